Source: an optimization exercise on an open RTL-to-GDS flow (aim: small area and a short achievable clock period). Production flows keep margins and buffers that such runs may drop.
At most, simulation tests tie the RTL to the original design; equivalence was not proved.
Order is by start time. A run may have started before the one above it ended, and the first run may already hold edits.
The series may have gaps, and a smaller design here may also do less where the tests do not look.
Function not checked in runs 4 to 6: the RTL went through the layout flow alone.
No activity file was given, so power comes from the tool's default toggle rates.

File: flow/run.sh
#!/bin/bash
# synth_recipe.tcl (not shown) runs the flow's synth.tcl, then flattens the netlist and writes it again
# the make line also repeats each setting of config.mk as NAME=value (left out here)
make -C /OpenROAD-flow-scripts/flow DESIGN_CONFIG=/design/flow/config.mk WORK_HOME=/design/flow/orfs CLKGATE_MAP_FILE= SYNTH_SCRIPT=/design/flow/synth_recipe.tcl finish
File: flow/config.mk
export PLATFORM = sky130hd
export DESIGN_NAME = cpu_top
export DESIGN_NICKNAME = cpu_top
export VERILOG_FILES = /design/flow/design.v
export SDC_FILE = /design/flow/constraint.sdc
export NUM_CORES = 4
export LEC_CHECK = 0
export CAP_MARGIN = 20
export CORE_MARGIN = 2
export CORE_UTILIZATION = 30
export SLEW_MARGIN = 20
File: flow/constraint.sdc
create_clock -name core_clock -period 14.0 [get_ports {clk}]
set_input_delay 2.8000 -clock core_clock [delete_from_list [all_inputs] [get_ports {clk}]]
set_output_delay 2.8000 -clock core_clock [all_outputs]
set_load 0.01 [all_outputs]
File: flow/design.v
`timescale 1ns/10ps
module extend_unit #(parameter WIDTH_I) (in, sign, out);
    input  logic [WIDTH_I-1 :0] in;
    input  logic                sign;
    output logic [31:0]         out;
    assign out[WIDTH_I-1:0] = in;
    assign out[31:WIDTH_I] = sign ? in[WIDTH_I-1] ? '1 : '0 : '0;
endmodule
`timescale 1ns/10ps
module fw_unit (SourceReg, DestReg1, DestReg2, WrEn1, WrEn2, Fw_SourceReg);
	input  logic [3:0] SourceReg, DestReg1, DestReg2;
	input  logic       WrEn1, WrEn2;
	output logic [1:0] Fw_SourceReg;                         
	assign Fw_SourceReg[0] = (SourceReg == DestReg1) && WrEn1;
	assign Fw_SourceReg[1] = (SourceReg == DestReg2) && WrEn2;
endmodule
`timescale 1ns/10ps
module alu (A, B, ctrl, result, negative, zero, overflow, cout);
    input  logic [31:0] A, B;
    input  logic [ 2:0] ctrl;
    output logic [31:0] result;
    output logic        negative, zero, overflow, cout;
    logic [32:0] result_w_cout;
    always_comb begin
        case (ctrl)
            3'd0:    result_w_cout = {1'b0, A};
            3'd1:    result_w_cout = {1'b0, B};
            3'd2:    result_w_cout = A + B;
            3'd3:    result_w_cout = A - B;
            3'd4:    result_w_cout = ~A;
            3'd5:    result_w_cout = A & B;
            3'd6:    result_w_cout = A | B;
            3'd7:    result_w_cout = A ^ B;
            default: result_w_cout = '0;
        endcase
    end
    logic overflow_add, overflow_sub;
    assign overflow_add = (A[31] == B[31]) && (A[31] != result[31]); 
    assign overflow_sub = (A[31] != B[31]) && (A[31] != result[31]);
    assign result = result_w_cout[31:0];
    assign negative = result[31];
    assign zero     = (result == 0);
    always_comb begin
        case (ctrl)
            3'd2: overflow = overflow_add;
            3'd3: overflow = overflow_sub;
            default: overflow = 1'b0;
        endcase
    end
    assign cout = result_w_cout[32];
endmodule
`timescale 1ns/10ps
module shifter (in, op, shAmt, out);
    input  logic [31:0] in, shAmt;
    input  logic [ 1:0] op;      
    output logic [31:0] out;
    logic [127:0] temp;
    always_comb begin
        temp = '0;
        case(op)
            2'b00: out = in << shAmt;             
            2'b01: out = in >> shAmt;             
            2'b10: out = $signed(in) >>> shAmt;   
            2'b11: begin
                temp = {in, in} >> shAmt;
                out = temp[31:0];                 
            end
        endcase
    end
endmodule
`timescale 1ns/10ps
module regfile (rdAddr1, rdAddr2, rdData1, rdData2, rdPC, wrAddr, wrData, wrPC, wrEn, clk, rst);
    input  logic [ 3:0] rdAddr1, rdAddr2, wrAddr;
    input  logic        clk, rst, wrEn;
    input  logic [31:0] wrData, wrPC;
    output logic [31:0] rdData1, rdData2, rdPC;
    logic [15:0][31:0] mem;
    assign rdData1 = mem[rdAddr1];
    assign rdData2 = mem[rdAddr2];
    always_ff @(posedge clk)
        rdPC <= mem[15];
    always_ff @(negedge clk) begin
        if (rst) mem <= '0;
        else begin
            if (wrEn && wrAddr < 15) mem[wrAddr] <= wrData;
            mem[15] <= wrPC;
        end
    end
endmodule
`timescale 1ns/10ps
module instr_dec (instr, ctrl, cmp, addsub, movbx, zero, negative, overflow, carry, ctrl_flags);
    input  logic [15:0] instr;
    output logic [18:0] ctrl;                              
    input  logic        zero, negative, overflow, carry;   
    output logic        cmp, addsub, movbx;                
    output logic [ 3:0] ctrl_flags;                        
    parameter ALUOp = 16'b00xxxxxxxxxxxxxx,  
              DPOp  = 16'b010000xxxxxxxxxx,  
              SDIOp = 16'b010001xxxxxxxxxx,  
              LDROp = 16'b01101xxxxxxxxxxx,  
              STROp = 16'b01100xxxxxxxxxxx,  
              SPOp  = 16'b101100xxxxxxxxxx,  
              CBOp  = 16'b1101xxxxxxxxxxxx,  
              BOp   = 16'b11100xxxxxxxxxxx,  
              NOp   = 16'b1011111100000000;  
    assign cmp    = (instr[15:10] == 6'b010000) && (instr[9:6] == 4'b1010);                           
    assign addsub = (instr[15:14] == 2'b00) && (instr[13:9] == 5'b01100 || instr[13:9] == 5'b01101);  
    assign movbx  = (instr[15:10] == 6'b010001) && (instr[9:8] == 2'b10 || instr[9:7] == 3'b110);      
    always_comb begin
        casex (instr)
            ALUOp: begin
                casex (instr[13:9])
                    5'b011xx: ctrl_flags = 4'b1111;  
                    5'b100xx: ctrl_flags = 4'b1100;  
                    default:  ctrl_flags = 4'b0000;
                endcase
            end
            DPOp: begin
                case (instr[9:6])
                    4'b0000: ctrl_flags = 4'b1100;  
                    4'b0001: ctrl_flags = 4'b1100;  
                    4'b0010: ctrl_flags = 4'b1110;  
                    4'b0011: ctrl_flags = 4'b1110;  
                    4'b0100: ctrl_flags = 4'b1110;  
                    4'b0111: ctrl_flags = 4'b1110;  
                    4'b1010: ctrl_flags = 4'b1111;  
                    4'b1100: ctrl_flags = 4'b1100;  
                    4'b1111: ctrl_flags = 4'b1100;  
                    default: ctrl_flags = 4'b0000;  
                endcase
            end
            default: ctrl_flags = 4'b0000;  
        endcase 
    end
    always_comb begin
        casex (instr)
            ALUOp: begin
                casex (instr[13:9])
                    5'b01100: ctrl = 19'b111_00_0_010_0_00_0000000;  
                    5'b01101: ctrl = 19'b111_00_0_011_0_00_0000000;  
                    5'b01110: ctrl = 19'b101_00_1_010_0_00_0000000;  
                    5'b01111: ctrl = 19'b101_00_1_011_0_00_0000000;  
                    5'b100xx: ctrl = 19'b001_11_1_001_0_00_0000000;  
                    default:  ctrl = 19'b000_00_0_000_0_00_0000000;  
                endcase
            end
            DPOp: begin
                case (instr[9:6])
                    4'b0000: ctrl = 19'b001_00_0_101_0_00_0000000;  
                    4'b0001: ctrl = 19'b001_00_0_111_0_00_0000000;  
                    4'b0010: ctrl = 19'b001_00_0_000_1_00_0000000;  
                    4'b0011: ctrl = 19'b001_00_0_000_1_01_0000000;  
                    4'b0100: ctrl = 19'b001_00_0_000_1_10_0000000;  
                    4'b0111: ctrl = 19'b001_00_0_000_1_11_0000000;  
                    4'b1010: ctrl = 19'b110_00_0_011_0_00_0000000;  
                    4'b1100: ctrl = 19'b001_00_0_110_0_00_0000000;  
                    4'b1111: ctrl = 19'b001_00_0_100_0_00_0000000;  
                    default: ctrl = 19'b000_00_0_000_0_00_0000000;  
                endcase
            end
            SDIOp: begin
                casex (instr[9:6])
                    4'b10xx: ctrl = 19'b001_00_0_000_0_00_0000000;  
                    4'b110x: ctrl = 19'b000_00_0_000_0_00_0001000;  
                    4'b0100: ctrl = 19'b001_00_0_000_0_00_0000110;  
                    default: ctrl = 19'b000_00_0_000_0_00_0000000;  
                endcase
            end
            LDROp: ctrl = 19'b101_01_1_010_0_00_0100000;  
            STROp: ctrl = 19'b100_01_1_010_0_00_1000000;  
            SPOp: begin
                case (instr[9:7])
                    3'b000:  ctrl = 19'b101_10_1_010_0_00_0000001;  
                    3'b001:  ctrl = 19'b101_10_1_011_0_00_0000001;  
                    default: ctrl = 19'b000_00_0_000_0_00_0000000;  
                endcase
            end
            CBOp: begin
                ctrl[18:3] = 16'b000_00_0_000_0_00_0000;
                ctrl[ 1:0] = 2'b00;
                case (instr[11:8])  
                    4'b0000: ctrl[2] = zero;                               
                    4'b0001: ctrl[2] = ~zero;                              
                    4'b0010: ctrl[2] = carry;                              
                    4'b0011: ctrl[2] = ~carry;                             
                    4'b0100: ctrl[2] = negative;                           
                    4'b0101: ctrl[2] = ~negative;                          
                    4'b0110: ctrl[2] = overflow;                           
                    4'b0111: ctrl[2] = ~overflow;                          
                    4'b1000: ctrl[2] = (carry && ~zero);                   
                    4'b1001: ctrl[2] = (~carry || zero);                   
                    4'b1010: ctrl[2] = (negative == overflow);             
                    4'b1011: ctrl[2] = (negative != overflow);             
                    4'b1100: ctrl[2] = ~zero && (negative == overflow);    
                    4'b1101: ctrl[2] = zero || (negative != overflow);     
                    default: ctrl[2] = 1'b0;
                endcase
            end
            BOp:     ctrl = 19'b000_00_0_000_0_00_0010100;  
            NOp:     ctrl = 19'b000_00_0_000_0_00_0000000;  
            default: ctrl = 19'b000_00_0_000_0_00_0000000;  
        endcase
    end
 endmodule
`timescale 1ns/10ps
module cpu_top (
    input  logic clk,
    input  logic rst,
    input  logic activate,  
    input  logic isolate,
    output logic [31:0] imem_addr,
    input  logic [15:0] imem_data,
    output logic [31:0] dmem_addr,
    output logic        dmem_wren,
    output logic        dmem_rden,
    output logic [31:0] dmem_wrdata,
    input  logic [31:0] dmem_rddata
);
    logic [18:0] packed_ctrl;
    logic Reg1Loc, Reg2Loc, UncondBr, BX, BrTaken, SP;      
    logic [ 1:0] ImmSel;                                    
    logic [ 1:0][ 2:0] ALUOp;                               
    logic [ 1:0][ 1:0] ShiftOp;                             
    logic [ 1:0]       Shift;                               
    logic [ 1:0]       ALUSrc;                              
    logic [ 2:0]       MemWrite, MemToReg, BL;              
    logic [ 3:0]       RegWrite;                            
    always_ff @(posedge clk) begin
        ALUOp[1] <= rst ? '0 : ALUOp[0];
        ShiftOp[1] <= rst ? '0 : ShiftOp[0];
        Shift[1] <= rst ? '0 : Shift[0];
        ALUSrc[1] <= rst ? '0 : ALUSrc[0];
        MemWrite[2] <= rst ? '0 : MemWrite[1];
        MemWrite[1] <= rst ? '0 : MemWrite[0];
        MemToReg[2] <= rst ? '0 : MemToReg[1];
        MemToReg[1] <= rst ? '0 : MemToReg[0];
        BL[2] <= rst ? '0 : BL[1];
        BL[1] <= rst ? '0 : BL[0];
        RegWrite[3] <= rst ? '0 : RegWrite[2];
        RegWrite[2] <= rst ? '0 : RegWrite[1];
        RegWrite[1] <= rst ? '0 : RegWrite[0];
    end
    assign Reg1Loc     = packed_ctrl[18];
    assign Reg2Loc     = packed_ctrl[17];
    assign RegWrite[0] = packed_ctrl[16];
    assign ImmSel      = packed_ctrl[15:14];
    assign ALUSrc[0]   = packed_ctrl[13];
    assign ALUOp[0]    = packed_ctrl[12:10];
    assign Shift[0]    = packed_ctrl[9];
    assign ShiftOp[0]  = packed_ctrl[8:7];
    assign MemWrite[0] = packed_ctrl[6];
    assign MemToReg[0] = packed_ctrl[5];
    assign UncondBr    = packed_ctrl[4];
    assign BX          = packed_ctrl[3];
    assign BrTaken     = packed_ctrl[2];
    assign BL[0]       = packed_ctrl[1];
    assign SP          = packed_ctrl[0];
    logic [15:0] instr;                                 
    logic [ 3:0] Rd, Rn, Rm;
    logic        dec_cmp, dec_addsub, dec_movbx;        
    assign Rd = (instr[15:11] == 5'b00100) ? {1'b0, instr[10:8]} : {1'b0, instr[2:0]};       
    assign Rn = dec_cmp ? {1'b0, instr[2:0]} : {1'b0, instr[5:3]};
    assign Rm = (~dec_movbx) ? dec_addsub ? {1'b0, instr[8:6]} : {1'b0, instr[5:3]} : instr[6:3];
    logic [ 2:0] Imm3;
    logic [ 4:0] Imm5;
    logic [ 5:0] Imm6;
    logic [ 6:0] Imm7;
    logic [ 7:0] Imm8;
    logic [10:0] Imm11;
    assign Imm3 = instr[8:6];
    assign Imm5 = instr[10:6];
    assign Imm6 = instr[5:0];
    assign Imm7 = instr[6:0];
    assign Imm8 = instr[7:0];
    assign Imm11 = instr[10:0];
    logic [31:0] Imm3_extended, Imm5_extended, Imm6_extended,
                 Imm7_extended, Imm8_extendedz, Imm8_extendeds, Imm11_extended;  
    extend_unit #(3)  extend_imm3 (.in(Imm3), .sign(1'b0), .out(Imm3_extended));
    extend_unit #(5)  extend_imm5 (.in(Imm5), .sign(1'b0), .out(Imm5_extended));
    extend_unit #(6)  extend_imm6 (.in(Imm6), .sign(1'b1), .out(Imm6_extended));
    extend_unit #(7)  extend_imm7 (.in(Imm7), .sign(1'b0), .out(Imm7_extended));
    extend_unit #(8)  extend_imm8z (.in(Imm8), .sign(1'b0), .out(Imm8_extendedz));
    extend_unit #(8)  extend_imm8s (.in(Imm8), .sign(1'b1), .out(Imm8_extendeds));
    extend_unit #(11) extend_imm11 (.in(Imm11), .sign(1'b1), .out(Imm11_extended));
    logic [31:0] Imm_br, PC_nextval, reg_D1, PC_val, PC_prevval;
    always_ff @(posedge clk) 
        PC_prevval <= PC_val;                                    
    logic [2:0][31:0] PCplusone;                                 
    always_ff @(posedge clk) begin
        PCplusone[1] <= rst ? '0 : PCplusone[0];
        PCplusone[2] <= rst ? '0 : PCplusone[1];
    end
    assign PCplusone[0] = PC_val + 1;
    assign Imm_br = (~BL[0]) ? UncondBr ? Imm11_extended : Imm8_extendeds : Imm6_extended;
    logic [31:0] reg_D1_RD;                                     
    assign PC_nextval = (~BX) ? BrTaken ? (PC_prevval + Imm_br) : (PC_val + 1) : reg_D1_RD;
    assign imem_addr  = PC_val;
    logic [15:0] instr_IF;
    assign instr_IF = imem_data;
    logic alu_negative, alu_zero, alu_overflow, alu_cout;
    logic negative_reg, zero_reg, overflow_reg, cout_reg;
    logic [1:0][3:0] ctrl_flags;
    always_ff @(posedge clk)
        ctrl_flags[1] <= rst ? '0 : ctrl_flags[0];
    always_ff @(posedge clk) begin
        negative_reg <= (~rst) ? ctrl_flags[1][3] ? alu_negative : negative_reg : '0 ;
        zero_reg     <= (~rst) ? ctrl_flags[1][2] ? alu_zero : zero_reg : '0 ;
        cout_reg     <= (~rst) ? ctrl_flags[1][1] ? alu_cout : cout_reg : '0 ;
        overflow_reg <= (~rst) ? ctrl_flags[1][0] ? alu_overflow : overflow_reg : '0 ;
    end
    logic [15:0] instr_RD;
    always_ff @(posedge clk)
        instr_RD <= rst ? '0 : instr_IF;
    assign instr = instr_RD;
    instr_dec instr_dec1 (
        .instr,
        .ctrl       (packed_ctrl),
        .cmp        (dec_cmp),
        .addsub     (dec_addsub),
        .movbx      (dec_movbx),
        .zero       (ctrl_flags[1][2] ? alu_zero : zero_reg),
        .negative   (ctrl_flags[1][3] ? alu_negative : negative_reg),
        .overflow   (ctrl_flags[1][0] ? alu_overflow : overflow_reg),
        .carry      (ctrl_flags[1][1] ? alu_cout : cout_reg),            
        .ctrl_flags (ctrl_flags[0])
    );
    logic [ 3:0] rdAddr1, rdAddr2;
    logic [ 3:0][ 3:0] wrAddr;
    logic [31:0] reg_D2, reg_wrData; 
    assign rdAddr1 = Reg1Loc ? SP ? 4'd13 : Rn : Rm;
    assign rdAddr2 = Reg2Loc ? Rm : Rd;
    assign wrAddr[0]  = (~BL[0]) ? SP ? 4'd13 : Rd : 4'd14;
    always_ff @(posedge clk) begin
        wrAddr[1] <= rst ? '0 : wrAddr[0];
        wrAddr[2] <= rst ? '0 : wrAddr[1];
        wrAddr[3] <= rst ? '0 : wrAddr[2];
    end
    regfile regfile1(
        .rdAddr1,
        .rdAddr2,
        .rdData1(reg_D1),
        .rdData2(reg_D2),
        .rdPC   (PC_val),          
        .wrAddr (wrAddr[3]),
        .wrData (reg_wrData),
        .wrPC   (PC_nextval),      
        .wrEn   (RegWrite[3]),
        .clk,
        .rst
    );
    logic [31:0] Imm_RD, Imm_EX;
    always_comb begin
        case (ImmSel)
            2'b00: Imm_RD = Imm3_extended;
            2'b01: Imm_RD = Imm5_extended;
            2'b10: Imm_RD = Imm7_extended;
            2'b11: Imm_RD = Imm8_extendedz;
        endcase
    end
    logic [31:0] reg_D1_EX, reg_D2_RD, reg_D2_EX, reg_D2_MEM;
    logic [1:0] fwSel1, fwSel2;
    fw_unit fw_unit1 (
        .SourceReg(rdAddr1),
        .DestReg1(wrAddr[1]),
        .DestReg2(wrAddr[2]),
        .WrEn1(RegWrite[1]),
        .WrEn2(RegWrite[2]), 
        .Fw_SourceReg(fwSel1)
    );
    fw_unit fw_unit2 (
        .SourceReg(rdAddr2),
        .DestReg1(wrAddr[1]),
        .DestReg2(wrAddr[2]),
        .WrEn1(RegWrite[1]),
        .WrEn2(RegWrite[2]), 
        .Fw_SourceReg(fwSel2)
    );
    logic [31:0] ex_out_EX, mem_out_MEM;
    always_comb begin
        case (fwSel1)
            2'b00: reg_D1_RD = reg_D1;
            2'b01: reg_D1_RD = ex_out_EX;
            2'b10: reg_D1_RD = mem_out_MEM;
            2'b11: reg_D1_RD = ex_out_EX;
        endcase
        case (fwSel2)
            2'b00: reg_D2_RD = reg_D2;
            2'b01: reg_D2_RD = ex_out_EX;
            2'b10: reg_D2_RD = mem_out_MEM;
            2'b11: reg_D2_RD = ex_out_EX;
        endcase
    end
    always_ff @(posedge clk) begin
        reg_D1_EX <= rst ? '0 : reg_D1_RD;
        reg_D2_EX <= rst ? '0 : reg_D2_RD;
        Imm_EX    <= rst ? '0 : Imm_RD;
    end
    logic [31:0] op1, op2;
    assign op1 = reg_D1_EX;
    assign op2 = ALUSrc[1] ? Imm_EX : reg_D2_EX;
    logic [31:0] alu_out;
    alu alu1(
        .A       (op1),
        .B       (op2),
        .ctrl    (ALUOp[1]),
        .result  (alu_out),
        .negative(alu_negative),                  
        .zero    (alu_zero),
        .overflow(alu_overflow),
        .cout    (alu_cout)
    );
    logic [31:0] shifter_out;
    shifter shifter1(
        .in   (reg_D2_EX),
        .op   (ShiftOp[1]),
        .shAmt(reg_D1_EX),
        .out  (shifter_out)
    );
    logic [31:0] ex_out_MEM;
    assign ex_out_EX = Shift[1] ? shifter_out : alu_out;   
    always_ff @(posedge clk) begin
        ex_out_MEM <= rst ? '0 : ex_out_EX;
        reg_D2_MEM <= rst ? '0 : reg_D2_EX;
    end
    assign dmem_wrdata = ((wrAddr[3] == wrAddr[2]) && (RegWrite[3] == 1'b1)) ? reg_wrData : reg_D2_MEM;
    logic [31:0] mem_Data, mem_out_WB;
    assign dmem_addr  = ex_out_MEM;
    assign dmem_wren = MemWrite[2];
    assign dmem_rden = MemToReg[2];
    assign mem_Data = dmem_rddata; 
    assign mem_out_MEM = (~BL[2]) ? MemToReg[2] ? mem_Data : ex_out_MEM : PCplusone[2];
    always_ff @(posedge clk)
        mem_out_WB <= rst ? '0 : mem_out_MEM;
    assign reg_wrData = mem_out_WB;
endmodule
==> summary.txt, run 1 <==
DP HPWL around 160000 um; Pins Over Slew Limit 0; Vias roughly 54000; Synth Net Count between 6000 and 7000; FF/Latch Area around 17000 um^2; max incr delay on CP 0.57 ns; top-count cell post-synth nand2_1; hold_sp PCplusone[60]; mean post-synth cell area around 7.5 um^2; total gr overflow 0; #FFs+latches synth just under 900; post-synthesis cell count between 6000 and 7000; clk slew on worst S/H paths 0.06 ns; top flop regs regfile1.mem x512, PCplusone x64; area share of the largest cell type after synthesis 0.3403; Root Buffer clkbuf_16; CP Launch Point ALUSrc[1]; largest net degree at the start of global routing 158; share of layout cells above drive strength 1 0.07818; initial antenna violation count 8; sequential-to-total area share from yosys stat 0.3403; Pleak approximately 23 nW; post-route ant nets 0; Top FF cell, synth dfxtp_1; Slew @ Worst Pin around 1.2 ns; synthesized cell area between 50000 and 60000 um^2; DRC Markers 0; drt total wl around 230000 um; number of synthesized flops with an enable pin 0; critical path type reg2reg; RSZ-0062 raised after global routing no; Routability Congestion 0.9909; synth warn 14; DR iter-0 viols 6801; max-cap violations 0; top cells by area, synth dfxtp_1 34%, nand2_1 9.1%, a21oi_1 5.2%, nor2_1 4.9%, a211oi_1 4.1%; Biggest register regfile1.mem; Area growth, synth to finish 17.76%; sum of negative setup slack 0 ns; worst-path maximum fanout 19; Tot GR Track Use 0.2558; H-tree depth 3; 1st-pass router iterations 7; Die ar. around 170000 um^2; CTS tree done; clk sinks 870; Nets ~7300; top cell type by total area after synthesis dfxtp_1; Top Ports 150; Async SR Flop Fraction 0; final clock skew approximately 0.036 ns; vias in the first global route between 50000 and 60000; clock latency on the worst-skew pair about 0.72 ns; Peak supply drop about 0.11 mV; CP Data Arrival Time around 7.4 ns; max reg flops between 500 and 600; post-synth cell types 104; Startpoint Class register; Worst EP required ~7.6 ns; Non-Filler Instances between 9000 and 10000; Hold/Removal Path Class reg2reg; number of fill cells ~18000; R2R depth 27; post-DR wirelength/cell 24.65 um; number of port buffers roughly 150; Core Region 169500 um^2; Final Hold Fails 0; Hold Path End PCplusone[92]; PwrDens 123.4 nW/um^2; Die W 417.0 um; Post-synth top cells 1241 x nand2_1, 870 x dfxtp_1, 671 x nor2_1, 528 x a21oi_1, 461 x clkbuf_1; starting density of the core 0.3020; Setup violations, final 0; CP Capture Type register; worst reg2reg path startpoint ALUSrc[1]; R2R Setup Slk approximately 0.25 ns; die height around 420 um; via/cell ratio between 5 and 6; Num CTS Buffers 98; post-placement cell count 8734; Worst path slowest cell or4b_1; hold depth 1; wire length of the first global-routing pass approximately 340000 um; area occupied by multi-input gates roughly 31000 um^2; FP Rows 151; relative slew slack 0.1681; Longest Clk Path Bufs 3; status complete, no violations; Reg-to-Reg End regfile1.mem[507]
-- worst max path at each step --
stage	to	slack [ns]	depth (start not counted)
final	regfile1.mem[507]	0.25	27
after detailed placement	regfile1.mem[509]	0.11	26
after global placement	regfile1.mem[509]	0.06	26
after CTS	regfile1.mem[501]	0.08	26
after floorplan	regfile1.mem[487]	0.67	29
after global routing	regfile1.mem[510]	0.01	27
-- where the power goes --
part | internal, mW | leakage, nW | total, mW | switching (mW)
sequential | 2.54 | 7.04 | 2.65 | 0.113
combinational | 0.440 | 11.6 | 1.37 | 0.931
clock | 1.88 | 4.50 | 3.42 | 1.54
total | 4.86 | 23.2 | 7.44 | 2.58
-- routing by layer --
layer	vias to the layer above	wire (um)	track usage
li1	24670	-	-
met1	25890	89820	0.3185
met2	3063	102600	0.3968
met3	662	21420	0.04571
met4	6	18730	0.1863
met5	-	69	0
-- layout make-up --
cell class,count,share of cell area
clock inverters,580,0.04624
flip-flops and latches,870,0.2894
repair buffers,333,0.05085
clock buffers,117,0.04420
well taps,2218,0.04605
multi-input cells,5195,0.5156
inverters,119,0.007412
diodes,5,0.0002076
-- critical path: cells and delay by family, from the launching register on --
kind | cells | cell delay (ns)
and+or+nand+nor | 10 | 2.58
AOI/OAI and AO/OA | 8 | 1.76
buffers and inverters | 5 | 0.89
muxes | 2 | 0.47
DFF | 1 | 0.40
adders and majority gates | 1 | 0.37
xor gates and xnor gates | 1 | 0.15
-- cells by family after synthesis --
logic type               after synthesis  share of synthesized area
AO/OA/AOI/OAI                       1843                     0.2382
AND/OR/NAND/NOR                     2813                     0.2461
XOR/XNOR                             133                    0.02276
buffers and inverters                742                    0.05731
flip-flops                           870                     0.3403
adder cells (fa/ha/maj)              139                    0.03428
multiplexers                         267                    0.06103
-- placed cells by master (no fill, tap or decap), types with 31 or more instances in the layout --
| master | synthesis | layout |
|---|---|---|
| nand2_1 | 1241 | 1227 |
| dfxtp_1 | 870 | 857 |
| nor2_1 | 671 | 667 |
| inv_1 | 114 | 633 |
| a21oi_1 | 528 | 525 |
| a211oi_1 | 280 | 280 |
| a22oi_1 | 239 | 239 |
| o21ai_0 | 234 | 231 |
| and2_1 | 217 | 212 |
| nand3_1 | 177 | 176 |
| buf_4 | 3 | 170 |
| mux2i_1 | 159 | 157 |
| clkdlybuf4s50_1 | 0 | 146 |
| ha_1 | 137 | 136 |
| nor2b_1 | 131 | 130 |
| a31oi_1 | 128 | 127 |
| nor3_1 | 113 | 104 |
| clkbuf_16 | 0 | 100 |
| a311oi_1 | 95 | 95 |
| and3_1 | 95 | 92 |
| xnor2_1 | 78 | 78 |
| mux2_2 | 79 | 78 |
| xor2_1 | 55 | 55 |
| nand2b_1 | 48 | 48 |
| o211ai_1 | 36 | 36 |
| nand4_1 | 34 | 34 |
| o22ai_1 | 31 | 31 |
-- metrics by stage --
stage	total power, mW	util	hold WS, ns	setup WS [ns]	instance area, um^2
2_1_floorplan	3.659	-	0.3932	0.6654	51180
5_1_grt	7.754	0.3555	0.4153	0.01033	60250
6_report	7.436	0.3556	0.4136	0.2472	60260
4_1_cts	7.414	0.3552	0.4119	0.08022	60200
3_3_place_gp	4.220	0.3230	0.4142	0.06280	54740
3_5_place_dp	4.221	0.3231	0.4131	0.1150	54750
-- timing repair --
| item | 4_1_cts | 5_1_grt |
|---|---|---|
| gates resized for setup | 0 | 12 |
| endpoints found under the setup margin | 0 | 32 |
| buffers inserted | 0 | 2 |
| hold buffers | 0 | 0 |
==> run 2, diff against run 1 <==
==> flow/design.v (replaced) <==
`timescale 1ns/10ps
module cpu_top (
    input  logic clk,
    input  logic rst,
    input  logic activate,  
    input  logic isolate,   
    output logic [31:0] imem_addr,
    input  logic [15:0] imem_data,
    output logic [31:0] dmem_addr,
    output logic        dmem_wren,
    output logic        dmem_rden,
    output logic [31:0] dmem_wrdata,
    input  logic [31:0] dmem_rddata
);
    logic [31:0] pc, pc_prev;
    logic [15:0] instr;
    logic [31:0] r [0:7];
    logic [31:0] r13, r14;
    logic        n_reg, z_reg, c_reg, v_reg;
    logic [31:0] a_ex, b_ex;
    logic [ 7:0] imm_ex;
    logic        alusrc_ex, add_ex, sub_ex, sh_ex;
    logic [ 3:0] lut_ex;         
    logic [ 1:0] shop_ex;        
    logic [ 3:0] fm_ex;          
    logic        rw_ex, mw_ex, mr_ex, bl_ex;
    logic [ 3:0] wa_ex;
    logic [31:0] exo_mem, wd_mem;
    logic        rw_mem, mw_mem, mr_mem, bl_mem;
    logic [ 3:0] wa_mem;
    logic [31:0] wb_val;
    logic        rw_wb;
    logic [ 3:0] wa_wb;
    logic d_addsub_reg, d_addsub_imm, d_movimm, d_dp, d_sdi, d_mov, d_bx, d_bl;
    logic d_ldr, d_str, d_sp, d_cb, d_b, d_cmp;
    logic [3:0] dpop;
    assign dpop         = instr[9:6];
    assign d_addsub_reg = instr[15:10] == 6'b000110;
    assign d_addsub_imm = instr[15:10] == 6'b000111;
    assign d_movimm     = instr[15:11] == 5'b00100;
    assign d_dp         = instr[15:10] == 6'b010000;
    assign d_sdi        = instr[15:10] == 6'b010001;
    assign d_mov        = d_sdi && instr[9:8] == 2'b10;
    assign d_bx         = d_sdi && instr[9:7] == 3'b110;
    assign d_bl         = d_sdi && instr[9:6] == 4'b0100;
    assign d_ldr        = instr[15:11] == 5'b01101;
    assign d_str        = instr[15:11] == 5'b01100;
    assign d_sp         = instr[15:8] == 8'b10110000;
    assign d_cb         = instr[15:12] == 4'b1101;
    assign d_b          = instr[15:11] == 5'b11100;
    assign d_cmp        = d_dp && dpop == 4'b1010;
    logic dp_and, dp_eor, dp_shift, dp_orr, dp_mvn;
    assign dp_and   = d_dp && dpop == 4'b0000;
    assign dp_eor   = d_dp && dpop == 4'b0001;
    assign dp_shift = d_dp && (dpop == 4'b0010 || dpop == 4'b0011 || dpop == 4'b0100 || dpop == 4'b0111);
    assign dp_orr   = d_dp && dpop == 4'b1100;
    assign dp_mvn   = d_dp && dpop == 4'b1111;
    logic [2:0] rd;
    logic [3:0] ra1, wa;
    logic [2:0] ra2;
    assign rd  = d_movimm ? instr[10:8] : instr[2:0];
    assign ra1 = d_sp ? 4'd13 : (d_mov || d_bx) ? instr[6:3] : d_cmp ? {1'b0, instr[2:0]} : {1'b0, instr[5:3]};
    assign ra2 = d_addsub_reg ? instr[8:6] : d_cmp ? instr[5:3] : instr[2:0];
    assign wa  = d_bl ? 4'd14 : d_sp ? 4'd13 : {1'b0, rd};
    logic dec_rw, dec_add, dec_sub, dec_alusrc;
    logic [3:0] dec_lut, dec_fm;
    logic [7:0] dec_imm;
    assign dec_rw = d_addsub_reg || d_addsub_imm || d_movimm || dp_and || dp_eor || dp_shift
                 || dp_orr || dp_mvn || d_mov || d_ldr || d_sp || d_bl;
    assign dec_add = ((d_addsub_reg || d_addsub_imm) && !instr[9]) || d_ldr || d_str || (d_sp && !instr[7]);
    assign dec_sub = ((d_addsub_reg || d_addsub_imm) &&  instr[9]) || d_cmp || (d_sp && instr[7]);
    assign dec_alusrc = d_addsub_imm || d_movimm || d_ldr || d_str || d_sp;
    always_comb begin
        if (d_movimm)    dec_lut = 4'b1010;  
        else if (dp_and) dec_lut = 4'b1000;
        else if (dp_eor) dec_lut = 4'b0110;
        else if (dp_orr) dec_lut = 4'b1110;
        else if (dp_mvn) dec_lut = 4'b0011;
        else             dec_lut = 4'b1100;  
    end
    always_comb begin
        if (d_addsub_reg || d_addsub_imm || d_cmp) dec_fm = 4'b1111;
        else if (dp_shift)                         dec_fm = 4'b1110;
        else if (d_movimm || dp_and || dp_eor || dp_orr || dp_mvn) dec_fm = 4'b1100;
        else                                       dec_fm = 4'b0000;
    end
    always_comb begin
        if (d_addsub_imm)        dec_imm = {5'b0, instr[8:6]};
        else if (d_ldr || d_str) dec_imm = {3'b0, instr[10:6]};
        else if (d_sp)           dec_imm = {1'b0, instr[6:0]};
        else                     dec_imm = instr[7:0];
    end
    logic [31:0] op2, b2;
    logic [32:0] sum;
    assign op2 = alusrc_ex ? {24'b0, imm_ex} : b_ex;
    assign b2  = sub_ex ? ~op2 : op2;
    assign sum = {1'b0, a_ex} + {1'b0, b2} + {32'b0, sub_ex};
    logic [31:0] lg;
    always_comb
        for (int i = 0; i < 32; i++)
            lg[i] = lut_ex[{a_ex[i], op2[i]}];
    logic [31:0] hx;
    logic        zsum;
    always_comb begin
        hx[0] = (a_ex[0] ^ b2[0]) ~^ sub_ex;
        for (int i = 1; i < 32; i++)
            hx[i] = (a_ex[i] ^ b2[i]) ~^ (a_ex[i-1] | b2[i-1]);
    end
    assign zsum = &hx;
    logic addsub_ex;
    assign addsub_ex = add_ex || sub_ex;
    logic alu_n, alu_z, alu_c, alu_v;
    assign alu_n = addsub_ex ? sum[31] : lg[31];
    assign alu_z = addsub_ex ? zsum : ~|lg;
    assign alu_c = addsub_ex && (sum[32] ^ sub_ex);
    assign alu_v = addsub_ex && (a_ex[31] == b2[31]) && (a_ex[31] != sum[31]);
    logic [4:0]  k, rot;
    logic        big, lsl, asr, ror, allfill, fill;
    logic [31:0] rv, wrapm, shr;
    assign k    = a_ex[4:0];
    assign big  = |a_ex[31:6];
    assign lsl  = shop_ex == 2'b00;
    assign asr  = shop_ex == 2'b10;
    assign ror  = shop_ex == 2'b11;
    assign rot  = lsl ? (5'd0 - k) : k;
    assign fill = asr && b_ex[31];
    assign allfill = big || (a_ex[5] && !ror);
    always_comb begin
        rv = b_ex;
        if (rot[0]) rv = {rv[ 0:0], rv[31: 1]};
        if (rot[1]) rv = {rv[ 1:0], rv[31: 2]};
        if (rot[2]) rv = {rv[ 3:0], rv[31: 4]};
        if (rot[3]) rv = {rv[ 7:0], rv[31: 8]};
        if (rot[4]) rv = {rv[15:0], rv[31:16]};
    end
    always_comb
        for (int i = 0; i < 32; i++)
            wrapm[i] = lsl ? (i < k) : ((i + k) >= 32 && !(ror && !a_ex[5]));
    always_comb
        for (int i = 0; i < 32; i++)
            shr[i] = (allfill || wrapm[i]) ? fill : rv[i];
    logic [31:0] ex_out;
    assign ex_out = addsub_ex ? sum[31:0] : sh_ex ? shr : lg;
    logic [31:0] mem_out;
    assign mem_out = mr_mem ? dmem_rddata : bl_mem ? wd_mem : exo_mem;
    assign dmem_addr   = exo_mem;
    assign dmem_wren   = mw_mem;
    assign dmem_rden   = mr_mem;
    assign dmem_wrdata = wd_mem;
    logic [31:0] rf1, rf2;
    always_comb begin
        case (ra1)
            4'd0, 4'd1, 4'd2, 4'd3, 4'd4, 4'd5, 4'd6, 4'd7: rf1 = r[ra1[2:0]];
            4'd13:   rf1 = r13;
            4'd14:   rf1 = r14;
            4'd15:   rf1 = pc;
            default: rf1 = 32'b0;
        endcase
    end
    assign rf2 = d_bl ? pc_inc : r[ra2];
    logic fe1, fm1, fw1, fe2, fm2, fw2;
    assign fe1 = rw_ex  && wa_ex  == ra1;
    assign fm1 = rw_mem && wa_mem == ra1;
    assign fw1 = rw_wb  && wa_wb  == ra1;
    assign fe2 = !d_bl && rw_ex  && wa_ex  == {1'b0, ra2};
    assign fm2 = !d_bl && rw_mem && wa_mem == {1'b0, ra2};
    assign fw2 = !d_bl && rw_wb  && wa_wb  == {1'b0, ra2};
    logic [31:0] pc_inc;
    assign pc_inc = pc + 32'd1;
    logic [31:0] d1_bx, d1, d2;
    assign d1_bx = fe1 ? ex_out : fm1 ? mem_out : rf1;
    assign d1    = fe1 ? ex_out : fm1 ? mem_out : fw1 ? wb_val : (ra1 == 4'd15) ? pc_inc : rf1;
    assign d2    = fe2 ? ex_out : fm2 ? mem_out : fw2 ? wb_val : rf2;
    logic fn, fz, fc, fv, cond;
    assign fn = fm_ex[3] ? alu_n : n_reg;
    assign fz = fm_ex[2] ? alu_z : z_reg;
    assign fc = fm_ex[1] ? alu_c : c_reg;
    assign fv = fm_ex[0] ? alu_v : v_reg;
    always_comb begin
        case (instr[11:8])
            4'b0000: cond = fz;
            4'b0001: cond = !fz;
            4'b0010: cond = fc;
            4'b0011: cond = !fc;
            4'b0100: cond = fn;
            4'b0101: cond = !fn;
            4'b0110: cond = fv;
            4'b0111: cond = !fv;
            4'b1000: cond = fc && !fz;
            4'b1001: cond = !fc || fz;
            4'b1010: cond = fn == fv;
            4'b1011: cond = fn != fv;
            4'b1100: cond = !fz && (fn == fv);
            4'b1101: cond = fz || (fn != fv);
            default: cond = 1'b0;
        endcase
    end
    logic [31:0] imm_br, br_tgt, pc_next;
    logic        taken;
    assign imm_br = d_bl ? {{26{instr[5]}}, instr[5:0]}
                  : d_b  ? {{21{instr[10]}}, instr[10:0]}
                  :        {{24{instr[7]}}, instr[7:0]};
    assign br_tgt = pc_prev + imm_br;
    assign taken  = d_b || d_bl || (d_cb && cond);
    assign pc_next = d_bx ? d1_bx : taken ? br_tgt : pc_inc;
    assign imem_addr = pc;
    always_ff @(posedge clk) begin
        pc      <= rst ? 32'b0 : pc_next;
        pc_prev <= pc;
        instr   <= rst ? 16'b0 : imem_data;
        a_ex      <= d1;
        b_ex      <= d2;
        imm_ex    <= dec_imm;
        alusrc_ex <= dec_alusrc;
        add_ex    <= dec_add;
        sub_ex    <= dec_sub;
        sh_ex     <= dp_shift;
        shop_ex   <= {dpop[2], dpop[0]};
        lut_ex    <= dec_lut;
        wa_ex     <= wa;
        fm_ex     <= rst ? 4'b0 : dec_fm;
        rw_ex     <= !rst && dec_rw;
        mw_ex     <= !rst && d_str;
        mr_ex     <= !rst && d_ldr;
        bl_ex     <= d_bl;
        exo_mem <= ex_out;
        wd_mem  <= (!bl_ex && rw_mem && wa_mem == wa_ex) ? mem_out : b_ex;
        rw_mem  <= rw_ex;
        mw_mem  <= mw_ex;
        mr_mem  <= mr_ex;
        bl_mem  <= bl_ex;
        wa_mem  <= wa_ex;
        wb_val <= mem_out;
        rw_wb  <= rw_mem;
        wa_wb  <= wa_mem;
        if (rst) begin
            n_reg <= 1'b0; z_reg <= 1'b0; c_reg <= 1'b0; v_reg <= 1'b0;
        end else begin
            if (fm_ex[3]) n_reg <= alu_n;
            if (fm_ex[2]) z_reg <= alu_z;
            if (fm_ex[1]) c_reg <= alu_c;
            if (fm_ex[0]) v_reg <= alu_v;
        end
        if (rst) begin
            for (int i = 0; i < 8; i++) r[i] <= 32'b0;
            r13 <= 32'b0;
            r14 <= 32'b0;
        end else if (rw_wb) begin
            if (wa_wb == 4'd13)     r13 <= wb_val;
            else if (wa_wb[3]) r14 <= wb_val;
            else          r[wa_wb[2:0]] <= wb_val;
        end
    end
endmodule
==> flow/flow/run.sh (new file) <==
#!/bin/bash
# Standard ORFS layout (standard.sh, unchanged synthesis), with the
# timing repair steps asked to leave setup slack margin so that they
# optimise for a shorter period than the 14 ns constraint.
set -euo pipefail
bash standard.sh SETUP_SLACK_MARGIN=10 finish > standard_flow.log 2>&1
==> flow/standard.sh (new file) <==
#!/bin/bash
# synth_recipe.tcl (not shown) runs the flow's synth.tcl, then flattens the netlist and writes it again
# the make line also repeats each setting of config.mk as NAME=value (left out here)
make -C /OpenROAD-flow-scripts/flow DESIGN_CONFIG=/design/flow/config.mk WORK_HOME=/design/flow/orfs CLKGATE_MAP_FILE= SYNTH_SCRIPT=/design/flow/synth_recipe.tcl "${@:-finish}"
removed: flow/run.sh
==> summary.txt, run 2 <==
critical path type reg2reg; Longest Clk Path Bufs 3 (unchanged); top-count cell post-synth nand2_1; synthesized cell area 38140 um^2 (-25%); post-DR wirelength/cell 26.87 um (+9.0%); power share of the clock group 0.316 (-0.143); RSZ-0062 raised after global routing yes; Root Buffer clkbuf_16; Die W 360.6 um (-14%); wire length of the first global-routing pass 239200 um (-29%); max frequency ~210 MHz; drt total wl 167300 um (-28%); FF/Latch Area 14900 um^2 (-15%); Biggest register r; clk slew on worst S/H paths 0.06 ns (about the same); relative slew slack 0.2043 (+0.03616); area occupied by multi-input gates 24250 um^2 (-22%); Tot GR Track Use 0.2467 (-0.009172); most frequent cells in the layout 682 x nand2_1, 296 x a21oi_1, 271 x and2_1; Top FF cell, synth dfxtp_1; Int Pwr 3.948 mW (-19%); PwrDens 127.8 nW/um^2 (+3.6%); Top Ports 150 (unchanged); status complete, no violations; top cell type by total area after synthesis edfxtp_1; post-route ant nets 0 (unchanged); CP Data Arrival Time 5.18 ns (-2.20 ns); Min Hold Slack 0.3246 ns (-0.08902 ns); DR iter-0 viols 4299 (-37%); Peak supply drop 0.08629 mV (-22%); FP Rows 130 (-14%); Slew @ Worst Pin 1.181 ns (-0.06537 ns); Startpoint Class register; initial antenna violation count 7 (-1); Worst path slowest cell dfxtp_4; period utilisation layout 0.3334; Vias 36020 (-34%); Post-synth top cells 690 x nand2_1, 350 x dfxtp_1, 320 x a21oi_1, 296 x clkbuf_1, 275 x and2_1; H-tree depth 3 (unchanged); number of fill cells 12430 (-30%); total gr overflow 0 (unchanged); Setup violations, final 0 (unchanged); DP HPWL 104600 um (-35%); Area growth, synth to finish 26.78%; synth warn 1 (-13); P_sw 2.232 mW (-13%); Core Region 125900 um^2 (-26%); #FFs+latches synth 606 (-30%); number of synthesized flops with an enable pin 256 (+256); 1st-pass router iterations 12 (+5); Die ar. 130000 um^2 (-25%); Hold/Removal Path Class reg2reg; clk sinks 606 (-30%); Non-Filler Instances 6226 (-34%); vias in the first global route 34120 (-32%); Routability Congestion 0.9985 (+0.77%); via/cell ratio 5.786 (+0.58%); Seq pwr share 0.358 (+0.002); area share of the largest cell type after synthesis 0.2015 (-0.1388); Core Util, Final 0.3841 (+0.02850); Worst EP required 14.51 ns (+6.88 ns); combinational share of power 0.326 (+0.142); number of port buffers 147 (unchanged); Pins Over Slew Limit 0 (unchanged); largest net degree at the start of global routing 79 (-50%); post-synth cell types 98 (-5.8%); fin crit period between 4 and 5 ns; CP cell instances buf_12 -> buf_16 -> mux2i_4 -> xnor2_2 -> ha_2 -> a211oi_4 -> buf_4 -> o211ai_1 -> o21ai_2 -> o32ai_2 -> buf_4 -> or3_4 -> a41oi_4 -> nor3_2 -> or3_4 -> a31oi_4 -> buf_6 -> buf_16 -> or3_1 -> o31ai_1 -> a2111oi_2; top cells by area, synth edfxtp_1 20%, dfxtp_1 18%, mux4_2 6.9%, nand2_1 6.8%, and2_1 4.5%; max reg flops 256 (-50%); final clock skew 0.03272 ns (-0.003378 ns); Async SR Flop Fraction 0 (unchanged); DRC Markers 0 (unchanged); clock latency on the worst-skew pair 0.67 ns (-0.05 ns); Sw Ratio 0.3612 (+0.01429); sequential-to-total area share from yosys stat 0.3852 (+0.04490); share of layout cells above drive strength 1 0.2475 (+0.1693); post-placement cell count 5849 (-33%); commonest non-fill, non-tap cell in the layout nand2_1; starting density of the core 0.3030 (+0.001001); Final Hold Fails 0 (unchanged); CP Capture Type register; worst-path maximum fanout 8 (-11); sum of negative setup slack 0 ns (unchanged); Pleak 18.42 nW (-21%); Nets 4668 (-36%); Num CTS Buffers 72 (-27%); max incr delay on CP 0.38 ns (-0.19 ns); post-synthesis cell count 4324 (-36%); mean post-synth cell area 8.821 um^2 (+17%); Synth Net Count 4473 (-36%); die height 360.6 um (-14%); CTS tree done; max-cap violations 0 (unchanged)
run 2: cell types whose count changed in the layout (fill, tap and decap cells not counted), sizes merged, moves of 90 or more:
cell           change
a311oi            -90
clkdlybuf4s50     -98
a211oi           -150
buf              +226
dfxtp            -520
nor2             -479
nand2            -550
inv              -531
mux4              +90
a21oi            -208
a31oi            -108
a22oi            -235
edfxtp           +256
run 2: cells by family (layout without fill, tap and decap cells):
logic type                 count (synthesis)  after routing  share of synthesized area
adders and majority gates                 97             97                    0.03221
muxes                                    283            284                     0.1137
xor gates and xnor gates                 178            178                    0.04087
other                                      0              2                          0
AOI/OAI and AO/OA                        979            981                     0.1642
buffers and inverters                    484            720                    0.04924
DFF                                      606            606                     0.3852
and+or+nand+nor                         1697           1708                     0.2145
run 2: worst max-delay path, delay by kind of cell, from the launching register on:
kind	cells	cell delay (ns)
AOI/OAI and AO/OA	8	1.68
buffers and inverters	6	0.94
and+or+nand+nor	4	0.88
DFF	1	0.38
muxes	1	0.28
adders and majority gates	1	0.22
xor gates and xnor gates	1	0.12
run 2: what timing repair did:
item                                    CTS  global route
buffers inserted                        148            72
cloned                                   23             3
pin swaps                                94            50
endpoints found under the setup margin  387           209
hold buffers                              0             0
gates resized for setup                 872           139
run 2: power groups by stage:
stage / sequential (mW) / combinational (mW) / clock [mW]
floorplan: 2.10 / 1.08 / 0
global placement: 2.23 / 1.60 / 0
detailed placement: 2.23 / 1.60 / 0
CTS: 2.19 / 1.86 / 1.97
global route: 2.22 / 2.11 / 2.04
finish: 2.21 / 2.01 / 1.96
run 2: cell type report:
type	instances	share of cell area
multi-input combinational	3248	0.5014
inverter	121	0.01058
sequential	606	0.3081
tap	1650	0.04269
clock inverter	38	0.009056
timing repair inverter	2	0.0005692
timing repair buffer	468	0.08691
antenna	2	0.0001035
clock buffer	91	0.04062
run 2: worst paths after layout:
path | startpoint | cells after the start | end | slack (ns)
setup / recovery | alusrc_ex | 21 | pc[0] | 9.33
hold / removal | mr_ex | 0 | mr_mem | 0.32
setup reg to reg | alusrc_ex | 21 | pc[0] | 9.33
hold reg to reg | mr_ex | 0 | mr_mem | 0.32
run 2: per-stage QoR:
stage          power (mW)  worst slack [ns]  cell area [um^2]
2_1_floorplan       3.183             9.712             38640
3_3_place_gp        3.829             7.754             41500
3_5_place_dp        3.831             7.800             41500
4_1_cts             6.016             9.372             47050
5_1_grt             6.367             9.191             48350
6_report            6.180             9.333             48360
run 2: per-layer routing:
| layer | wire, um | share of wire | GRT usage |
|---|---|---|---|
| met3 | 17470 | 0.10 | 0.05413 |
| met2 | 75130 | 0.45 | 0.3905 |
| met1 | 64820 | 0.39 | 0.3166 |
| met4 | 9879 | 0.059 | 0.1235 |
| met5 | 26 | 0.00016 | 0 |
==> run 3, diff against run 2 <==
==> flow/run.sh (new file) <==
#!/bin/bash
# synth_recipe.tcl (not shown) runs the flow's synth.tcl, then flattens the netlist and writes it again
# the make line also repeats each setting of config.mk as NAME=value (left out here)
make -C /OpenROAD-flow-scripts/flow DESIGN_CONFIG=/design/flow/config.mk WORK_HOME=/design/flow/orfs CLKGATE_MAP_FILE= SYNTH_SCRIPT=/design/flow/synth_recipe.tcl finish
removed: flow/flow/run.sh
removed: flow/standard.sh
==> summary.txt, run 3 <==
via/cell ratio 5.679 (-1.9%); simple-gate share of the synthesized area 0.2145 (unchanged); wire length of the first global-routing pass 217900 um (-8.9%); status complete, no violations; clk slew on worst S/H paths 0.06 ns (about the same); critical path type reg2reg; post-synthesis cell count 4324 (unchanged); total gr overflow 0 (unchanged); period utilisation layout 0.4377 (+0.1043); max frequency 163.2 MHz (-24%); PwrDens 132.7 nW/um^2 (+3.8%); max reg flops 256 (unchanged); starting density of the core 0.3030 (unchanged); Async SR Flop Fraction 0 (unchanged); Num CTS Buffers 71 (-1.4%); Reg-to-Reg End pc[31]; Slew @ Worst Pin 1.267 ns (+0.08608 ns); Top FF cell, synth dfxtp_1; hold_sp mr_ex; commonest non-fill, non-tap cell in the layout nand2_1; CP most frequent cell a21oi_1; Hold Path End mr_mem; synth warn 1 (unchanged); most frequent cells in the layout 689 x nand2_1, 347 x dfxtp_1, 316 x a21oi_1; relative slew slack 0.1552 (-0.04907); R2R depth 20 (-4.8%); initial antenna violation count 5 (-2); Levels on crit path 20 (-4.8%); DP HPWL 104900 um (+0.33%); top-count cell post-synth nand2_1; Routability Congestion 0.9948 (-0.37%); Worst path slowest cell o31ai_1; combinational share of power 0.280 (-0.046); CP Capture Type register; post-DR wirelength/cell 25.10 um (-6.6%); Core Util, Final 0.3476 (-0.03650); drt total wl 150200 um (-10%); Nets 4429 (-5.1%); R2R Setup Slk 7.87 ns (-1.46 ns); top cell type by total area after synthesis edfxtp_1; #FFs+latches synth 606 (unchanged); Final Hold Fails 0 (unchanged); Synth Area in XOR/XNOR 0.04087 (unchanged); Startpoint Class register; mux cell area share after synthesis 0.1137 (unchanged); worst reg2reg path startpoint instr[14]; largest family of logic cells by synthesized area simple AND/OR/NAND/NOR gates; fin crit period 6.127 ns (+1.460 ns); CTS tree done; Core Region 125900 um^2 (unchanged); Die W 360.6 um (unchanged); hold depth 0 (unchanged); CP Data Arrival Time 6.66 ns (+1.48 ns); Pins Over Slew Limit 0 (unchanged); clk sinks 606 (unchanged); Seq pwr share 0.379 (+0.021); Top Ports 150 (unchanged); CP cell instances nor4b_2 -> and2_1 -> nand3_2 -> buf_4 -> clkinv_1 -> buf_4 -> a21o_1 -> ha_1 -> a21o_1 -> a21oi_1 -> o22ai_1 -> o31ai_1 -> a21oi_1 -> and3_1 -> o221ai_1 -> a21oi_1 -> a21o_1 -> a21oi_1 -> xnor2_1 -> o221a_2; final clock skew 0.03026 ns (-0.002453 ns); max incr delay on CP 0.75 ns (+0.37 ns); number of port buffers 147 (unchanged); post-placement cell count 5857 (+0.14%); H-tree depth 3 (unchanged); P_sw 2.005 mW (-10%); CTS Hold Bufs 0 (unchanged); Tot GR Track Use 0.2227 (-0.02394); worst-path maximum fanout 46 (+38); Sw Ratio 0.3453 (-0.01589); post-synthesis compound-gate area fraction 0.1642 (unchanged); Int Pwr 3.801 mW (-3.7%); area share of the largest cell type after synthesis 0.2015 (unchanged); Root Buffer clkbuf_16; Non-Filler Instances 5984 (-3.9%); Post-synth top cells 690 x nand2_1, 350 x dfxtp_1, 320 x a21oi_1, 296 x clkbuf_1, 275 x and2_1; Biggest register r; Longest Clk Path Bufs 3 (unchanged); vias in the first global route 31990 (-6.2%); Setup violations, final 0 (unchanged); post-synth cell types 98 (unchanged); post-route ant nets 0 (unchanged); cts repair resizes 0 (-100%); die height 360.6 um (unchanged); max-cap violations 0 (unchanged); Die ar. 130000 um^2 (unchanged); DRC Markers 0 (unchanged); Synth Net Count 4473 (unchanged); number of synthesized flops with an enable pin 256 (unchanged); sequential-to-total area share from yosys stat 0.3852 (unchanged); Hold/Removal Path Class reg2reg; Pleak 16.46 nW (-11%); largest net degree at the start of global routing 74 (-6.3%); RSZ-0062 raised after global routing no; 1st-pass router iterations 6 (-6); FP Rows 130 (unchanged); power share of the clock group 0.341 (+0.025); DR iter-0 viols 3977 (-7.5%); sum of negative setup slack 0 ns (unchanged); synthesized-area fraction occupied by adder cells 0.03221 (unchanged); Peak supply drop 0.08838 mV (+2.4%); cell family with most CP delay compound AO/OA/AOI/OAI gates; clock latency on the worst-skew pair 0.63 ns (-0.04 ns); synthesized cell area 38140 um^2 (unchanged); top cells by area, synth edfxtp_1 20%, dfxtp_1 18%, mux4_2 6.9%, nand2_1 6.8%, and2_1 4.5%; Post-CTS Setup Inserts 0 (-100%); Area growth, synth to finish 14.73%; Buf/Inv on CP 3 (-3); Worst EP required 14.53 ns (+0.02 ns); mean post-synth cell area 8.821 um^2 (unchanged); Vias 33980 (-5.7%); CP Launch Point instr[14]; share of layout cells above drive strength 1 0.1032 (-0.1443)
-- run 3: cell count changes in the layout (fill, tap and decap cells not counted), sizes merged, moves of 2 or more --
cell / before / now
clkbuf: 94 / 84
or2: 14 / 12
nor2: 192 / 189
nand3: 264 / 261
clkinv: 26 / 21
and3: 34 / 32
bufbuf: 4 / 0
buf: 413 / 100
clkdlybuf4s50: 48 / 146
bufinv: 7 / 11
-- run 3: how the worst max path moves through the flow --
stage	endpoint	slack, ns
2_1_floorplan	r[4][0]	7.94
3_3_place_gp	pc[31]	7.96
3_5_place_dp	pc[31]	7.95
4_1_cts	pc[31]	7.96
5_1_grt	pc[31]	7.68
6_report	pc[31]	7.87
-- run 3: layout make-up --
type,instances,area (um^2)
diodes,2,5.005
multi-input cells,3234,21850
flip-flops and latches,606,14700
clock inverters,41,533.0
well taps,1650,2064
fillers,12930,82140
repair buffers,246,2220
inverters,121,454.2
clock buffers,84,1939
-- run 3: per-layer routing --
metal / wire (um) / GRT usage / share of wire / vias to the layer above
li1: - / - / - / 15450
met1: 62620 / 0.2989 / 0.42 / 16510
met2: 67990 / 0.3533 / 0.45 / 1734
met3: 12800 / 0.03486 / 0.085 / 295
met4: 6806 / 0.09837 / 0.045 / 2
met5: 13 / 0 / 0.000087 / -
-- run 3: power groups by stage --
stage / Clock [mW] / Sequential (mW) / Combinational [mW]
3_5_place_dp: 0 / 2.23 / 1.59
3_3_place_gp: 0 / 2.22 / 1.59
6_report: 1.98 / 2.20 / 1.63
4_1_cts: 2.01 / 2.19 / 1.60
5_1_grt: 2.08 / 2.21 / 1.72
2_1_floorplan: 0 / 2.10 / 1.05
-- run 3: stage by stage --
stage | power, mW | hold WS [ns] | cell area [um^2] | setup WS, ns
2_1_floorplan | 3.151 | 0.3096 | 38140 | 7.935
3_3_place_gp | 3.811 | 0.3113 | 41270 | 7.956
3_5_place_dp | 3.814 | 0.3145 | 41280 | 7.948
4_1_cts | 5.795 | 0.3269 | 43760 | 7.964
5_1_grt | 6.011 | 0.3314 | 43760 | 7.682
6_report | 5.806 | 0.3250 | 43760 | 7.873
-- run 3: cell families after synthesis --
logic type / after synthesis
simple gates: 1697
compound gates: 979
flops: 606
buf+inv: 484
mux: 283
xor+xnor: 178
fa+ha+maj: 97
==> run 4, diff against run 3 <==
--- a/flow/design.v
+++ b/flow/design.v
@@ -1,3 +1,29 @@
+`timescale 1ns/10ps
+module branch_cond (
+    input  logic [3:0] cc,
+    input  logic       n, z, c, v,
+    output logic       taken
+);
+    always_comb begin
+        case (cc)
+            4'b0000: taken = z;
+            4'b0001: taken = !z;
+            4'b0010: taken = c;
+            4'b0011: taken = !c;
+            4'b0100: taken = n;
+            4'b0101: taken = !n;
+            4'b0110: taken = v;
+            4'b0111: taken = !v;
+            4'b1000: taken = c && !z;
+            4'b1001: taken = !c || z;
+            4'b1010: taken = n == v;
+            4'b1011: taken = n != v;
+            4'b1100: taken = !z && (n == v);
+            4'b1101: taken = z || (n != v);
+            default: taken = 1'b0;
+        endcase
+    end
+endmodule
 `timescale 1ns/10ps
 module cpu_top (
     input  logic clk,
@@ -17,6 +43,7 @@
     logic [31:0] r [0:7];
     logic [31:0] r13, r14;
     logic        n_reg, z_reg, c_reg, v_reg;
+    logic        rst_q;      
     logic [31:0] a_ex, b_ex;
     logic [ 7:0] imm_ex;
     logic        alusrc_ex, add_ex, sub_ex, sh_ex;
@@ -90,11 +117,15 @@
         else if (d_sp)           dec_imm = {1'b0, instr[6:0]};
         else                     dec_imm = instr[7:0];
     end
-    logic [31:0] op2, b2;
-    logic [32:0] sum;
+    logic [31:0] op2, b2, sum;
+    logic [31:0] low;            
+    logic        c31, c32;
     assign op2 = alusrc_ex ? {24'b0, imm_ex} : b_ex;
     assign b2  = sub_ex ? ~op2 : op2;
-    assign sum = {1'b0, a_ex} + {1'b0, b2} + {32'b0, sub_ex};
+    assign low = {1'b0, a_ex[30:0]} + {1'b0, b2[30:0]} + {31'b0, sub_ex};
+    assign c31 = low[31];
+    assign sum = {a_ex[31] ^ b2[31] ^ c31, low[30:0]};
+    assign c32 = (a_ex[31] & b2[31]) | ((a_ex[31] | b2[31]) & c31);
     logic [31:0] lg;
     always_comb
         for (int i = 0; i < 32; i++)
@@ -112,8 +143,17 @@
     logic alu_n, alu_z, alu_c, alu_v;
     assign alu_n = addsub_ex ? sum[31] : lg[31];
     assign alu_z = addsub_ex ? zsum : ~|lg;
-    assign alu_c = addsub_ex && (sum[32] ^ sub_ex);
+    assign alu_c = addsub_ex && (c32 ^ sub_ex);
     assign alu_v = addsub_ex && (a_ex[31] == b2[31]) && (a_ex[31] != sum[31]);
+    logic [1:0] fn_x, fc_x, fv_x;
+    logic       fz;
+    always_comb
+        for (int x = 0; x < 2; x++) begin
+            fn_x[x] = fm_ex[3] ? (addsub_ex ? (a_ex[31] ^ b2[31] ^ x[0]) : lg[31]) : n_reg;
+            fc_x[x] = fm_ex[1] ? (addsub_ex && (((a_ex[31] & b2[31]) | ((a_ex[31] | b2[31]) & x[0])) ^ sub_ex)) : c_reg;
+            fv_x[x] = fm_ex[0] ? (addsub_ex && (a_ex[31] == b2[31]) && (a_ex[31] != (a_ex[31] ^ b2[31] ^ x[0]))) : v_reg;
+        end
+    assign fz = fm_ex[2] ? alu_z : z_reg;
     logic [4:0]  k, rot;
     logic        big, lsl, asr, ror, allfill, fill;
     logic [31:0] rv, wrapm, shr;
@@ -122,11 +162,11 @@
     assign lsl  = shop_ex == 2'b00;
     assign asr  = shop_ex == 2'b10;
     assign ror  = shop_ex == 2'b11;
-    assign rot  = lsl ? (5'd0 - k) : k;
+    assign rot  = k ^ {5{lsl}};
     assign fill = asr && b_ex[31];
     assign allfill = big || (a_ex[5] && !ror);
     always_comb begin
-        rv = b_ex;
+        rv = lsl ? {b_ex[0], b_ex[31:1]} : b_ex;
         if (rot[0]) rv = {rv[ 0:0], rv[31: 1]};
         if (rot[1]) rv = {rv[ 1:0], rv[31: 2]};
         if (rot[2]) rv = {rv[ 3:0], rv[31: 4]};
@@ -141,8 +181,9 @@
             shr[i] = (allfill || wrapm[i]) ? fill : rv[i];
     logic [31:0] ex_out;
     assign ex_out = addsub_ex ? sum[31:0] : sh_ex ? shr : lg;
-    logic [31:0] mem_out;
-    assign mem_out = mr_mem ? dmem_rddata : bl_mem ? wd_mem : exo_mem;
+    logic [31:0] mem_out, mem_nold;
+    assign mem_nold = bl_mem ? wd_mem : exo_mem;
+    assign mem_out  = mr_mem ? dmem_rddata : mem_nold;
     assign dmem_addr   = exo_mem;
     assign dmem_wren   = mw_mem;
     assign dmem_rden   = mr_mem;
@@ -167,34 +208,18 @@
     assign fw2 = !d_bl && rw_wb  && wa_wb  == {1'b0, ra2};
     logic [31:0] pc_inc;
     assign pc_inc = pc + 32'd1;
+    logic        ld1, ld2;
     logic [31:0] d1_bx, d1, d2;
-    assign d1_bx = fe1 ? ex_out : fm1 ? mem_out : rf1;
-    assign d1    = fe1 ? ex_out : fm1 ? mem_out : fw1 ? wb_val : (ra1 == 4'd15) ? pc_inc : rf1;
-    assign d2    = fe2 ? ex_out : fm2 ? mem_out : fw2 ? wb_val : rf2;
-    logic fn, fz, fc, fv, cond;
-    assign fn = fm_ex[3] ? alu_n : n_reg;
-    assign fz = fm_ex[2] ? alu_z : z_reg;
-    assign fc = fm_ex[1] ? alu_c : c_reg;
-    assign fv = fm_ex[0] ? alu_v : v_reg;
-    always_comb begin
-        case (instr[11:8])
-            4'b0000: cond = fz;
-            4'b0001: cond = !fz;
-            4'b0010: cond = fc;
-            4'b0011: cond = !fc;
-            4'b0100: cond = fn;
-            4'b0101: cond = !fn;
-            4'b0110: cond = fv;
-            4'b0111: cond = !fv;
-            4'b1000: cond = fc && !fz;
-            4'b1001: cond = !fc || fz;
-            4'b1010: cond = fn == fv;
-            4'b1011: cond = fn != fv;
-            4'b1100: cond = !fz && (fn == fv);
-            4'b1101: cond = fz || (fn != fv);
-            default: cond = 1'b0;
-        endcase
-    end
+    assign ld1   = !fe1 && fm1 && mr_mem;
+    assign ld2   = !fe2 && fm2 && mr_mem;
+    assign d1_bx = fe1 ? ex_out : fm1 ? mem_nold : rf1;
+    assign d1    = ld1 ? dmem_rddata : fe1 ? ex_out : fm1 ? mem_nold : fw1 ? wb_val : (ra1 == 4'd15) ? pc_inc : rf1;
+    assign d2    = ld2 ? dmem_rddata : fe2 ? ex_out : fm2 ? mem_nold : fw2 ? wb_val : rf2;
+    logic [1:0] cond_x;
+    logic       cond;
+    branch_cond bc0 (.cc(instr[11:8]), .n(fn_x[0]), .z(fz), .c(fc_x[0]), .v(fv_x[0]), .taken(cond_x[0]));
+    branch_cond bc1 (.cc(instr[11:8]), .n(fn_x[1]), .z(fz), .c(fc_x[1]), .v(fv_x[1]), .taken(cond_x[1]));
+    assign cond = c31 ? cond_x[1] : cond_x[0];
     logic [31:0] imm_br, br_tgt, pc_next;
     logic        taken;
     assign imm_br = d_bl ? {{26{instr[5]}}, instr[5:0]}
@@ -202,12 +227,13 @@
                   :        {{24{instr[7]}}, instr[7:0]};
     assign br_tgt = pc_prev + imm_br;
     assign taken  = d_b || d_bl || (d_cb && cond);
-    assign pc_next = d_bx ? d1_bx : taken ? br_tgt : pc_inc;
+    assign pc_next = (d_bx && ld1) ? dmem_rddata : taken ? br_tgt : d_bx ? d1_bx : pc_inc;
     assign imem_addr = pc;
     always_ff @(posedge clk) begin
         pc      <= rst ? 32'b0 : pc_next;
         pc_prev <= pc;
         instr   <= rst ? 16'b0 : imem_data;
+        rst_q   <= rst;
         a_ex      <= d1;
         b_ex      <= d2;
         imm_ex    <= dec_imm;
@@ -233,7 +259,7 @@
         wb_val <= mem_out;
         rw_wb  <= rw_mem;
         wa_wb  <= wa_mem;
-        if (rst) begin
+        if (rst_q) begin
             n_reg <= 1'b0; z_reg <= 1'b0; c_reg <= 1'b0; v_reg <= 1'b0;
         end else begin
             if (fm_ex[3]) n_reg <= alu_n;
@@ -241,7 +267,7 @@
             if (fm_ex[1]) c_reg <= alu_c;
             if (fm_ex[0]) v_reg <= alu_v;
         end
-        if (rst) begin
+        if (rst_q) begin
             for (int i = 0; i < 8; i++) r[i] <= 32'b0;
             r13 <= 32'b0;
             r14 <= 32'b0;
==> flow/flow/run.sh (new file) <==
#!/bin/bash
# Standard ORFS layout (standard.sh, unchanged synthesis), with the
# timing repair steps asked to leave setup slack margin so that they
# optimise for a shorter period than the 14 ns constraint.
set -euo pipefail
bash standard.sh SETUP_SLACK_MARGIN=10.4 finish > standard_flow.log 2>&1
==> flow/standard.sh (new file) <==
#!/bin/bash
# synth_recipe.tcl (not shown) runs the flow's synth.tcl, then flattens the netlist and writes it again
# the make line also repeats each setting of config.mk as NAME=value (left out here)
make -C /OpenROAD-flow-scripts/flow DESIGN_CONFIG=/design/flow/config.mk WORK_HOME=/design/flow/orfs CLKGATE_MAP_FILE= SYNTH_SCRIPT=/design/flow/synth_recipe.tcl "${@:-finish}"
--- a/flow/config.mk
+++ b/flow/config.mk
@@ -7,5 +7,7 @@
 export LEC_CHECK = 0
 export CAP_MARGIN = 20
 export CORE_MARGIN = 2
-export CORE_UTILIZATION = 30
+export CORE_UTILIZATION = 50
+export CTS_CLUSTER_DIAMETER = 60
+export CTS_CLUSTER_SIZE = 30
 export SLEW_MARGIN = 20
removed: flow/run.sh
==> summary.txt, run 4 <==
post-synth cell types 100 (+2.0%); area share of the largest cell type after synthesis 0.1955 (-0.006016); die height 284.4 um (-21%); clk sinks 607 (+0.17%); RSZ-0062 raised after global routing yes; PwrDens 117.1 nW/um^2 (-12%); Async SR Flop Fraction 0 (unchanged); drt total wl 192100 um (+28%); synth warn 2 (+1); number of synthesized flops with an enable pin 256 (unchanged); Worst path slowest cell or4_4; CP most frequent cell buf_4; top cells by area, synth edfxtp_1 20%, dfxtp_1 18%, mux4_2 7.3%, nand2_1 5.1%, and2_1 4.3%; post-DR wirelength/cell 34.06 um (+36%); synthesized cell area 39320 um^2 (+3.1%); starting density of the core 0.5067 (+0.2037); Hold/Removal Path Class reg2reg; Worst EP required 14.53 ns (about the same); status complete, no violations; Placement Setup Slack 8.110 ns (+0.1613 ns); CP cell instances buf_12 -> buf_16 -> mux2i_4 -> xnor2_2 -> inv_2 -> ha_4 -> buf_4 -> buf_4 -> buf_4 -> o211a_1 -> o211ai_1 -> a21oi_2 -> or2_4 -> a41oi_4 -> buf_4 -> or4_4 -> and3_4 -> a22oi_2 -> a21oi_1; largest family of logic cells by synthesized area simple AND/OR/NAND/NOR gates; clock latency on the worst-skew pair 0.68 ns (+0.05 ns); Synth Net Count 4431 (-0.94%); clk slew on worst S/H paths 0.08 ns (+0.02 ns); CP Capture Type register; Pins Over Slew Limit 0 (unchanged); Biggest register r; Root Buffer clkbuf_16; #FFs+latches synth 607 (+0.17%); Top FF cell, synth dfxtp_1; period utilisation layout 0.3316 (-0.1060); vias in the first global route 35220 (+10%); CP Data Arrival Time 5.17 ns (-1.49 ns); Tot GR Track Use 0.4468 (+0.2241); total power 5.952 mW (+2.5%); Pleak 19.29 nW (+17%); wire length of the first global-routing pass 260900 um (+20%); simple-gate share of the synthesized area 0.1905 (-0.02397); post-route ant nets 0 (unchanged); mean post-synth cell area 9.182 um^2 (+4.1%); Min Hold Slack 0.3290 ns (+0.003968 ns); CTS tree done; DP HPWL 120500 um (+15%); top cell type by total area after synthesis edfxtp_1; commonest non-fill, non-tap cell in the layout nand2_1; total gr overflow 0 (unchanged); Routability Congestion 1.036 (+4.1%); sum of negative setup slack 0 ns (unchanged); max incr delay on CP 0.63 ns (-0.12 ns); number of port buffers 147 (unchanged); sequential-to-total area share from yosys stat 0.3742 (-0.01099); Setup violations, final 0 (unchanged); Post-synth top cells 535 x nand2_1, 351 x dfxtp_1, 308 x a21oi_1, 293 x clkbuf_1, 269 x and2_1; Peak supply drop 0.1194 mV (+35%); FP Rows 102 (-22%); initial antenna violation count 12 (+7); Startpoint Class register; Slew @ Worst Pin 1.100 ns (-0.1677 ns); DR iter-0 viols 6149 (+55%); final clock skew 0.04263 ns (+0.01236 ns); DRC Markers 0 (unchanged); post-synthesis cell count 4282 (-0.97%); Die W 284.4 um (-21%); CTS Hold Bufs 0 (unchanged); via/cell ratio 6.836 (+20%); relative slew slack 0.2592 (+0.1040); Final Hold Fails 0 (unchanged); share of layout cells above drive strength 1 0.3105 (+0.2073); Vias 38560 (+13%); max frequency 215.4 MHz (+32%); Area growth, synth to finish 29.23%; Top Ports 150 (unchanged); H-tree depth 2 (-1); post-synthesis compound-gate area fraction 0.1768 (+0.01257); 1st-pass router iterations 7 (+1); number of fill cells 6456 (-50%); Setup WS post-layout 9.357 ns (+1.484 ns); FF/Latch Area 15050 um^2 (+2.4%); Longest Clk Path Bufs 3 (unchanged); top-count cell post-synth nand2_1; mux cell area share after synthesis 0.1416 (+0.02795); critical path type reg2reg; Die ar. 80890 um^2 (-38%); Synth Area in XOR/XNOR 0.03876 (-0.002111); worst-path maximum fanout 7 (-85%); largest net degree at the start of global routing 55 (-26%); Core Region 77590 um^2 (-38%); fin crit period 4.643 ns (-1.484 ns); most frequent cells in the layout 526 x nand2_1, 283 x buf_4, 275 x a21oi_1; synthesized-area fraction occupied by adder cells 0.03144 (-0.0007706); max reg flops 256 (unchanged); Num CTS Buffers 52 (-27%); Nets 4701 (+6.1%); max-cap violations 0 (unchanged); area occupied by multi-input gates 25970 um^2 (+19%)
## run 4: worst paths after layout
check | cells past startpoint | slack [ns] | end | from
worst min-delay path | 0 | 0.33 | mr_mem | mr_ex
worst min register to register | 0 | 0.33 | mr_mem | mr_ex
worst max register to register | 19 | 9.36 | pc[15] | alusrc_ex
worst max-delay path | 19 | 9.36 | pc[15] | alusrc_ex
## run 4: cell type report
class,count,area share
antenna,4,0.0001970
multi-input combinational,3224,0.5112
clock inverter,38,0.008964
sequential,607,0.2962
tap,1040,0.02561
clock buffer,60,0.02721
timing repair buffer,560,0.1223
inverter,107,0.008274
## run 4: routing by layer
metal | vias to the layer above | global-route usage | part of all wire
met4 | 12 | 0.2997 | 0.094
met2 | 2755 | 0.6670 | 0.42
met5 | - | 0 | 0.00043
met3 | 793 | 0.1269 | 0.12
met1 | 18710 | 0.5630 | 0.36
li1 | 16280 | - | -
## run 4: logic make-up (layout without fill, tap and decap cells)
logic type / after synthesis / after routing
and+or+nand+nor: 1492 / 1506
buffers and inverters: 465 / 765
adders and majority gates: 97 / 97
xor gates and xnor gates: 174 / 174
other: 0 / 4
muxes: 384 / 384
DFF: 607 / 607
AOI/OAI and AO/OA: 1063 / 1063
## run 4: stage by stage
stage	area, um^2	utilization	instances
floorplan	39550	-	4282
global placement	41860	0.5395	5222
detailed placement	41860	0.5395	5222
CTS	48640	0.6269	5502
global route	50800	0.6547	5636
finish	50810	0.6548	5640
## run 4: what timing repair did
| item | 4_1_cts | 5_1_grt |
|---|---|---|
| gates resized for setup | 1182 | 248 |
| setup endpoints to repair | 232 | 218 |
| cloned | 28 | 18 |
| setup buffers | 154 | 116 |
| pin swaps | 114 | 94 |
## run 4: worst max-delay path, delay by kind of cell, from the launching register on
kind / cells / cell delay, ns
AO/OA/AOI/OAI: 6 / 1.35
XOR/XNOR: 1 / 0.16
adder cells (fa/ha/maj): 1 / 0.31
buffers and inverters: 7 / 0.86
flip-flops: 1 / 0.38
multiplexers: 1 / 0.31
AND/OR/NAND/NOR: 3 / 1.13
## run 4: power breakdown
part | total (mW) | internal (mW) | switching (mW)
registers | 2.27 | 1.98 | 0.289
clock network | 1.60 | 0.790 | 0.806
logic | 2.08 | 0.933 | 1.15
==> run 5, diff against run 4 <==
--- a/flow/config.mk
+++ b/flow/config.mk
@@ -8,6 +8,4 @@
 export CAP_MARGIN = 20
 export CORE_MARGIN = 2
 export CORE_UTILIZATION = 50
-export CTS_CLUSTER_DIAMETER = 60
-export CTS_CLUSTER_SIZE = 30
 export SLEW_MARGIN = 20
==> summary.txt, run 5 <==
status complete, no violations; R2R depth 20 (+1); relative slew slack 0.2367 (-0.02254); clk sinks 607 (unchanged); Startpoint Class register; #FFs+latches synth 607 (unchanged); post-synth cell types 100 (unchanged); most frequent cells in the layout 525 x nand2_1, 293 x buf_4, 268 x a21oi_1; Pins Over Slew Limit 0 (unchanged); cell family with most CP delay simple AND/OR/NAND/NOR gates; post-synthesis compound-gate area fraction 0.1768 (unchanged); Synth Net Count 4431 (unchanged); Area growth, synth to finish 35.04%; Reg-to-Reg End pc[8]; critical path type reg2reg; Die ar. 80890 um^2 (unchanged); hold_sp mr_ex; CP most frequent cell buf_12; 1st-pass router iterations 9 (+2); die height 284.4 um (unchanged); Biggest register r; synthesized cell area 39320 um^2 (unchanged); CP Data Arrival Time 5.15 ns (-0.02 ns); Synth Area in XOR/XNOR 0.03876 (unchanged); worst reg2reg path startpoint alusrc_ex; simple-gate share of the synthesized area 0.1905 (unchanged); CTS tree done; Routability Congestion 1.036 (unchanged); fin crit period 4.682 ns (+0.03890 ns); wire length of the first global-routing pass 265900 um (+1.9%); via/cell ratio 6.920 (+1.2%); PwrDens 122.8 nW/um^2 (+4.8%); largest family of logic cells by synthesized area simple AND/OR/NAND/NOR gates; Buf/Inv on CP 7 (unchanged); DR iter-0 viols 6046 (-1.7%); post-DR wirelength/cell 34.83 um (+2.2%); R2R Setup Slk 9.32 ns (-0.04 ns); mean post-synth cell area 9.182 um^2 (unchanged); FP Rows 102 (unchanged); post-route ant nets 0 (unchanged); Pleak 20.25 nW (+5.0%); drt total wl 199900 um (+4.1%); DRC Markers 0 (unchanged); Worst path slowest cell or4b_4; Post-synth top cells 535 x nand2_1, 351 x dfxtp_1, 308 x a21oi_1, 293 x clkbuf_1, 269 x and2_1; CP Capture Type register; Setup violations, final 0 (unchanged); Tot GR Track Use 0.4572 (+0.01039); Longest Clk Path Bufs 3 (unchanged); hold depth 0 (unchanged); CTS Hold Bufs 0 (unchanged); Top Ports 150 (unchanged); Hold Path End mr_mem; number of fill cells 6096 (-5.6%); Hold/Removal Path Class reg2reg; Vias 39730 (+3.0%); synth warn 2 (unchanged); area share of the largest cell type after synthesis 0.1955 (unchanged); Top FF cell, synth dfxtp_1; Slew @ Worst Pin 1.141 ns (+0.04156 ns); H-tree depth 3 (+1); DP HPWL 120500 um (unchanged); CP Launch Point alusrc_ex; clock latency on the worst-skew pair 0.66 ns (-0.02 ns); Peak supply drop 0.1059 mV (-11%); max incr delay on CP 0.62 ns (about the same); Core Region 77590 um^2 (unchanged); RSZ-0062 raised after global routing yes; post-synthesis cell count 4282 (unchanged); commonest non-fill, non-tap cell in the layout nand2_1; top cells by area, synth edfxtp_1 20%, dfxtp_1 18%, mux4_2 7.3%, nand2_1 5.1%, and2_1 4.3%; Final Hold Fails 0 (unchanged); synthesized-area fraction occupied by adder cells 0.03144 (unchanged); share of layout cells above drive strength 1 0.3319 (+0.02142); final clock skew 0.03585 ns (-0.006776 ns); total power 6.521 mW (+9.6%); sequential-to-total area share from yosys stat 0.3742 (unchanged); mux cell area share after synthesis 0.1416 (unchanged); max reg flops 256 (unchanged); top-count cell post-synth nand2_1; period utilisation layout 0.3344 (+0.002779); top cell type by total area after synthesis edfxtp_1; Die W 284.4 um (unchanged); initial antenna violation count 16 (+4); largest net degree at the start of global routing 55 (unchanged); sum of negative setup slack 0 ns (unchanged); vias in the first global route 35790 (+1.6%); number of port buffers 147 (unchanged); max frequency 213.6 MHz (-0.83%); clk slew on worst S/H paths 0.06 ns (-0.02 ns); max-cap violations 0 (unchanged); worst-path maximum fanout 6 (-1); Root Buffer clkbuf_16; Async SR Flop Fraction 0 (unchanged); Nets 4783 (+1.7%); starting density of the core 0.5067 (unchanged); number of synthesized flops with an enable pin 256 (unchanged); Num CTS Buffers 70 (+35%); total gr overflow 0 (unchanged); CP cell instances buf_12 -> buf_12 -> mux2i_4 -> xnor2_2 -> inv_2 -> ha_4 -> xnor2_4 -> nor4_1 -> and3_4 -> a31oi_4 -> nand2b_4 -> o2111ai_4 -> a2111o_1 -> or4b_4 -> buf_12 -> a31oi_4 -> buf_12 -> buf_8 -> buf_12 -> a221oi_2; Worst EP required 14.46 ns (-0.07 ns)
-- run 5: layer usage --
metal  share of wire  wire length, um  global-route usage
met2            0.42            83120              0.6702
met4            0.10            20620              0.3389
met1            0.34            68870              0.5698
met3            0.14            27270              0.1361
met5         0.00029               58                   0
-- run 5: logic make-up after synthesis --
| family | after synthesis |
|---|---|
| xor+xnor | 174 |
| compound gates | 1063 |
| simple gates | 1492 |
| mux | 384 |
| flops | 607 |
| fa+ha+maj | 97 |
| buf+inv | 465 |
-- run 5: worst max path at each step --
| stage | to | slack [ns] | cells past startpoint |
|---|---|---|---|
| 5_1_grt | pc[8] | 9.26 | 19 |
| 2_1_floorplan | pc[29] | 9.84 | 21 |
| 3_5_place_dp | pc[14] | 8.11 | 16 |
| 4_1_cts | pc[8] | 9.57 | 19 |
| 6_report | pc[8] | 9.32 | 20 |
| 3_3_place_gp | pc[14] | 8.11 | 16 |
-- run 5: repair_timing --
action                      CTS  global route
setup endpoints to repair   235           220
resized for setup          1226           332
pin swaps                   146           139
setup buffers               177           147
cloned                       35            20
-- run 5: area by class of cell --
| type | count | area (um^2) | share of cell area |
|---|---|---|---|
| inverter | 107 | 416.7 | 0.007848 |
| tap | 1040 | 1301 | 0.02451 |
| sequential | 607 | 15040 | 0.2832 |
| timing repair buffer | 625 | 7187 | 0.1354 |
| antenna | 10 | 25.02 | 0.0004713 |
| clock inverter | 41 | 603.1 | 0.01136 |
| multi-input combinational | 3223 | 26640 | 0.5018 |
| clock buffer | 88 | 1879 | 0.03540 |
-- run 5: stage by stage --
stage               area, um^2  std cells  utilization  hold WS [ns]  setup slack [ns]
finish                   53090       5741       0.6842        0.3262             9.318
global placement         41860       5222       0.5395        0.3132             8.107
detailed placement       41860       5222       0.5395        0.3167             8.110
CTS                      49920       5563       0.6433        0.3267             9.572
floorplan                39550       4282            -        0.3096             9.839
global route             53070       5734       0.6840        0.3292             9.260
-- run 5: report_power, final --
part / internal [mW] / switching, mW / leakage [nW]
Combinational: 1.01 / 1.20 / 13.4
Clock: 1.20 / 0.823 / 1.21
Sequential: 1.98 / 0.298 / 5.59
Total: 4.19 / 2.33 / 20.2
==> run 6, diff against run 5 <==
--- a/flow/design.v
+++ b/flow/design.v
@@ -45,8 +45,8 @@
     logic        n_reg, z_reg, c_reg, v_reg;
     logic        rst_q;      
     logic [31:0] a_ex, b_ex;
-    logic [ 7:0] imm_ex;
-    logic        alusrc_ex, add_ex, sub_ex, sh_ex;
+    logic [ 4:0] imm_ex;         
+    logic        str_ex, add_ex, sub_ex, sh_ex;
     logic [ 3:0] lut_ex;         
     logic [ 1:0] shop_ex;        
     logic [ 3:0] fm_ex;          
@@ -96,7 +96,7 @@
                  || dp_orr || dp_mvn || d_mov || d_ldr || d_sp || d_bl;
     assign dec_add = ((d_addsub_reg || d_addsub_imm) && !instr[9]) || d_ldr || d_str || (d_sp && !instr[7]);
     assign dec_sub = ((d_addsub_reg || d_addsub_imm) &&  instr[9]) || d_cmp || (d_sp && instr[7]);
-    assign dec_alusrc = d_addsub_imm || d_movimm || d_ldr || d_str || d_sp;
+    assign dec_alusrc = d_addsub_imm || d_movimm || d_ldr || d_sp;
     always_comb begin
         if (d_movimm)    dec_lut = 4'b1010;  
         else if (dp_and) dec_lut = 4'b1000;
@@ -117,19 +117,37 @@
         else if (d_sp)           dec_imm = {1'b0, instr[6:0]};
         else                     dec_imm = instr[7:0];
     end
-    logic [31:0] op2, b2, sum;
+    logic [31:0] b2, sum;
     logic [31:0] low;            
     logic        c31, c32;
-    assign op2 = alusrc_ex ? {24'b0, imm_ex} : b_ex;
-    assign b2  = sub_ex ? ~op2 : op2;
-    assign low = {1'b0, a_ex[30:0]} + {1'b0, b2[30:0]} + {31'b0, sub_ex};
+    assign b2  = b_ex;
+    logic [31:0] pg, pp, hp;
+    always_comb begin
+        pg[0] = sub_ex;
+        pp[0] = 1'b0;
+        for (int k = 1; k < 32; k++) begin
+            pg[k] = a_ex[k-1] & b2[k-1];
+            pp[k] = a_ex[k-1] ^ b2[k-1];
+        end
+        hp = pp;
+        for (int l = 0; l < 5; l++)
+            for (int k = 0; k < 32; k++)
+                if ((k >> l) & 1) begin
+                    pg[k] = pg[k] | (hp[k] & pg[((k >> l) << l) - 1]);
+                    hp[k] = hp[k] & hp[((k >> l) << l) - 1];
+                end
+    end
+    always_comb
+        for (int k = 0; k < 31; k++)
+            low[k] = a_ex[k] ^ b2[k] ^ pg[k];
+    assign low[31] = pg[31];
     assign c31 = low[31];
     assign sum = {a_ex[31] ^ b2[31] ^ c31, low[30:0]};
     assign c32 = (a_ex[31] & b2[31]) | ((a_ex[31] | b2[31]) & c31);
     logic [31:0] lg;
     always_comb
         for (int i = 0; i < 32; i++)
-            lg[i] = lut_ex[{a_ex[i], op2[i]}];
+            lg[i] = lut_ex[{a_ex[i], b_ex[i]}];
     logic [31:0] hx;
     logic        zsum;
     always_comb begin
@@ -145,15 +163,15 @@
     assign alu_z = addsub_ex ? zsum : ~|lg;
     assign alu_c = addsub_ex && (c32 ^ sub_ex);
     assign alu_v = addsub_ex && (a_ex[31] == b2[31]) && (a_ex[31] != sum[31]);
-    logic [1:0] fn_x, fc_x, fv_x;
-    logic       fz;
+    logic [1:0] fn_x, fc_x, fv_x, fz_y;
     always_comb
         for (int x = 0; x < 2; x++) begin
             fn_x[x] = fm_ex[3] ? (addsub_ex ? (a_ex[31] ^ b2[31] ^ x[0]) : lg[31]) : n_reg;
             fc_x[x] = fm_ex[1] ? (addsub_ex && (((a_ex[31] & b2[31]) | ((a_ex[31] | b2[31]) & x[0])) ^ sub_ex)) : c_reg;
             fv_x[x] = fm_ex[0] ? (addsub_ex && (a_ex[31] == b2[31]) && (a_ex[31] != (a_ex[31] ^ b2[31] ^ x[0]))) : v_reg;
         end
-    assign fz = fm_ex[2] ? alu_z : z_reg;
+    assign fz_y[0] = fm_ex[2] ? 1'b0 : z_reg;
+    assign fz_y[1] = fm_ex[2] ? 1'b1 : z_reg;
     logic [4:0]  k, rot;
     logic        big, lsl, asr, ror, allfill, fill;
     logic [31:0] rv, wrapm, shr;
@@ -179,7 +197,8 @@
     always_comb
         for (int i = 0; i < 32; i++)
             shr[i] = (allfill || wrapm[i]) ? fill : rv[i];
-    logic [31:0] ex_out;
+    logic [31:0] ex_out, str_addr;
+    assign str_addr = a_ex + {27'b0, imm_ex};
     assign ex_out = addsub_ex ? sum[31:0] : sh_ex ? shr : lg;
     logic [31:0] mem_out, mem_nold;
     assign mem_nold = bl_mem ? wd_mem : exo_mem;
@@ -198,14 +217,16 @@
             default: rf1 = 32'b0;
         endcase
     end
-    assign rf2 = d_bl ? pc_inc : r[ra2];
+    logic [31:0] imm32;
+    assign imm32 = {24'b0, dec_imm};
+    assign rf2 = dec_alusrc ? imm32 : d_bl ? pc_inc : r[ra2];
     logic fe1, fm1, fw1, fe2, fm2, fw2;
     assign fe1 = rw_ex  && wa_ex  == ra1;
     assign fm1 = rw_mem && wa_mem == ra1;
     assign fw1 = rw_wb  && wa_wb  == ra1;
-    assign fe2 = !d_bl && rw_ex  && wa_ex  == {1'b0, ra2};
-    assign fm2 = !d_bl && rw_mem && wa_mem == {1'b0, ra2};
-    assign fw2 = !d_bl && rw_wb  && wa_wb  == {1'b0, ra2};
+    assign fe2 = !d_bl && !dec_alusrc && rw_ex  && wa_ex  == {1'b0, ra2};
+    assign fm2 = !d_bl && !dec_alusrc && rw_mem && wa_mem == {1'b0, ra2};
+    assign fw2 = !d_bl && !dec_alusrc && rw_wb  && wa_wb  == {1'b0, ra2};
     logic [31:0] pc_inc;
     assign pc_inc = pc + 32'd1;
     logic        ld1, ld2;
@@ -215,11 +236,13 @@
     assign d1_bx = fe1 ? ex_out : fm1 ? mem_nold : rf1;
     assign d1    = ld1 ? dmem_rddata : fe1 ? ex_out : fm1 ? mem_nold : fw1 ? wb_val : (ra1 == 4'd15) ? pc_inc : rf1;
     assign d2    = ld2 ? dmem_rddata : fe2 ? ex_out : fm2 ? mem_nold : fw2 ? wb_val : rf2;
-    logic [1:0] cond_x;
+    logic [3:0] cond_xy;
     logic       cond;
-    branch_cond bc0 (.cc(instr[11:8]), .n(fn_x[0]), .z(fz), .c(fc_x[0]), .v(fv_x[0]), .taken(cond_x[0]));
-    branch_cond bc1 (.cc(instr[11:8]), .n(fn_x[1]), .z(fz), .c(fc_x[1]), .v(fv_x[1]), .taken(cond_x[1]));
-    assign cond = c31 ? cond_x[1] : cond_x[0];
+    branch_cond bc0 (.cc(instr[11:8]), .n(fn_x[0]), .z(fz_y[0]), .c(fc_x[0]), .v(fv_x[0]), .taken(cond_xy[0]));
+    branch_cond bc1 (.cc(instr[11:8]), .n(fn_x[1]), .z(fz_y[0]), .c(fc_x[1]), .v(fv_x[1]), .taken(cond_xy[1]));
+    branch_cond bc2 (.cc(instr[11:8]), .n(fn_x[0]), .z(fz_y[1]), .c(fc_x[0]), .v(fv_x[0]), .taken(cond_xy[2]));
+    branch_cond bc3 (.cc(instr[11:8]), .n(fn_x[1]), .z(fz_y[1]), .c(fc_x[1]), .v(fv_x[1]), .taken(cond_xy[3]));
+    assign cond = cond_xy[{alu_z, c31}];
     logic [31:0] imm_br, br_tgt, pc_next;
     logic        taken;
     assign imm_br = d_bl ? {{26{instr[5]}}, instr[5:0]}
@@ -235,9 +258,9 @@
         instr   <= rst ? 16'b0 : imem_data;
         rst_q   <= rst;
         a_ex      <= d1;
-        b_ex      <= d2;
-        imm_ex    <= dec_imm;
-        alusrc_ex <= dec_alusrc;
+        b_ex      <= d2 ^ {32{dec_sub}};
+        imm_ex    <= instr[10:6];
+        str_ex    <= d_str;
         add_ex    <= dec_add;
         sub_ex    <= dec_sub;
         sh_ex     <= dp_shift;
@@ -249,7 +272,7 @@
         mw_ex     <= !rst && d_str;
         mr_ex     <= !rst && d_ldr;
         bl_ex     <= d_bl;
-        exo_mem <= ex_out;
+        exo_mem <= str_ex ? str_addr : ex_out;
         wd_mem  <= (!bl_ex && rw_mem && wa_mem == wa_ex) ? mem_out : b_ex;
         rw_mem  <= rw_ex;
         mw_mem  <= mw_ex;
--- a/flow/config.mk
+++ b/flow/config.mk
@@ -9,3 +9,4 @@
 export CORE_MARGIN = 2
 export CORE_UTILIZATION = 50
 export SLEW_MARGIN = 20
+export TNS_END_PERCENT = 5
==> summary.txt, run 6 <==
sum of negative setup slack 0 ns (unchanged); max reg flops 256 (unchanged); area share of the largest cell type after synthesis 0.1870 (-0.008539); Final Hold Fails 0 (unchanged); top routing layer in use met5; PwrDens 121.1 nW/um^2 (-1.4%); sequential-to-total area share from yosys stat 0.3555 (-0.01878); Setup WS post-layout 9.916 ns (+0.5976 ns); number of synthesized flops with an enable pin 256 (unchanged); status complete, no violations; synth warn 3 (+1); Tot GR Track Use 0.4641 (+0.006877); clock latency on the worst-skew pair 0.66 ns (about the same); vias in the first global route 39030 (+9.1%); combinational share of power 0.347 (+0.008); Async SR Flop Fraction 0 (unchanged); Placed Area 43370 um^2 (+3.6%); Nets 5104 (+6.7%); clk slew on worst S/H paths 0.06 ns (about the same); Seq pwr share 0.354 (+0.004); RSZ-0062 raised after global routing yes; initial antenna violation count 9 (-7); total gr overflow 0 (unchanged); Post-synth top cells 632 x nand2_1, 346 x dfxtp_1, 297 x a21oi_1, 273 x clkbuf_1, 256 x edfxtp_1; Biggest register r; CTS Hold Bufs 0 (unchanged); mean post-synth cell area 8.862 um^2 (-3.5%); Root Buffer clkbuf_16; Vias 42660 (+7.4%); period utilisation layout 0.2917 (-0.04269); commonest non-fill, non-tap cell in the layout nand2_1; Int Pwr 4.013 mW (-4.3%); Core Region 81720 um^2 (+5.3%); post-synthesis cell count 4639 (+8.3%); synthesized cell area 41110 um^2 (+4.6%); Pleak 20.01 nW (-1.2%); most frequent cells in the layout 619 x nand2_1, 314 x buf_4, 270 x a21oi_1; Longest Clk Path Bufs 3 (unchanged); via/cell ratio 7.024 (+1.5%); top cell type by total area after synthesis edfxtp_1; number of port buffers 147 (unchanged); Worst EP required 14.52 ns (+0.06 ns); Die ar. 84530 um^2 (+4.5%); Placement Setup Slack 8.305 ns (+0.1953 ns); Core Util, Final 0.6487 (-0.03549); number of fill cells 6596 (+8.2%); max-cap violations 0 (unchanged); share of layout cells above drive strength 1 0.2787 (-0.05317); final clock skew 0.03476 ns (-0.001092 ns); worst-path maximum fanout 6 (unchanged); Worst path slowest cell mux4_2; max incr delay on CP 0.66 ns (+0.04 ns); Area growth, synth to finish 28.95%; FP Rows 105 (+2.9%); top cells by area, synth edfxtp_1 19%, dfxtp_1 17%, nand2_1 5.8%, mux4_2 4.8%, mux2i_1 4.2%; CTS tree done; critical path type reg2reg; CP cell instances buf_12 -> or2_4 -> buf_16 -> buf_6 -> a221o_1 -> mux4_2 -> mux2i_4 -> nand2_2 -> a311oi_4 -> o32a_1 -> nor3_2 -> a211o_1 -> a221o_1; clk sinks 602 (-0.82%); DR WL met3 28090 um (+3.0%); Hold/Removal Path Class reg2reg; die height 290.7 um (+2.2%); post-synth cell types 103 (+3.0%); drt total wl 208100 um (+4.1%); CP most frequent cell a221o_1; max frequency 244.8 MHz (+15%); CP Data Arrival Time 4.60 ns (-0.55 ns); wire length of the first global-routing pass 286100 um (+7.6%); H-tree depth 3 (unchanged); Synth Net Count 4799 (+8.3%); Pins Over Slew Limit 0 (unchanged); Peak supply drop 0.1208 mV (+14%); met2 routed WL 87150 um (+4.9%); 1st-pass router iterations 9 (unchanged); DP HPWL 124200 um (+3.1%); top-count cell post-synth nand2_1; Finished Cell Area 53010 um^2 (-0.15%); Top Ports 150 (unchanged); DR iter-0 viols 7047 (+17%); power share of the clock group 0.299 (-0.012); Routability Congestion 1.038 (+0.24%); R2R depth 13 (-35%); Top FF cell, synth dfxtp_1; Slew @ Worst Pin 1.077 ns (-0.06413 ns); DRC Markers 0 (unchanged); Startpoint Class register; Die W 290.7 um (+2.2%); P_sw 2.407 mW (+3.5%); hold depth 0 (unchanged); post-route ant nets 0 (unchanged); largest net degree at the start of global routing 110 (+100%); relative slew slack 0.2820 (+0.04533); Setup violations, final 0 (unchanged); fin crit period 4.084 ns (-0.5976 ns); Num CTS Buffers 71 (+1.4%); starting density of the core 0.5031 (-0.003584); CP Capture Type register; post-DR wirelength/cell 34.26 um (-1.6%); met1 WL 73050 um (+6.1%); Sw Ratio 0.3749 (+0.01820); #FFs+latches synth 602 (-0.82%); R2R Setup Slk 9.92 ns (+0.60 ns)
## run 6: what timing repair did
item | in CTS | in global routing
pin swaps | 94 | 84
setup buffers | 201 | 109
resized for setup | 1082 | 179
endpoints found under the setup margin | 231 | 220
cloned | 49 | 13
## run 6: layout make-up
class | instances | area (um^2) | share of cell area
multi-input combinational | 3534 | 27080 | 0.5109
clock buffer | 95 | 1969 | 0.03715
tap | 1070 | 1339 | 0.02525
sequential | 602 | 15050 | 0.2840
clock inverter | 35 | 379.1 | 0.007151
timing repair buffer | 614 | 6668 | 0.1258
antenna | 2 | 5.005 | 0.00009441
timing repair inverter | 1 | 8.758 | 0.0001652
inverter | 120 | 506.7 | 0.009559
## run 6: worst max-delay path: cells and delay by family (launching register included)
kind	cells	cell delay [ns]
buffers and inverters	3	0.44
DFF	1	0.39
muxes	2	0.90
AOI/OAI and AO/OA	5	1.72
and+or+nand+nor	3	0.47
## run 6: power by group through the flow
stage	registers [mW]	clock network (mW)	logic (mW)
final	2.28	1.92	2.23
after global routing	2.28	1.99	2.29
after global placement	2.28	0	1.68
after detailed placement	2.28	0	1.68
after floorplan	2.12	0	1.11
after CTS	2.25	1.91	2.04
## run 6: path summary, 6_finish.rpt
kind              endpoint  startpoint
setup / recovery    pc[17]   imm_ex[2]
hold / removal      mr_mem       mr_ex
setup reg to reg    pc[17]   imm_ex[2]
hold reg to reg     mr_mem       mr_ex
## run 6: logic make-up (layout without fill, tap and decap cells)
logic type,count (synthesis),in the layout,synth area share
multiplexers,331,334,0.1093
buffers and inverters,513,865,0.05165
AND/OR/NAND/NOR,1714,1718,0.2090
XOR/XNOR,193,193,0.04148
AO/OA/AOI/OAI,1178,1181,0.1988
other,0,2,0
adder cells (fa/ha/maj),108,108,0.03433
flip-flops,602,602,0.3555
## run 6: routing by layer
metal,global-route usage,up-vias
li1,-,17830
met1,0.5846,20350
met2,0.6839,3483
met3,0.1330,986
met4,0.3277,10
met5,0,-
## run 6: stage by stage
stage | cells | total power [mW] | hold WS, ns
5_1_grt | 6071 | 6.556 | 0.3262
6_report | 6073 | 6.420 | 0.3225
2_1_floorplan | 4639 | 3.235 | 0.3096
3_3_place_gp | 5569 | 3.962 | 0.3135
4_1_cts | 5949 | 6.194 | 0.3202
3_5_place_dp | 5569 | 3.962 | 0.3132
==> run 7, diff against run 6 <==
--- a/flow/design.v
+++ b/flow/design.v
@@ -1,4 +1,31 @@
 `timescale 1ns/10ps
+module prefix_add #(parameter int W = 32) (
+    input  logic [W-1:0] a, b,
+    input  logic         cin,
+    output logic [W-1:0] sum,
+    output logic         cout
+);
+    logic [W:0] g, p;
+    always_comb begin
+        g[0] = cin;
+        p[0] = 1'b0;
+        for (int k = 1; k <= W; k++) begin
+            g[k] = a[k-1] & b[k-1];
+            p[k] = a[k-1] ^ b[k-1];
+        end
+        for (int l = 0; (1 << l) <= W; l++)
+            for (int k = 0; k <= W; k++)
+                if ((k >> l) & 1) begin
+                    g[k] = g[k] | (p[k] & g[((k >> l) << l) - 1]);
+                    p[k] = p[k] & p[((k >> l) << l) - 1];
+                end
+    end
+    always_comb
+        for (int i = 0; i < W; i++)
+            sum[i] = a[i] ^ b[i] ^ g[i];
+    assign cout = g[W];
+endmodule
+`timescale 1ns/10ps
 module branch_cond (
     input  logic [3:0] cc,
     input  logic       n, z, c, v,
@@ -53,7 +80,7 @@
     logic        rw_ex, mw_ex, mr_ex, bl_ex;
     logic [ 3:0] wa_ex;
     logic [31:0] exo_mem, wd_mem;
-    logic        rw_mem, mw_mem, mr_mem, bl_mem;
+    logic        rw_mem, mw_mem, mr_mem;
     logic [ 3:0] wa_mem;
     logic [31:0] wb_val;
     logic        rw_wb;
@@ -198,10 +225,10 @@
         for (int i = 0; i < 32; i++)
             shr[i] = (allfill || wrapm[i]) ? fill : rv[i];
     logic [31:0] ex_out, str_addr;
-    assign str_addr = a_ex + {27'b0, imm_ex};
+    prefix_add #(32) add_str (.a(a_ex), .b({27'b0, imm_ex}), .cin(1'b0), .sum(str_addr), .cout());
     assign ex_out = addsub_ex ? sum[31:0] : sh_ex ? shr : lg;
     logic [31:0] mem_out, mem_nold;
-    assign mem_nold = bl_mem ? wd_mem : exo_mem;
+    assign mem_nold = exo_mem;
     assign mem_out  = mr_mem ? dmem_rddata : mem_nold;
     assign dmem_addr   = exo_mem;
     assign dmem_wren   = mw_mem;
@@ -213,7 +240,7 @@
             4'd0, 4'd1, 4'd2, 4'd3, 4'd4, 4'd5, 4'd6, 4'd7: rf1 = r[ra1[2:0]];
             4'd13:   rf1 = r13;
             4'd14:   rf1 = r14;
-            4'd15:   rf1 = pc;
+            4'd15:   rf1 = d_bx ? pc : pc_inc;   
             default: rf1 = 32'b0;
         endcase
     end
@@ -228,13 +255,12 @@
     assign fm2 = !d_bl && !dec_alusrc && rw_mem && wa_mem == {1'b0, ra2};
     assign fw2 = !d_bl && !dec_alusrc && rw_wb  && wa_wb  == {1'b0, ra2};
     logic [31:0] pc_inc;
-    assign pc_inc = pc + 32'd1;
+    prefix_add #(32) add_inc (.a(pc), .b(32'b0), .cin(1'b1), .sum(pc_inc), .cout());
     logic        ld1, ld2;
-    logic [31:0] d1_bx, d1, d2;
+    logic [31:0] d1, d2;
     assign ld1   = !fe1 && fm1 && mr_mem;
     assign ld2   = !fe2 && fm2 && mr_mem;
-    assign d1_bx = fe1 ? ex_out : fm1 ? mem_nold : rf1;
-    assign d1    = ld1 ? dmem_rddata : fe1 ? ex_out : fm1 ? mem_nold : fw1 ? wb_val : (ra1 == 4'd15) ? pc_inc : rf1;
+    assign d1    = ld1 ? dmem_rddata : fe1 ? ex_out : fm1 ? mem_nold : (fw1 && !d_bx) ? wb_val : rf1;
     assign d2    = ld2 ? dmem_rddata : fe2 ? ex_out : fm2 ? mem_nold : fw2 ? wb_val : rf2;
     logic [3:0] cond_xy;
     logic       cond;
@@ -248,9 +274,9 @@
     assign imm_br = d_bl ? {{26{instr[5]}}, instr[5:0]}
                   : d_b  ? {{21{instr[10]}}, instr[10:0]}
                   :        {{24{instr[7]}}, instr[7:0]};
-    assign br_tgt = pc_prev + imm_br;
+    prefix_add #(32) add_br (.a(pc_prev), .b(imm_br), .cin(1'b0), .sum(br_tgt), .cout());
     assign taken  = d_b || d_bl || (d_cb && cond);
-    assign pc_next = (d_bx && ld1) ? dmem_rddata : taken ? br_tgt : d_bx ? d1_bx : pc_inc;
+    assign pc_next = taken ? br_tgt : d_bx ? d1 : pc_inc;
     assign imem_addr = pc;
     always_ff @(posedge clk) begin
         pc      <= rst ? 32'b0 : pc_next;
@@ -272,12 +298,11 @@
         mw_ex     <= !rst && d_str;
         mr_ex     <= !rst && d_ldr;
         bl_ex     <= d_bl;
-        exo_mem <= str_ex ? str_addr : ex_out;
-        wd_mem  <= (!bl_ex && rw_mem && wa_mem == wa_ex) ? mem_out : b_ex;
+        exo_mem <= bl_ex ? b_ex : str_ex ? str_addr : ex_out;
+        wd_mem  <= (rw_mem && wa_mem == wa_ex) ? mem_out : b_ex;
         rw_mem  <= rw_ex;
         mw_mem  <= mw_ex;
         mr_mem  <= mr_ex;
-        bl_mem  <= bl_ex;
         wa_mem  <= wa_ex;
         wb_val <= mem_out;
         rw_wb  <= rw_mem;
@@ -290,14 +315,20 @@
             if (fm_ex[1]) c_reg <= alu_c;
             if (fm_ex[0]) v_reg <= alu_v;
         end
-        if (rst_q) begin
-            for (int i = 0; i < 8; i++) r[i] <= 32'b0;
-            r13 <= 32'b0;
-            r14 <= 32'b0;
-        end else if (rw_wb) begin
-            if (wa_wb == 4'd13)     r13 <= wb_val;
-            else if (wa_wb[3]) r14 <= wb_val;
-            else          r[wa_wb[2:0]] <= wb_val;
-        end
+    end
+    logic [31:0] rf_wd;
+    logic [ 9:0] rf_we;      
+    assign rf_wd = rst_q ? 32'b0 : wb_val;
+    always_comb begin
+        for (int i = 0; i < 8; i++)
+            rf_we[i] = rst_q || (rw_wb && wa_wb == i);
+        rf_we[8] = rst_q || (rw_wb && wa_wb == 4'd13);
+        rf_we[9] = rst_q || (rw_wb && wa_wb == 4'd14);
+    end
+    always_ff @(posedge clk) begin
+        for (int i = 0; i < 8; i++)
+            if (rf_we[i]) r[i] <= rf_wd;
+        if (rf_we[8]) r13 <= rf_wd;
+        if (rf_we[9]) r14 <= rf_wd;
     end
 endmodule
==> flow/flow/run.sh (replaced) <==
#!/bin/bash
# Standard ORFS layout (standard.sh, unchanged synthesis), with the
# timing repair steps asked to leave setup slack margin so that they
# optimise for a shorter period than the 14 ns constraint.
set -euo pipefail
bash standard.sh SETUP_SLACK_MARGIN=9.7 finish > standard_flow.log 2>&1
==> summary.txt, run 7 <==
CTS Hold Bufs 0 (unchanged); mux cell area share after synthesis 0.09369 (-0.01556); Peak supply drop 0.1134 mV (-6.2%); clock latency on the worst-skew pair 0.63 ns (-0.03 ns); Setup violations, final 0 (unchanged); Longest Clk Path Bufs 3 (unchanged); Setup WS post-layout 9.393 ns (-0.5224 ns); Area growth, synth to finish 16.25%; Tot GR Track Use 0.4382 (-0.02589); CTS tree done; CP Launch Point imm_ex[2]; #FFs+latches synth 601 (-0.17%); Placement Setup Slack 7.894 ns (-0.4111 ns); Hold/Removal Path Class reg2reg; Pins Over Slew Limit 0 (unchanged); number of synthesized flops with an enable pin 320 (+25%); clk slew on worst S/H paths 0.07 ns (about the same); wire length of the first global-routing pass 247000 um (-14%); post-synthesis cell count 4027 (-13%); Root Buffer clkbuf_16; initial antenna violation count 9 (unchanged); area share of the largest cell type after synthesis 0.2520 (+0.06497); Synth Area in XOR/XNOR 0.05075 (+0.009270); largest net degree at the start of global routing 70 (-36%); post-DR wirelength/cell 34.11 um (-0.44%); synthesized-area fraction occupied by adder cells 0.04075 (+0.006416); RSZ-0062 raised after global routing yes; H-tree depth 3 (unchanged); Die ar. 78500 um^2 (-7.1%); critical path type reg2reg; Post-synth top cells 429 x nand2_1, 320 x edfxtp_1, 281 x dfxtp_1, 237 x nor2_1; sum of negative setup slack 0 ns (unchanged); FP Rows 101 (-3.8%); Num CTS Buffers 68 (-4.2%); CP endpoint exo_mem[18]; drt total wl 175200 um (-16%); max-cap violations 0 (unchanged); status complete, no violations; starting density of the core 0.5038 (+0.0007348); clk sinks 601 (-0.17%); share of layout cells above drive strength 1 0.1683 (-0.1104); Routability Congestion 1.053 (+1.4%); Worst EP required 14.46 ns (-0.06 ns); PwrDens 150.6 nW/um^2 (+24%); Async SR Flop Fraction 0 (unchanged); Slew @ Worst Pin 1.158 ns (+0.08095 ns); Pleak 16.40 nW (-18%); number of fill cells 6729 (+2.0%); post-synth cell types 99 (-3.9%); via/cell ratio 7.063 (+0.55%); worst-path maximum fanout 55 (+49); Startpoint Class register; sequential-to-total area share from yosys stat 0.3994 (+0.04398); worst reg2reg path startpoint imm_ex[2]; Vias 36270 (-15%); CP Data Arrival Time 5.07 ns (+0.47 ns); final clock skew 0.03512 ns (+0.0003622 ns); Top Ports 150 (unchanged); Synth Net Count 4196 (-13%); max frequency 217.1 MHz (-11%); R2R depth 13 (unchanged); period utilisation layout 0.3291 (+0.03732); 1st-pass router iterations 8 (-1); relative slew slack 0.2060 (-0.07605); Core Region 75700 um^2 (-7.4%); R2R Setup Slk 9.39 ns (-0.52 ns); synthesized cell area 38140 um^2 (-7.2%); post-route ant nets 0 (unchanged); most frequent cells in the layout 421 x nand2_1, 320 x edfxtp_1, 230 x nor2_1; DRC Markers 0 (unchanged); number of port buffers 147 (unchanged); Nets 4273 (-16%); top-count cell post-synth nand2_1; Reg-to-Reg End exo_mem[18]; fin crit period 4.607 ns (+0.5224 ns); max reg flops 256 (unchanged); Biggest register r; top cell type by total area after synthesis edfxtp_1; DR iter-0 viols 5283 (-25%); CP Capture Type register; post-synthesis compound-gate area fraction 0.2025 (+0.003655); mean post-synth cell area 9.471 um^2 (+6.9%); Die W 280.2 um (-3.6%); Final Hold Fails 0 (unchanged); largest family of logic cells by synthesized area compound AO/OA/AOI/OAI gates; Top FF cell, synth edfxtp_1; synth warn 5 (+2); DP HPWL 121800 um (-1.9%); commonest non-fill, non-tap cell in the layout nand2_1; die height 280.2 um (-3.6%); hold_sp mw_ex; total gr overflow 0 (unchanged); simple-gate share of the synthesized area 0.1667 (-0.04227); top cells by area, synth edfxtp_1 25%, dfxtp_1 15%, mux4_2 4.8%, nand2_1 4.2%, xnor2_1 3.6%; vias in the first global route 33290 (-15%)
run 7: cell count changes after synthesis, sizes merged, moves of 29 or more:
cell,previous run,this run
and2,253,26
nand2,633,430
a21oi,297,192
mux2i,172,105
dfxtp,346,281
edfxtp,256,320
o21ai,173,227
clkbuf,273,222
xnor2,113,155
and3,65,30
nand3,114,144
o221ai,18,47
run 7: repair_timing:
| item | CTS | global route |
|---|---|---|
| setup endpoints to repair | 188 | 179 |
| endpoints found under the hold margin | 0 | 0 |
| pin swaps | 17 | 11 |
| gates resized for setup | 192 | 86 |
| gates cloned | 8 | 0 |
| buffers inserted | 37 | 17 |
run 7: area by class of cell:
| cell class | instances | area [um^2] | area share |
|---|---|---|---|
| clock inverter | 32 | 282.8 | 0.006378 |
| clock buffer | 87 | 1844 | 0.04160 |
| sequential | 601 | 15370 | 0.3466 |
| inverter | 121 | 480.5 | 0.01084 |
| multi-input combinational | 2991 | 22030 | 0.4970 |
| timing repair buffer | 321 | 3095 | 0.06982 |
| antenna | 4 | 10.01 | 0.0002258 |
| tap | 978 | 1224 | 0.02760 |
run 7: cells by family after synthesis:
logic type      Yosys count
buf+inv                 439
mux                     247
flops                   601
simple gates           1290
compound gates         1112
xor+xnor                221
fa+ha+maj               117
run 7: worst min path at each step:
stage             end  slack (ns)  depth (start not counted)
3_5_place_dp   mr_mem        0.31                          0
5_1_grt        mr_mem        0.33                          0
4_1_cts        mw_mem        0.32                          0
2_1_floorplan  mr_mem        0.31                          0
6_report       mw_mem        0.32                          0
3_3_place_gp   mr_mem        0.31                          0
run 7: power by group:
part	switching [mW]	internal, mW	leakage [nW]	total [mW]
registers	0.301	2.17	5.63	2.47
clock network	0.779	0.978	1.04	1.76
logic	1.48	0.970	9.73	2.45
total	2.56	4.11	16.4	6.68
run 7: layer usage:
layer  GRT usage  routed length, um  vias up
li1            -                  -    15400
met1      0.5820              66690    17690
met2      0.6502              74200     2609
met3      0.1018              21140      564
met4      0.2634              13120        4
met5           0                 27        -
run 7: metrics by stage:
stage | hold slack [ns] | cells | util | power, mW | area (um^2)
2_1_floorplan | 0.3096 | 4027 | - | 3.750 | 38170
3_3_place_gp | 0.3125 | 4950 | 0.5367 | 4.701 | 40630
3_5_place_dp | 0.3142 | 4950 | 0.5367 | 4.703 | 40630
4_1_cts | 0.3237 | 5114 | 0.5796 | 6.550 | 43870
5_1_grt | 0.3262 | 5132 | 0.5856 | 6.869 | 44330
6_report | 0.3218 | 5135 | 0.5857 | 6.678 | 44340
run 7: critical path, stage by stage, from the launching register on:
cell,delay (ns)
dfxtp_1,0.29
buf_4,0.28
nor2_4,0.24
buf_6,0.36
xnor2_2,0.16
buf_6,0.35
mux4_2,0.55
mux2i_1,0.24
nand2_1,0.08
o21ai_0,0.10
a21oi_1,0.20
a211oi_1,0.80
mux2i_1,0.16
o21ai_0,0.47
==> run 8, diff against run 7 <==
==> flow/flow/run.sh (replaced) <==
#!/bin/bash
# Standard ORFS layout (standard.sh, unchanged synthesis), with the
# timing repair steps asked to leave setup slack margin so that they
# optimise for a shorter period than the 14 ns constraint.
set -euo pipefail
bash standard.sh SETUP_SLACK_MARGIN=10.4 finish > standard_flow.log 2>&1
==> summary.txt, run 8 <==
Biggest register r; CP Capture Type output pin; CTS tree done; #FFs+latches synth 601 (unchanged); synthesized cell area 38140 um^2 (unchanged); initial antenna violation count 15 (+6); Buf/Inv on CP 1 (-2); DP HPWL 121800 um (about the same); max reg flops 256 (unchanged); 1st-pass router iterations 6 (-2); Seq pwr share 0.357 (-0.012); PwrDens 147.0 nW/um^2 (-2.4%); mean post-synth cell area 9.471 um^2 (unchanged); max-cap violations 0 (unchanged); critical path type reg2out; post-route ant nets 0 (unchanged); total gr overflow 0 (unchanged); Die ar. 78500 um^2 (unchanged); Pleak 17.71 nW (+8.0%); starting density of the core 0.5038 (unchanged); power share of the clock group 0.269 (+0.006); worst-path maximum fanout 6 (-89%); synth warn 5 (unchanged); number of fill cells 6338 (-5.8%); clk slew on worst S/H paths 0.06 ns (about the same); CP Data Arrival Time 1.45 ns (-3.62 ns); Slew @ Worst Pin 1.127 ns (-0.03052 ns); FP Rows 101 (unchanged); most frequent cells in the layout 422 x nand2_1, 320 x edfxtp_1, 225 x nor2_1; sequential-to-total area share from yosys stat 0.3994 (unchanged); status complete, no violations; RSZ-0062 raised after global routing yes; post-synthesis cell count 4027 (unchanged); Hold/Removal Path Class reg2reg; share of layout cells above drive strength 1 0.2261 (+0.05783); Placement Setup Slack 8.216 ns (+0.3226 ns); area share of the largest cell type after synthesis 0.2520 (unchanged); Nets 4391 (+2.8%); Core Util, Final 0.6206 (+0.03489); clock latency on the worst-skew pair 0.63 ns (about the same); Top Ports 150 (unchanged); Setup violations, final 0 (unchanged); fin crit period 4.252 ns (-0.3550 ns); DRC Markers 0 (unchanged); commonest non-fill, non-tap cell in the layout nand2_1; Pins Over Slew Limit 0 (unchanged); Vias 37400 (+3.1%); Worst path slowest cell dfxtp_2; Core Region 75700 um^2 (unchanged); number of synthesized flops with an enable pin 320 (unchanged); clk sinks 601 (unchanged); Peak supply drop 0.1148 mV (+1.2%); drt total wl 185400 um (+5.8%); Setup WS post-layout 9.748 ns (+0.3550 ns); post-synth cell types 99 (unchanged); Worst EP required 11.20 ns (-3.26 ns); vias in the first global route 34270 (+2.9%); wire length of the first global-routing pass 256500 um (+3.8%); Synth Net Count 4196 (unchanged); sum of negative setup slack 0 ns (unchanged); number of port buffers 147 (unchanged); via/cell ratio 7.101 (+0.54%); max incr delay on CP 0.47 ns (-0.33 ns); final clock skew 0.03088 ns (-0.004248 ns); Routability Congestion 1.005 (-4.6%); top-count cell post-synth nand2_1; P_sw 2.645 mW (+3.2%); CP cell instances dlygate4sd2_1; combinational share of power 0.374 (+0.007); Tot GR Track Use 0.4568 (+0.01861); post-DR wirelength/cell 35.20 um (+3.2%); top cells by area, synth edfxtp_1 25%, dfxtp_1 15%, mux4_2 4.8%, nand2_1 4.2%, xnor2_1 3.6%; relative slew slack 0.2484 (+0.04243); die height 280.2 um (unchanged); Longest Clk Path Bufs 3 (unchanged); Die W 280.2 um (unchanged); Num CTS Buffers 69 (+1.5%); top cell type by total area after synthesis edfxtp_1; Int Pwr 4.263 mW (+3.6%); largest net degree at the start of global routing 71 (+1.4%); period utilisation layout 0.3037 (-0.02535); Area growth, synth to finish 23.17%; Final Hold Fails 0 (unchanged); Post-synth top cells 429 x nand2_1, 320 x edfxtp_1, 281 x dfxtp_1, 237 x nor2_1; cell family with most CP delay flip-flops; H-tree depth 3 (unchanged); Root Buffer clkbuf_16; Top FF cell, synth edfxtp_1; DR iter-0 viols 5867 (+11%); Sw Ratio 0.3829 (-0.001056); max frequency 235.2 MHz (+8.3%); Startpoint Class register; Async SR Flop Fraction 0 (unchanged)
[run 8: layout make-up]
cell class              count  area [um^2]  share of cell area
repair inverters            1        8.758           0.0001864
clock buffers              92         1938             0.04126
diodes                     12        30.03           0.0006392
inverters                 121        503.0             0.01071
clock inverters            33        334.1            0.007111
repair buffers            432         4551             0.09687
well taps                 978         1224             0.02605
flip-flops and latches    601        15520              0.3304
multi-input cells        2996        22870              0.4867
[run 8: through the flow]
step	hold WS (ns)	cell area [um^2]	cells	total power, mW
after floorplan	0.3096	38290	4027	3.752
after global placement	0.3106	40680	4942	4.693
after detailed placement	0.3120	40680	4942	4.690
after CTS	0.3231	45850	5210	6.700
after global routing	0.3279	46950	5256	7.088
final	0.3242	46980	5266	6.908
[run 8: routing by layer]
| layer | wire length (um) | GRT usage | vias up | part of all wire |
|---|---|---|---|---|
| met4 | 16640 | 0.3093 | 12 | 0.090 |
| met1 | 66820 | 0.5801 | 18020 | 0.36 |
| met3 | 24130 | 0.1302 | 721 | 0.13 |
| met2 | 77730 | 0.6749 | 2960 | 0.42 |
| met5 | 77 | 0 | - | 0.00042 |
| li1 | - | - | 15680 | - |
[run 8: logic make-up (layout without fill, tap and decap cells)]
group                      Yosys count  after routing  synth area share
adders and majority gates          117            117           0.04075
muxes                              247            247           0.09369
AOI/OAI and AO/OA                 1112           1114            0.2025
xor gates and xnor gates           221            221           0.05075
and+or+nand+nor                   1290           1297            0.1667
buffers and inverters              439            679           0.04616
other                                0             12                 0
DFF                                601            601            0.3994
[run 8: path summary, 6_finish.rpt]
kind / startpoint / end / slack [ns] / cells past startpoint
setup / recovery: pc[15] / imem_addr[15] / 9.75 / 1
hold / removal: mw_ex / mw_mem / 0.32 / 0
setup reg to reg: a_ex[0] / pc[31] / 9.78 / 17
hold reg to reg: mw_ex / mw_mem / 0.32 / 0
[run 8: power groups by stage]
| stage | logic (mW) | registers [mW] | clock network [mW] |
|---|---|---|---|
| 3_3_place_gp | 2.23 | 2.47 | 0 |
| 4_1_cts | 2.41 | 2.44 | 1.85 |
| 3_5_place_dp | 2.22 | 2.47 | 0 |
| 5_1_grt | 2.68 | 2.48 | 1.92 |
| 6_report | 2.58 | 2.47 | 1.86 |
| 2_1_floorplan | 1.39 | 2.36 | 0 |
[run 8: repair_timing]
item	4_1_cts	5_1_grt
endpoints found under the hold margin	0	0
setup endpoints to repair	235	237
hold buffers	0	0
gates cloned	25	5
resized for setup	525	154
setup buffers	118	38
pin swaps	52	39
[run 8: worst reg2reg max path, delay by kind of cell (launching register included)]
kind            cells  cell delay, ns
flops               1            0.43
compound gates      7            1.37
fa+ha+maj           2            0.93
buf+inv             3            0.26
simple gates        5            1.13
==> run 9, diff against run 8 <==
==> flow/flow/run.sh (replaced) <==
#!/bin/bash
# Standard ORFS layout (standard.sh, unchanged synthesis), with the
# timing repair steps asked to leave setup slack margin so that they
# optimise for a shorter period than the 14 ns constraint, and the port
# buffers made as plain buf_2 cells (the resizer still sizes them).
set -euo pipefail
bash standard.sh SETUP_SLACK_MARGIN=10.4 \
  "BUFFER_PORTS_ARGS=-buffer_cell sky130_fd_sc_hd__buf_2" finish > standard_flow.log 2>&1
==> summary.txt, run 9 <==
met1 WL 64650 um (-3.2%); Hold Path End mr_mem; Core Region 75700 um^2 (unchanged); Pleak 18.02 nW (+1.7%); Vias 38000 (+1.6%); critical path type reg2reg; CTS Hold Bufs 0 (unchanged); commonest non-fill, non-tap cell in the layout nand2_1; CTS tree done; Longest Clk Path Bufs 3 (unchanged); Root Buffer clkbuf_16; worst-path maximum fanout 49 (+43); area share of the largest cell type after synthesis 0.2520 (unchanged); 1st-pass router iterations 6 (unchanged); hold depth 0 (unchanged); most frequent cells in the layout 415 x nand2_1, 320 x edfxtp_1, 226 x nor2_1; number of synthesized flops with an enable pin 320 (unchanged); Die ar. 78500 um^2 (unchanged); period utilisation layout 0.3061 (+0.002412); sequential-to-total area share from yosys stat 0.3994 (unchanged); post-synth cell types 99 (unchanged); post-synthesis cell count 4027 (unchanged); mean post-synth cell area 9.471 um^2 (unchanged); Async SR Flop Fraction 0 (unchanged); max-cap violations 0 (unchanged); Worst EP required 14.55 ns (+3.35 ns); wire length of the first global-routing pass 253200 um (-1.3%); total power 6.980 mW (+1.0%); Area growth, synth to finish 23.72%; CP Data Arrival Time 4.84 ns (+3.39 ns); DR WL met3 25580 um (+6.0%); largest net degree at the start of global routing 65 (-8.5%); clk sinks 601 (unchanged); post-placement cell count 4946 (+0.081%); H-tree depth 3 (unchanged); Final Hold Fails 0 (unchanged); CP Capture Type register; die height 280.2 um (unchanged); simple-gate share of the synthesized area 0.1667 (unchanged); number of port buffers 147 (unchanged); FP Rows 101 (unchanged); vias in the first global route 34770 (+1.5%); DP HPWL 119600 um (-1.7%); post-route ant nets 0 (unchanged); Min Hold Slack 0.3372 ns (+0.01301 ns); Num CTS Buffers 70 (+1.4%); Core Util, Final 0.6234 (+0.002761); Peak supply drop 0.1091 mV (-4.9%); R2R Setup Slk 9.71 ns (-0.07 ns); Top FF cell, synth edfxtp_1; Die W 280.2 um (unchanged); Setup violations, final 0 (unchanged); PwrDens 147.9 nW/um^2 (+0.60%); Setup WS post-layout 9.714 ns (-0.03377 ns); Synth Net Count 4196 (unchanged); Nets 4432 (+0.93%); Hold/Removal Path Class reg2reg; Reg-to-Reg End pc[24]; starting density of the core 0.5038 (unchanged); worst reg2reg path startpoint instr[11]; synth warn 5 (unchanged); total gr overflow 0 (unchanged); largest family of logic cells by synthesized area compound AO/OA/AOI/OAI gates; Top Ports 150 (unchanged); synthesized-area fraction occupied by adder cells 0.04075 (unchanged); Placed Area 39970 um^2 (-1.7%); post-synthesis compound-gate area fraction 0.2025 (unchanged); Synth Area in XOR/XNOR 0.05075 (unchanged); Startpoint Class register; Placement Setup Slack 7.800 ns (-0.4169 ns); Non-Filler Instances 5301 (+0.66%); post-DR wirelength/cell 34.79 um (-1.2%); Routability Congestion 1.054 (+4.9%); hold_sp mr_ex; relative slew slack 0.1760 (-0.07239); Biggest register r; synthesized cell area 38140 um^2 (unchanged); Post-synth top cells 429 x nand2_1, 320 x edfxtp_1, 281 x dfxtp_1, 237 x nor2_1; Finished Cell Area 47190 um^2 (+0.44%); met2 routed WL 76850 um (-1.1%); initial antenna violation count 17 (+2); clk slew on worst S/H paths 0.06 ns (about the same); Tot GR Track Use 0.4489 (-0.007834); Pins Over Slew Limit 0 (unchanged); final clock skew 0.05046 ns (+0.01959 ns); sum of negative setup slack 0 ns (unchanged); status complete, no violations; top cell type by total area after synthesis edfxtp_1; top routing layer in use met5; #FFs+latches synth 601 (unchanged); clock latency on the worst-skew pair 0.66 ns (+0.03 ns); max frequency 233.3 MHz (-0.79%); R2R depth 10 (-7); drt total wl 184400 um (-0.52%); top cells by area, synth edfxtp_1 25%, dfxtp_1 15%, mux4_2 4.8%, nand2_1 4.2%, xnor2_1 3.6%; DR iter-0 viols 5977 (+1.9%); RSZ-0062 raised after global routing yes; via/cell ratio 7.169 (+0.95%); fin crit period 4.286 ns (+0.03377 ns); Slew @ Worst Pin 1.223 ns (+0.09566 ns); mux cell area share after synthesis 0.09369 (unchanged); DRC Markers 0 (unchanged); max reg flops 256 (unchanged); top-count cell post-synth nand2_1; share of layout cells above drive strength 1 0.2644 (+0.03822)
==> run 9: layer usage <==
layer  GRT usage  vias to the layer above
met5           0                        -
met4      0.3200                       10
met3      0.1330                      844
met2      0.6557                     3176
met1      0.5671                    18240
li1            -                    15740
==> run 9: worst max path at each step <==
stage | start | end | slack (ns) | cells after the start
after global routing | a_ex[0] | pc[31] | 9.66 | 19
after floorplan | instr[13] | pc[31] | 9.92 | 17
after global placement | a_ex[0] | pc[31] | 7.82 | 17
after detailed placement | a_ex[0] | pc[31] | 7.80 | 17
final | instr[11] | pc[24] | 9.71 | 10
after CTS | pc[23] | imem_addr[23] | 9.74 | 1
==> run 9: final cells by class <==
cell class,count,area (um^2)
diodes,7,17.52
clock buffers,93,1933
clock inverters,32,379.1
fillers,6294,28510
inverters,121,540.5
multi-input cells,2992,22950
flip-flops and latches,601,15400
well taps,978,1224
repair buffers,476,4718
repair inverters,1,16.27
==> run 9: worst max-delay path: stages (launching register included) <==
cell       delay [ns]
dfxtp_4          0.44
nor2_2           0.52
nand4_1          0.51
nand3_4          0.43
buf_6            0.47
nand2_4          0.24
o22ai_1          0.53
a2111oi_0        0.17
o31a_1           0.37
a211o_1          0.24
a221oi_1         0.25
==> run 9: report_power, final <==
| part | switching [mW] | internal [mW] |
|---|---|---|
| Clock | 0.810 | 1.04 |
| Combinational | 1.60 | 1.07 |
| Sequential | 0.288 | 2.17 |
==> run 9: kinds of logic (layout without fill, tap and decap cells) <==
kind of cell             after synthesis  after routing
AO/OA/AOI/OAI                       1112           1112
flip-flops                           601            601
AND/OR/NAND/NOR                     1290           1294
XOR/XNOR                             221            222
multiplexers                         247            247
buffers and inverters                439            723
adder cells (fa/ha/maj)              117            117
other                                  0              7
==> run 9: timing repair <==
action	in CTS	in global routing
setup endpoints to repair	230	227
gates cloned	27	11
setup buffers	125	60
resized for setup	394	188
pin swaps	60	61
==> run 10, diff against run 9 <==
--- a/flow/design.v
+++ b/flow/design.v
@@ -51,6 +51,38 @@
         endcase
     end
 endmodule
+module idec (
+    input  logic [15:0] i,
+    output logic [ 3:0] ra1,      
+    output logic [ 2:0] ra2,      
+    output logic [ 3:0] wa,       
+    output logic        rw,       
+    output logic        alusrc,   
+    output logic        bl, bx, b, cb
+);
+    logic addsub_reg, addsub_imm, movimm, dp, sdi, mov, ldr, sp, cmp, dp_rw;
+    assign addsub_reg = i[15:10] == 6'b000110;
+    assign addsub_imm = i[15:10] == 6'b000111;
+    assign movimm     = i[15:11] == 5'b00100;
+    assign dp         = i[15:10] == 6'b010000;
+    assign sdi        = i[15:10] == 6'b010001;
+    assign mov        = sdi && i[9:8] == 2'b10;
+    assign bx         = sdi && i[9:7] == 3'b110;
+    assign bl         = sdi && i[9:6] == 4'b0100;
+    assign ldr        = i[15:11] == 5'b01101;
+    assign sp         = i[15:8] == 8'b10110000;
+    assign cb         = i[15:12] == 4'b1101;
+    assign b          = i[15:11] == 5'b11100;
+    assign cmp        = dp && i[9:6] == 4'b1010;
+    assign dp_rw      = dp && (i[9:6] == 4'b0000 || i[9:6] == 4'b0001 || i[9:6] == 4'b0010
+                            || i[9:6] == 4'b0011 || i[9:6] == 4'b0100 || i[9:6] == 4'b0111
+                            || i[9:6] == 4'b1100 || i[9:6] == 4'b1111);
+    assign ra1    = sp ? 4'd13 : (mov || bx) ? i[6:3] : cmp ? {1'b0, i[2:0]} : {1'b0, i[5:3]};
+    assign ra2    = addsub_reg ? i[8:6] : cmp ? i[5:3] : i[2:0];
+    assign wa     = bl ? 4'd14 : sp ? 4'd13 : {1'b0, movimm ? i[10:8] : i[2:0]};
+    assign rw     = addsub_reg || addsub_imm || movimm || dp_rw || mov || ldr || sp || bl;
+    assign alusrc = addsub_imm || movimm || ldr || sp;
+endmodule
 `timescale 1ns/10ps
 module cpu_top (
     input  logic clk,
@@ -110,11 +142,8 @@
     assign dp_orr   = d_dp && dpop == 4'b1100;
     assign dp_mvn   = d_dp && dpop == 4'b1111;
     logic [2:0] rd;
-    logic [3:0] ra1, wa;
-    logic [2:0] ra2;
+    logic [3:0] wa;
     assign rd  = d_movimm ? instr[10:8] : instr[2:0];
-    assign ra1 = d_sp ? 4'd13 : (d_mov || d_bx) ? instr[6:3] : d_cmp ? {1'b0, instr[2:0]} : {1'b0, instr[5:3]};
-    assign ra2 = d_addsub_reg ? instr[8:6] : d_cmp ? instr[5:3] : instr[2:0];
     assign wa  = d_bl ? 4'd14 : d_sp ? 4'd13 : {1'b0, rd};
     logic dec_rw, dec_add, dec_sub, dec_alusrc;
     logic [3:0] dec_lut, dec_fm;
@@ -234,33 +263,53 @@
     assign dmem_wren   = mw_mem;
     assign dmem_rden   = mr_mem;
     assign dmem_wrdata = wd_mem;
+    logic [15:0] iw;
+    logic [ 3:0] if_ra1;
+    logic [ 2:0] if_ra2;
+    logic        if_alusrc, if_bl, if_bx, if_b, if_cb, if_g2;
+    assign iw = rst ? 16'b0 : imem_data;
+    idec dec_if (.i(iw), .ra1(if_ra1), .ra2(if_ra2), .wa(), .rw(), .alusrc(if_alusrc),
+                 .bl(if_bl), .bx(if_bx), .b(if_b), .cb(if_cb));
+    assign if_g2 = !if_bl && !if_alusrc;
+    logic [3:0] ra1_q;
+    logic [2:0] ra2_q;
+    logic       alusrc_q, bl_q, bx_q, b_q, cb_q;
+    logic       fe1, fm1, fw1, fe2, fm2, fw2;
+    always_ff @(posedge clk) begin
+        ra1_q    <= if_ra1;
+        ra2_q    <= if_ra2;
+        alusrc_q <= if_alusrc;
+        bl_q     <= if_bl;
+        bx_q     <= if_bx;
+        b_q      <= if_b;
+        cb_q     <= if_cb;
+        fe1 <= !rst && dec_rw && wa == if_ra1;
+        fm1 <= rw_ex  && wa_ex  == if_ra1;
+        fw1 <= rw_mem && wa_mem == if_ra1;
+        fe2 <= if_g2 && !rst && dec_rw && wa == {1'b0, if_ra2};
+        fm2 <= if_g2 && rw_ex  && wa_ex  == {1'b0, if_ra2};
+        fw2 <= if_g2 && rw_mem && wa_mem == {1'b0, if_ra2};
+    end
     logic [31:0] rf1, rf2;
     always_comb begin
-        case (ra1)
-            4'd0, 4'd1, 4'd2, 4'd3, 4'd4, 4'd5, 4'd6, 4'd7: rf1 = r[ra1[2:0]];
+        case (ra1_q)
+            4'd0, 4'd1, 4'd2, 4'd3, 4'd4, 4'd5, 4'd6, 4'd7: rf1 = r[ra1_q[2:0]];
             4'd13:   rf1 = r13;
             4'd14:   rf1 = r14;
-            4'd15:   rf1 = d_bx ? pc : pc_inc;   
+            4'd15:   rf1 = bx_q ? pc : pc_inc;   
             default: rf1 = 32'b0;
         endcase
     end
     logic [31:0] imm32;
     assign imm32 = {24'b0, dec_imm};
-    assign rf2 = dec_alusrc ? imm32 : d_bl ? pc_inc : r[ra2];
-    logic fe1, fm1, fw1, fe2, fm2, fw2;
-    assign fe1 = rw_ex  && wa_ex  == ra1;
-    assign fm1 = rw_mem && wa_mem == ra1;
-    assign fw1 = rw_wb  && wa_wb  == ra1;
-    assign fe2 = !d_bl && !dec_alusrc && rw_ex  && wa_ex  == {1'b0, ra2};
-    assign fm2 = !d_bl && !dec_alusrc && rw_mem && wa_mem == {1'b0, ra2};
-    assign fw2 = !d_bl && !dec_alusrc && rw_wb  && wa_wb  == {1'b0, ra2};
+    assign rf2 = alusrc_q ? imm32 : bl_q ? pc_inc : r[ra2_q];
     logic [31:0] pc_inc;
     prefix_add #(32) add_inc (.a(pc), .b(32'b0), .cin(1'b1), .sum(pc_inc), .cout());
     logic        ld1, ld2;
     logic [31:0] d1, d2;
     assign ld1   = !fe1 && fm1 && mr_mem;
     assign ld2   = !fe2 && fm2 && mr_mem;
-    assign d1    = ld1 ? dmem_rddata : fe1 ? ex_out : fm1 ? mem_nold : (fw1 && !d_bx) ? wb_val : rf1;
+    assign d1    = ld1 ? dmem_rddata : fe1 ? ex_out : fm1 ? mem_nold : (fw1 && !bx_q) ? wb_val : rf1;
     assign d2    = ld2 ? dmem_rddata : fe2 ? ex_out : fm2 ? mem_nold : fw2 ? wb_val : rf2;
     logic [3:0] cond_xy;
     logic       cond;
@@ -271,12 +320,12 @@
     assign cond = cond_xy[{alu_z, c31}];
     logic [31:0] imm_br, br_tgt, pc_next;
     logic        taken;
-    assign imm_br = d_bl ? {{26{instr[5]}}, instr[5:0]}
-                  : d_b  ? {{21{instr[10]}}, instr[10:0]}
+    assign imm_br = bl_q ? {{26{instr[5]}}, instr[5:0]}
+                  : b_q  ? {{21{instr[10]}}, instr[10:0]}
                   :        {{24{instr[7]}}, instr[7:0]};
     prefix_add #(32) add_br (.a(pc_prev), .b(imm_br), .cin(1'b0), .sum(br_tgt), .cout());
-    assign taken  = d_b || d_bl || (d_cb && cond);
-    assign pc_next = taken ? br_tgt : d_bx ? d1 : pc_inc;
+    assign taken  = b_q || bl_q || (cb_q && cond);
+    assign pc_next = taken ? br_tgt : bx_q ? d1 : pc_inc;
     assign imem_addr = pc;
     always_ff @(posedge clk) begin
         pc      <= rst ? 32'b0 : pc_next;
==> flow/flow/run.sh (replaced) <==
#!/bin/bash
# Standard ORFS layout (standard.sh, unchanged synthesis), with the
# timing repair steps asked to leave setup slack margin so that they
# optimise for a shorter period than the 14 ns constraint.
set -euo pipefail
bash standard.sh SETUP_SLACK_MARGIN=10.4 finish > standard_flow.log 2>&1
==> summary.txt, run 10 <==
status complete, no violations; Nets 4206 (-5.1%); busiest metal layer after global routing met2; Core Region 75700 um^2 (unchanged); global routing usage on met2 0.6280 (-0.02774); sequential-to-total area share from yosys stat 0.4087 (+0.009301); share of layout cells above drive strength 1 0.2177 (-0.04662); Final Hold Fails 0 (unchanged); clk sinks 619 (+3.0%); starting density of the core 0.5040 (about the same); Num CTS Buffers 69 (-1.4%); CP Data Arrival Time 4.68 ns (-0.16 ns); Pins Over Slew Limit 0 (unchanged); CTS tree done; commonest non-fill, non-tap cell in the layout edfxtp_1; CP Capture Type register; 1st-pass router iterations 6 (unchanged); total power 6.912 mW (-0.99%); post-route ant nets 0 (unchanged); total gr overflow 0 (unchanged); DP HPWL 113000 um (-5.6%); post-synth cell types 95 (-4.0%); number of synthesized flops with an enable pin 320 (unchanged); Global Route met1 Usage 0.5241 (-0.04299); top cell type by total area after synthesis edfxtp_1; DR iter-0 viols 4844 (-19%); Setup violations, final 0 (unchanged); synth warn 5 (unchanged); FP Rows 101 (unchanged); Routability Congestion 1.006 (-4.5%); Startpoint Class input port; Async SR Flop Fraction 0 (unchanged); post-synthesis compound-gate area fraction 0.1972 (-0.005287); post-synthesis cell count 3883 (-3.6%); period utilisation layout 0.2976 (-0.008487); Root Buffer clkbuf_16; sum of negative setup slack 0 ns (unchanged); simple-gate share of the synthesized area 0.1368 (-0.02997); max frequency 240.0 MHz (+2.9%); CTS Hold Bufs 0 (unchanged); Finished Cell Area 45920 um^2 (-2.7%); Placed Area 40520 um^2 (+1.4%); synthesized cell area 38150 um^2 (about the same); Top FF cell, synth edfxtp_1; area share of the largest cell type after synthesis 0.2519 (about the same); most frequent cells in the layout 320 x edfxtp_1, 283 x nor2_1, 269 x nand2_1; largest net degree at the start of global routing 77 (+18%); max-cap violations 0 (unchanged); critical path type in2reg; Area growth, synth to finish 20.35%; relative slew slack 0.2438 (+0.06780); top-count cell post-synth edfxtp_1; #FFs+latches synth 619 (+3.0%); met3 Use GR 0.07028 (-0.06270); Non-Filler Instances 5072 (-4.3%); die height 280.2 um (about the same); RSZ-0062 raised after global routing yes; vias in the first global route 32870 (-5.5%); DRC Markers 0 (unchanged); Worst EP required 14.52 ns (-0.03 ns); Slew @ Worst Pin 1.134 ns (-0.08878 ns); fin crit period 4.167 ns (-0.1188 ns); Top Ports 150 (unchanged); Vias 35050 (-7.8%); Longest Clk Path Bufs 3 (unchanged); mux cell area share after synthesis 0.1200 (+0.02630); Tot GR Track Use 0.4012 (-0.04775); mean post-synth cell area 9.826 um^2 (+3.7%); synthesized-area fraction occupied by adder cells 0.04060 (-0.0001459); clock latency on the worst-skew pair 0.65 ns (about the same); wire length of the first global-routing pass 231100 um (-8.7%); Post-synth top cells 320 x edfxtp_1, 299 x dfxtp_1, 290 x nor2_1, 272 x nand2_1, 245 x a21oi_1; via/cell ratio 6.911 (-3.6%); number of port buffers 147 (unchanged); largest family of logic cells by synthesized area compound AO/OA/AOI/OAI gates; clk slew on worst S/H paths 0.06 ns (about the same); Hold/Removal Path Class reg2reg; Peak supply drop 0.1417 mV (+30%); Die ar. 78530 um^2 (about the same); post-DR wirelength/cell 32.34 um (-7.1%); Pleak 17.26 nW (-4.2%); post-placement cell count 4798 (-3.0%); max reg flops 256 (unchanged); top cells by area, synth edfxtp_1 25%, dfxtp_1 16%, mux4_2 6.6%, mux2i_1 3.9%, ha_1 3.4%; final clock skew 0.04436 ns (-0.006101 ns); PwrDens 150.5 nW/um^2 (+1.8%); drt total wl 164000 um (-11%); Synth Net Count 4051 (-3.5%); Synth Area in XOR/XNOR 0.04886 (-0.001888); H-tree depth 3 (unchanged); worst-path maximum fanout 3 (-94%); Die W 280.2 um (about the same); Biggest register r; initial antenna violation count 7 (-10); number of fill cells 6291 (-0.048%)
run 10: final cells by class:
type / count / area [um^2] / area share
antenna: 2 / 5.005 / 0.0001090
clock buffer: 90 / 1899 / 0.04136
clock inverter: 35 / 524.3 / 0.01142
inverter: 162 / 644.4 / 0.01403
multi-input combinational: 2800 / 22050 / 0.4801
sequential: 619 / 15870 / 0.3456
tap: 978 / 1224 / 0.02665
timing repair buffer: 386 / 3706 / 0.08071
run 10: critical path: stages:
cell	delay (ns)
clkdlybuf4s50_1	0.41
mux2i_1	0.63
inv_1	0.13
o21ai_0	0.22
mux2i_1	0.22
o21ai_1	0.19
o21ai_1	0.08
run 10: final timing paths:
kind	from	to	slack (ns)	depth (start not counted)
max	dmem_rddata[1]	pc[1]	9.83	7
min reg2reg	mr_ex	mr_mem	0.32	0
min	mr_ex	mr_mem	0.32	0
max reg2reg	shop_ex[0]	pc[4]	9.86	12
run 10: timing repair:
item	in CTS	in global routing
gates cloned	9	11
setup endpoints to repair	254	248
setup buffers	71	56
gates resized for setup	549	106
pin swaps	40	29
run 10: stage by stage:
step | utilization | hold WS [ns] | worst slack [ns]
detailed placement | 0.5353 | 0.3120 | 8.145
global route | 0.6065 | 0.3293 | 9.845
floorplan | - | 0.3096 | 9.488
global placement | 0.5352 | 0.3148 | 8.178
finish | 0.6066 | 0.3236 | 9.833
CTS | 0.5919 | 0.3239 | 9.923
run 10: cells by family (layout without fill, tap and decap cells):
logic type,after synthesis,after routing
compound gates,1108,1108
buf+inv,467,673
flops,619,619
fa+ha+maj,116,116
simple gates,1050,1053
mux,311,311
xor+xnor,212,212
other cells,0,2
run 10: power by group:
group	internal, mW	switching (mW)
logic	0.993	1.49
clock network	1.13	0.806
registers	2.22	0.283
run 10: routing by layer:
layer  vias up  wire length [um]
met3       494             15950
met2      2284             73690
met4         4             12610
met5         -                27
met1     17290             61730
li1      14980                 -
==> run 11, diff against run 10 <==
==> flow/flow/run.sh (replaced) <==
#!/bin/bash
# Standard ORFS layout (standard.sh, unchanged synthesis), with the
# timing repair steps asked to leave setup slack margin so that they
# optimise for a shorter period than the 14 ns constraint, and the port
# buffers made as plain buf_2 cells (the resizer still sizes them).
set -euo pipefail
bash standard.sh SETUP_SLACK_MARGIN=10.4 \
  "BUFFER_PORTS_ARGS=-buffer_cell sky130_fd_sc_hd__buf_2" finish > standard_flow.log 2>&1
==> summary.txt, run 11 <==
H-tree depth 3 (unchanged); post-DR wirelength/cell 30.56 um (-5.5%); Core Region 75700 um^2 (unchanged); hold_sp mr_ex; Worst path slowest cell mux4_2; max incr delay on CP 0.51 ns (-0.12 ns); final clock skew 0.02230 ns (-0.02206 ns); #FFs+latches synth 619 (unchanged); Post-synth top cells 320 x edfxtp_1, 299 x dfxtp_1, 290 x nor2_1, 272 x nand2_1, 245 x a21oi_1; Die W 280.2 um (unchanged); period utilisation layout 0.2928 (-0.004806); top-count cell post-synth edfxtp_1; synth warn 5 (unchanged); Die ar. 78530 um^2 (unchanged); Longest Clk Path Bufs 3 (unchanged); commonest non-fill, non-tap cell in the layout edfxtp_1; area share of the largest cell type after synthesis 0.2519 (unchanged); Nets 4165 (-0.97%); clk sinks 619 (unchanged); Top Ports 150 (unchanged); CP Launch Point lut_ex[3]; CP most frequent cell buf_6; Tot GR Track Use 0.3838 (-0.01737); die height 280.2 um (unchanged); total gr overflow 0 (unchanged); Peak supply drop 0.1446 mV (+2.1%); mean post-synth cell area 9.826 um^2 (unchanged); Pins Over Slew Limit 0 (unchanged); top cell type by total area after synthesis edfxtp_1; CP Data Arrival Time 4.66 ns (-0.02 ns); max reg flops 256 (unchanged); initial antenna violation count 2 (-5); Buf/Inv on CP 7 (+5); number of port buffers 147 (unchanged); CTS tree done; wire length of the first global-routing pass 221100 um (-4.3%); worst reg2reg path startpoint lut_ex[3]; relative slew slack 0.2081 (-0.03572); Async SR Flop Fraction 0 (unchanged); FP Rows 101 (unchanged); Biggest register r; Setup violations, final 0 (unchanged); cell family with most CP delay simple AND/OR/NAND/NOR gates; Slew @ Worst Pin 1.185 ns (+0.05114 ns); clk slew on worst S/H paths 0.07 ns (about the same); critical path type reg2reg; DP HPWL 105800 um (-6.3%); Pleak 16.82 nW (-2.5%); number of fill cells 6471 (+2.9%); post-synth cell types 95 (unchanged); status complete, no violations; post-placement cell count 4799 (+0.021%); drt total wl 153900 um (-6.2%); Non-Filler Instances 5035 (-0.73%); Setup WS post-layout 9.901 ns (+0.06728 ns); CP cell instances buf_16 -> mux4_2 -> nor4_4 -> nand4_1 -> nor3_4 -> buf_6 -> nor3_4 -> a221oi_2 -> a211oi_2 -> buf_4 -> o311ai_4 -> buf_6 -> nand2_8 -> buf_4 -> buf_6 -> buf_12 -> a211oi_1; Startpoint Class register; Vias 34130 (-2.6%); clock latency on the worst-skew pair 0.64 ns (about the same); PwrDens 151.7 nW/um^2 (+0.78%); number of synthesized flops with an enable pin 320 (unchanged); Synth Net Count 4051 (unchanged); vias in the first global route 31470 (-4.2%); via/cell ratio 6.779 (-1.9%); 1st-pass router iterations 9 (+3); sum of negative setup slack 0 ns (unchanged); largest net degree at the start of global routing 96 (+25%); total power 6.754 mW (-2.3%); Root Buffer clkbuf_16; RSZ-0062 raised after global routing yes; Num CTS Buffers 71 (+2.9%); top cells by area, synth edfxtp_1 25%, dfxtp_1 16%, mux4_2 6.6%, mux2i_1 3.9%, ha_1 3.4%; synthesized cell area 38150 um^2 (unchanged); Worst EP required 14.56 ns (+0.04 ns); Final Hold Fails 0 (unchanged); max-cap violations 0 (unchanged); Hold/Removal Path Class reg2reg; post-synthesis cell count 3883 (unchanged); CTS Hold Bufs 0 (unchanged); worst-path maximum fanout 7 (+4); Placement Setup Slack 8.156 ns (+0.01067 ns); Top FF cell, synth edfxtp_1; DRC Markers 0 (unchanged); CP Capture Type register; share of layout cells above drive strength 1 0.2239 (+0.006179); Area growth, synth to finish 16.70%; most frequent cells in the layout 320 x edfxtp_1, 286 x nor2_1, 267 x nand2_1; sequential-to-total area share from yosys stat 0.4087 (unchanged); max frequency 243.9 MHz (+1.6%); Routability Congestion 1.040 (+3.4%); fin crit period 4.099 ns (-0.06728 ns); starting density of the core 0.5040 (unchanged); DR iter-0 viols 4545 (-6.2%); post-route ant nets 0 (unchanged)
## run 11: changes by cell type in the layout (fill, tap and decap cells not counted), sizes merged, moves of 5 or more
cell	change
buf	+93
clkdlybuf4s50	-38
clkbuf	-8
inv	+5
clkdlybuf4s15	-28
dlygate4sd2	-60
## run 11: final timing paths
| check | end | slack (ns) | cells after the start |
|---|---|---|---|
| max | pc[25] | 9.90 | 17 |
| min | mr_mem | 0.33 | 0 |
| max reg2reg | pc[25] | 9.90 | 17 |
| min reg2reg | mr_mem | 0.33 | 0 |
## run 11: worst register-to-register path, stage by stage (launching register included)
cell and delay [ns]:
dfxtp_4 0.40, buf_16 0.17, mux4_2 0.52, nor4_4 0.47, nand4_1 0.27, nor3_4 0.37
buf_6 0.16, nor3_4 0.04, a221oi_2 0.25, a211oi_2 0.08, buf_4 0.16, o311ai_4 0.29
buf_6 0.18, nand2_8 0.10, buf_4 0.15, buf_6 0.12, buf_12 0.12, a211oi_1 0.18
## run 11: what timing repair did
| item | 4_1_cts | 5_1_grt |
|---|---|---|
| gates cloned | 8 | 1 |
| endpoints found under the setup margin | 248 | 228 |
| hold endpoints to repair | 0 | 0 |
| setup buffers | 69 | 25 |
| gates resized for setup | 293 | 73 |
| pin swaps | 48 | 35 |
## run 11: metal layers
| metal | share of wire | global-route usage |
|---|---|---|
| met3 | 0.098 | 0.06487 |
| met1 | 0.39 | 0.5164 |
| met5 | 0 | 0 |
| met2 | 0.44 | 0.5767 |
| met4 | 0.072 | 0.2405 |
## run 11: cell type report
| class | instances | area (um^2) | area share |
|---|---|---|---|
| Sequential cell | 619 | 15860 | 0.3563 |
| Tap cell | 978 | 1224 | 0.02748 |
| Inverter | 162 | 636.9 | 0.01430 |
| Clock buffer | 90 | 1931 | 0.04336 |
| Multi-Input combinational cell | 2797 | 21620 | 0.4857 |
| Clock inverter | 41 | 471.7 | 0.01059 |
| Timing Repair Buffer | 346 | 2768 | 0.06216 |
| Antenna cell | 2 | 5.005 | 0.0001124 |
## run 11: report_power, final
group / leakage [nW] / switching (mW) / internal (mW) / total (mW)
Sequential: 5.79 / 0.266 / 2.22 / 2.49
Clock: 1.16 / 0.819 / 1.11 / 1.92
Combinational: 9.87 / 1.40 / 0.941 / 2.34
## run 11: logic make-up (layout without fill, tap and decap cells)
family          count (synthesis)  in the layout  share of synthesized area
mux                           311            311                     0.1200
buf+inv                       467            639                    0.04785
fa+ha+maj                     116            116                    0.04060
flops                         619            619                     0.4087
other cells                     0              2                          0
xor+xnor                      212            212                    0.04886
compound gates               1108           1108                     0.1972
simple gates                 1050           1050                     0.1368
## run 11: per-stage QoR
| step | hold slack, ns | instance area (um^2) | utilization |
|---|---|---|---|
| finish | 0.3258 | 44520 | 0.5882 |
| detailed placement | 0.3138 | 39780 | 0.5256 |
| global route | 0.3363 | 44520 | 0.5881 |
| global placement | 0.3104 | 39780 | 0.5256 |
| floorplan | 0.3096 | 38200 | - |
| CTS | 0.3257 | 44040 | 0.5818 |
==> run 12, diff against run 11 <==
--- a/flow/design.v
+++ b/flow/design.v
@@ -108,6 +108,7 @@
     logic        str_ex, add_ex, sub_ex, sh_ex;
     logic [ 3:0] lut_ex;         
     logic [ 1:0] shop_ex;        
+    logic        lsl_ex;
     logic [ 3:0] fm_ex;          
     logic        rw_ex, mw_ex, mr_ex, bl_ex;
     logic [ 3:0] wa_ex;
@@ -233,7 +234,7 @@
     logic [31:0] rv, wrapm, shr;
     assign k    = a_ex[4:0];
     assign big  = |a_ex[31:6];
-    assign lsl  = shop_ex == 2'b00;
+    assign lsl  = lsl_ex;
     assign asr  = shop_ex == 2'b10;
     assign ror  = shop_ex == 2'b11;
     assign rot  = k ^ {5{lsl}};
@@ -267,7 +268,7 @@
     logic [ 3:0] if_ra1;
     logic [ 2:0] if_ra2;
     logic        if_alusrc, if_bl, if_bx, if_b, if_cb, if_g2;
-    assign iw = rst ? 16'b0 : imem_data;
+    assign iw = imem_data;
     idec dec_if (.i(iw), .ra1(if_ra1), .ra2(if_ra2), .wa(), .rw(), .alusrc(if_alusrc),
                  .bl(if_bl), .bx(if_bx), .b(if_b), .cb(if_cb));
     assign if_g2 = !if_bl && !if_alusrc;
@@ -279,14 +280,14 @@
         ra1_q    <= if_ra1;
         ra2_q    <= if_ra2;
         alusrc_q <= if_alusrc;
-        bl_q     <= if_bl;
-        bx_q     <= if_bx;
-        b_q      <= if_b;
-        cb_q     <= if_cb;
-        fe1 <= !rst && dec_rw && wa == if_ra1;
+        bl_q     <= !rst && if_bl;
+        bx_q     <= !rst && if_bx;
+        b_q      <= !rst && if_b;
+        cb_q     <= !rst && if_cb;
+        fe1 <= dec_rw && wa == if_ra1;
         fm1 <= rw_ex  && wa_ex  == if_ra1;
         fw1 <= rw_mem && wa_mem == if_ra1;
-        fe2 <= if_g2 && !rst && dec_rw && wa == {1'b0, if_ra2};
+        fe2 <= if_g2 && dec_rw && wa == {1'b0, if_ra2};
         fm2 <= if_g2 && rw_ex  && wa_ex  == {1'b0, if_ra2};
         fw2 <= if_g2 && rw_mem && wa_mem == {1'b0, if_ra2};
     end
@@ -340,6 +341,7 @@
         sub_ex    <= dec_sub;
         sh_ex     <= dp_shift;
         shop_ex   <= {dpop[2], dpop[0]};
+        lsl_ex    <= dpop[3:0] == 4'b0010;
         lut_ex    <= dec_lut;
         wa_ex     <= wa;
         fm_ex     <= rst ? 4'b0 : dec_fm;
==> summary.txt, run 12 <==
Peak supply drop 0.1187 mV (-18%); wire length of the first global-routing pass 233000 um (+5.4%); number of port buffers 147 (unchanged); Tot GR Track Use 0.4119 (+0.02813); Pins Over Slew Limit 0 (unchanged); Area growth, synth to finish 16.69% (about the same); final clock skew 0.06371 ns (+0.04141 ns); Top Ports 150 (unchanged); top cell type by total area after synthesis edfxtp_1; Setup violations, final 0 (unchanged); mean post-synth cell area 9.837 um^2 (+0.11%); worst-path maximum fanout 23 (+16); post-synth cell types 98 (+3.2%); H-tree depth 3 (unchanged); Biggest register r; FP Rows 100 (-0.99%); Core Util, Final 0.5900 (+0.001791); DR iter-0 viols 5361 (+18%); Slew @ Worst Pin 1.197 ns (+0.01130 ns); synthesized cell area 37700 um^2 (-1.2%); synth warn 5 (unchanged); post-route ant nets 0 (unchanged); CP Data Arrival Time 4.69 ns (+0.03 ns); die height 278.6 um (-0.58%); post-DR wirelength/cell 33.06 um (+8.2%); Die ar. 77620 um^2 (-1.2%); cell family with most CP delay compound AO/OA/AOI/OAI gates; Routability Congestion 1.024 (-1.6%); Core Region 74570 um^2 (-1.5%); commonest non-fill, non-tap cell in the layout edfxtp_1; clock latency on the worst-skew pair 0.65 ns (about the same); status complete, no violations; max incr delay on CP 0.78 ns (+0.27 ns); area share of the largest cell type after synthesis 0.2549 (+0.003001); Longest Clk Path Bufs 3 (unchanged); CTS tree done; Nets 4104 (-1.5%); clk sinks 620 (+0.16%); total gr overflow 0 (unchanged); total power 6.631 mW (-1.8%); vias in the first global route 32560 (+3.4%); largest net degree at the start of global routing 65 (-32%); most frequent cells in the layout 320 x edfxtp_1, 295 x nand2_1, 282 x nor2_1; top-count cell post-synth edfxtp_1; Die W 278.6 um (-0.58%); DP HPWL 114600 um (+8.3%); post-synthesis cell count 3833 (-1.3%); #FFs+latches synth 620 (+0.16%); Non-Filler Instances 4964 (-1.4%); Final Hold Fails 0 (unchanged); Synth Net Count 4001 (-1.2%); via/cell ratio 6.967 (+2.8%); critical path type reg2reg; max-cap violations 0 (unchanged); max frequency 237.1 MHz (-2.8%); CP Capture Type register; Num CTS Buffers 71 (unchanged); PwrDens 150.7 nW/um^2 (-0.65%); Root Buffer clkbuf_16; relative slew slack 0.2022 (-0.005908); Worst EP required 14.47 ns (-0.09 ns); top cells by area, synth edfxtp_1 25%, dfxtp_1 16%, mux4_2 6.7%, a21oi_1 3.5%, xnor2_1 3.5%; Vias 34590 (+1.3%); initial antenna violation count 8 (+6); RSZ-0062 raised after global routing yes; Hold/Removal Path Class reg2reg; share of layout cells above drive strength 1 0.2129 (-0.01105); Async SR Flop Fraction 0 (unchanged); clk slew on worst S/H paths 0.09 ns (+0.02 ns); Min Hold Slack 0.3317 ns (+0.005970 ns); Buf/Inv on CP 4 (-3); DRC Markers 0 (unchanged); starting density of the core 0.5056 (+0.001579); CP cell instances buf_12 -> buf_4 -> clkinv_2 -> buf_12 -> o211a_1 -> o32ai_1 -> mux4_2 -> mux2i_1 -> a21oi_1 -> o22ai_1 -> a21oi_1 -> mux2i_1 -> o21ai_0; period utilisation layout 0.3013 (+0.008473); Worst path slowest cell o32ai_1; Top FF cell, synth edfxtp_1; drt total wl 164100 um (+6.7%); post-placement cell count 4749 (-1.0%); Pleak 16.75 nW (-0.40%); 1st-pass router iterations 9 (unchanged); number of synthesized flops with an enable pin 320 (unchanged); max reg flops 256 (unchanged); Startpoint Class register; sum of negative setup slack 0 ns (unchanged); Post-synth top cells 320 x edfxtp_1, 300 x dfxtp_1, 296 x nand2_1, 288 x nor2_1, 262 x a21oi_1; sequential-to-total area share from yosys stat 0.4142 (+0.005401); fin crit period 4.218 ns (+0.1186 ns)
-- run 12: final cells by class --
cell class	count	area, um^2
fillers	6179	30580
flip-flops and latches	620	15840
inverters	168	651.9
diodes	2	5.005
well taps	969	1212
repair buffers	316	2525
clock inverters	33	419.2
multi-input cells	2759	21390
clock buffers	97	1956
-- run 12: worst paths after layout --
| kind | slack (ns) | cells past startpoint | to | startpoint |
|---|---|---|---|---|
| setup / recovery | 9.78 | 13 | exo_mem[27] | a_ex[0] |
| hold / removal | 0.33 | 0 | mr_mem | mr_ex |
| setup reg to reg | 9.78 | 13 | exo_mem[27] | a_ex[0] |
| hold reg to reg | 0.33 | 0 | mr_mem | mr_ex |
-- run 12: power breakdown --
group          switching, mW  internal (mW)
logic                   1.35          0.893
clock network          0.831           1.06
registers              0.287           2.20
-- run 12: timing repair --
| action | 4_1_cts | 5_1_grt |
|---|---|---|
| hold buffers | 0 | 0 |
| endpoints found under the setup margin | 238 | 238 |
| pin swaps | 25 | 19 |
| hold endpoints to repair | 0 | 0 |
| resized for setup | 219 | 95 |
| buffers inserted | 59 | 12 |
| gates cloned | 9 | 3 |
-- run 12: cells by family (layout without fill, tap and decap cells) --
logic type / count (synthesis) / after routing / share of synthesized area
AO/OA/AOI/OAI: 1087 / 1088 / 0.1967
XOR/XNOR: 227 / 227 / 0.05333
adder cells (fa/ha/maj): 116 / 116 / 0.04108
buffers and inverters: 455 / 614 / 0.04686
flip-flops: 620 / 620 / 0.4142
multiplexers: 300 / 300 / 0.1192
other: 0 / 2 / 0
AND/OR/NAND/NOR: 1028 / 1028 / 0.1288
-- run 12: routing by layer --
metal,routed length (um),vias up,track usage
met1,62020,17030,0.5378
li1,-,14590,-
met2,71810,2428,0.6256
met4,12650,2,0.2628
met5,12,-,0
met3,17620,530,0.08437
-- run 12: per-stage QoR --
stage	setup WS (ns)	area (um^2)
global route	9.730	43990
CTS	9.814	43320
finish	9.782	44000
floorplan	9.898	37860
detailed placement	8.425	39410
global placement	8.466	39410
==> run 13, diff against run 12 <==
--- a/flow/design.v
+++ b/flow/design.v
@@ -108,7 +108,6 @@
     logic        str_ex, add_ex, sub_ex, sh_ex;
     logic [ 3:0] lut_ex;         
     logic [ 1:0] shop_ex;        
-    logic        lsl_ex;
     logic [ 3:0] fm_ex;          
     logic        rw_ex, mw_ex, mr_ex, bl_ex;
     logic [ 3:0] wa_ex;
@@ -234,7 +233,7 @@
     logic [31:0] rv, wrapm, shr;
     assign k    = a_ex[4:0];
     assign big  = |a_ex[31:6];
-    assign lsl  = lsl_ex;
+    assign lsl  = shop_ex == 2'b00;
     assign asr  = shop_ex == 2'b10;
     assign ror  = shop_ex == 2'b11;
     assign rot  = k ^ {5{lsl}};
@@ -268,7 +267,7 @@
     logic [ 3:0] if_ra1;
     logic [ 2:0] if_ra2;
     logic        if_alusrc, if_bl, if_bx, if_b, if_cb, if_g2;
-    assign iw = imem_data;
+    assign iw = rst ? 16'b0 : imem_data;
     idec dec_if (.i(iw), .ra1(if_ra1), .ra2(if_ra2), .wa(), .rw(), .alusrc(if_alusrc),
                  .bl(if_bl), .bx(if_bx), .b(if_b), .cb(if_cb));
     assign if_g2 = !if_bl && !if_alusrc;
@@ -280,14 +279,14 @@
         ra1_q    <= if_ra1;
         ra2_q    <= if_ra2;
         alusrc_q <= if_alusrc;
-        bl_q     <= !rst && if_bl;
-        bx_q     <= !rst && if_bx;
-        b_q      <= !rst && if_b;
-        cb_q     <= !rst && if_cb;
-        fe1 <= dec_rw && wa == if_ra1;
+        bl_q     <= if_bl;
+        bx_q     <= if_bx;
+        b_q      <= if_b;
+        cb_q     <= if_cb;
+        fe1 <= !rst && dec_rw && wa == if_ra1;
         fm1 <= rw_ex  && wa_ex  == if_ra1;
         fw1 <= rw_mem && wa_mem == if_ra1;
-        fe2 <= if_g2 && dec_rw && wa == {1'b0, if_ra2};
+        fe2 <= if_g2 && !rst && dec_rw && wa == {1'b0, if_ra2};
         fm2 <= if_g2 && rw_ex  && wa_ex  == {1'b0, if_ra2};
         fw2 <= if_g2 && rw_mem && wa_mem == {1'b0, if_ra2};
     end
@@ -341,7 +340,6 @@
         sub_ex    <= dec_sub;
         sh_ex     <= dp_shift;
         shop_ex   <= {dpop[2], dpop[0]};
-        lsl_ex    <= dpop[3:0] == 4'b0010;
         lut_ex    <= dec_lut;
         wa_ex     <= wa;
         fm_ex     <= rst ? 4'b0 : dec_fm;
--- a/flow/config.mk
+++ b/flow/config.mk
@@ -5,6 +5,7 @@
 export SDC_FILE = /design/flow/constraint.sdc
 export NUM_CORES = 4
 export LEC_CHECK = 0
+export ABC_AREA = 1
 export CAP_MARGIN = 20
 export CORE_MARGIN = 2
 export CORE_UTILIZATION = 50
==> summary.txt, run 13 <==
starting density of the core 0.5021 (-0.003485); Routability Congestion 1.013 (-1.0%); Core Region 75570 um^2 (+1.3%); synthesized-area fraction occupied by adder cells 0.04082 (-0.0002615); CP cell instances buf_2; Die ar. 78110 um^2 (+0.63%); Top Ports 150 (unchanged); most frequent cells in the layout 1368 x nand2_1, 531 x nand3_1, 469 x inv_1; share of layout cells above drive strength 1 0.1156 (-0.09732); top cell type by total area after synthesis edfxtp_1; Slew @ Worst Pin 1.126 ns (-0.07041 ns); Hold/Removal Path Class reg2reg; RSZ-0062 raised after global routing yes; Biggest register r; post-synthesis cell count 5165 (+35%); CP Launch Point pc[27]; Sw Ratio 0.3796 (+0.006941); Longest Clk Path Bufs 3 (unchanged); Placed Area 39660 um^2 (+0.63%); Synth Area in XOR/XNOR 0.02621 (-0.02711); commonest non-fill, non-tap cell in the layout nand2_1; cell family with most CP delay flip-flops; Root Buffer clkbuf_16; PwrDens 146.5 nW/um^2 (-2.8%); area share of the largest cell type after synthesis 0.2532 (-0.001622); Pleak 18.53 nW (+11%); via/cell ratio 6.126 (-12%); Setup violations, final 0 (unchanged); mean post-synth cell area 7.347 um^2 (-25%); clk slew on worst S/H paths 0.06 ns (-0.03 ns); post-synth cell types 62 (-37%); DR iter-0 viols 5312 (-0.91%); worst-path maximum fanout 5 (-78%); initial antenna violation count 4 (-4); CP Data Arrival Time 1.31 ns (-3.38 ns); Startpoint Class register; combinational share of power 0.312 (-0.027); number of port buffers 147 (unchanged); sum of negative setup slack 0 ns (unchanged); Post-synth top cells 1382 x nand2_1, 535 x nand3_1, 487 x inv_1, 422 x o21ai_0, 364 x nor2_1; Levels on crit path 1 (-12); simple-gate share of the synthesized area 0.2790 (+0.1502); DP HPWL 112600 um (-1.8%); total power 6.336 mW (-4.4%); power share of the clock group 0.301 (+0.015); post-placement cell count 6120 (+29%); number of synthesized flops with an enable pin 320 (unchanged); Buf/Inv on CP 1 (-3); total gr overflow 0 (unchanged); die height 279.5 um (+0.31%); DRC Markers 0 (unchanged); mux cell area share after synthesis 0 (-0.1192); period utilisation layout 0.2932 (-0.008060); Pins Over Slew Limit 0 (unchanged); CTS Hold Bufs 0 (unchanged); Final Hold Fails 0 (unchanged); largest net degree at the start of global routing 92 (+42%); post-route ant nets 0 (unchanged); Top FF cell, synth edfxtp_1; H-tree depth 3 (unchanged); fin crit period 4.105 ns (-0.1128 ns); Nets 5442 (+33%); Area growth, synth to finish 14.01%; R2R depth 14 (+1); synthesized cell area 37950 um^2 (+0.64%); CP Capture Type output pin; Vias 38660 (+12%); clk sinks 619 (-0.16%); Worst path slowest cell dfxtp_2; P_sw 2.405 mW (-2.7%); Async SR Flop Fraction 0 (unchanged); Seq pwr share 0.387 (+0.011); CP endpoint imem_addr[27]; max incr delay on CP 0.48 ns (-0.30 ns); FP Rows 101 (+1.0%); top-count cell post-synth nand2_1; Reg-to-Reg End b_ex[0]; clock latency on the worst-skew pair 0.66 ns (about the same); Worst EP required 11.20 ns (-3.27 ns); relative slew slack 0.2422 (+0.04001); post-synthesis compound-gate area fraction 0.1639 (-0.03271); worst reg2reg path startpoint ra2_q[2]; max frequency 243.6 MHz (+2.7%); sequential-to-total area share from yosys stat 0.4110 (-0.003163); #FFs+latches synth 619 (-0.16%); CTS tree done; drt total wl 156300 um (-4.8%); top cells by area, synth edfxtp_1 25%, dfxtp_1 16%, nand2_1 14%, nand3_1 7.1%, o21ai_0 5.6%; 1st-pass router iterations 9 (unchanged); Non-Filler Instances 6310 (+27%); final clock skew 0.05214 ns (-0.01157 ns); synth warn 5 (unchanged); Synth Net Count 5333 (+33%); critical path type reg2out; vias in the first global route 35280 (+8.4%); Tot GR Track Use 0.3893 (-0.02269); Int Pwr 3.931 mW (-5.5%); R2R Setup Slk 10.07 ns (+0.29 ns); Num CTS Buffers 71 (unchanged); wire length of the first global-routing pass 226700 um (-2.7%); Peak supply drop 0.09167 mV (-23%); max reg flops 256 (unchanged); Finished Cell Area 43260 um^2 (-1.7%); largest family of logic cells by synthesized area simple AND/OR/NAND/NOR gates; post-DR wirelength/cell 24.77 um (-25%); max-cap violations 0 (unchanged); status complete, no violations; Die W 279.5 um (+0.31%); Core Util, Final 0.5725 (-0.01753)
==> run 13: power groups by stage <==
stage | logic [mW] | clock network (mW) | registers [mW]
6_report | 1.98 | 1.91 | 2.45
5_1_grt | 2.16 | 1.98 | 2.47
4_1_cts | 1.90 | 1.91 | 2.44
3_5_place_dp | 1.83 | 0 | 2.47
3_3_place_gp | 1.82 | 0 | 2.47
2_1_floorplan | 1.21 | 0 | 2.41
==> run 13: layout make-up <==
type,count,area (um^2)
diodes,1,2.502
clock buffers,91,1902
clock inverters,39,485.5
fillers,7239,32310
inverters,509,1996
multi-input cells,3790,19980
flip-flops and latches,619,15690
well taps,978,1224
repair buffers,280,1954
repair inverters,3,23.77
==> run 13: worst min path at each step <==
stage | from | end | slack (ns) | depth (start not counted)
CTS | mw_ex | mw_mem | 0.33 | 0
global route | mw_ex | mw_mem | 0.33 | 0
global placement | mw_ex | mw_mem | 0.31 | 0
finish | mw_ex | mw_mem | 0.33 | 0
detailed placement | mw_ex | mw_mem | 0.31 | 0
floorplan | mr_ex | mr_mem | 0.31 | 0
==> run 13: what timing repair did <==
item,in CTS,in global routing
resized for setup,138,66
pin swaps,17,12
setup buffers,37,13
endpoints found under the setup margin,245,190
cloned,7,2
==> run 13: cell families after synthesis <==
logic type | Yosys count
AND/OR/NAND/NOR | 2494
flip-flops | 619
adder cells (fa/ha/maj) | 116
XOR/XNOR | 111
buffers and inverters | 758
AO/OA/AOI/OAI | 1067
==> run 13: through the flow <==
step                hold slack, ns  setup slack, ns
CTS                         0.3256            9.917
finish                      0.3259            9.895
global placement            0.3147            8.618
floorplan                   0.3096            9.637
global route                0.3279            9.827
detailed placement          0.3121            8.575
==> run 13: routing by layer <==
metal	wire length (um)	global-route usage	vias up	part of all wire
li1	-	-	17730	-
met1	63590	0.5454	18070	0.41
met2	65730	0.5735	2435	0.42
met3	18800	0.08490	415	0.12
met4	8114	0.1792	10	0.052
met5	65	0	-	0.00042
==> run 14, diff against run 13 <==
--- a/flow/flow/run.sh
+++ b/flow/flow/run.sh
@@ -4,5 +4,5 @@
 # optimise for a shorter period than the 14 ns constraint, and the port
 # buffers made as plain buf_2 cells (the resizer still sizes them).
 set -euo pipefail
-bash standard.sh SETUP_SLACK_MARGIN=10.4 \
+bash standard.sh SETUP_SLACK_MARGIN=10.8 \
   "BUFFER_PORTS_ARGS=-buffer_cell sky130_fd_sc_hd__buf_2" finish > standard_flow.log 2>&1
--- a/flow/config.mk
+++ b/flow/config.mk
@@ -5,7 +5,6 @@
 export SDC_FILE = /design/flow/constraint.sdc
 export NUM_CORES = 4
 export LEC_CHECK = 0
-export ABC_AREA = 1
 export CAP_MARGIN = 20
 export CORE_MARGIN = 2
 export CORE_UTILIZATION = 50
==> summary.txt, run 14 <==
Longest Clk Path Bufs 3 (unchanged); top cells by area, synth edfxtp_1 25%, dfxtp_1 16%, mux4_2 6.6%, mux2i_1 3.9%, ha_1 3.4%; R2R Setup Slk 9.94 ns (-0.13 ns); area share of the largest cell type after synthesis 0.2519 (-0.001379); Pins Over Slew Limit 0 (unchanged); DR iter-0 viols 4689 (-12%); R2R depth 19 (+5); worst-path maximum fanout 7 (+2); clk slew on worst S/H paths 0.06 ns (about the same); Slew @ Worst Pin 1.093 ns (-0.03284 ns); Startpoint Class input port; number of port buffers 147 (unchanged); total gr overflow 0 (unchanged); relative slew slack 0.2710 (+0.02882); cell family with most CP delay simple AND/OR/NAND/NOR gates; fin crit period 4.086 ns (-0.01958 ns); Worst path slowest cell mux2_4; hold_sp mr_ex; Root Buffer clkbuf_16; post-route ant nets 0 (unchanged); vias in the first global route 31900 (-9.6%); PwrDens 152.1 nW/um^2 (+3.8%); Peak supply drop 0.09770 mV (+6.6%); CP Capture Type register; initial antenna violation count 6 (+2); post-synth cell types 95 (+53%); number of synthesized flops with an enable pin 320 (unchanged); status complete, no violations; Post-synth top cells 320 x edfxtp_1, 299 x dfxtp_1, 290 x nor2_1, 272 x nand2_1, 245 x a21oi_1; FP Rows 101 (unchanged); Die ar. 78530 um^2 (+0.54%); DRC Markers 0 (unchanged); total power 6.858 mW (+8.2%); sum of negative setup slack 0 ns (unchanged); Core Region 75700 um^2 (+0.17%); Top Ports 150 (unchanged); CTS Hold Bufs 0 (unchanged); final clock skew 0.02524 ns (-0.02690 ns); max-cap violations 0 (unchanged); Area growth, synth to finish 18.17%; Async SR Flop Fraction 0 (unchanged); Nets 4169 (-23%); max frequency 244.8 MHz (+0.48%); die height 280.2 um (+0.27%); Routability Congestion 1.041 (+2.7%); starting density of the core 0.5040 (+0.001906); synthesized cell area 38150 um^2 (+0.55%); clock latency on the worst-skew pair 0.65 ns (about the same); Biggest register r; Worst EP required 14.56 ns (+3.36 ns); power share of the clock group 0.282 (-0.019); synth warn 5 (unchanged); CTS tree done; worst reg2reg path startpoint a_ex[4]; Setup violations, final 0 (unchanged); #FFs+latches synth 619 (unchanged); top cell type by total area after synthesis edfxtp_1; post-DR wirelength/cell 31.37 um (+27%); Vias 34320 (-11%); 1st-pass router iterations 8 (-1); Buf/Inv on CP 4 (+3); Hold/Removal Path Class reg2reg; most frequent cells in the layout 320 x edfxtp_1, 286 x nor2_1, 266 x nand2_1; Core Util, Final 0.5956 (+0.02318); share of layout cells above drive strength 1 0.2359 (+0.1203); Synth Net Count 4051 (-24%); Num CTS Buffers 71 (unchanged); max reg flops 256 (unchanged); Top FF cell, synth edfxtp_1; Sw Ratio 0.3717 (-0.007879); Reg-to-Reg End pc[31]; Final Hold Fails 0 (unchanged); CP Data Arrival Time 4.65 ns (+3.34 ns); Seq pwr share 0.363 (-0.024); hold depth 0 (unchanged); Die W 280.2 um (+0.27%); Hold Path End mr_mem; clk sinks 619 (unchanged); DP HPWL 105500 um (-6.3%); Antenna Cells 0 (-1); Pleak 16.99 nW (-8.3%); CP most frequent cell buf_12; period utilisation layout 0.2918 (-0.001399); post-synthesis cell count 3883 (-25%); H-tree depth 3 (unchanged); P_sw 2.549 mW (+6.0%); Int Pwr 4.309 mW (+9.6%); CP cell instances buf_12 -> buf_12 -> buf_1 -> nor2b_2 -> nand4_1 -> buf_6 -> mux2_4 -> nor2_4 -> a21oi_4 -> xnor2_1 -> nand4b_1 -> nor3_2; top-count cell post-synth edfxtp_1; via/cell ratio 6.817 (+11%); Tot GR Track Use 0.3847 (-0.004542); drt total wl 158000 um (+1.0%); wire length of the first global-routing pass 221900 um (-2.1%); critical path type in2reg; mean post-synth cell area 9.826 um^2 (+34%); max incr delay on CP 0.31 ns (-0.17 ns); combinational share of power 0.355 (+0.043); RSZ-0062 raised after global routing yes; commonest non-fill, non-tap cell in the layout edfxtp_1; largest net degree at the start of global routing 102 (+11%); sequential-to-total area share from yosys stat 0.4087 (-0.002237)
run 14: through the flow:
stage | std cells | setup slack, ns | hold WS [ns] | instance area, um^2
2_1_floorplan | 3883 | 9.488 | 0.3096 | 38260
3_3_place_gp | 4793 | 8.122 | 0.3112 | 39770
3_5_place_dp | 4793 | 8.122 | 0.3147 | 39770
4_1_cts | 5000 | 9.950 | 0.3276 | 44030
5_1_grt | 5035 | 9.801 | 0.3295 | 45090
6_report | 5035 | 9.914 | 0.3272 | 45090
run 14: power by group through the flow:
stage	logic, mW	clock network (mW)	registers (mW)
floorplan	1.38	0	2.39
global placement	2.04	0	2.50
detailed placement	2.04	0	2.50
CTS	2.23	1.95	2.47
global route	2.53	2.02	2.51
finish	2.43	1.93	2.49
run 14: kinds of logic (layout without fill, tap and decap cells):
family,after synthesis,in the layout,share of synthesized area
AOI/OAI and AO/OA,1108,1109,0.1972
and+or+nand+nor,1050,1052,0.1368
DFF,619,619,0.4087
buffers and inverters,467,638,0.04785
muxes,311,311,0.1200
xor gates and xnor gates,212,212,0.04886
adders and majority gates,116,116,0.04060
run 14: layout make-up:
| class | instances | area (um^2) |
|---|---|---|
| Sequential cell | 619 | 15890 |
| Multi-Input combinational cell | 2800 | 21960 |
| Timing Repair Buffer | 347 | 2948 |
| Inverter | 162 | 640.6 |
| Fill cell | 6537 | 30610 |
| Clock buffer | 96 | 1972 |
| Clock inverter | 33 | 455.4 |
| Tap cell | 978 | 1224 |
run 14: worst max path at each step:
stage | from | endpoint | slack, ns | cells after the start
finish | rst | fm2 | 9.91 | 12
global route | rst | fe2 | 9.80 | 12
CTS | rst | fm2 | 9.95 | 12
detailed placement | rst | fe2 | 8.12 | 9
global placement | rst | fe2 | 8.12 | 9
floorplan | imem_data[12] | fe2 | 9.49 | 9
run 14: routing by layer:
metal	share of wire	global-route usage	up-vias
met1	0.38	0.5085	16670
met4	0.079	0.2343	6
met2	0.43	0.5852	2203
li1	-	-	14890
met5	0.00022	0	-
met3	0.10	0.07353	555
run 14: repair_timing:
item	4_1_cts	5_1_grt
gates cloned	9	9
resized for setup	304	142
setup buffers	69	26
pin swaps	47	36
setup endpoints to repair	264	258
==> run 15, diff against run 14 <==
--- a/flow/config.mk
+++ b/flow/config.mk
@@ -5,6 +5,7 @@
 export SDC_FILE = /design/flow/constraint.sdc
 export NUM_CORES = 4
 export LEC_CHECK = 0
+export ABC_AREA = 1
 export CAP_MARGIN = 20
 export CORE_MARGIN = 2
 export CORE_UTILIZATION = 50
==> summary.txt, run 15 <==
FP Rows 101 (unchanged); Core Util, Final 0.5885 (-0.007150); drt total wl 160900 um (+1.9%); Hold/Removal Path Class reg2reg; CTS Hold Bufs 0 (unchanged); post-synthesis cell count 5165 (+33%); clock latency on the worst-skew pair 0.64 ns (about the same); clk sinks 619 (unchanged); RSZ-0062 raised after global routing yes; via/cell ratio 6.173 (-9.5%); cell family with most CP delay flip-flops; Biggest register r; Post-synth top cells 1382 x nand2_1, 535 x nand3_1, 487 x inv_1, 422 x o21ai_0, 364 x nor2_1; Synth Net Count 5333 (+32%); sequential-to-total area share from yosys stat 0.4110 (+0.002237); #FFs+latches synth 619 (unchanged); H-tree depth 3 (unchanged); clk slew on worst S/H paths 0.06 ns (about the same); Buf/Inv on CP 1 (-3); Die ar. 78110 um^2 (-0.54%); wire length of the first global-routing pass 230900 um (+4.1%); Placed Area 39640 um^2 (-0.32%); DRC Markers 0 (unchanged); Top FF cell, synth edfxtp_1; Peak supply drop 0.09584 mV (-1.9%); initial antenna violation count 3 (-3); post-DR wirelength/cell 25.23 um (-20%); synth warn 5 (unchanged); top-count cell post-synth nand2_1; status complete, no violations; number of port buffers 147 (unchanged); CTS tree done; max incr delay on CP 0.42 ns (+0.11 ns); Routability Congestion 1.016 (-2.4%); Top Ports 150 (unchanged); max-cap violations 0 (unchanged); Tot GR Track Use 0.3973 (+0.01260); Startpoint Class register; synthesized cell area 37950 um^2 (-0.54%); relative slew slack 0.2527 (-0.01829); top cell type by total area after synthesis edfxtp_1; Root Buffer clkbuf_16; Worst EP required 11.20 ns (-3.36 ns); total power 6.415 mW (-6.5%); final clock skew 0.04241 ns (+0.01717 ns); DP HPWL 112500 um (+6.7%); Sw Ratio 0.3838 (+0.01203); commonest non-fill, non-tap cell in the layout nand2_1; period utilisation layout 0.2872 (-0.004621); die height 279.5 um (-0.27%); mean post-synth cell area 7.347 um^2 (-25%); starting density of the core 0.5021 (-0.001906); Seq pwr share 0.382 (+0.019); 1st-pass router iterations 9 (+1); most frequent cells in the layout 1355 x nand2_1, 505 x nand3_1, 451 x inv_1; P_sw 2.462 mW (-3.4%); sum of negative setup slack 0 ns (unchanged); CP Data Arrival Time 1.22 ns (-3.43 ns); Int Pwr 3.953 mW (-8.2%); CP cell instances buf_2; largest net degree at the start of global routing 65 (-36%); critical path type reg2out; area share of the largest cell type after synthesis 0.2532 (+0.001379); fin crit period 4.021 ns (-0.06469 ns); number of fill cells 7076 (+8.2%); Async SR Flop Fraction 0 (unchanged); share of layout cells above drive strength 1 0.1474 (-0.08850); worst-path maximum fanout 3 (-4); PwrDens 144.3 nW/um^2 (-5.2%); post-route ant nets 0 (unchanged); top cells by area, synth edfxtp_1 25%, dfxtp_1 16%, nand2_1 14%, nand3_1 7.1%, o21ai_0 5.6%; Pins Over Slew Limit 0 (unchanged); Nets 5508 (+32%); R2R depth 16 (-3); Vias 39360 (+15%); Num CTS Buffers 71 (unchanged); Setup violations, final 0 (unchanged); number of synthesized flops with an enable pin 320 (unchanged); max frequency 248.7 MHz (+1.6%); post-synth cell types 62 (-35%); max reg flops 256 (unchanged); Finished Cell Area 44470 um^2 (-1.4%); Pleak 19.03 nW (+12%); Core Region 75570 um^2 (-0.17%); CP Capture Type output pin; total gr overflow 0 (unchanged); Levels on crit path 1 (-11); Die W 279.5 um (-0.27%); Area growth, synth to finish 17.20%; hold depth 0 (unchanged); vias in the first global route 35170 (+10%); Final Hold Fails 0 (unchanged); DR iter-0 viols 5743 (+22%); power share of the clock group 0.287 (+0.005); combinational share of power 0.331 (-0.024); Slew @ Worst Pin 1.120 ns (+0.02621 ns); Worst path slowest cell dfxtp_1; Longest Clk Path Bufs 3 (unchanged); Min Hold Slack 0.3257 ns (-0.001458 ns)
==> run 15: cell types whose count changed after synthesis, moves of 99 or more <==
cell and change:
mux4_2 -112, xnor2_1 -117, nor2b_1 -99, inv_1 +332, o21ai_0 +183, nand3_1 +464
nand2_1 +1110, mux2i_1 -148
==> run 15: worst paths after layout <==
check,startpoint,endpoint,slack [ns]
max,exo_mem[22],dmem_addr[22],9.98
max reg2reg,ra1_q[2],pc[4],10.10
min reg2reg,mw_ex,mw_mem,0.33
min,mw_ex,mw_mem,0.33
==> run 15: logic make-up after synthesis <==
group | Yosys count | synth area share
flops | 619 | 0.4110
compound gates | 1067 | 0.1639
simple gates | 2494 | 0.2790
fa+ha+maj | 116 | 0.04082
buf+inv | 758 | 0.07904
xor+xnor | 111 | 0.02621
==> run 15: per-layer routing <==
metal  GRT usage  up-vias  routed length [um]
met3     0.07965      400               20030
met5           0        -                   0
met1      0.5631    18490               65180
met4      0.1589        0                7407
met2      0.5941     2566               68260
li1            -    17900                   -
==> run 15: cell type report <==
type,count,area [um^2],area share
diodes,4,10.01,0.0002251
clock buffers,89,1909,0.04293
clock inverters,38,376.6,0.008469
inverters,509,2042,0.04592
multi-input cells,3796,20490,0.4607
flip-flops and latches,619,15780,0.3549
well taps,978,1224,0.02752
repair buffers,338,2596,0.05838
repair inverters,5,41.29,0.0009285
==> run 15: timing repair <==
action	CTS	global route
buffers inserted	73	37
resized for setup	289	112
gates cloned	14	5
pin swaps	36	32
setup endpoints to repair	257	221
==> run 15: per-stage QoR <==
step / worst slack [ns] / cells
6_report: 9.979 / 6376
5_1_grt: 9.924 / 6372
4_1_cts: 9.984 / 6330
3_5_place_dp: 8.472 / 6116
3_3_place_gp: 8.445 / 6116
2_1_floorplan: 9.637 / 5165
==> run 15: worst reg2reg max path, stage by stage (launching register included) <==
cell	delay, ns
dfxtp_1	0.69
nand3_1	0.47
buf_4	0.37
nor2_2	0.11
buf_4	0.37
inv_1	0.25
a21oi_1	0.33
a221oi_1	0.09
nand2_1	0.08
nand2_1	0.08
o211ai_1	0.28
a22oi_1	0.13
nand2_1	0.21
nand2_1	0.09
nand2_1	0.10
nand2_1	0.07
a21oi_1	0.11
==> run 15: power groups by stage <==
stage	Clock (mW)	Combinational (mW)	Sequential (mW)
floorplan	0	1.21	2.41
global placement	0	1.82	2.47
detailed placement	0	1.82	2.47
CTS	1.85	1.98	2.44
global route	1.92	2.29	2.47
finish	1.84	2.12	2.45
==> run 16, diff against run 15 <==
--- a/flow/design.v
+++ b/flow/design.v
@@ -108,6 +108,7 @@
     logic        str_ex, add_ex, sub_ex, sh_ex;
     logic [ 3:0] lut_ex;         
     logic [ 1:0] shop_ex;        
+    logic        lsl_ex;
     logic [ 3:0] fm_ex;          
     logic        rw_ex, mw_ex, mr_ex, bl_ex;
     logic [ 3:0] wa_ex;
@@ -233,7 +234,7 @@
     logic [31:0] rv, wrapm, shr;
     assign k    = a_ex[4:0];
     assign big  = |a_ex[31:6];
-    assign lsl  = shop_ex == 2'b00;
+    assign lsl  = lsl_ex;
     assign asr  = shop_ex == 2'b10;
     assign ror  = shop_ex == 2'b11;
     assign rot  = k ^ {5{lsl}};
@@ -267,7 +268,7 @@
     logic [ 3:0] if_ra1;
     logic [ 2:0] if_ra2;
     logic        if_alusrc, if_bl, if_bx, if_b, if_cb, if_g2;
-    assign iw = rst ? 16'b0 : imem_data;
+    assign iw = imem_data;
     idec dec_if (.i(iw), .ra1(if_ra1), .ra2(if_ra2), .wa(), .rw(), .alusrc(if_alusrc),
                  .bl(if_bl), .bx(if_bx), .b(if_b), .cb(if_cb));
     assign if_g2 = !if_bl && !if_alusrc;
@@ -279,14 +280,14 @@
         ra1_q    <= if_ra1;
         ra2_q    <= if_ra2;
         alusrc_q <= if_alusrc;
-        bl_q     <= if_bl;
-        bx_q     <= if_bx;
-        b_q      <= if_b;
-        cb_q     <= if_cb;
-        fe1 <= !rst && dec_rw && wa == if_ra1;
+        bl_q     <= !rst && if_bl;
+        bx_q     <= !rst && if_bx;
+        b_q      <= !rst && if_b;
+        cb_q     <= !rst && if_cb;
+        fe1 <= dec_rw && wa == if_ra1;
         fm1 <= rw_ex  && wa_ex  == if_ra1;
         fw1 <= rw_mem && wa_mem == if_ra1;
-        fe2 <= if_g2 && !rst && dec_rw && wa == {1'b0, if_ra2};
+        fe2 <= if_g2 && dec_rw && wa == {1'b0, if_ra2};
         fm2 <= if_g2 && rw_ex  && wa_ex  == {1'b0, if_ra2};
         fw2 <= if_g2 && rw_mem && wa_mem == {1'b0, if_ra2};
     end
@@ -340,6 +341,7 @@
         sub_ex    <= dec_sub;
         sh_ex     <= dp_shift;
         shop_ex   <= {dpop[2], dpop[0]};
+        lsl_ex    <= dpop[3:0] == 4'b0010;
         lut_ex    <= dec_lut;
         wa_ex     <= wa;
         fm_ex     <= rst ? 4'b0 : dec_fm;
--- a/flow/flow/run.sh
+++ b/flow/flow/run.sh
@@ -4,5 +4,5 @@
 # optimise for a shorter period than the 14 ns constraint, and the port
 # buffers made as plain buf_2 cells (the resizer still sizes them).
 set -euo pipefail
-bash standard.sh SETUP_SLACK_MARGIN=10.8 \
+bash standard.sh SETUP_SLACK_MARGIN=10.4 \
   "BUFFER_PORTS_ARGS=-buffer_cell sky130_fd_sc_hd__buf_2" finish > standard_flow.log 2>&1
==> summary.txt, run 16 <==
Setup WS post-layout 10.03 ns (+0.05253 ns); Top Ports 150 (unchanged); Slew @ Worst Pin 1.180 ns (+0.06058 ns); fin crit period 3.968 ns (-0.05253 ns); Hold/Removal Path Class reg2reg; clock latency on the worst-skew pair 0.67 ns (+0.03 ns); clk sinks 620 (+0.16%); post-route ant nets 0 (unchanged); starting density of the core 0.5052 (+0.003094); Vias 38780 (-1.5%); max-cap violations 0 (unchanged); Final Hold Fails 0 (unchanged); Biggest register r; Async SR Flop Fraction 0 (unchanged); R2R Setup Slk 10.18 ns (+0.08 ns); max reg flops 256 (unchanged); status complete, no violations; final clock skew 0.05577 ns (+0.01336 ns); Die W 281.3 um (+0.63%); CP Launch Point exo_mem[14]; vias in the first global route 34490 (-1.9%); H-tree depth 3 (unchanged); Longest Clk Path Bufs 3 (unchanged); CP Capture Type output pin; CP Data Arrival Time 1.17 ns (-0.05 ns); worst-path maximum fanout 2 (-1); Post-synth top cells 1436 x nand2_1, 573 x nand3_1, 553 x inv_1, 343 x nor2_1, 330 x o21ai_0; Die ar. 79100 um^2 (+1.3%); #FFs+latches synth 620 (+0.16%); Peak supply drop 0.1184 mV (+24%); total gr overflow 0 (unchanged); sequential-to-total area share from yosys stat 0.4063 (-0.004710); DP HPWL 114100 um (+1.4%); area share of the largest cell type after synthesis 0.2500 (-0.003223); hold_sp mr_ex; number of port buffers 147 (unchanged); Pleak 19.24 nW (+1.1%); share of layout cells above drive strength 1 0.1249 (-0.02250); die height 281.3 um (+0.63%); synth warn 5 (unchanged); post-synth cell types 69 (+11%); PwrDens 143.5 nW/um^2 (-0.52%); post-DR wirelength/cell 24.62 um (-2.4%); Synth Net Count 5412 (+1.5%); Core Region 76080 um^2 (+0.67%); Placement Setup Slack 9.274 ns (+0.8020 ns); drt total wl 158800 um (-1.3%); Nets 5533 (+0.45%); sum of negative setup slack 0 ns (unchanged); Root Buffer clkbuf_16; Pins Over Slew Limit 0 (unchanged); CTS tree done; top-count cell post-synth nand2_1; wire length of the first global-routing pass 228700 um (-0.94%); number of synthesized flops with an enable pin 320 (unchanged); commonest non-fill, non-tap cell in the layout nand2_1; period utilisation layout 0.2835 (-0.003752); Num CTS Buffers 70 (-1.4%); critical path type reg2out; FP Rows 101 (unchanged); Tot GR Track Use 0.3935 (-0.003765); via/cell ratio 6.011 (-2.6%); top cells by area, synth edfxtp_1 25%, dfxtp_1 16%, nand2_1 14%, nand3_1 7.5%, inv_1 5.4%; Top FF cell, synth edfxtp_1; max frequency 252.0 MHz (+1.3%); worst reg2reg path startpoint ra1_q[0]; initial antenna violation count 6 (+3); Routability Congestion 0.9935 (-2.2%); largest net degree at the start of global routing 67 (+3.1%); DRC Markers 0 (unchanged); Worst EP required 11.20 ns (about the same); 1st-pass router iterations 6 (-3); DR iter-0 viols 5787 (+0.77%); Buf/Inv on CP 1 (unchanged); post-synthesis cell count 5244 (+1.5%); Setup violations, final 0 (unchanged); clk slew on worst S/H paths 0.06 ns (about the same); max incr delay on CP 0.39 ns (-0.03 ns); top cell type by total area after synthesis edfxtp_1; RSZ-0062 raised after global routing yes; mean post-synth cell area 7.329 um^2 (-0.24%); most frequent cells in the layout 1427 x nand2_1, 568 x nand3_1, 540 x inv_1; Startpoint Class register; cell family with most CP delay flip-flops; relative slew slack 0.2102 (-0.04247); synthesized cell area 38430 um^2 (+1.3%); Worst path slowest cell dfxtp_4; Area growth, synth to finish 13.71%; number of fill cells 7319 (+3.4%); CP cell instances buf_2
## run 16: cell count changes in the layout (fill, tap and decap cells not counted), moves of 20 or more
cell,delta
inv_1,+89
a21oi_1,-21
dfxtp_4,+20
nand2_1,+72
o22ai_1,+47
nand3_1,+63
o21ai_0,-81
buf_4,-22
o211ai_1,-34
dfxtp_2,-28
## run 16: cell type report
type                            count  area [um^2]  area share
Antenna cell                        1        2.502  0.00005726
Clock buffer                       84         1926     0.04406
Clock inverter                     44        585.6     0.01340
Inverter                          587         2246     0.05139
Multi-Input combinational cell   3794        19860      0.4544
Sequential cell                   620        15840      0.3625
Tap cell                         1030         1289     0.02949
Timing Repair Buffer              289         1934     0.04426
Timing Repair inverter              3        20.02   0.0004581
## run 16: repair_timing
action | 4_1_cts | 5_1_grt
hold buffers | 0 | 0
pin swaps | 12 | 21
setup endpoints to repair | 238 | 152
resized for setup | 182 | 44
gates cloned | 4 | 1
setup buffers | 51 | 20
## run 16: worst reg2reg max path, stage by stage, from the launching register on
cell and delay [ns]:
dfxtp_1 0.69, nand3_4 0.54, inv_4 0.42, nand2_1 0.33, inv_4 0.40, nand2_1 0.25, nand2_1 0.11, nand2_1 0.05
nand2_1 0.11, a21boi_1 0.07, nand2_1 0.20, nand2_1 0.13, nand2_1 0.23, nand2_1 0.10, a21oi_2 0.10
## run 16: worst paths after layout
| path | end | cells past startpoint |
|---|---|---|
| worst max-delay path | dmem_addr[14] | 1 |
| worst min-delay path | mr_mem | 0 |
| worst max register to register | pc[29] | 14 |
| worst min register to register | mr_mem | 0 |
## run 16: routing by layer
layer  vias up  global-route usage  part of all wire
li1      17890                   -                 -
met1     18180              0.5586              0.42
met2      2372              0.5757              0.41
met3       335             0.09319              0.12
met4         8              0.1559             0.043
met5         -                   0           0.00029
## run 16: cells by family after synthesis
group	count (synthesis)	synth area share
xor+xnor	104	0.02429
compound gates	978	0.1506
simple gates	2594	0.2902
flops	620	0.4063
fa+ha+maj	116	0.04030
buf+inv	832	0.08838
## run 16: through the flow
stage | total power [mW] | area [um^2] | cells | hold slack, ns | utilization
floorplan | 3.532 | 38450 | 5244 | 0.3096 | -
global placement | 4.174 | 40010 | 6247 | 0.3120 | 0.5259
detailed placement | 4.183 | 40010 | 6247 | 0.3120 | 0.5259
CTS | 6.195 | 43410 | 6430 | 0.3246 | 0.5706
global route | 6.530 | 43700 | 6451 | 0.3385 | 0.5745
finish | 6.272 | 43700 | 6452 | 0.3239 | 0.5745
## run 16: power by group
group | switching (mW) | total, mW | internal [mW]
Combinational | 1.30 | 1.86 | 0.562
Sequential | 0.204 | 2.42 | 2.21
Clock | 0.841 | 1.99 | 1.15
==> run 17, diff against run 16 <==
--- a/flow/config.mk
+++ b/flow/config.mk
@@ -10,4 +10,4 @@
 export CORE_MARGIN = 2
 export CORE_UTILIZATION = 50
 export SLEW_MARGIN = 20
-export TNS_END_PERCENT = 5
+export TNS_END_PERCENT = 0
==> summary.txt, run 17 <==
FP Rows 101 (unchanged); Finished Cell Area 43510 um^2 (-0.46%); DP HPWL 114100 um (unchanged); post-synthesis cell count 5244 (unchanged); number of synthesized flops with an enable pin 320 (unchanged); max reg flops 256 (unchanged); synthesized cell area 38430 um^2 (unchanged); Core Util, Final 0.5719 (-0.002615); sum of negative setup slack 0 ns (unchanged); max frequency 252.2 MHz (about the same); Vias 38890 (+0.29%); Longest Clk Path Bufs 3 (unchanged); status complete, no violations; Top Ports 150 (unchanged); starting density of the core 0.5052 (unchanged); DR iter-0 viols 5737 (-0.86%); total gr overflow 0 (unchanged); Biggest register r; number of fill cells 7351 (+0.44%); sequential-to-total area share from yosys stat 0.4063 (unchanged); final clock skew 0.05753 ns (+0.001759 ns); clk sinks 620 (unchanged); worst-path maximum fanout 2 (unchanged); Pleak 19.18 nW (-0.29%); wire length of the first global-routing pass 228400 um (-0.16%); die height 281.3 um (unchanged); Tot GR Track Use 0.3926 (-0.0009715); max-cap violations 0 (unchanged); top cells by area, synth edfxtp_1 25%, dfxtp_1 16%, nand2_1 14%, nand3_1 7.5%, inv_1 5.4%; FF/Latch Area 15840 um^2 (about the same); Worst EP required 11.20 ns (about the same); area occupied by multi-input gates 19780 um^2 (-0.40%); cell family with most CP delay flip-flops; clk slew on worst S/H paths 0.06 ns (about the same); CTS Hold Bufs 0 (unchanged); Top FF cell, synth edfxtp_1; Buf/Inv on CP 1 (unchanged); top-count cell post-synth nand2_1; R2R Setup Slk 10.05 ns (-0.13 ns); DRC Markers 0 (unchanged); most frequent cells in the layout 1431 x nand2_1, 570 x nand3_1, 543 x inv_1; Hold/Removal Path Class reg2reg; Min Hold Slack 0.3239 ns (-0.000001000 ns); period utilisation layout 0.2833 (about the same); CP Data Arrival Time 1.17 ns (about the same); Worst path slowest cell dfxtp_4; initial antenna violation count 6 (unchanged); number of port buffers 147 (unchanged); Routability Congestion 0.9935 (unchanged); clock latency on the worst-skew pair 0.66 ns (about the same); relative slew slack 0.2124 (+0.002112); CP Capture Type output pin; CTS tree done; Root Buffer clkbuf_16; fin crit period 3.966 ns (-0.002600 ns); Die W 281.3 um (unchanged); Setup violations, final 0 (unchanged); Setup WS post-layout 10.03 ns (+0.002600 ns); via/cell ratio 6.038 (+0.44%); share of layout cells above drive strength 1 0.1189 (-0.006031); Peak supply drop 0.1192 mV (+0.64%); Core Region 76080 um^2 (unchanged); PwrDens 143.7 nW/um^2 (+0.15%); Die ar. 79100 um^2 (unchanged); 1st-pass router iterations 6 (unchanged); vias in the first global route 34400 (-0.28%); commonest non-fill, non-tap cell in the layout nand2_1; largest net degree at the start of global routing 67 (unchanged); Pins Over Slew Limit 0 (unchanged); post-synth cell types 69 (unchanged); #FFs+latches synth 620 (unchanged); RSZ-0062 raised after global routing yes; drt total wl 158600 um (-0.16%); Num CTS Buffers 70 (unchanged); critical path type reg2out; Placement Setup Slack 9.274 ns (unchanged); mean post-synth cell area 7.329 um^2 (unchanged); synth warn 5 (unchanged); Async SR Flop Fraction 0 (unchanged); Slew @ Worst Pin 1.177 ns (-0.003157 ns); Area growth, synth to finish 13.19%; Post-synth top cells 1436 x nand2_1, 573 x nand3_1, 553 x inv_1, 343 x nor2_1, 330 x o21ai_0; Synth Net Count 5412 (unchanged); H-tree depth 3 (unchanged); post-route ant nets 0 (unchanged); Placed Area 40010 um^2 (unchanged); Final Hold Fails 0 (unchanged); CP cell instances buf_2; Nets 5522 (-0.20%); top cell type by total area after synthesis edfxtp_1; max incr delay on CP 0.39 ns (about the same); area share of the largest cell type after synthesis 0.2500 (unchanged); Startpoint Class register; post-DR wirelength/cell 24.62 um (about the same)
run 17: changes by cell type in the layout (fill, tap and decap cells not counted), sizes merged:
cell and change:
buf -11, clkbuf +1, clkinv +1, clkinvlp -1
diode +1, inv -1
run 17: routing by layer:
layer / share of wire / track usage / vias to the layer above
met5: 0.00024 / 0 / -
met4: 0.043 / 0.1552 / 6
met3: 0.13 / 0.08978 / 337
met2: 0.42 / 0.5747 / 2447
met1: 0.41 / 0.5590 / 18230
li1: - / - / 17880
run 17: where the power goes:
group | total, mW | switching [mW] | internal (mW) | leakage, nW
Clock | 1.99 | 0.840 | 1.15 | 1.21
Sequential | 2.42 | 0.203 | 2.21 | 5.80
Combinational | 1.85 | 1.29 | 0.554 | 12.2
Total | 6.25 | 2.33 | 3.92 | 19.2
run 17: final cells by class:
| type | instances | share of cell area |
|---|---|---|
| Multi-Input combinational cell | 3794 | 0.4546 |
| Sequential cell | 620 | 0.3640 |
| Inverter | 587 | 0.05145 |
| Clock buffer | 84 | 0.04426 |
| Timing Repair Buffer | 279 | 0.04213 |
| Tap cell | 1030 | 0.02962 |
| Clock inverter | 44 | 0.01346 |
| Timing Repair inverter | 2 | 0.0003451 |
| Antenna cell | 2 | 0.0001150 |
run 17: cell families after synthesis:
family,Yosys count,synth area share
flops,620,0.4063
simple gates,2594,0.2902
buf+inv,832,0.08838
xor+xnor,104,0.02429
fa+ha+maj,116,0.04030
compound gates,978,0.1506
run 17: per-stage QoR:
step	std cells	total power, mW
after floorplan	5244	3.532
final	6442	6.253
after global placement	6247	4.174
after global routing	6440	6.513
after detailed placement	6247	4.183
after CTS	6427	6.185
run 17: worst paths after layout:
kind                                   from            end  cells past startpoint
worst max-delay path            exo_mem[17]  dmem_addr[17]                      1
worst min-delay path                  mr_ex         mr_mem                      0
worst max register to register       lsl_ex          pc[4]                     17
worst min register to register        mr_ex         mr_mem                      0
run 17: repair_timing:
item	in CTS	in global routing
endpoints found under the setup margin	238	227
gates cloned	3	1
buffers inserted	49	12
pin swaps	11	9
gates resized for setup	156	37
==> run 18, diff against run 17 <==
--- a/flow/config.mk
+++ b/flow/config.mk
@@ -8,6 +8,6 @@
 export ABC_AREA = 1
 export CAP_MARGIN = 20
 export CORE_MARGIN = 2
-export CORE_UTILIZATION = 50
+export CORE_UTILIZATION = 40
 export SLEW_MARGIN = 20
-export TNS_END_PERCENT = 0
+export TNS_END_PERCENT = 5
==> summary.txt, run 18 <==
Nets 5501 (-0.38%); Hold/Removal Path Class reg2reg; CTS tree done; CP Data Arrival Time 1.28 ns (+0.11 ns); clock latency on the worst-skew pair 0.66 ns (about the same); post-route ant nets 0 (unchanged); H-tree depth 3 (unchanged); Area growth, synth to finish 13.20% (about the same); Synth Net Count 5412 (unchanged); CP Capture Type output pin; Synth Area in XOR/XNOR 0.02429 (unchanged); starting density of the core 0.4039 (-0.1013); commonest non-fill, non-tap cell in the layout nand2_1; final clock skew 0.02651 ns (-0.03102 ns); sum of negative setup slack 0 ns (unchanged); Die W 314.0 um (+12%); Async SR Flop Fraction 0 (unchanged); Tot GR Track Use 0.3173 (-0.07526); DR iter-0 viols 5659 (-1.4%); DRC Markers 0 (unchanged); post-synthesis cell count 5244 (unchanged); largest family of logic cells by synthesized area simple AND/OR/NAND/NOR gates; number of synthesized flops with an enable pin 320 (unchanged); #FFs+latches synth 620 (unchanged); Buf/Inv on CP 1 (unchanged); fin crit period 4.081 ns (+0.1156 ns); simple-gate share of the synthesized area 0.2902 (unchanged); max reg flops 256 (unchanged); Final Hold Fails 0 (unchanged); Vias 38530 (-0.94%); Top Ports 150 (unchanged); post-synth cell types 69 (unchanged); cell family with most CP delay flip-flops; PwrDens 142.3 nW/um^2 (-0.98%); initial antenna violation count 12 (+6); Slew @ Worst Pin 1.094 ns (-0.08327 ns); Setup violations, final 0 (unchanged); Antenna Cells 0 (-2); top cells by area, synth edfxtp_1 25%, dfxtp_1 16%, nand2_1 14%, nand3_1 7.5%, inv_1 5.4%; Peak supply drop 0.09299 mV (-22%); clk sinks 620 (unchanged); Num CTS Buffers 74 (+5.7%); synth warn 5 (unchanged); post-DR wirelength/cell 24.30 um (-1.3%); DP HPWL 116200 um (+1.9%); Post-synth top cells 1436 x nand2_1, 573 x nand3_1, 553 x inv_1, 343 x nor2_1, 330 x o21ai_0; Startpoint Class register; number of port buffers 147 (unchanged); number of fill cells 9486 (+29%); Pins Over Slew Limit 0 (unchanged); clk slew on worst S/H paths 0.05 ns (about the same); critical path type reg2out; share of layout cells above drive strength 1 0.1165 (-0.002364); relative slew slack 0.2652 (+0.05280); CP cell instances buf_2; max-cap violations 0 (unchanged); Routability Congestion 0.9734 (-2.0%); wire length of the first global-routing pass 232200 um (+1.7%); RSZ-0062 raised after global routing yes; synthesized cell area 38430 um^2 (unchanged); drt total wl 161700 um (+2.0%); max frequency 245.0 MHz (-2.8%); Pleak 18.96 nW (-1.1%); mux cell area share after synthesis 0 (unchanged); Biggest register r; sequential-to-total area share from yosys stat 0.4063 (unchanged); synthesized-area fraction occupied by adder cells 0.04030 (unchanged); vias in the first global route 34640 (+0.70%); area share of the largest cell type after synthesis 0.2500 (unchanged); Worst EP required 11.20 ns (about the same); worst-path maximum fanout 2 (unchanged); total power 6.191 mW (-0.98%); Core Region 95150 um^2 (+25%); largest net degree at the start of global routing 65 (-3.0%); top cell type by total area after synthesis edfxtp_1; post-synthesis compound-gate area fraction 0.1506 (unchanged); Longest Clk Path Bufs 3 (unchanged); total gr overflow 0 (unchanged); max incr delay on CP 0.45 ns (+0.06 ns); Die ar. 98580 um^2 (+25%); R2R Setup Slk 10.09 ns (+0.04 ns); most frequent cells in the layout 1428 x nand2_1, 568 x nand3_1, 539 x inv_1; top-count cell post-synth nand2_1; Worst path slowest cell dfxtp_1; status complete, no violations; period utilisation layout 0.2915 (+0.008254); die height 314.0 um (+12%); 1st-pass router iterations 8 (+2); via/cell ratio 5.788 (-4.1%); mean post-synth cell area 7.329 um^2 (unchanged); FP Rows 113 (+12%); Root Buffer clkbuf_16; Top FF cell, synth edfxtp_1
==> run 18: worst paths after layout <==
path | depth (start not counted) | end | startpoint
max | 1 | dmem_addr[18] | exo_mem[18]
min | 0 | mw_mem | mw_ex
max reg2reg | 16 | b_ex[2] | ra2_q[1]
min reg2reg | 0 | mw_mem | mw_ex
==> run 18: report_power, final <==
| part | internal (mW) | switching (mW) |
|---|---|---|
| Combinational | 0.546 | 1.31 |
| Sequential | 2.21 | 0.211 |
| Clock | 1.09 | 0.829 |
| Total | 3.84 | 2.35 |
==> run 18: cell families after synthesis <==
logic type | Yosys count
XOR/XNOR | 104
buffers and inverters | 832
flip-flops | 620
AND/OR/NAND/NOR | 2594
AO/OA/AOI/OAI | 978
adder cells (fa/ha/maj) | 116
==> run 18: layout make-up <==
class | count | area, um^2 | area share
clock buffers | 98 | 2022 | 0.04647
clock inverters | 36 | 365.4 | 0.008397
inverters | 587 | 2251 | 0.05174
multi-input cells | 3793 | 19820 | 0.4555
flip-flops and latches | 620 | 15780 | 0.3626
well taps | 1265 | 1583 | 0.03638
repair buffers | 253 | 1668 | 0.03833
repair inverters | 4 | 25.02 | 0.0005752
==> run 18: through the flow <==
step | hold WS, ns | utilization | cell area (um^2) | std cells | setup slack, ns
finish | 0.3264 | 0.4572 | 43510 | 6656 | 9.919
CTS | 0.3296 | 0.4538 | 43180 | 6635 | 9.934
global route | 0.3321 | 0.4572 | 43510 | 6656 | 9.904
detailed placement | 0.3131 | 0.4234 | 40290 | 6480 | 9.248
floorplan | 0.3096 | - | 38450 | 5244 | 9.773
global placement | 0.3115 | 0.4234 | 40290 | 6480 | 9.277
==> run 18: timing repair <==
item / 4_1_cts / 5_1_grt
cloned: 6 / 1
endpoints found under the setup margin: 238 / 171
pin swaps: 2 / 15
resized for setup: 135 / 48
setup buffers: 15 / 20
hold buffers: 0 / 0
==> run 18: metal layers <==
metal / vias to the layer above / routed length (um) / GRT usage
met1: 18060 / 68290 / 0.4478
met4: 18 / 7521 / 0.1307
met5: - / 124 / 0
li1: 17850 / - / -
met2: 2216 / 67380 / 0.4651
met3: 384 / 18410 / 0.07398
==> run 19, diff against run 18 <==
--- a/flow/flow/run.sh
+++ b/flow/flow/run.sh
@@ -4,5 +4,5 @@
 # optimise for a shorter period than the 14 ns constraint, and the port
 # buffers made as plain buf_2 cells (the resizer still sizes them).
 set -euo pipefail
-bash standard.sh SETUP_SLACK_MARGIN=10.4 \
+bash standard.sh SETUP_SLACK_MARGIN=10.0 \
   "BUFFER_PORTS_ARGS=-buffer_cell sky130_fd_sc_hd__buf_2" finish > standard_flow.log 2>&1
--- a/flow/config.mk
+++ b/flow/config.mk
@@ -8,6 +8,6 @@
 export ABC_AREA = 1
 export CAP_MARGIN = 20
 export CORE_MARGIN = 2
-export CORE_UTILIZATION = 40
+export CORE_UTILIZATION = 50
 export SLEW_MARGIN = 20
 export TNS_END_PERCENT = 5
==> summary.txt, run 19 <==
status complete, no violations; Root Buffer clkbuf_16; largest net degree at the start of global routing 67 (+3.1%); most frequent cells in the layout 1431 x nand2_1, 572 x nand3_1, 547 x inv_1; CP cell instances buf_2; clk sinks 620 (unchanged); H-tree depth 3 (unchanged); Core Region 76080 um^2 (-20%); die height 281.3 um (-10%); Die ar. 79100 um^2 (-20%); Num CTS Buffers 70 (-5.4%); post-synth cell types 69 (unchanged); vias in the first global route 34160 (-1.4%); Pins Over Slew Limit 0 (unchanged); CP Data Arrival Time 1.27 ns (about the same); share of layout cells above drive strength 1 0.1051 (-0.01136); busiest metal layer after global routing met2; CTS Hold Bufs 0 (unchanged); Longest Clk Path Bufs 3 (unchanged); Core Util, Final 0.5631 (+0.1059); top cells by area, synth edfxtp_1 25%, dfxtp_1 16%, nand2_1 14%, nand3_1 7.5%, inv_1 5.4%; final clock skew 0.06056 ns (+0.03405 ns); Worst path slowest cell dfxtp_1; critical path type reg2out; cell family with most CP delay flip-flops; Global Route met1 Usage 0.5513 (+0.1035); number of fill cells 7430 (-22%); DRC Markers 0 (unchanged); worst-path maximum fanout 3 (+1); max reg flops 256 (unchanged); Async SR Flop Fraction 0 (unchanged); initial antenna violation count 5 (-7); wire length of the first global-routing pass 226200 um (-2.6%); fin crit period 4.074 ns (-0.007590 ns); Setup violations, final 0 (unchanged); CTS tree done; sum of negative setup slack 0 ns (unchanged); top-count cell post-synth nand2_1; Tot GR Track Use 0.3884 (+0.07106); DR iter-0 viols 5597 (-1.1%); mean post-synth cell area 7.329 um^2 (unchanged); met3 Use GR 0.08770 (+0.01373); synth warn 5 (unchanged); total gr overflow 0 (unchanged); Nets 5467 (-0.62%); Biggest register r; drt total wl 156800 um (-3.1%); post-synthesis cell count 5244 (unchanged); CP Capture Type output pin; global routing usage on met2 0.5694 (+0.1043); Top Ports 150 (unchanged); Synth Net Count 5412 (unchanged); Slew @ Worst Pin 1.153 ns (+0.05909 ns); Startpoint Class register; RSZ-0062 raised after global routing yes; post-route ant nets 0 (unchanged); via/cell ratio 6.039 (+4.3%); commonest non-fill, non-tap cell in the layout nand2_1; synthesized cell area 38430 um^2 (unchanged); Pleak 18.84 nW (-0.64%); Post-synth top cells 1436 x nand2_1, 573 x nand3_1, 553 x inv_1, 343 x nor2_1, 330 x o21ai_0; post-DR wirelength/cell 24.55 um (+1.0%); Die W 281.3 um (-10%); Worst EP required 11.20 ns (about the same); max frequency 245.5 MHz (+0.19%); clock latency on the worst-skew pair 0.67 ns (about the same); max-cap violations 0 (unchanged); area share of the largest cell type after synthesis 0.2500 (unchanged); period utilisation layout 0.2910 (-0.0005421); Top FF cell, synth edfxtp_1; number of port buffers 147 (unchanged); 1st-pass router iterations 7 (-1); Final Hold Fails 0 (unchanged); number of synthesized flops with an enable pin 320 (unchanged); sequential-to-total area share from yosys stat 0.4063 (unchanged); Peak supply drop 0.1193 mV (+28%); max incr delay on CP 0.47 ns (+0.02 ns); Buf/Inv on CP 1 (unchanged); Routability Congestion 0.9935 (+2.1%); top cell type by total area after synthesis edfxtp_1; clk slew on worst S/H paths 0.06 ns (about the same); Min Hold Slack 0.3257 ns (-0.0006250 ns); Vias 38560 (+0.091%); Hold/Removal Path Class reg2reg; relative slew slack 0.2266 (-0.03854); PwrDens 145.0 nW/um^2 (+1.9%); Area growth, synth to finish 11.46%; DP HPWL 114100 um (-1.8%); starting density of the core 0.5052 (+0.1013); #FFs+latches synth 620 (unchanged); FP Rows 101 (-11%)
[run 19: cell counts after synthesis]
Identical to the previous run, type by type.
[run 19: per-stage QoR]
stage | setup WS, ns | area (um^2) | std cells | power [mW]
CTS | 9.906 | 42610 | 6377 | 6.151
detailed placement | 9.274 | 40010 | 6247 | 4.183
global placement | 9.279 | 40010 | 6247 | 4.174
finish | 9.926 | 42840 | 6386 | 6.213
floorplan | 9.773 | 38450 | 5244 | 3.532
global route | 9.845 | 42840 | 6385 | 6.472
[run 19: area by class of cell]
class	instances	area [um^2]	share of cell area
antenna	1	2.502	0.00005841
sequential	620	15720	0.3670
timing repair inverter	2	15.01	0.0003505
clock buffer	84	1926	0.04495
multi-input combinational	3794	19740	0.4608
clock inverter	44	585.6	0.01367
timing repair buffer	224	1333	0.03111
inverter	587	2226	0.05196
tap	1030	1289	0.03008
[run 19: what timing repair did]
action                     in CTS  in global routing
pin swaps                       0                  4
setup buffers                   0                  6
gates resized for setup        46                 57
setup endpoints to repair     124                118
gates cloned                    2                  2
[run 19: worst paths after layout]
kind               from      endpoint  slack, ns  cells after the start
max          exo_mem[7]  dmem_addr[7]       9.93                      1
min               mr_ex        mr_mem       0.33                      0
max reg2reg    ra1_q[2]        pc[28]      10.00                     14
min reg2reg       mr_ex        mr_mem       0.33                      0
[run 19: cells by family (layout without fill, tap and decap cells)]
group                    after synthesis  after routing  synth area share
other                                  0              1                 0
AO/OA/AOI/OAI                        978            978            0.1506
buffers and inverters                832            941           0.08838
flip-flops                           620            620            0.4063
AND/OR/NAND/NOR                     2594           2596            0.2902
XOR/XNOR                             104            104           0.02429
adder cells (fa/ha/maj)              116            116           0.04030
[run 19: report_power, final]
part           switching (mW)  total (mW)  internal [mW]
registers               0.209        2.42           2.21
clock network           0.838        1.99           1.15
logic                    1.28        1.81          0.528
total                    2.33        6.21           3.89
[run 19: per-layer routing]
| layer | wire length (um) | part of all wire |
|---|---|---|
| met5 | 38 | 0.00024 |
| met3 | 19440 | 0.12 |
| met1 | 65140 | 0.42 |
| met4 | 7109 | 0.045 |
| met2 | 65040 | 0.41 |
==> run 20, diff against run 19 <==
--- a/flow/flow/run.sh
+++ b/flow/flow/run.sh
@@ -4,5 +4,5 @@
 # optimise for a shorter period than the 14 ns constraint, and the port
 # buffers made as plain buf_2 cells (the resizer still sizes them).
 set -euo pipefail
-bash standard.sh SETUP_SLACK_MARGIN=10.0 \
+bash standard.sh SETUP_SLACK_MARGIN=10.4 \
   "BUFFER_PORTS_ARGS=-buffer_cell sky130_fd_sc_hd__buf_2" finish > standard_flow.log 2>&1
--- a/flow/config.mk
+++ b/flow/config.mk
@@ -9,5 +9,6 @@
 export CAP_MARGIN = 20
 export CORE_MARGIN = 2
 export CORE_UTILIZATION = 50
+export CTS_BUF_LIST = sky130_fd_sc_hd__clkbuf_8
 export SLEW_MARGIN = 20
 export TNS_END_PERCENT = 5
==> summary.txt, run 20 <==
max incr delay on CP 0.35 ns (-0.12 ns); Hold/Removal Path Class reg2reg; Sw Ratio 0.3862 (+0.01184); Pleak 19.39 nW (+2.9%); CP Data Arrival Time 1.26 ns (about the same); post-synthesis cell count 5244 (unchanged); CP Capture Type output pin; top cell type by total area after synthesis edfxtp_1; Finished Cell Area 43800 um^2 (+2.2%); post-synth cell types 69 (unchanged); drt total wl 160400 um (+2.3%); Global Route met1 Usage 0.5575 (+0.006239); Setup WS post-layout 9.937 ns (+0.01086 ns); synthesized-area fraction occupied by adder cells 0.04030 (unchanged); fin crit period 4.063 ns (-0.01086 ns); top-count cell post-synth nand2_1; Longest Clk Path Bufs 3 (unchanged); Async SR Flop Fraction 0 (unchanged); Setup violations, final 0 (unchanged); Die W 281.3 um (unchanged); post-route ant nets 0 (unchanged); clock latency on the worst-skew pair 0.80 ns (+0.13 ns); Post-synth top cells 1436 x nand2_1, 573 x nand3_1, 553 x inv_1, 343 x nor2_1, 330 x o21ai_0; Root Buffer clkbuf_8; Vias 39110 (+1.4%); sequential-to-total area share from yosys stat 0.4063 (unchanged); Worst EP required 11.20 ns (about the same); mux cell area share after synthesis 0 (unchanged); synth warn 5 (unchanged); largest net degree at the start of global routing 67 (unchanged); Nets 5585 (+2.2%); critical path type reg2out; initial antenna violation count 9 (+4); max-cap violations 0 (unchanged); Top Ports 150 (unchanged); combinational share of power 0.317 (+0.026); largest family of logic cells by synthesized area simple AND/OR/NAND/NOR gates; status complete, no violations; H-tree depth 3 (unchanged); relative slew slack 0.2569 (+0.03028); CP cell instances buf_2; cell family with most CP delay flip-flops; Buf/Inv on CP 1 (unchanged); DRC Markers 0 (unchanged); number of port buffers 147 (unchanged); synthesized cell area 38430 um^2 (unchanged); via/cell ratio 5.984 (-0.90%); clk sinks 620 (unchanged); Num CTS Buffers 106 (+51%); P_sw 2.348 mW (+0.94%); PwrDens 138.8 nW/um^2 (-4.3%); FP Rows 101 (unchanged); global routing usage on met2 0.5718 (+0.002406); total gr overflow 0 (unchanged); max frequency 246.1 MHz (+0.27%); vias in the first global route 34610 (+1.3%); #FFs+latches synth 620 (unchanged); CTS tree done; Pins Over Slew Limit 0 (unchanged); number of synthesized flops with an enable pin 320 (unchanged); max reg flops 256 (unchanged); Startpoint Class register; Seq pwr share 0.399 (+0.010); Tot GR Track Use 0.3932 (+0.004806); Peak supply drop 0.07607 mV (-36%); share of layout cells above drive strength 1 0.1383 (+0.03313); Int Pwr 3.731 mW (-4.0%); Synth Area in XOR/XNOR 0.02429 (unchanged); Placed Area 40010 um^2 (unchanged); busiest metal layer after global routing met2; most frequent cells in the layout 1428 x nand2_1, 568 x inv_1, 568 x nand3_1; Area growth, synth to finish 13.96%; Die ar. 79100 um^2 (unchanged); total power 6.079 mW (-2.2%); starting density of the core 0.5052 (unchanged); Top FF cell, synth edfxtp_1; wire length of the first global-routing pass 228900 um (+1.2%); Worst path slowest cell dfxtp_2; 1st-pass router iterations 8 (+1); RSZ-0062 raised after global routing yes; DR iter-0 viols 5263 (-6.0%); Synth Net Count 5412 (unchanged); Final Hold Fails 0 (unchanged); mean post-synth cell area 7.329 um^2 (unchanged); simple-gate share of the synthesized area 0.2902 (unchanged); area share of the largest cell type after synthesis 0.2500 (unchanged); met3 Use GR 0.09668 (+0.008978); worst-path maximum fanout 2 (-1); clk slew on worst S/H paths 0.07 ns (about the same); final clock skew 0.08692 ns (+0.02636 ns); period utilisation layout 0.2902 (-0.0007757); commonest non-fill, non-tap cell in the layout nand2_1; Min Hold Slack 0.3283 ns (+0.002596 ns); DP HPWL 114100 um (unchanged); top cells by area, synth edfxtp_1 25%, dfxtp_1 16%, nand2_1 14%, nand3_1 7.5%, inv_1 5.4%; post-DR wirelength/cell 24.55 um (about the same); Core Region 76080 um^2 (unchanged); Placement Setup Slack 9.274 ns (unchanged); power share of the clock group 0.285 (-0.035); die height 281.3 um (unchanged); sum of negative setup slack 0 ns (unchanged); Routability Congestion 0.9935 (unchanged); post-synthesis compound-gate area fraction 0.1506 (unchanged); Slew @ Worst Pin 1.108 ns (-0.04513 ns); Biggest register r
run 20: kinds of logic after synthesis:
group	after synthesis
xor+xnor	104
simple gates	2594
compound gates	978
fa+ha+maj	116
flops	620
buf+inv	832
run 20: power groups by stage:
stage,clock (mW),combinational [mW],sequential (mW)
2_1_floorplan,0,1.15,2.38
3_3_place_gp,0,1.74,2.44
3_5_place_dp,0,1.74,2.44
4_1_cts,1.74,1.78,2.41
5_1_grt,1.82,2.08,2.44
6_report,1.73,1.93,2.42
run 20: per-layer routing:
metal / share of wire / wire length, um / vias up
li1: - / - / 18020
met5: 0.00029 / 46 / -
met1: 0.41 / 66460 / 18270
met3: 0.13 / 20250 / 362
met2: 0.41 / 66530 / 2443
met4: 0.044 / 7131 / 8
run 20: worst paths after layout:
| kind | slack [ns] | cells past startpoint | to | start |
|---|---|---|---|---|
| hold reg to reg | 0.33 | 0 | mr_mem | mr_ex |
| setup reg to reg | 10.26 | 17 | pc[4] | lsl_ex |
| hold / removal | 0.33 | 0 | mr_mem | mr_ex |
| setup / recovery | 9.94 | 1 | dmem_addr[25] | exo_mem[25] |
run 20: through the flow:
step / cells / utilization
2_1_floorplan: 5244 / -
3_3_place_gp: 6247 / 0.5259
3_5_place_dp: 6247 / 0.5259
4_1_cts: 6482 / 0.5633
5_1_grt: 6535 / 0.5757
6_report: 6535 / 0.5757
run 20: cell type report:
| cell class | instances | area (um^2) |
|---|---|---|
| diodes | 1 | 2.502 |
| clock inverters | 75 | 564.3 |
| fillers | 7400 | 32280 |
| inverters | 587 | 2261 |
| clock buffers | 120 | 1652 |
| repair inverters | 3 | 22.52 |
| repair buffers | 304 | 2161 |
| well taps | 1030 | 1289 |
| flip-flops and latches | 620 | 15870 |
| multi-input cells | 3795 | 19970 |
run 20: what timing repair did:
item / CTS / global route
setup endpoints to repair: 236 / 188
cloned: 3 / 5
setup buffers: 37 / 47
hold buffers: 0 / 0
resized for setup: 142 / 151
pin swaps: 1 / 19
==> run 21, diff against run 20 <==
--- a/flow/config.mk
+++ b/flow/config.mk
@@ -9,6 +9,7 @@
 export CAP_MARGIN = 20
 export CORE_MARGIN = 2
 export CORE_UTILIZATION = 50
-export CTS_BUF_LIST = sky130_fd_sc_hd__clkbuf_8
+export CTS_CLUSTER_DIAMETER = 80
+export CTS_CLUSTER_SIZE = 25
 export SLEW_MARGIN = 20
 export TNS_END_PERCENT = 5
==> summary.txt, run 21 <==
max frequency 248.3 MHz (+0.90%); worst reg2reg path startpoint lsl_ex; number of fill cells 7495 (+1.3%); Worst path slowest cell dfxtp_1; number of port buffers 147 (unchanged); Startpoint Class register; die height 281.3 um (unchanged); Final Hold Fails 0 (unchanged); R2R depth 19 (+2); post-DR wirelength/cell 24.64 um (+0.37%); synthesized cell area 38430 um^2 (unchanged); Setup WS post-layout 9.973 ns (+0.03613 ns); Hold/Removal Path Class reg2reg; CP Launch Point exo_mem[21]; R2R Setup Slk 10.21 ns (-0.05 ns); Core Util, Final 0.5537 (-0.02201); P_sw 2.203 mW (-6.2%); total power 5.540 mW (-8.9%); CTS Hold Bufs 0 (unchanged); Peak supply drop 0.1071 mV (+41%); starting density of the core 0.5052 (unchanged); Worst EP required 11.20 ns (about the same); Reg-to-Reg End pc[27]; DP HPWL 114100 um (unchanged); Non-Filler Instances 6357 (-2.7%); Placed Area 40010 um^2 (unchanged); Pleak 18.48 nW (-4.7%); cell family with most CP delay flip-flops; Die W 281.3 um (unchanged); Async SR Flop Fraction 0 (unchanged); initial antenna violation count 6 (-3); largest net degree at the start of global routing 67 (unchanged); Min Hold Slack 0.3299 ns (+0.001560 ns); total gr overflow 0 (unchanged); most frequent cells in the layout 1431 x nand2_1, 570 x nand3_1, 543 x inv_1; Nets 5469 (-2.1%); Pins Over Slew Limit 0 (unchanged); clk sinks 620 (unchanged); post-placement cell count 6247 (unchanged); vias in the first global route 33870 (-2.1%); Int Pwr 3.338 mW (-11%); max-cap violations 0 (unchanged); Finished Cell Area 42120 um^2 (-3.8%); RSZ-0062 raised after global routing yes; Seq pwr share 0.435 (+0.036); top cell type by total area after synthesis edfxtp_1; Buf/Inv on CP 1 (unchanged); CP endpoint dmem_addr[21]; post-route ant nets 0 (unchanged); Biggest register r; Routability Congestion 0.9935 (unchanged); synth warn 5 (unchanged); worst-path maximum fanout 2 (unchanged); via/cell ratio 6.041 (+0.95%); Vias 38410 (-1.8%); DRC Markers 0 (unchanged); sum of negative setup slack 0 ns (unchanged); CP Capture Type output pin; 1st-pass router iterations 6 (-2); DR iter-0 viols 5775 (+9.7%); power share of the clock group 0.233 (-0.052); top-count cell post-synth nand2_1; Longest Clk Path Bufs 3 (unchanged); Core Region 76080 um^2 (unchanged); commonest non-fill, non-tap cell in the layout nand2_1; Setup violations, final 0 (unchanged); H-tree depth 2 (-1); CP Data Arrival Time 1.23 ns (-0.03 ns); PwrDens 131.5 nW/um^2 (-5.2%); FF/Latch Area 15800 um^2 (-0.45%); #FFs+latches synth 620 (unchanged); Antenna Cells 0 (-1); Die ar. 79100 um^2 (unchanged); area share of the largest cell type after synthesis 0.2500 (unchanged); post-synthesis cell count 5244 (unchanged); Levels on crit path 1 (unchanged); Tot GR Track Use 0.3881 (-0.005034); Sw Ratio 0.3975 (+0.01129); share of layout cells above drive strength 1 0.1074 (-0.03089); critical path type reg2out; final clock skew 0.03742 ns (-0.04950 ns); Area growth, synth to finish 9.600%; Top Ports 150 (unchanged); fin crit period 4.027 ns (-0.03613 ns); sequential-to-total area share from yosys stat 0.4063 (unchanged); clk slew on worst S/H paths 0.11 ns (+0.04 ns); max incr delay on CP 0.43 ns (+0.08 ns); Post-synth top cells 1436 x nand2_1, 573 x nand3_1, 553 x inv_1, 343 x nor2_1, 330 x o21ai_0; Synth Net Count 5412 (unchanged); Num CTS Buffers 37 (-65%); top cells by area, synth edfxtp_1 25%, dfxtp_1 16%, nand2_1 14%, nand3_1 7.5%, inv_1 5.4%; Root Buffer clkbuf_16; max reg flops 256 (unchanged); area occupied by multi-input gates 19830 um^2 (-0.73%); post-synth cell types 69 (unchanged); CP cell instances buf_2; mean post-synth cell area 7.329 um^2 (unchanged); CTS tree done; Slew @ Worst Pin 1.160 ns (+0.05196 ns); drt total wl 156600 um (-2.4%); wire length of the first global-routing pass 225800 um (-1.4%); clock latency on the worst-skew pair 0.64 ns (-0.16 ns); relative slew slack 0.2240 (-0.03293); FP Rows 101 (unchanged); Top FF cell, synth edfxtp_1; combinational share of power 0.331 (+0.014); number of synthesized flops with an enable pin 320 (unchanged); status complete, no violations; period utilisation layout 0.2876 (-0.002581); Placement Setup Slack 9.274 ns (unchanged)
## run 21: changes by cell type in the layout (fill, tap and decap cells not counted), moves of 12 or more
cell / change
clkbuf_8: -119
clkbuf_16: +37
dfxtp_1: +25
inv_1: -25
clkinv_1: -13
dfxtp_4: -16
buf_4: -42
buf_2: +17
buf_6: -16
ha_1: +12
## run 21: area by class of cell
cell class,instances,share of cell area
multi-input combinational,3794,0.4707
sequential,620,0.3751
inverter,587,0.05314
timing repair buffer,259,0.03912
tap,1030,0.03059
clock buffer,45,0.02394
clock inverter,20,0.007069
timing repair inverter,2,0.0002970
## run 21: logic make-up after synthesis
group	Yosys count	share of synthesized area
adder cells (fa/ha/maj)	116	0.04030
flip-flops	620	0.4063
AO/OA/AOI/OAI	978	0.1506
AND/OR/NAND/NOR	2594	0.2902
buffers and inverters	832	0.08838
XOR/XNOR	104	0.02429
## run 21: timing repair
action / CTS / global route
gates resized for setup: 138 / 38
pin swaps: 4 / 12
cloned: 4 / 0
setup buffers: 23 / 18
endpoints found under the setup margin: 238 / 149
## run 21: how the worst min path moves through the flow
| stage | end | start | cells after the start |
|---|---|---|---|
| 2_1_floorplan | mr_mem | mr_ex | 0 |
| 3_3_place_gp | mr_mem | mr_ex | 0 |
| 3_5_place_dp | mr_mem | mr_ex | 0 |
| 4_1_cts | mr_mem | mr_ex | 0 |
| 5_1_grt | mr_mem | mr_ex | 0 |
| 6_report | mr_mem | mr_ex | 0 |
## run 21: power by group through the flow
stage	Clock, mW	Combinational [mW]	Sequential [mW]
detailed placement	0	1.74	2.44
floorplan	0	1.15	2.38
global placement	0	1.74	2.44
finish	1.29	1.84	2.41
CTS	1.30	1.78	2.40
global route	1.36	1.99	2.43
## run 21: metal layers
| metal | wire length [um] | vias up | GRT usage | part of all wire |
|---|---|---|---|---|
| li1 | - | 17740 | - | - |
| met1 | 65830 | 18010 | 0.5561 | 0.42 |
| met2 | 65250 | 2358 | 0.5714 | 0.42 |
| met3 | 18770 | 297 | 0.08189 | 0.12 |
| met4 | 6755 | 6 | 0.1492 | 0.043 |
| met5 | 34 | - | 0 | 0.00022 |
==> run 22, diff against run 21 <==
--- a/flow/config.mk
+++ b/flow/config.mk
@@ -9,7 +9,7 @@
 export CAP_MARGIN = 20
 export CORE_MARGIN = 2
 export CORE_UTILIZATION = 50
-export CTS_CLUSTER_DIAMETER = 80
-export CTS_CLUSTER_SIZE = 25
+export CTS_CLUSTER_DIAMETER = 70
+export CTS_CLUSTER_SIZE = 30
 export SLEW_MARGIN = 20
 export TNS_END_PERCENT = 5
==> summary.txt, run 22 <==
status complete, no violations; hold depth 0 (unchanged); R2R depth 15 (-4); commonest non-fill, non-tap cell in the layout nand2_1; synth warn 5 (unchanged); most frequent cells in the layout 1427 x nand2_1, 569 x nand3_1, 541 x inv_1; top cell type by total area after synthesis edfxtp_1; Top Ports 150 (unchanged); period utilisation layout 0.2831 (-0.004549); R2R Setup Slk 10.31 ns (+0.10 ns); Non-Filler Instances 6404 (+0.74%); P_sw 2.276 mW (+3.3%); Async SR Flop Fraction 0 (unchanged); Vias 38530 (+0.32%); clk slew on worst S/H paths 0.08 ns (-0.03 ns); Sw Ratio 0.3999 (+0.002379); top-count cell post-synth nand2_1; Biggest register r; max frequency 252.3 MHz (+1.6%); sequential-to-total area share from yosys stat 0.4063 (unchanged); power share of the clock group 0.247 (+0.014); wire length of the first global-routing pass 226900 um (+0.50%); die height 281.3 um (unchanged); clock latency on the worst-skew pair 0.64 ns (about the same); mean post-synth cell area 7.329 um^2 (unchanged); Worst path slowest cell dfxtp_1; Worst EP required 11.20 ns (about the same); Post-synth top cells 1436 x nand2_1, 573 x nand3_1, 553 x inv_1, 343 x nor2_1, 330 x o21ai_0; Buf/Inv on CP 1 (unchanged); cell family with most CP delay flip-flops; Top FF cell, synth edfxtp_1; Startpoint Class register; Die ar. 79100 um^2 (unchanged); DP HPWL 114100 um (unchanged); post-synth cell types 69 (unchanged); share of layout cells above drive strength 1 0.1173 (+0.009875); Area growth, synth to finish 11.36%; post-placement cell count 6247 (unchanged); RSZ-0062 raised after global routing yes; Int Pwr 3.415 mW (+2.3%); Longest Clk Path Bufs 3 (unchanged); FP Rows 101 (unchanged); 1st-pass router iterations 6 (unchanged); post-DR wirelength/cell 24.75 um (+0.43%); initial antenna violation count 5 (-1); synthesized cell area 38430 um^2 (unchanged); max reg flops 256 (unchanged); Nets 5509 (+0.73%); total gr overflow 0 (unchanged); clk sinks 620 (unchanged); combinational share of power 0.330 (about the same); fin crit period 3.963 ns (-0.06368 ns); H-tree depth 2 (unchanged); max incr delay on CP 0.41 ns (-0.02 ns); DR iter-0 viols 5753 (-0.38%); hold_sp mr_ex; CP cell instances buf_2; Reg-to-Reg End pc[21]; Setup violations, final 0 (unchanged); CTS Hold Bufs 0 (unchanged); sum of negative setup slack 0 ns (unchanged); DRC Markers 0 (unchanged); Seq pwr share 0.423 (-0.012); largest net degree at the start of global routing 67 (unchanged); CP Data Arrival Time 1.16 ns (-0.07 ns); vias in the first global route 34060 (+0.57%); busiest metal layer after global routing met2; drt total wl 158500 um (+1.2%); final clock skew 0.06874 ns (+0.03131 ns); Core Region 76080 um^2 (unchanged); max-cap violations 0 (unchanged); starting density of the core 0.5052 (unchanged); number of synthesized flops with an enable pin 320 (unchanged); PwrDens 132.9 nW/um^2 (+1.1%); Peak supply drop 0.1243 mV (+16%); Die W 281.3 um (unchanged); post-route ant nets 0 (unchanged); Slew @ Worst Pin 1.152 ns (-0.008136 ns); CTS tree done; Root Buffer clkbuf_16; critical path type reg2out; Hold Path End mr_mem; worst reg2reg path startpoint imm_ex[2]; post-synthesis cell count 5244 (unchanged); CP Capture Type output pin; Global Route met1 Usage 0.5592 (+0.003075); Pins Over Slew Limit 0 (unchanged); global routing usage on met2 0.5706 (-0.0007597); number of fill cells 7456 (-0.52%); area share of the largest cell type after synthesis 0.2500 (unchanged); Synth Net Count 5412 (unchanged); relative slew slack 0.2294 (+0.005444); #FFs+latches synth 620 (unchanged); Hold/Removal Path Class reg2reg; top cells by area, synth edfxtp_1 25%, dfxtp_1 16%, nand2_1 14%, nand3_1 7.5%, inv_1 5.4%; worst-path maximum fanout 2 (unchanged); Final Hold Fails 0 (unchanged); via/cell ratio 6.016 (-0.42%); met3 Use GR 0.08779 (+0.005902); Tot GR Track Use 0.3901 (+0.001983); Pleak 18.80 nW (+1.7%); Routability Congestion 0.9935 (unchanged); Num CTS Buffers 41 (+11%); number of port buffers 147 (unchanged)
-- run 22: cells by family after synthesis --
kind of cell    synth area share
simple gates              0.2902
flops                     0.4063
buf+inv                  0.08838
xor+xnor                 0.02429
fa+ha+maj                0.04030
compound gates            0.1506
-- run 22: layout make-up --
| class | instances | area (um^2) | area share |
|---|---|---|---|
| antenna | 1 | 2.502 | 0.00005846 |
| clock inverter | 30 | 405.4 | 0.009471 |
| timing repair inverter | 3 | 17.52 | 0.0004092 |
| sequential | 620 | 15850 | 0.3703 |
| clock buffer | 45 | 1115 | 0.02605 |
| inverter | 587 | 2247 | 0.05250 |
| multi-input combinational | 3794 | 19870 | 0.4641 |
| tap | 1030 | 1289 | 0.03011 |
| timing repair buffer | 294 | 2013 | 0.04703 |
-- run 22: how the worst max path moves through the flow --
stage / from / end / slack [ns] / depth (start not counted)
after floorplan: imem_data[11] / fw1 / 9.77 / 9
after global placement: imem_data[14] / fm1 / 9.28 / 8
after detailed placement: imem_data[11] / fw1 / 9.27 / 9
after CTS: exo_mem[31] / dmem_addr[31] / 10.04 / 1
after global routing: imem_data[10] / fw1 / 9.96 / 11
final: exo_mem[20] / dmem_addr[20] / 10.04 / 1
-- run 22: per-layer routing --
metal	vias to the layer above	routed length, um
met4	6	7122
li1	17830	-
met1	18030	66200
met5	-	34
met3	315	19520
met2	2349	65600
-- run 22: metrics by stage --
step | util | power, mW | hold WS (ns) | setup slack (ns) | area (um^2)
2_1_floorplan | - | 3.532 | 0.3096 | 9.773 | 38450
3_3_place_gp | 0.5259 | 4.174 | 0.3120 | 9.279 | 40010
3_5_place_dp | 0.5259 | 4.183 | 0.3120 | 9.274 | 40010
4_1_cts | 0.5576 | 5.621 | 0.3286 | 10.04 | 42420
5_1_grt | 0.5626 | 5.941 | 0.3426 | 9.957 | 42800
6_report | 0.5626 | 5.690 | 0.3281 | 10.04 | 42800
-- run 22: power by group through the flow --
stage / Combinational, mW / Sequential [mW] / Clock [mW]
final: 1.88 / 2.40 / 1.41
after global routing: 2.04 / 2.43 / 1.48
after CTS: 1.81 / 2.40 / 1.42
after detailed placement: 1.74 / 2.44 / 0
after global placement: 1.74 / 2.44 / 0
after floorplan: 1.15 / 2.38 / 0
-- run 22: timing repair --
| item | 4_1_cts | 5_1_grt |
|---|---|---|
| gates cloned | 4 | 3 |
| endpoints found under the setup margin | 237 | 156 |
| pin swaps | 5 | 13 |
| gates resized for setup | 171 | 54 |
| setup buffers | 55 | 19 |
==> run 23, diff against run 22 <==
--- a/flow/config.mk
+++ b/flow/config.mk
@@ -9,7 +9,7 @@
 export CAP_MARGIN = 20
 export CORE_MARGIN = 2
 export CORE_UTILIZATION = 50
-export CTS_CLUSTER_DIAMETER = 70
-export CTS_CLUSTER_SIZE = 30
+export CTS_CLUSTER_DIAMETER = 100
+export CTS_CLUSTER_SIZE = 20
 export SLEW_MARGIN = 20
 export TNS_END_PERCENT = 5
==> summary.txt, run 23 <==
largest net degree at the start of global routing 67 (unchanged); final clock skew 0.04033 ns (-0.02841 ns); Peak supply drop 0.09963 mV (-20%); Min Hold Slack 0.3283 ns (+0.0002260 ns); Slew @ Worst Pin 1.126 ns (-0.02556 ns); Global Route met1 Usage 0.5562 (-0.003005); Die W 281.3 um (unchanged); top-count cell post-synth nand2_1; busiest metal layer after global routing met2; clk sinks 620 (unchanged); max incr delay on CP 0.27 ns (-0.14 ns); Sw Ratio 0.3972 (-0.002768); post-synthesis cell count 5244 (unchanged); sum of negative setup slack 0 ns (unchanged); Pins Over Slew Limit 0 (unchanged); Seq pwr share 0.444 (+0.021); CP cell instances buf_2 -> inv_4 -> nand3_2 -> nor4_4 -> nand2_2 -> buf_6 -> buf_4 -> o211ai_1 -> o21ai_2 -> xor2_1 -> a2111oi_1; period utilisation layout 0.2872 (+0.004082); 1st-pass router iterations 6 (unchanged); most frequent cells in the layout 1430 x nand2_1, 571 x nand3_1, 544 x inv_1; Die ar. 79100 um^2 (unchanged); synthesized cell area 38430 um^2 (unchanged); Core Util, Final 0.5506 (-0.01201); fin crit period 4.020 ns (+0.05715 ns); starting density of the core 0.5052 (unchanged); Worst EP required 14.48 ns (+3.28 ns); R2R depth 18 (+3); Num CTS Buffers 39 (-4.9%); Tot GR Track Use 0.3877 (-0.002400); Post-synth top cells 1436 x nand2_1, 573 x nand3_1, 553 x inv_1, 343 x nor2_1, 330 x o21ai_0; P_sw 2.161 mW (-5.0%); die height 281.3 um (unchanged); Startpoint Class input port; FP Rows 101 (unchanged); post-synth cell types 69 (unchanged); Final Hold Fails 0 (unchanged); DP HPWL 114100 um (unchanged); Worst path slowest cell a2111oi_1; post-DR wirelength/cell 24.68 um (-0.25%); global routing usage on met2 0.5691 (-0.001519); CTS tree done; clock latency on the worst-skew pair 0.62 ns (-0.02 ns); Nets 5463 (-0.83%); DRC Markers 0 (unchanged); max-cap violations 0 (unchanged); Root Buffer clkbuf_16; worst-path maximum fanout 4 (+2); max reg flops 256 (unchanged); post-placement cell count 6247 (unchanged); via/cell ratio 6.030 (+0.22%); Levels on crit path 11 (+10); number of fill cells 7523 (+0.90%); drt total wl 156800 um (-1.0%); FF/Latch Area 15780 um^2 (-0.41%); RSZ-0062 raised after global routing yes; synth warn 5 (unchanged); power share of the clock group 0.222 (-0.025); number of synthesized flops with an enable pin 320 (unchanged); share of layout cells above drive strength 1 0.1032 (-0.01408); Top Ports 150 (unchanged); number of port buffers 147 (unchanged); DR iter-0 viols 5582 (-3.0%); Non-Filler Instances 6353 (-0.80%); mean post-synth cell area 7.329 um^2 (unchanged); Pleak 18.36 nW (-2.3%); met3 Use GR 0.08155 (-0.006235); CTS Hold Bufs 0 (unchanged); area occupied by multi-input gates 19820 um^2 (-0.24%); CP Data Arrival Time 4.50 ns (+3.34 ns); max frequency 248.7 MHz (-1.4%); combinational share of power 0.335 (+0.005); top cell type by total area after synthesis edfxtp_1; total gr overflow 0 (unchanged); commonest non-fill, non-tap cell in the layout nand2_1; Routability Congestion 0.9935 (unchanged); clk slew on worst S/H paths 0.09 ns (about the same); Hold/Removal Path Class reg2reg; H-tree depth 2 (unchanged); Setup violations, final 0 (unchanged); Int Pwr 3.280 mW (-3.9%); Async SR Flop Fraction 0 (unchanged); Vias 38310 (-0.58%); initial antenna violation count 4 (-1); vias in the first global route 33900 (-0.49%); status complete, no violations; PwrDens 129.9 nW/um^2 (-2.3%); critical path type in2reg; #FFs+latches synth 620 (unchanged); area share of the largest cell type after synthesis 0.2500 (unchanged); hold depth 0 (unchanged); Longest Clk Path Bufs 3 (unchanged); sequential-to-total area share from yosys stat 0.4063 (unchanged); Area growth, synth to finish 8.988%; cell family with most CP delay compound AO/OA/AOI/OAI gates; post-route ant nets 0 (unchanged); Placed Area 40010 um^2 (unchanged); top cells by area, synth edfxtp_1 25%, dfxtp_1 16%, nand2_1 14%, nand3_1 7.5%, inv_1 5.4%; relative slew slack 0.2447 (+0.01524); Core Region 76080 um^2 (unchanged); CP Capture Type register; Top FF cell, synth edfxtp_1; wire length of the first global-routing pass 226000 um (-0.41%); R2R Setup Slk 10.06 ns (-0.25 ns); Synth Net Count 5412 (unchanged); Finished Cell Area 41890 um^2 (-2.1%); Buf/Inv on CP 4 (+3); Biggest register r
run 23: changes by cell type in the layout (fill, tap and decap cells not counted), moves of 4 or more:
cell,before,now
inv_8,5,1
inv_16,5,1
dfxtp_4,55,30
clkbuf_1,0,20
clkbuf_16,46,39
buf_4,138,100
dfxtp_2,21,44
buf_2,133,140
buf_6,15,8
clkinv_8,5,1
run 23: final timing paths:
kind                                   start      to
worst max-delay path            imem_data[6]     fw2
worst max register to register        lsl_ex  pc[27]
worst min-delay path                   mr_ex  mr_mem
worst min register to register         mr_ex  mr_mem
run 23: power groups by stage:
stage | clock [mW] | sequential [mW] | combinational [mW]
floorplan | 0 | 2.38 | 1.15
global placement | 0 | 2.44 | 1.74
detailed placement | 0 | 2.44 | 1.74
CTS | 1.21 | 2.40 | 1.77
global route | 1.27 | 2.43 | 1.98
finish | 1.21 | 2.41 | 1.82
run 23: final cells by class:
cell class	count	area share
Tap cell	1030	0.03077
Timing Repair Buffer	251	0.03799
Timing Repair inverter	2	0.0002987
Multi-Input combinational cell	3794	0.4731
Antenna cell	2	0.0001195
Inverter	587	0.05350
Sequential cell	620	0.3768
Clock inverter	8	0.002360
Clock buffer	59	0.02509
run 23: stage by stage:
step | setup slack (ns) | power, mW
6_report | 9.980 | 5.441
2_1_floorplan | 9.773 | 3.532
5_1_grt | 9.862 | 5.684
3_5_place_dp | 9.274 | 4.183
3_3_place_gp | 9.279 | 4.174
4_1_cts | 10.01 | 5.385
run 23: logic make-up (layout without fill, tap and decap cells):
family,after synthesis,in the layout,synth area share
and+or+nand+nor,2594,2596,0.2902
AOI/OAI and AO/OA,978,978,0.1506
buffers and inverters,832,907,0.08838
DFF,620,620,0.4063
adders and majority gates,116,116,0.04030
xor gates and xnor gates,104,104,0.02429
other,0,2,0
run 23: repair_timing:
item | in CTS | in global routing
endpoints found under the setup margin | 239 | 156
setup buffers | 24 | 9
gates cloned | 4 | 0
pin swaps | 13 | 10
resized for setup | 148 | 25
run 23: per-layer routing:
| metal | vias up | part of all wire |
|---|---|---|
| li1 | 17720 | - |
| met1 | 18030 | 0.42 |
| met2 | 2229 | 0.41 |
| met3 | 331 | 0.12 |
| met4 | 4 | 0.046 |
| met5 | - | 0.00015 |

[re-timing with driven ports]
No port has a modelled driver above. Below, the same layouts with a new extraction and two added sets of constraints. Step 1: set_driving_cell puts a clkbuf_16 on clk and a buf_2 on each other input, an assumption about the parent block. Step 2, shift: input delay + t, output delay - t, t = (earliest + latest rising clock arrival at the registers) / 2. This alone moves slack from input paths to output paths. a / b / c = no drivers / after step 1 / after step 2; a / b = the first two.
run | shift t [ns] | slack for setup (ns) | worst setup path after step 2 | worst slew at a driven data input, ns
run 2 | 0.730 | 9.333 / 9.333 / 8.843 | input to register | 0.17
run 3 | 0.694 | 7.873 / 7.873 / 7.873 | register to register | 0.06
run 4 | 0.730 | 9.357 / 9.357 / 9.357 | register to register | 0.09
run 5 | 0.717 | 9.318 / 9.318 / 9.318 | register to register | 0.09
run 6 | 0.716 | 9.916 / 9.890 / 9.334 | input to register | 0.05
run 7 | 0.688 | 9.393 / 9.349 / 8.984 | input to register | 0.08
run 8 | 0.689 | 9.748 / 9.676 / 9.183 | input to register | 0.09
run 9 | 0.704 | 9.714 / 9.662 / 9.331 | input to register | 0.08
run 10 | 0.704 | 9.833 / 9.835 / 9.168 | input to register | 0.06
run 11 | 0.704 | 9.901 / 9.896 / 9.234 | input to register | 0.06
run 12 | 0.692 | 9.782 / 9.728 / 9.306 | input to register | 0.05
run 13 | 0.700 | 9.895 / 9.821 / 9.256 | input to register | 0.16
run 14 | 0.709 | 9.914 / 9.867 / 9.225 | input to register | 0.07
run 15 | 0.690 | 9.979 / 9.911 / 9.234 | input to register | 0.20
run 16 | 0.710 | 10.032 / 9.961 / 9.376 | input to register | 0.16
run 17 | 0.715 | 10.034 / 9.958 / 9.380 | input to register | 0.17
run 18 | 0.722 | 9.919 / 9.844 / 9.346 | input to register | 0.20
run 19 | 0.714 | 9.926 / 9.851 / 9.394 | input to register | 0.17
run 20 | 0.821 | 9.937 / 9.872 / 9.426 | input to register | 0.16
run 21 | 0.688 | 9.973 / 9.905 / 9.439 | input to register | 0.15
run 22 | 0.677 | 10.037 / 9.967 / 9.415 | input to register | 0.17
run 23 | 0.668 | 9.980 / 9.951 / 9.349 | input to register | 0.15
After both steps setup and hold are still met in every run listed. For run 15, which loses most, drivers alone change the setup slack by -0.068 ns; drivers and shift together by -0.745 ns.
